Background: an optimization exercise with open tools, aiming at small area. Do not read the settings as production practice.
At most, simulation tests tie the RTL to the original design; equivalence was not proved.
Runs are listed by start time; runs that overlapped did not see each other's results, and the first one shown may already differ from the original design.
Not every run is shown, and edits may drop behaviour that the tests do not exercise.
Function not checked in runs 17, 18, 21 and 22: the RTL went through the layout flow alone.
No driver is modelled on the clock port, so clocking that relies on it looks cheaper here than on a real chip.

==> design.v <==
module uart (
  input wire clk,
  input wire rst,
  input wire en,
  input wire [7:0] tx_byte,
  input wire tx_rdy,
  output reg tx,
  output reg [7:0] rx_byte,
  output reg rx_rdy,
  input wire rx
);
  reg [3:0] tx_state;
  always @ (posedge clk)
  begin
    if (rst) begin
      tx_state <= 0;
      tx <= 1;
    end
    else if (en) begin
    if (tx_state == 0) begin
      if (tx_rdy) begin
        tx_state <= 1;
        tx <= 0;
      end
      else
        tx <= 1;
    end
    else if (tx_state == 9) begin
      tx <= 1;
      tx_state <= 0;
    end
    else begin
      tx <= tx_byte[tx_state - 1];
      tx_state <= tx_state + 1;
    end
    end
  end
  reg [3:0] rx_state;
  always @ (posedge clk)
  begin
    if (rst) begin
      rx_state <= 0;
      rx_rdy <= 0;
    end
    else if (en) begin
    if (rx_state == 0) begin
      rx_rdy <= 0;
      if (~rx)
        rx_state <= 1;
    end
    else if (rx_state == 9) begin
      rx_state <= 0;
      rx_rdy <= 1;  
    end
    else begin
      rx_byte[rx_state - 1] <= rx;
      rx_state <= rx_state + 1;
    end
    end
  end
endmodule
module top (
  input wire clk,
  input wire rst,
  input wire rx,
  output wire tx
);
  reg tx_rdy;
  reg [7:0] tx_byte;
  wire rx_rdy;
  wire [7:0] rx_byte;
  reg [31:0] clk_counter;
  reg clk_uart;
  wire uart_tick = (clk_counter == 542);
  wire uart_rise = uart_tick & ~clk_uart;
  wire uart_fall = uart_tick & clk_uart;
  always @ (posedge clk)
  begin
    if (rst)
    begin
      clk_counter <= 0;
      clk_uart <= 0;
    end
    else if (clk_counter == 542)
    begin
      clk_counter <= 0;
      clk_uart <= ~clk_uart;
    end
    else
      clk_counter <= clk_counter + 1;
  end
  uart u (
    .clk(clk),
    .rst(rst),
    .en(uart_rise),
    .tx_byte(tx_byte),
    .tx_rdy(tx_rdy),
    .tx(tx),
    .rx_byte(rx_byte),
    .rx_rdy(rx_rdy),
    .rx(rx)
  );
  always @ (posedge clk)
  begin
    if (rst)
      tx_rdy <= 0;
    else if (uart_fall)
    begin
      tx_rdy <= rx_rdy;
      if (rx_rdy)
      begin
        if (rx_byte >= 65 && rx_byte <= 90)
          tx_byte <= rx_byte + 32;
        else if (rx_byte >= 97 && rx_byte <= 122)
          tx_byte <= rx_byte - 32;
        else
          tx_byte <= rx_byte;
      end
    end
  end
endmodule
==> run.sh <==
#!/bin/bash
# synth_recipe.tcl (not shown) runs the flow's synth.tcl, then flattens the netlist and writes it again
# the make line also repeats each setting of config.mk as NAME=value (left out here)
make -C /OpenROAD-flow-scripts/flow DESIGN_CONFIG=/design/flow/config.mk WORK_HOME=/design/flow/orfs CLKGATE_MAP_FILE= SYNTH_SCRIPT=/design/flow/synth_recipe.tcl finish
==> config.mk <==
export PLATFORM = sky130hd
export DESIGN_NAME = top
export DESIGN_NICKNAME = top
export VERILOG_FILES = /design/flow/design.v
export SDC_FILE = /design/flow/constraint.sdc
export NUM_CORES = 4
export LEC_CHECK = 0
export CAP_MARGIN = 20
export CORE_MARGIN = 2
export CORE_UTILIZATION = 40
export SLEW_MARGIN = 20
==> constraint.sdc <==
create_clock -name core_clock -period 8.0 [get_ports {clk}]
set_input_delay 1.6000 -clock core_clock [delete_from_list [all_inputs] [get_ports {clk}]]
set_output_delay 1.6000 -clock core_clock [all_outputs]
set_load 0.01 [all_outputs]
==> impl_metrics.ini, run 1 <==
[synth]
yosys_warnings = 2
ys.flop_type = dfxtp_1
synth.area.top_cells = dfxtp_1 (26%), edfxtp_1 (14%), xor2_1 (8.0%)
synth_area_um2 = 3390
yosys.area.top_type = dfxtp_1
synth_cell_types = 60
async_flop_share_pct = 0
yosysSeqAreaShare_pct = 40.1
synth_edf_count = 16
ys_ff_latch = 60
syn_nets = 374
synthCells = 353
avgSynthCellArea_um2 = 9.61
yosysTopAreaCellShare_pct = 26.0

[clock_network]
cts_tree = yes
cts_made_buffers = 9
clk_latency_ps = 330
hold_buffers = 0
cts_buffer_depth = 2
h-tree-depth = 3
path_clk_slew_ps = 70
post_cts_buffers = 0
cts.sinks = 60
clockRootBuffer = clkbuf_8
cts-resized-gates = 0

[grt]
grt_overflow = 0
antenna_found_initial = 0
grt_start_max_net_pins = 33
grt_usage_pct = 15.6
grt_pass1_wl_um = 11500
grt_pass1_vias = 2457

[floorplan]
start_util_pct = 41.3
core_area_um2 = 8220
die-area_um2 = 9230
io_pins = 4
die_x_um = 96.1
die_y_um = 96.1
num_rows = 33

[placed_design]
place_area_um2 = 3470
io_buffers = 3
gp_congestion = 0.801
hpwlAfterDp_um = 4540
placedCellCount = 446

[worst_setup_path]
rrSetupSlack_ps = 4040
crit_fanout = 19
worstPathCellList = inv_1, ha_1, or3_1, o21ai_0, nand2_1, ha_1, or4b_4, nor4_4, nor3b_2, nand3_1, mux2_1
worstReg2RegStart = u.rx_state[0]$_SDFFE_PP0P_
cp-end-kind = flip-flop
max_stage_delay_ps = 740
timing.rr.end = u.rx_byte[3]$_DFFE_PP_
start_kind = flip-flop
critPathLaunch = u.rx_state[0]$_SDFFE_PP0P_
path_class = flip-flop to flip-flop
arrival_ps = 4030
crit_slowest_cell = dfxtp_1
cp_data_required_time_ps = 8070
crit_top_cell = ha_1
worstRegToRegCells = 11
timing.critical_path.to = u.rx_byte[3]$_DFFE_PP_

[routing]
via_per_inst = 5.56
ant_nets = 0
vias = 2567
wirelength_um = 6480
detail_route.wl_per_cell_um = 14.0
drt-pass1-iter-count = 4
drt_iter0_drc = 104
drc = 0

[timing]
fin_crit_ps = 3960
skew_ps = 8.18
tightest_slew_ps = 721
rsz0062_at_grt = false
finalCritPeriodShare_pct = 49.5
max_freq_mhz = 253
drv_slew = 0
hold_violations = 0
setup_viol = 0
slew_headroom_pct = 51.5
setup_tns_ps = 0

[cells_and_area]
layout_common_cells = nor2_1 (45), dfxtp_1 (44), xor2_1 (31)
final_area_um2 = 3690
regArea_um2 = 1360
nNetsFinal = 373
nFillCells = 795
antenna_cells = 0
final_util_pct = 44.9
area_growth_pct = 8.82
final_common_cell = nor2_1
stdcell_count = 462
multiInputGateArea_um2 = 1920
layout-drive-gt1-share_pct = 10.1

[status]
outcome = no timing/DRC/antenna violations

[job]
cap_viol_max_count = 0

[worst_hold_path]
hold_class = flip-flop to flip-flop
worst max-delay path, delay by kind of cell, from the launching register on:
family / cells / cell delay [ps]
compound gates: 1 / 130
fa+ha+maj: 2 / 600
buf+inv: 1 / 160
flops: 1 / 740
mux: 1 / 360
simple gates: 6 / 1700
cell usage after synthesis, types with 9 or more instances:
master,count
nor2_1,45
dfxtp_1,44
xor2_1,31
nand2_1,20
nand4_1,19
ha_1,18
nand3_1,18
edfxtp_1,16
nor3_1,10
inv_1,9
cells by family (layout without fill, tap and decap cells):
group / count (synthesis) / in the layout / share of synthesized area (%)
adder cells (fa/ha/maj): 18 / 18 / 6.64
flip-flops: 60 / 60 / 40.1
AO/OA/AOI/OAI: 37 / 37 / 8.45
multiplexers: 8 / 8 / 3.25
buffers and inverters: 25 / 29 / 3.76
AND/OR/NAND/NOR: 167 / 167 / 27.5
XOR/XNOR: 38 / 38 / 10.3
state kept, by name, summed over array words and instances, names as in the netlist:
register and count:
tx_byte 8, u.tx_state 4, clk_counter 32, u.rx_state 4
tx_rdy 1, u.tx 1, u.rx_byte 8, clk_uart 1
u.rx_rdy 1
per-layer routing:
metal,up-vias,track usage [%],wire length [um]
li1,1295,-,-
met1,1237,21.8,3300
met2,29,24.3,2960
met3,6,2.82,144
met4,0,5.36,74
met5,-,0,0
metrics by stage:
stage / hold slack, ps / setup WS, ps
3_3_place_gp: 471 / 4200
5_1_grt: 519 / 3740
4_1_cts: 496 / 4030
3_5_place_dp: 480 / 4040
2_1_floorplan: 452 / 4360
6_report: 495 / 4040
final cells by class:
| cell class | count | share of cell area, % |
|---|---|---|
| clock buffer | 12 | 4.78 |
| clock inverter | 4 | 0.780 |
| inverter | 9 | 0.916 |
| multi-input combinational | 268 | 52.1 |
| sequential | 60 | 36.9 |
| tap | 105 | 3.56 |
| timing repair buffer | 4 | 1.02 |
worst min-delay path by stage:
| stage | from | to | slack, ps | depth (start not counted) |
|---|---|---|---|---|
| global placement | clk_counter[0]$_SDFF_PP0_ | clk_counter[0]$_SDFF_PP0_ | 470 | 1 |
| global route | clk_counter[0]$_SDFF_PP0_ | clk_counter[0]$_SDFF_PP0_ | 520 | 1 |
| floorplan | u.rx_byte[0]$_DFFE_PP_ | tx_byte[0]$_DFFE_PP_ | 450 | 0 |
| detailed placement | clk_counter[0]$_SDFF_PP0_ | clk_counter[0]$_SDFF_PP0_ | 480 | 1 |
| CTS | clk_counter[0]$_SDFF_PP0_ | clk_counter[0]$_SDFF_PP0_ | 500 | 1 |
| finish | clk_counter[0]$_SDFF_PP0_ | clk_counter[0]$_SDFF_PP0_ | 490 | 1 |
Power of run 1 is not shown: the default activity estimate is doubtful for this run.
==> inputs of run 2 (changes only) <==
==> design.v (replaced) <==
module top (
  input wire clk,
  input wire rst,
  input wire rx,
  output wire tx
);
  localparam [10:0] LFSR_END  = 11'd144;
  localparam [10:0] LFSR_MASK = 11'b11101101011;
  reg [10:0] lfsr;
  wire tick = (lfsr & LFSR_MASK) == (LFSR_END & LFSR_MASK);
  always @(posedge clk)
    lfsr <= {lfsr[9:0], lfsr[10] ^ lfsr[1] ^ tick};
  reg [3:0] fc;
  wire idle    = ~fc[3] & ~fc[2] & ~fc[0];
  wire at_stop =  fc[3] & ~fc[1] & ~fc[0];
  wire fc_in   = ~(fc[3] ^ (fc[2] & ~fc[0]));
  always @(posedge clk)
    if (rst)
      fc <= 4'd0;
    else if (tick & ~(idle & rx))
      fc <= {fc[2:0], fc_in};
  reg [9:0] line;
  wire [7:0] byte_in = {line[0], line[1], line[2], line[3],
                        line[4], line[5], line[6], line[7]};
  wire letter = (byte_in[7:6] == 2'b01) &&
                (byte_in[4:0] != 5'd0) && (byte_in[4:0] <= 5'd26);
  wire flip = at_stop & letter;
  always @(posedge clk)
    if (rst)
      line <= 10'h3ff;
    else if (tick)
      line <= {line[8:3], line[2] ^ flip, line[1:0], rx};
  assign tx = line[9];
endmodule
--- a/config.mk
+++ b/config.mk
@@ -8,4 +8,6 @@
 export CAP_MARGIN = 20
-export CORE_MARGIN = 2
-export CORE_UTILIZATION = 40
+export CORE_AREA = 2 2 60 60
+export CTS_BUF_LIST = sky130_fd_sc_hd__clkbuf_8
+export DIE_AREA = 0 0 62 62
+export PLACE_DENSITY = 0.95
 export SLEW_MARGIN = 20
==> run 2 against run 1 <==
Sequential share of layout area increased by 14 points. Synthesized cell count decreased by 74%. Clock-buffer cell count decreased by 9. Register-to-register slack improved by 2300 ps. Setup slack improved by 1200 ps. Via count decreased by 77%. Design area decreased by 74%. Final cell count decreased by 69%. Global-route usage decreased by 7.1 points. Sequential cell count decreased by 35.
==> impl_metrics.ini, run 2 <==
[status]
outcome = no timing/DRC/antenna violations

[synth]
synthAdderAreaFrac_pct = 0
ys_ff_latch = 25
async_flop_share_pct = 0
yosys.area.top_type = dfxtp_1
synth_edf_count = 0
syn_nets = 96
synth_commonest_cells = dfxtp_1 (25), nand2_1 (25), nand3b_1 (9)
synth_top_family_by_area = simple AND/OR/NAND/NOR gates
yosysTopAreaCellShare_pct = 58.1
synth_area_um2 = 862
synth-compound-area-share_pct = 6.53
muxShareOfSynthArea_pct = 0
yosys_warnings = 1
avgSynthCellArea_um2 = 9.27
yosysSeqAreaShare_pct = 58.1
synth.area.top_cells = dfxtp_1 (58%), nand2_1 (11%), nand3b_1 (7.8%)
synthCells = 93
synth_xor_area_share_pct = 1.02
synth_cell_types = 22
yosys.area_share.simple_pct = 31.9
ys.flop_type = dfxtp_1

[routing]
ant_nets = 0
drc = 0
vias = 603
drt_iter0_drc = 56
via_per_inst = 4.25
detail_route.wl_per_cell_um = 9.46
wirelength_um = 1340
drt-pass1-iter-count = 4

[placed_design]
post-place-ws_ps = 5080
io_buffers = 3
hpwlAfterDp_um = 918
gp_congestion = 0.751
place_area_um2 = 932

[clock_network]
cts_buffer_depth = 2
cts.sinks = 25
path_clk_slew_ps = 80
cts_tree = yes
post_cts_buffers = 0
cts_made_buffers = 3
clk_latency_ps = 260
h-tree-depth = 1
cts-resized-gates = 0
hold_buffers = 0
clockRootBuffer = clkbuf_8

[timing]
skew_ps = 7.58
rsz0062_at_grt = false
hold_violations = 0
drv_slew = 0
tightest_slew_ps = 481
slew_headroom_pct = 67.8
max_freq_mhz = 360
setup_viol = 0
fin_crit_ps = 2780
setup_tns_ps = 0
finalCritPeriodShare_pct = 34.7
setup_slack_ps = 5220

[worst_setup_path]
rrSetupSlack_ps = 6360
critPathLaunch = line[9]$_SDFFE_PP1N_
crit_slowest_cell = clkdlybuf4s50_1
path_class = flip-flop to primary output
start_kind = flip-flop
arrival_ps = 1180
timing.rr.end = line[3]$_SDFFE_PP1N_
crit_buf_inv = 1
worstRegToRegCells = 4
cp.depth = 1
crit_fanout = 2
max_stage_delay_ps = 550
worstPathCellList = clkdlybuf4s50_1
worstReg2RegStart = lfsr[1]$_DFF_P_
cp_data_required_time_ps = 6400
cp-end-kind = primary output
crit_family = buffers and inverters
timing.critical_path.to = tx

[grt]
grt_start_max_net_pins = 17
grt_pass1_vias = 506
antenna_found_initial = 0
grtUsageMet2_pct = 11.3
grt_overflow = 0
met3_usage_pct = 4.35
grt_pass1_wl_um = 2250
grt_usage_pct = 8.55
grt_use_met1_pct = 10.4
top_usage_layer = met2

[cells_and_area]
layout_common_cells = nand2_1 (25), dfxtp_1 (25), nand3b_1 (9)
area_growth_pct = 13.4
largest_reg_flops = 11
antenna_cells = 0
reg.largest.list = lfsr x11, line x10, fc x4
final_area_um2 = 977
regMostFlops = lfsr
nNetsFinal = 100
layout-drive-gt1-share_pct = 5.21
final_util_pct = 29.8

[floorplan]
die_y_um = 62
die_x_um = 62
num_rows = 21
io_pins = 4
core_area_um2 = 3280
start_util_pct = 26.2
die-area_um2 = 3840

[worst_hold_path]
holdPathStages = 0
hold_class = flip-flop to flip-flop

[job]
cap_viol_max_count = 0
## run 2: kinds of logic after synthesis
family	Yosys count
buffers and inverters	5
AND/OR/NAND/NOR	53
XOR/XNOR	1
AO/OA/AOI/OAI	9
flip-flops	25
## run 2: cell type report
| type | instances | area, um2 |
|---|---|---|
| Multi-Input combinational cell | 63 | 340 |
| Timing Repair Buffer | 3 | 30.0 |
| Sequential cell | 25 | 500 |
| Tap cell | 46 | 57.6 |
| Inverter | 1 | 3.75 |
| Clock buffer | 3 | 41.3 |
| Fill cell | 343 | 2310 |
| Clock inverter | 1 | 3.75 |
## run 2: per-stage QoR
step,instances,hold WS (ps)
final,142,330
after global routing,142,342
after CTS,142,330
after detailed placement,138,312
after global placement,138,311
after floorplan,93,310
## run 2: worst min-delay path by stage
stage                               start              end  slack [ps]
after global routing      lfsr[4]$_DFF_P_  lfsr[5]$_DFF_P_         340
final                     lfsr[4]$_DFF_P_  lfsr[5]$_DFF_P_         330
after detailed placement  lfsr[7]$_DFF_P_  lfsr[8]$_DFF_P_         310
after floorplan           lfsr[2]$_DFF_P_  lfsr[3]$_DFF_P_         310
after global placement    lfsr[4]$_DFF_P_  lfsr[5]$_DFF_P_         310
after CTS                 lfsr[7]$_DFF_P_  lfsr[8]$_DFF_P_         330
## run 2: per-layer routing
layer | part of all wire [%] | vias up
met5 | 0 | -
met4 | 2.5 | 0
met3 | 4.7 | 4
met2 | 41 | 10
met1 | 52 | 271
li1 | - | 318
Power of run 2 is not shown: the default activity estimate is doubtful for this run.
==> inputs of run 3 (changes only) <==
--- a/config.mk
+++ b/config.mk
@@ -9,3 +9,5 @@
 export CORE_AREA = 2 2 60 60
-export CTS_BUF_LIST = sky130_fd_sc_hd__clkbuf_8
+export CTS_BUF_LIST = sky130_fd_sc_hd__clkbuf_16
+export CTS_CLUSTER_DIAMETER = 100
+export CTS_CLUSTER_SIZE = 30
 export DIE_AREA = 0 0 62 62
==> run 3 against run 2 <==
Via count stayed put. Register-to-register slack about the same. Setup slack better by 17 ps. Hold slack worse by 4.2 ps. Critical path depth unchanged. Sequential share of layout area fell by 1.7 points. Sequential cell count did not move. Utilization grew 1.0 points. Global-route usage down 0.086 points. Routed wire length rose by 1.3%. Clock-buffer cell count did not move. Largest cell class unchanged.
==> impl_metrics.ini, run 3 <==
[status]
outcome = no timing/DRC/antenna violations

[worst_setup_path]
crit_slowest_cell = clkdlybuf4s50_1
timing.rr.end = line[3]$_SDFFE_PP1N_
crit_buf_inv = 1
cp_data_required_time_ps = 6400
crit_fanout = 2
worstReg2RegStart = lfsr[1]$_DFF_P_
path_class = flip-flop to primary output
critPathLaunch = line[9]$_SDFFE_PP1N_
timing.critical_path.to = tx
worstPathCellList = clkdlybuf4s50_1
crit_family = buffers and inverters
arrival_ps = 1160
max_stage_delay_ps = 550
rrSetupSlack_ps = 6370
start_kind = flip-flop
cp-end-kind = primary output
worstRegToRegCells = 4
cp.depth = 1

[grt]
grt_overflow = 0
grt_pass1_vias = 502
grt_pass1_wl_um = 2240
antenna_found_initial = 0
grt_start_max_net_pins = 17
grt_usage_pct = 8.47

[synth]
synthCells = 93
synth.area.top_cells = dfxtp_1 (58%), nand2_1 (11%), nand3b_1 (7.8%)
avgSynthCellArea_um2 = 9.27
ys_ff_latch = 25
ys.flop_type = dfxtp_1
synth_edf_count = 0
yosysSeqAreaShare_pct = 58.1
syn_nets = 96
async_flop_share_pct = 0
yosysTopAreaCellShare_pct = 58.1
yosys_warnings = 1
yosys.area.top_type = dfxtp_1
synth_cell_types = 22
synth_commonest_cells = dfxtp_1 (25), nand2_1 (25), nand3b_1 (9)
synth_area_um2 = 862

[placed_design]
hpwlAfterDp_um = 918
gp_congestion = 0.751
io_buffers = 3

[cells_and_area]
area_growth_pct = 17.3
regMostFlops = lfsr
layout_common_cells = nand2_1 (25), dfxtp_1 (25), nand3b_1 (9)
antenna_cells = 0
reg.largest.list = lfsr x11, line x10, fc x4
nFillCells = 337
largest_reg_flops = 11
nNetsFinal = 100
layout-drive-gt1-share_pct = 5.21

[floorplan]
core_area_um2 = 3280
num_rows = 21
die_x_um = 62
die-area_um2 = 3840
die_y_um = 62
io_pins = 4
start_util_pct = 26.2

[routing]
via_per_inst = 4.25
detail_route.wl_per_cell_um = 9.59
drt-pass1-iter-count = 4
drt_iter0_drc = 31
vias = 603
wirelength_um = 1360
ant_nets = 0
drc = 0

[worst_hold_path]
hold_class = flip-flop to flip-flop
min-delay-start = lfsr[4]$_DFF_P_

[timing]
setup_viol = 0
setup_tns_ps = 0
hold_violations = 0
drv_slew = 0
rsz0062_at_grt = false
finalCritPeriodShare_pct = 34.5
tightest_slew_ps = 484
slew_headroom_pct = 67.6
skew_ps = 5.17
max_freq_mhz = 362
fin_crit_ps = 2760

[clock_network]
cts_buffer_depth = 2
cts-resized-gates = 0
clk_latency_ps = 250
h-tree-depth = 1
cts_tree = yes
cts_made_buffers = 3
cts.sinks = 25
hold_buffers = 0
post_cts_buffers = 0
path_clk_slew_ps = 60
clockRootBuffer = clkbuf_16

[job]
cap_viol_max_count = 0
-- run 3: cell counts after synthesis --
Identical to the previous run, type by type.
-- run 3: metrics by stage --
step	util (%)	std cells	hold slack, ps	worst slack (ps)	instance area, um2
CTS	30.8	142	325	5220	1010
global route	30.8	142	336	5200	1010
floorplan	-	93	310	5670	862
detailed placement	28.4	138	312	5080	932
global placement	28.4	138	311	5100	932
finish	30.8	142	325	5240	1010
-- run 3: per-layer routing --
layer / share of wire, % / vias up / GRT usage [%]
li1: - / 319 / -
met1: 49 / 262 / 10.6
met2: 43 / 17 / 11.3
met3: 5.5 / 5 / 4.35
met4: 2.1 / 0 / 5.47
met5: 0 / - / 0
-- run 3: cell families (layout without fill, tap and decap cells) --
kind of cell	count (synthesis)	count (layout)	share of synthesized area (%)
AND/OR/NAND/NOR	53	53	31.9
flip-flops	25	25	58.1
AO/OA/AOI/OAI	9	9	6.53
buffers and inverters	5	8	2.47
XOR/XNOR	1	1	1.02
-- run 3: worst min-delay path by stage --
| stage | endpoint | cells after the start |
|---|---|---|
| final | lfsr[5]$_DFF_P_ | 0 |
| after global routing | lfsr[5]$_DFF_P_ | 0 |
| after CTS | lfsr[8]$_DFF_P_ | 0 |
| after detailed placement | lfsr[8]$_DFF_P_ | 0 |
| after global placement | lfsr[5]$_DFF_P_ | 0 |
| after floorplan | lfsr[3]$_DFF_P_ | 0 |
-- run 3: area by class of cell --
cell class	instances	area [um2]	share of cell area [%]
flip-flops and latches	25	500	49.5
repair buffers	3	30.0	2.97
multi-input cells	63	340	33.7
well taps	46	57.6	5.69
clock inverters	1	3.75	0.371
inverters	1	3.75	0.371
clock buffers	3	75.1	7.43
Power of run 3 is not shown: the default activity estimate is doubtful for this run.
==> inputs of run 4 (changes only) <==
--- a/config.mk
+++ b/config.mk
@@ -9,3 +9,3 @@
 export CORE_AREA = 2 2 60 60
-export CTS_BUF_LIST = sky130_fd_sc_hd__clkbuf_16
+export CTS_BUF_LIST = sky130_fd_sc_hd__clkbuf_8
 export CTS_CLUSTER_DIAMETER = 100
==> run 4 against run 3 <==
Register-to-register slack about the same. Global-route usage rose by 0.086 points. Non-clock buffer count unchanged.
==> impl_metrics.ini, run 4 <==
[status]
outcome = no timing/DRC/antenna violations

[routing]
wirelength_um = 1340
vias = 603
drt_iter0_drc = 56
drc = 0
via_per_inst = 4.25
ant_nets = 0
drt-pass1-iter-count = 4
detail_route.wl_per_cell_um = 9.46

[synth]
ys_ff_latch = 25
yosysTopAreaCellShare_pct = 58.1
synth_edf_count = 0
synth_commonest_cells = dfxtp_1 (25), nand2_1 (25), nand3b_1 (9)
yosysSeqAreaShare_pct = 58.1
yosys_warnings = 1
synthCells = 93
yosys.area.top_type = dfxtp_1
synth.area.top_cells = dfxtp_1 (58%), nand2_1 (11%), nand3b_1 (7.8%)
avgSynthCellArea_um2 = 9.27
async_flop_share_pct = 0
syn_nets = 96
synth_cell_types = 22
ys.flop_type = dfxtp_1
synth_area_um2 = 862

[timing]
max_freq_mhz = 360
skew_ps = 7.58
rsz0062_at_grt = false
setup_slack_ps = 5220
whs_ps = 330
fin_crit_ps = 2780
finalCritPeriodShare_pct = 34.7
slew_headroom_pct = 67.8
setup_tns_ps = 0
setup_viol = 0
tightest_slew_ps = 481
drv_slew = 0
hold_violations = 0

[clock_network]
hold_buffers = 0
h-tree-depth = 1
cts-resized-gates = 0
cts_made_buffers = 3
post_cts_buffers = 0
path_clk_slew_ps = 80
cts_buffer_depth = 2
clk_latency_ps = 260
clockRootBuffer = clkbuf_8
cts.sinks = 25
cts_tree = yes

[cells_and_area]
regMostFlops = lfsr
nFillCells = 343
reg.largest.list = lfsr x11, line x10, fc x4
antenna_cells = 0
final_area_um2 = 977
largest_reg_flops = 11
layout_common_cells = nand2_1 (25), dfxtp_1 (25), nand3b_1 (9)
layout-drive-gt1-share_pct = 5.21
area_growth_pct = 13.4
nNetsFinal = 100

[grt]
grt_pass1_wl_um = 2250
grt_start_max_net_pins = 17
grt_usage_pct = 8.55
grt_pass1_vias = 506
grt_overflow = 0
antenna_found_initial = 0

[worst_setup_path]
max_stage_delay_ps = 550
cp_data_required_time_ps = 6400
crit_family = buffers and inverters
start_kind = flip-flop
worstPathCellList = clkdlybuf4s50_1
arrival_ps = 1180
crit_fanout = 2
crit_slowest_cell = clkdlybuf4s50_1
rrSetupSlack_ps = 6360
crit_buf_inv = 1
cp-end-kind = primary output
path_class = flip-flop to primary output

[placed_design]
io_buffers = 3
gp_congestion = 0.751
place_area_um2 = 932
hpwlAfterDp_um = 918
post-place-ws_ps = 5080

[floorplan]
die_x_um = 62
die_y_um = 62
core_area_um2 = 3280
num_rows = 21
io_pins = 4
die-area_um2 = 3840
start_util_pct = 26.2

[job]
cap_viol_max_count = 0

[worst_hold_path]
hold_class = flip-flop to flip-flop
run 4: cell counts after synthesis:
No cell type changed its count.
run 4: through the flow:
| stage | utilization (%) | cells |
|---|---|---|
| finish | 29.8 | 142 |
| global route | 29.8 | 142 |
| CTS | 29.8 | 142 |
| detailed placement | 28.4 | 138 |
| global placement | 28.4 | 138 |
| floorplan | - | 93 |
run 4: worst paths after layout:
kind                   startpoint                    to  cells past startpoint
max          line[9]$_SDFFE_PP1N_                    tx                      1
min               lfsr[4]$_DFF_P_       lfsr[5]$_DFF_P_                      0
max reg2reg       lfsr[1]$_DFF_P_  line[3]$_SDFFE_PP1N_                      4
min reg2reg       lfsr[4]$_DFF_P_       lfsr[5]$_DFF_P_                      0
run 4: metal layers:
| layer | global-route usage (%) | vias up | routed length, um | share of wire (%) |
|---|---|---|---|---|
| met2 | 11.3 | 10 | 551 | 41 |
| li1 | - | 318 | - | - |
| met3 | 4.35 | 4 | 63 | 4.7 |
| met4 | 6.38 | 0 | 34 | 2.5 |
| met1 | 10.4 | 271 | 695 | 52 |
| met5 | 0 | - | 0 | 0 |
run 4: cell type report:
| type | count | area, um2 | area share (%) |
|---|---|---|---|
| flip-flops and latches | 25 | 500 | 51.2 |
| repair buffers | 3 | 30.0 | 3.07 |
| well taps | 46 | 57.6 | 5.89 |
| clock buffers | 3 | 41.3 | 4.23 |
| clock inverters | 1 | 3.75 | 0.384 |
| inverters | 1 | 3.75 | 0.384 |
| multi-input cells | 63 | 340 | 34.8 |
run 4: cell families (layout without fill, tap and decap cells):
kind of cell / Yosys count / count (layout) / share of synthesized area (%)
compound gates: 9 / 9 / 6.53
xor+xnor: 1 / 1 / 1.02
simple gates: 53 / 53 / 31.9
flops: 25 / 25 / 58.1
buf+inv: 5 / 8 / 2.47
Power of run 4 is not shown: the default activity estimate is doubtful for this run.
==> inputs of run 5 (changes only) <==
--- a/config.mk
+++ b/config.mk
@@ -10,6 +10,3 @@
 export CTS_BUF_LIST = sky130_fd_sc_hd__clkbuf_8
-export CTS_CLUSTER_DIAMETER = 100
-export CTS_CLUSTER_SIZE = 30
 export DIE_AREA = 0 0 62 62
-export PLACE_DENSITY = 0.95
 export SLEW_MARGIN = 20
==> run 5 against run 4 <==
Still clean on timing, DRC and antenna. Sequential cell count unchanged. Non-clock buffer count unchanged. Register-to-register slack worse by 40 ps. Die area unchanged. Clock skew shrank 1.6 ps. Clock-buffer cell count unchanged. Hold slack improved by 2.3 ps. Sequential share of layout area is the same. Highest routed layer unchanged.
==> impl_metrics.ini, run 5 <==
[grt]
grt_pass1_wl_um = 2370
grt_pass1_vias = 552
grt_start_max_net_pins = 17
grt_usage_pct = 8.49
antenna_found_initial = 0
grt_overflow = 0

[synth]
ys.flop_type = dfxtp_1
synthCells = 93
syn_nets = 96
yosys.area.top_type = dfxtp_1
async_flop_share_pct = 0
yosys_warnings = 1
yosysSeqAreaShare_pct = 58.1
synth_commonest_cells = dfxtp_1 (25), nand2_1 (25), nand3b_1 (9)
avgSynthCellArea_um2 = 9.27
synth_area_um2 = 862
ys_ff_latch = 25
yosysTopAreaCellShare_pct = 58.1
synth_edf_count = 0
synth_cell_types = 22
synth.area.top_cells = dfxtp_1 (58%), nand2_1 (11%), nand3b_1 (7.8%)

[cells_and_area]
layout-drive-gt1-share_pct = 5.21
regMostFlops = lfsr
nFillCells = 352
area_growth_pct = 13.4
nNetsFinal = 100
layout_common_cells = nand2_1 (25), dfxtp_1 (25), nand3b_1 (9)
reg.largest.list = lfsr x11, line x10, fc x4
antenna_cells = 0
final_area_um2 = 977
largest_reg_flops = 11
stdcell_count = 142

[worst_setup_path]
max_stage_delay_ps = 530
crit_fanout = 2
start_kind = flip-flop
crit_family = buffers and inverters
rrSetupSlack_ps = 6320
crit_slowest_cell = clkdlybuf4s50_1
path_class = flip-flop to primary output
cp_data_required_time_ps = 6400
arrival_ps = 1110
crit_buf_inv = 1
cp-end-kind = primary output
worstPathCellList = clkdlybuf4s50_1

[placed_design]
post-place-ws_ps = 5070
hpwlAfterDp_um = 874
gp_congestion = 0.715
placedCellCount = 138
io_buffers = 3
place_area_um2 = 932

[timing]
setup_viol = 0
fin_crit_ps = 2710
setup_slack_ps = 5290
slew_headroom_pct = 66.1
tightest_slew_ps = 508
setup_tns_ps = 0
rsz0062_at_grt = false
skew_ps = 6.02
max_freq_mhz = 369
drv_slew = 0
finalCritPeriodShare_pct = 33.9
hold_violations = 0

[routing]
drt_iter0_drc = 46
drt-pass1-iter-count = 4
drc = 0
via_per_inst = 4.30
wirelength_um = 1350
vias = 610
ant_nets = 0
detail_route.wl_per_cell_um = 9.49

[floorplan]
die-area_um2 = 3840
start_util_pct = 26.2
io_pins = 4
die_y_um = 62
core_area_um2 = 3280
num_rows = 21
die_x_um = 62

[clock_network]
cts_made_buffers = 3
cts_tree = yes
cts-resized-gates = 0
post_cts_buffers = 0
cts.sinks = 25
clk_latency_ps = 260
path_clk_slew_ps = 70
cts_buffer_depth = 2
h-tree-depth = 1
hold_buffers = 0
clockRootBuffer = clkbuf_8

[status]
outcome = no timing/DRC/antenna violations

[job]
cap_viol_max_count = 0

[worst_hold_path]
hold_class = flip-flop to flip-flop
run 5: worst paths after layout:
kind / start / end / cells after the start
max: line[9]$_SDFFE_PP1N_ / tx / 1
max reg2reg: lfsr[1]$_DFF_P_ / line[3]$_SDFFE_PP1N_ / 4
min reg2reg: lfsr[2]$_DFF_P_ / lfsr[3]$_DFF_P_ / 0
min: lfsr[2]$_DFF_P_ / lfsr[3]$_DFF_P_ / 0
run 5: area by class of cell:
type / count / area [um2] / area share (%)
clock buffer: 3 / 41.3 / 4.23
clock inverter: 1 / 3.75 / 0.384
inverter: 1 / 3.75 / 0.384
multi-input combinational: 63 / 340 / 34.8
sequential: 25 / 500 / 51.2
tap: 46 / 57.6 / 5.89
timing repair buffer: 3 / 30.0 / 3.07
run 5: stage by stage:
stage	hold slack, ps	util (%)
2_1_floorplan	310	-
3_3_place_gp	313	28.4
3_5_place_dp	317	28.4
4_1_cts	336	29.8
5_1_grt	342	29.8
6_report	332	29.8
run 5: metal layers:
| metal | track usage (%) | part of all wire, % | vias to the layer above |
|---|---|---|---|
| met1 | 10.9 | 54 | 284 |
| li1 | - | - | 318 |
| met4 | 2.74 | 0.67 | 0 |
| met2 | 12.4 | 42 | 6 |
| met5 | 0 | 0 | - |
| met3 | 4.35 | 3.9 | 2 |
run 5: logic make-up (layout without fill, tap and decap cells):
kind of cell / Yosys count / in the layout / synth area share (%)
flip-flops: 25 / 25 / 58.1
buffers and inverters: 5 / 8 / 2.47
AND/OR/NAND/NOR: 53 / 53 / 31.9
AO/OA/AOI/OAI: 9 / 9 / 6.53
XOR/XNOR: 1 / 1 / 1.02
Power of run 5 is not shown: the default activity estimate is doubtful for this run.
==> inputs of run 6 (changes only) <==
--- a/design.v
+++ b/design.v
@@ -15,3 +15,3 @@
   wire at_stop =  fc[3] & ~fc[1] & ~fc[0];
-  wire fc_in   = ~(fc[3] ^ (fc[2] & ~fc[0]));
+  wire fc_in   = idle ? ~rx : ~(fc[3] ^ (fc[2] & ~fc[0]));
   always @(posedge clk)
@@ -19,3 +19,3 @@
       fc <= 4'd0;
-    else if (tick & ~(idle & rx))
+    else if (tick)
       fc <= {fc[2:0], fc_in};
==> run 6 against run 5 <==
Still clean. Maximum frequency decreased by 0.62%. Setup slack got worse by 17 ps. Routed wire length is 0.30% higher. Final cell count decreased by 2.1%. Hold slack better by 1.6 ps. Die area unchanged. Utilization increased by 0.72 points. Synthesized cell count is 4.3% lower. Sequential share of layout area fell by 1.2 points. Critical path type unchanged. Critical endpoint unchanged. Largest cell class unchanged.
==> impl_metrics.ini, run 6 <==
[clock_network]
post_cts_buffers = 0
path_clk_slew_ps = 90
cts.sinks = 25
cts_made_buffers = 3
hold_buffers = 0
h-tree-depth = 1
clk_latency_ps = 270
cts_tree = yes
cts_buffer_depth = 2
cts-resized-gates = 0
clockRootBuffer = clkbuf_8

[worst_setup_path]
crit_family = buffers and inverters
crit_buf_inv = 1
arrival_ps = 1130
worstReg2RegStart = lfsr[1]$_DFF_P_
path_class = flip-flop to primary output
timing.rr.end = line[3]$_SDFFE_PP1N_
start_kind = flip-flop
max_stage_delay_ps = 530
cp-end-kind = primary output
cp_data_required_time_ps = 6400
worstPathCellList = clkdlybuf4s50_1
rrSetupSlack_ps = 6440
worstRegToRegCells = 4
crit_fanout = 2
crit_slowest_cell = clkdlybuf4s50_1

[synth]
yosysTopAreaCellShare_pct = 56.3
synthCells = 89
yosys.area_share.simple_pct = 32.9
synth_cell_types = 22
syn_nets = 92
synthAdderAreaFrac_pct = 0
synth_commonest_cells = nand2_1 (27), dfxtp_1 (25), nand3b_1 (9)
synth_area_um2 = 890
muxShareOfSynthArea_pct = 0
yosys_warnings = 1
synth.area.top_cells = dfxtp_1 (56%), nand2_1 (11%), nand3b_1 (7.6%)
synth_edf_count = 0
avgSynthCellArea_um2 = 10.0
synth_most_common_cell = nand2_1
synth_xor_area_share_pct = 0.985
yosysSeqAreaShare_pct = 56.3
synth_top_family_by_area = simple AND/OR/NAND/NOR gates
async_flop_share_pct = 0
ys_ff_latch = 25
ys.flop_type = dfxtp_1
synth-compound-area-share_pct = 6.89
yosys.area.top_type = dfxtp_1

[routing]
wirelength_um = 1350
via_per_inst = 4.22
vias = 587
drt-pass1-iter-count = 4
ant_nets = 0
detail_route.wl_per_cell_um = 9.73
drt_iter0_drc = 45
drc = 0

[cells_and_area]
largest_reg_flops = 11
layout_common_cells = nand2_1 (27), dfxtp_1 (25), nand3b_1 (9)
final_util_pct = 30.5
area_growth_pct = 12.5
stdcell_count = 139
layout-drive-gt1-share_pct = 16.1
antenna_cells = 0
regMostFlops = lfsr
final_common_cell = nand2_1
nNetsFinal = 97
nFillCells = 334
reg.largest.list = lfsr x11, line x10, fc x4

[worst_hold_path]
min-delay-start = lfsr[7]$_DFF_P_
hold_class = flip-flop to flip-flop
min_to = lfsr[8]$_DFF_P_
holdPathStages = 0

[timing]
finalCritPeriodShare_pct = 34.1
max_freq_mhz = 366
fin_crit_ps = 2730
drv_slew = 0
setup_tns_ps = 0
rsz0062_at_grt = false
skew_ps = 3.56
whs_ps = 333
slew_headroom_pct = 64.3
tightest_slew_ps = 534
hold_violations = 0
setup_viol = 0

[placed_design]
hpwlAfterDp_um = 921
gp_congestion = 0.712
placedCellCount = 135
io_buffers = 3

[floorplan]
die-area_um2 = 3840
core_area_um2 = 3280
die_y_um = 62
num_rows = 21
die_x_um = 62
io_pins = 4
start_util_pct = 27.1

[grt]
grt_usage_pct = 8.49
grt_start_max_net_pins = 17
grt_pass1_vias = 541
grt_overflow = 0
antenna_found_initial = 0
grt_pass1_wl_um = 2320

[job]
cap_viol_max_count = 0

[status]
outcome = no timing/DRC/antenna violations
[run 6: cell type report]
class	count	area [um2]	share of cell area, %
timing repair buffer	3	30.0	3.00
multi-input combinational	61	363	36.3
tap	46	57.6	5.75
clock buffer	3	41.3	4.13
sequential	25	500	50.0
clock inverter	1	8.76	0.875
[run 6: worst max-delay path by stage]
stage | from | endpoint | slack (ps) | cells after the start
6_report | line[9]$_SDFFE_PP1N_ | tx | 5270 | 1
5_1_grt | line[9]$_SDFFE_PP1N_ | tx | 5200 | 1
3_5_place_dp | rst | line[3]$_SDFFE_PP1N_ | 5150 | 4
4_1_cts | line[9]$_SDFFE_PP1N_ | tx | 5240 | 1
3_3_place_gp | rst | line[3]$_SDFFE_PP1N_ | 5190 | 4
2_1_floorplan | rx | fc[0]$_SDFFE_PP0N_ | 5950 | 4
[run 6: per-layer routing]
layer | global-route usage (%) | up-vias | wire (um)
met4 | 2.74 | 0 | 10
li1 | - | 305 | -
met2 | 12.8 | 4 | 590
met3 | 4.97 | 2 | 49
met5 | 0 | - | 0
met1 | 10.1 | 276 | 701
[run 6: logic make-up (layout without fill, tap and decap cells)]
kind of cell / Yosys count / in the layout
xor+xnor: 1 / 1
buf+inv: 3 / 7
flops: 25 / 25
compound gates: 8 / 8
simple gates: 52 / 52
[run 6: worst reg2reg max path, delay by kind of cell, from the launching register on]
family | cells | cell delay [ps]
AND/OR/NAND/NOR | 3 | 1020
flip-flops | 1 | 350
AO/OA/AOI/OAI | 1 | 90
[run 6: stage by stage]
| step | area, um2 | setup slack (ps) |
|---|---|---|
| 3_5_place_dp | 951 | 5150 |
| 2_1_floorplan | 890 | 5950 |
| 5_1_grt | 1000 | 5200 |
| 3_3_place_gp | 951 | 5190 |
| 4_1_cts | 1000 | 5240 |
| 6_report | 1000 | 5270 |
Power of run 6 is not shown: the default activity estimate is doubtful for this run.
==> inputs of run 7 (changes only) <==
--- a/design.v
+++ b/design.v
@@ -15,3 +15,3 @@
   wire at_stop =  fc[3] & ~fc[1] & ~fc[0];
-  wire fc_in   = idle ? ~rx : ~(fc[3] ^ (fc[2] & ~fc[0]));
+  wire fc_in   = ~(fc[3] ^ (fc[2] & ~fc[0]));
   always @(posedge clk)
@@ -19,3 +19,3 @@
       fc <= 4'd0;
-    else if (tick)
+    else if (tick & ~(idle & rx))
       fc <= {fc[2:0], fc_in};
--- a/config.mk
+++ b/config.mk
@@ -7,2 +7,3 @@
 export LEC_CHECK = 0
+export ABC_AREA = 1
 export CAP_MARGIN = 20
==> run 7 against run 6 <==
Synthesized cell count is 12% higher. Sequential cell count unchanged. Final cell count rose by 8.6%. Register-to-register slack better by 330 ps. Via count grew 3.4%. First-iteration DRC count shrank 13%. Clock-buffer cell count unchanged. Non-clock buffer count unchanged. Clock skew decreased by 1.1 ps. Setup slack worse by 28 ps. Hold slack got worse by 1.1 ps. Routed wire length is 3.8% lower. Critical endpoint unchanged.
==> impl_metrics.ini, run 7 <==
[clock_network]
cts_tree = yes
h-tree-depth = 1
cts_made_buffers = 3
cts-resized-gates = 0
cts_buffer_depth = 2
post_cts_buffers = 0
path_clk_slew_ps = 80
clk_latency_ps = 260
hold_buffers = 0
clockRootBuffer = clkbuf_8
cts.sinks = 25

[synth]
synth-compound-area-share_pct = 11.9
synthAdderAreaFrac_pct = 0
ys.flop_type = dfxtp_1
async_flop_share_pct = 0
synth_xor_area_share_pct = 1.00
synth.area.top_cells = dfxtp_1 (57%), nand2_1 (9.0%), a21oi_1 (8.0%)
synth_edf_count = 0
yosysSeqAreaShare_pct = 57.1
yosysTopAreaCellShare_pct = 57.1
synth_area_um2 = 876
synthCells = 100
muxShareOfSynthArea_pct = 0
synth_commonest_cells = dfxtp_1 (25), nand2_1 (21), a21oi_1 (14)
yosys.area.top_type = dfxtp_1
syn_nets = 103
yosys_warnings = 1
ys_ff_latch = 25
synth_cell_types = 18
yosys.area_share.simple_pct = 24.0
synth_top_family_by_area = simple AND/OR/NAND/NOR gates
synth_most_common_cell = dfxtp_1
avgSynthCellArea_um2 = 8.76

[worst_setup_path]
worstPathCellList = clkdlybuf4s50_1
path_class = flip-flop to primary output
crit_fanout = 2
start_kind = flip-flop
max_stage_delay_ps = 540
crit_family = buffers and inverters
arrival_ps = 1160
cp_data_required_time_ps = 6400
crit_buf_inv = 1
crit_slowest_cell = clkdlybuf4s50_1
cp-end-kind = primary output

[cells_and_area]
area_growth_pct = 13.0
antenna_cells = 0
nFillCells = 364
regMostFlops = lfsr
reg.largest.list = lfsr x11, line x10, fc x4
layout_common_cells = dfxtp_1 (25), nand2_1 (21), a21oi_1 (14)
final_common_cell = dfxtp_1
layout-drive-gt1-share_pct = 12.4
largest_reg_flops = 11
nNetsFinal = 109

[grt]
grt_usage_pct = 7.51
antenna_found_initial = 0
grt_pass1_wl_um = 2050
grt_overflow = 0
grt_pass1_vias = 505
grt_start_max_net_pins = 20

[timing]
fin_crit_ps = 2760
setup_slack_ps = 5240
setup_viol = 0
hold_violations = 0
tightest_slew_ps = 478
finalCritPeriodShare_pct = 34.5
setup_tns_ps = 0
max_freq_mhz = 363
drv_slew = 0
skew_ps = 2.42
slew_headroom_pct = 68.0
rsz0062_at_grt = false

[placed_design]
io_buffers = 3
post-place-ws_ps = 5290
hpwlAfterDp_um = 940
gp_congestion = 0.666

[routing]
wirelength_um = 1300
detail_route.wl_per_cell_um = 8.62
via_per_inst = 4.02
drt-pass1-iter-count = 4
vias = 607
drc = 0
ant_nets = 0
drt_iter0_drc = 39

[job]
cap_viol_max_count = 0

[floorplan]
io_pins = 4
die_y_um = 62
core_area_um2 = 3280
num_rows = 21
die_x_um = 62
die-area_um2 = 3840
start_util_pct = 26.7

[worst_hold_path]
hold_class = flip-flop to flip-flop

[status]
outcome = no timing/DRC/antenna violations
==> run 7: cell types whose count changed in the layout (fill, tap and decap cells not counted), sizes merged, moves of 2 or more <==
cell	previous run	this run
a21oi	5	14
inv	1	8
nand2	27	24
nand3	2	9
nand3b	9	0
nor2	5	10
nor3	3	0
nor4	2	0
o21ai	0	6
==> run 7: cell type report <==
class | instances | area (um2) | share of cell area [%]
tap | 46 | 57.6 | 5.82
multi-input combinational | 65 | 323 | 32.6
inverter | 8 | 32.5 | 3.29
sequential | 25 | 500 | 50.6
timing repair buffer | 3 | 30.0 | 3.03
clock inverter | 1 | 5.00 | 0.506
clock buffer | 3 | 41.3 | 4.17
==> run 7: stage by stage <==
step | cell area [um2] | hold WS (ps) | utilization (%) | cells
5_1_grt | 990 | 350 | 30.1 | 151
4_1_cts | 990 | 337 | 30.1 | 151
6_report | 990 | 332 | 30.1 | 151
3_3_place_gp | 943 | 315 | 28.7 | 147
2_1_floorplan | 876 | 310 | - | 100
3_5_place_dp | 943 | 319 | 28.7 | 147
==> run 7: path summary, 6_finish.rpt <==
kind,start,end,slack [ps],depth (start not counted)
min,lfsr[7]$_DFF_P_,lfsr[8]$_DFF_P_,330,0
min reg2reg,lfsr[7]$_DFF_P_,lfsr[8]$_DFF_P_,330,0
max reg2reg,lfsr[6]$_DFF_P_,line[8]$_SDFFE_PP1N_,6770,6
max,line[9]$_SDFFE_PP1N_,tx,5240,1
==> run 7: cells by family after synthesis <==
logic type             after synthesis
AO/OA/AOI/OAI                       20
XOR/XNOR                             1
buffers and inverters               10
flip-flops                          25
AND/OR/NAND/NOR                     44
==> run 7: routing by layer <==
metal / share of wire, % / wire length (um) / global-route usage (%) / up-vias
met5: 0 / 0 / 0 / -
met4: 1.4 / 18 / 1.82 / 0
met3: 4.0 / 52 / 4.35 / 2
met2: 46 / 600 / 12.4 / 7
met1: 48 / 630 / 8.38 / 265
li1: - / - / - / 333
Power of run 7 is not shown: the default activity estimate is doubtful for this run.
==> inputs of run 8 (changes only) <==
--- a/design.v
+++ b/design.v
@@ -15,3 +15,3 @@
   wire at_stop =  fc[3] & ~fc[1] & ~fc[0];
-  wire fc_in   = ~(fc[3] ^ (fc[2] & ~fc[0]));
+  wire fc_in   = idle ? ~rx : ~(fc[3] ^ (fc[2] & ~fc[0]));
   always @(posedge clk)
@@ -19,3 +19,3 @@
       fc <= 4'd0;
-    else if (tick & ~(idle & rx))
+    else if (tick)
       fc <= {fc[2:0], fc_in};
==> run 8 against run 7 <==
Synthesized cell count down 2.0%. Hold slack better by 1.6 ps. Global-route usage up 0.95 points. Sequential share of layout area up 1.4 points. First-iteration DRC count down 15%. Via count unchanged. Routed wire length up 6.6%. Sequential cell count unchanged. Die area unchanged. Utilization down 0.84 points. Maximum frequency up 0.88%. Design area down 2.8%.
==> impl_metrics.ini, run 8 <==
[cells_and_area]
area_growth_pct = 12.9
regMostFlops = lfsr
reg.largest.list = lfsr x11, line x10, fc x4
nFillCells = 354
layout-drive-gt1-share_pct = 10.8
antenna_cells = 0
final_common_cell = dfxtp_1
nNetsFinal = 106
largest_reg_flops = 11
layout_common_cells = dfxtp_1 (25), nand2_1 (18), inv_1 (10), nor2_1 (10)

[clock_network]
cts-resized-gates = 0
hold_buffers = 0
post_cts_buffers = 0
cts_made_buffers = 3
h-tree-depth = 1
clockRootBuffer = clkbuf_8
cts.sinks = 25
clk_latency_ps = 260
cts_tree = yes
path_clk_slew_ps = 80
cts_buffer_depth = 2

[floorplan]
die-area_um2 = 3840
die_x_um = 62
start_util_pct = 25.9
num_rows = 21
io_pins = 4
die_y_um = 62
core_area_um2 = 3280

[routing]
ant_nets = 0
drc = 0
via_per_inst = 4.10
drt_iter0_drc = 33
drt-pass1-iter-count = 4
vias = 607
detail_route.wl_per_cell_um = 9.37
wirelength_um = 1390

[synth]
avgSynthCellArea_um2 = 8.69
synth.area.top_cells = dfxtp_1 (59%), nand2_1 (7.9%), inv_1 (4.4%)
yosys_warnings = 1
synthCells = 98
syn_nets = 101
synth_edf_count = 0
synth_area_um2 = 852
yosysTopAreaCellShare_pct = 58.7
synth_cell_types = 18
ys.flop_type = dfxtp_1
synth_most_common_cell = dfxtp_1
ys_ff_latch = 25
yosysSeqAreaShare_pct = 58.7
yosys.area.top_type = dfxtp_1
synth_commonest_cells = dfxtp_1 (25), nand2_1 (18), inv_1 (10), nor2_1 (10)
async_flop_share_pct = 0

[timing]
drv_slew = 0
tightest_slew_ps = 374
rsz0062_at_grt = false
finalCritPeriodShare_pct = 34.2
hold_violations = 0
setup_viol = 0
max_freq_mhz = 366
skew_ps = 1.14
setup_tns_ps = 0
slew_headroom_pct = 75.0
fin_crit_ps = 2730

[job]
cap_viol_max_count = 0

[worst_setup_path]
worstPathCellList = clkdlybuf4s50_1
cp-end-kind = primary output
worstReg2RegStart = lfsr[1]$_DFF_P_
timing.rr.end = line[6]$_SDFFE_PP1N_
crit_slowest_cell = clkdlybuf4s50_1
arrival_ps = 1130
crit_family = buffers and inverters
crit_fanout = 2
start_kind = flip-flop
worstRegToRegCells = 6
max_stage_delay_ps = 530
rrSetupSlack_ps = 6600
path_class = flip-flop to primary output
cp_data_required_time_ps = 6400
crit_buf_inv = 1

[placed_design]
io_buffers = 3
gp_congestion = 0.718
hpwlAfterDp_um = 989

[grt]
grt_pass1_vias = 572
antenna_found_initial = 0
grt_start_max_net_pins = 19
grt_usage_pct = 8.46
grt_pass1_wl_um = 2370
grt_overflow = 0

[worst_hold_path]
min_to = lfsr[8]$_DFF_P_
holdPathStages = 0
min-delay-start = lfsr[7]$_DFF_P_
hold_class = flip-flop to flip-flop

[status]
outcome = no timing/DRC/antenna violations
==> run 8: changes by cell type in the layout (fill, tap and decap cells not counted), moves of 2 or more <==
cell / before / now
a21oi_2: 0 / 3
inv_1: 6 / 10
o21ai_1: 5 / 3
nor2_1: 8 / 10
nand2_1: 21 / 18
a21oi_1: 14 / 6
nand2_2: 3 / 1
o21ai_0: 0 / 7
==> run 8: final cells by class <==
| cell class | count | area [um2] | area share, % |
|---|---|---|---|
| repair buffers | 3 | 30.0 | 3.12 |
| clock buffers | 3 | 41.3 | 4.29 |
| well taps | 46 | 57.6 | 5.98 |
| multi-input cells | 59 | 287 | 29.8 |
| inverters | 11 | 41.3 | 4.29 |
| clock inverters | 1 | 5.00 | 0.520 |
| flip-flops and latches | 25 | 500 | 52.0 |
==> run 8: worst max path at each step <==
stage / startpoint / endpoint / slack, ps / cells past startpoint
floorplan: rst / fc[1]$_SDFFE_PP0N_ / 5870 / 4
global placement: rst / fc[1]$_SDFFE_PP0N_ / 5270 / 4
detailed placement: rst / fc[1]$_SDFFE_PP0N_ / 5220 / 4
CTS: line[9]$_SDFFE_PP1N_ / tx / 5240 / 1
global route: line[9]$_SDFFE_PP1N_ / tx / 5210 / 1
finish: line[9]$_SDFFE_PP1N_ / tx / 5270 / 1
==> run 8: metrics by stage <==
step / utilization [%] / setup slack [ps] / hold slack (ps) / cells / area [um2]
after floorplan: - / 5870 / 310 / 98 / 852
after global placement: 27.9 / 5270 / 315 / 144 / 916
final: 29.3 / 5270 / 334 / 148 / 962
after global routing: 29.3 / 5210 / 338 / 148 / 962
after detailed placement: 27.9 / 5220 / 315 / 144 / 916
after CTS: 29.3 / 5240 / 335 / 148 / 962
==> run 8: metal layers <==
metal | track usage (%) | wire (um) | part of all wire, % | up-vias
li1 | - | - | - | 317
met2 | 14.4 | 692 | 50 | 9
met1 | 9.80 | 623 | 45 | 279
met5 | 0 | 0 | 0 | -
met3 | 3.73 | 61 | 4.4 | 2
met4 | 1.82 | 9 | 0.65 | 0
==> run 8: cells by family after synthesis <==
| kind of cell | share of synthesized area [%] |
|---|---|
| simple gates | 20.0 |
| flops | 58.7 |
| compound gates | 13.7 |
| buf+inv | 7.64 |
Power of run 8 is not shown: the default activity estimate is doubtful for this run.
==> inputs of run 9 (changes only) <==
==> flow/run.sh (new file) <==
#!/bin/bash
# Standard ORFS layout, with plain buf_1 cells as port buffers and a
# clock tree built from clkbuf_8 without dummy loads.
set -euo pipefail
bash standard.sh finish \
  'BUFFER_PORTS_ARGS=-buffer_cell sky130_fd_sc_hd__buf_1' \
  'CTS_ARGS=-sink_clustering_enable -repair_clock_nets -dont_use_dummy_load -buf_list sky130_fd_sc_hd__clkbuf_8 -root_buf sky130_fd_sc_hd__clkbuf_8 -sink_clustering_size 30 -sink_clustering_max_diameter 200' \
  > standard.log 2>&1
==> standard.sh (new file) <==
#!/bin/bash
# synth_recipe.tcl (not shown) runs the flow's synth.tcl, then flattens the netlist and writes it again
# the make line also repeats each setting of config.mk as NAME=value (left out here)
make -C /OpenROAD-flow-scripts/flow DESIGN_CONFIG=/design/flow/config.mk WORK_HOME=/design/flow/orfs CLKGATE_MAP_FILE= SYNTH_SCRIPT=/design/flow/synth_recipe.tcl "${@:-finish}"
removed: run.sh
==> run 9 against run 8 <==
Area after synthesis unchanged. Sequential share of layout area grew 1.3 points. First-iteration DRC count is 9.1% lower. Maximum frequency increased by 16%. Register-to-register slack lost 20 ps. Critical endpoint unchanged. Sequential cell count unchanged. Setup slack better by 370 ps. Highest routed layer unchanged.
==> impl_metrics.ini, run 9 <==
[routing]
detail_route.wl_per_cell_um = 9.52
drc = 0
vias = 620
dr_wl_met2_um = 654
wl_met1_um = 638
via_per_inst = 4.22
wirelength_um = 1400
drt-pass1-iter-count = 4
drt_iter0_drc = 30
dr_wl_met3_um = 67
ant_nets = 0
routed.top_layer = met4

[synth]
synthAdderAreaFrac_pct = 0
synth_top_family_by_area = simple AND/OR/NAND/NOR gates
synth.area.top_cells = dfxtp_1 (59%), nand2_1 (7.9%), inv_1 (4.4%)
synth_edf_count = 0
yosysTopAreaCellShare_pct = 58.7
synth_xor_area_share_pct = 0
async_flop_share_pct = 0
muxShareOfSynthArea_pct = 0
synth-compound-area-share_pct = 13.7
synth_commonest_cells = dfxtp_1 (25), nand2_1 (18), inv_1 (10), nor2_1 (10)
ys_ff_latch = 25
synth_area_um2 = 852
yosys_warnings = 1
synth_most_common_cell = dfxtp_1
synth_cell_types = 18
yosysSeqAreaShare_pct = 58.7
yosys.area.top_type = dfxtp_1
syn_nets = 101
ys.flop_type = dfxtp_1
synthCells = 98
avgSynthCellArea_um2 = 8.69
yosys.area_share.simple_pct = 20.0

[cells_and_area]
layout-drive-gt1-share_pct = 9.90
nNetsFinal = 106
regMostFlops = lfsr
layout_common_cells = dfxtp_1 (25), nand2_1 (18), inv_1 (10), nor2_1 (10)
antenna_cells = 0
area_growth_pct = 10.1
final_common_cell = dfxtp_1
largest_reg_flops = 11
reg.largest.list = lfsr x11, line x10, fc x4

[placed_design]
hpwlAfterDp_um = 1010
io_buffers = 3
gp_congestion = 0.726
post-place-ws_ps = 5540

[worst_setup_path]
crit_buf_inv = 1
crit_slowest_cell = dfxtp_1
cp_data_required_time_ps = 6400
cp-end-kind = primary output
start_kind = flip-flop
arrival_ps = 760
crit_family = flip-flops
crit_fanout = 2
max_stage_delay_ps = 340
worstPathCellList = buf_1
path_class = flip-flop to primary output

[clock_network]
cts.sinks = 25
post_cts_buffers = 0
hold_buffers = 0
clockRootBuffer = clkbuf_8
cts_made_buffers = 3
cts_tree = yes
clk_latency_ps = 270
cts-resized-gates = 0
path_clk_slew_ps = 80
cts_buffer_depth = 2
h-tree-depth = 1

[grt]
grt_start_max_net_pins = 19
grt_pass1_wl_um = 2300
grt_usage_pct = 8.74
antenna_found_initial = 0
grt_overflow = 0
grt_pass1_vias = 563

[timing]
tightest_slew_ps = 443
setup_viol = 0
drv_slew = 0
rsz0062_at_grt = false
setup_tns_ps = 0
skew_ps = 14.9
max_freq_mhz = 424
setup_slack_ps = 5640
slew_headroom_pct = 70.4
fin_crit_ps = 2360
hold_violations = 0
finalCritPeriodShare_pct = 29.5

[floorplan]
core_area_um2 = 3280
num_rows = 21
die_x_um = 62
die_y_um = 62
start_util_pct = 25.9
io_pins = 4
die-area_um2 = 3840

[job]
cap_viol_max_count = 0

[worst_hold_path]
hold_class = flip-flop to flip-flop

[status]
outcome = no timing/DRC/antenna violations
-- run 9: logic make-up (layout without fill, tap and decap cells) --
family                 count (synthesis)  count (layout)
AO/OA/AOI/OAI                         20              20
buffers and inverters                 14              17
flip-flops                            25              25
AND/OR/NAND/NOR                       39              39
-- run 9: routing by layer --
| layer | track usage, % | up-vias |
|---|---|---|
| met5 | 0 | - |
| li1 | - | 318 |
| met1 | 8.72 | 287 |
| met4 | 6.38 | 0 |
| met3 | 3.73 | 4 |
| met2 | 14.4 | 11 |
-- run 9: final cells by class --
class,instances,area [um2]
Fill cell,358,2350
Sequential cell,25,500
Multi-Input combinational cell,59,287
Tap cell,46,57.6
Clock buffer,3,41.3
Inverter,11,41.3
Timing Repair Buffer,3,11.3
-- run 9: path summary, 6_finish.rpt --
check | startpoint | endpoint | slack [ps] | cells past startpoint
hold / removal | lfsr[7]$_DFF_P_ | lfsr[8]$_DFF_P_ | 330 | 0
setup reg to reg | lfsr[1]$_DFF_P_ | line[6]$_SDFFE_PP1N_ | 6580 | 6
hold reg to reg | lfsr[7]$_DFF_P_ | lfsr[8]$_DFF_P_ | 330 | 0
setup / recovery | line[9]$_SDFFE_PP1N_ | tx | 5640 | 1
-- run 9: stage by stage --
stage                     utilization, %  hold slack (ps)  cell area [um2]  instances
after floorplan                        -              310              852         98
after global placement              27.3              316              897        144
after detailed placement            27.3              312              897        144
after CTS                           28.6              336              938        147
after global routing                28.6              339              938        147
final                               28.6              332              938        147
Power of run 9 is not shown: the default activity estimate is doubtful for this run.
==> inputs of run 10 (changes only) <==
==> flow/run.sh (replaced) <==
#!/bin/bash
set -euo pipefail
export ONE_CLKBUF=sky130_fd_sc_hd__clkbuf_16
bash standard.sh finish \
  'BUFFER_PORTS_ARGS=-buffer_cell sky130_fd_sc_hd__buf_1' \
  "PRE_CTS_TCL=$PWD/flow/clkbuf.tcl" \
  'CTS_ARGS=-clk_nets clk -dont_use_dummy_load' \
  > standard.log 2>&1
==> flow/clkbuf.tcl (new file) <==
# Drive every clock sink from one clock buffer placed at the sinks' centroid;
# the clock port then feeds only that buffer.
set block [ord::get_db_block]
set db [ord::get_db]
set clk [$block findNet clk]
set master [$db findMaster $::env(ONE_CLKBUF)]
set inst [odb::dbInst_create $block $master clkbuf_root]
set net [odb::dbNet_create $block clknet_root]
$net setSigType CLOCK
set sx 0; set sy 0; set n 0
foreach it [$clk getITerms] {
  set i [$it getInst]
  set bb [$i getBBox]
  set sx [expr {$sx + ([$bb xMin] + [$bb xMax]) / 2}]
  set sy [expr {$sy + ([$bb yMin] + [$bb yMax]) / 2}]
  incr n
  $it disconnect
  $it connect $net
}
[$inst findITerm A] connect $clk
[$inst findITerm X] connect $net
$inst setLocation [expr {$sx / $n}] [expr {$sy / $n}]
$inst setPlacementStatus PLACED
puts "clkbuf.tcl: $::env(ONE_CLKBUF) drives $n clock sinks"
--- a/config.mk
+++ b/config.mk
@@ -10,3 +10,2 @@
 export CORE_AREA = 2 2 60 60
-export CTS_BUF_LIST = sky130_fd_sc_hd__clkbuf_8
 export DIE_AREA = 0 0 62 62
==> run 10 against run 9 <==
Die area stayed put. Critical path depth is 3 higher. Highest routed layer unchanged. Critical endpoint is now fc[1]$_SDFFE_PP0N_. Global-route usage is 0.90 points lower. Design area is 1.7% lower. Setup slack better by 73 ps. Sequential cell count stayed put. Via count is 1.3% higher. Utilization is 0.50 points lower. Area after synthesis stayed put. Maximum frequency is 3.2% higher. Register-to-register slack better by 20 ps.
==> impl_metrics.ini, run 10 <==
[status]
outcome = no timing/DRC/antenna violations

[worst_setup_path]
arrival_ps = 2320
cp-end-kind = flip-flop
start_kind = primary input
rrSetupSlack_ps = 6600
crit_fanout = 8
cp_data_required_time_ps = 8040
path_class = primary input to flip-flop

[grt]
grt_pass1_wl_um = 2370
grt_usage_pct = 7.85
grt_overflow = 0
antenna_found_initial = 0
grt_start_max_net_pins = 26
grt_pass1_vias = 559

[timing]
drv_slew = 0
rsz0062_at_grt = false
hold_violations = 0
setup_viol = 0
tightest_slew_ps = 415
slew_headroom_pct = 72.3
setup_tns_ps = 0
fin_crit_ps = 2290
max_freq_mhz = 437
skew_ps = 3.91
finalCritPeriodShare_pct = 28.6

[synth]
synth_commonest_cells = dfxtp_1 (25), nand2_1 (18), inv_1 (10), nor2_1 (10)
async_flop_share_pct = 0
yosysSeqAreaShare_pct = 58.7
ys.flop_type = dfxtp_1
synth.area.top_cells = dfxtp_1 (59%), nand2_1 (7.9%), inv_1 (4.4%)
avgSynthCellArea_um2 = 8.69
yosys.area.top_type = dfxtp_1
synthCells = 98
yosys_warnings = 1
syn_nets = 101
ys_ff_latch = 25
synth_area_um2 = 852
yosysTopAreaCellShare_pct = 58.7
synth_edf_count = 0
synth_cell_types = 18
synth_most_common_cell = dfxtp_1

[floorplan]
die_y_um = 62
io_pins = 4
start_util_pct = 25.9
die-area_um2 = 3840
die_x_um = 62
core_area_um2 = 3280
num_rows = 21

[clock_network]
hold_buffers = 0
post_cts_buffers = 0
clk_latency_ps = 150
path_clk_slew_ps = 90
cts-resized-gates = 0

[routing]
via_per_inst = 4.33
detail_route.wl_per_cell_um = 9.80
ant_nets = 0
wirelength_um = 1420
drt-pass1-iter-count = 4
drt_iter0_drc = 26
vias = 628
drc = 0

[cells_and_area]
stdcell_count = 145
final_area_um2 = 922
multiInputGateArea_um2 = 287
nFillCells = 355
layout_common_cells = dfxtp_1 (25), nand2_1 (18), inv_1 (10), nor2_1 (10)
regMostFlops = lfsr
antenna_cells = 0
largest_reg_flops = 11
final_common_cell = dfxtp_1
regArea_um2 = 500
area_growth_pct = 8.22
reg.largest.list = lfsr x11, line x10, fc x4
layout-drive-gt1-share_pct = 8.08
nNetsFinal = 104

[placed_design]
gp_congestion = 0.726
hpwlAfterDp_um = 1010
placedCellCount = 144
place_area_um2 = 897
io_buffers = 3

[job]
cap_viol_max_count = 0

[worst_hold_path]
hold_class = flip-flop to flip-flop
-- run 10: cell counts after synthesis --
Identical to the previous run, type by type.
-- run 10: kinds of logic (layout without fill, tap and decap cells) --
kind of cell / after synthesis / count (layout) / share of synthesized area (%)
compound gates: 20 / 20 / 13.7
simple gates: 39 / 39 / 20.0
buf+inv: 14 / 15 / 7.64
flops: 25 / 25 / 58.7
-- run 10: worst paths after layout --
| path | to | cells past startpoint | start |
|---|---|---|---|
| min reg2reg | lfsr[8]$_DFF_P_ | 0 | lfsr[7]$_DFF_P_ |
| max reg2reg | line[6]$_SDFFE_PP1N_ | 6 | lfsr[1]$_DFF_P_ |
| max | fc[1]$_SDFFE_PP0N_ | 4 | rst |
| min | lfsr[8]$_DFF_P_ | 0 | lfsr[7]$_DFF_P_ |
-- run 10: cell type report --
| cell class | instances | share of cell area (%) |
|---|---|---|
| Buffer | 1 | 2.71 |
| Inverter | 11 | 4.48 |
| Multi-Input combinational cell | 59 | 31.1 |
| Sequential cell | 25 | 54.3 |
| Tap cell | 46 | 6.24 |
| Timing Repair Buffer | 3 | 1.22 |
-- run 10: per-stage QoR --
stage | util (%) | hold WS [ps] | setup slack, ps
6_report | 28.1 | 334 | 5710
5_1_grt | 28.1 | 342 | 5640
4_1_cts | 28.1 | 315 | 5530
3_5_place_dp | 27.3 | 312 | 5540
3_3_place_gp | 27.3 | 316 | 5610
2_1_floorplan | - | 310 | 5870
-- run 10: per-layer routing --
layer  share of wire (%)  global-route usage (%)  vias to the layer above
met5                   0                       0                        -
met4                0.63                   0.608                        0
met3                 4.6                   0.621                        2
met2                  49                    15.0                       12
met1                  46                    9.86                      299
li1                    -                       -                      315
-- run 10: critical path, stage by stage --
cell	delay (ps)
buf_1	320
inv_1	210
o21ai_0	120
a21oi_1	60
Power of run 10 is not shown: the default activity estimate is doubtful for this run.
==> inputs of run 11 (changes only) <==
--- a/flow/run.sh
+++ b/flow/run.sh
@@ -2,3 +2,3 @@
 set -euo pipefail
-export ONE_CLKBUF=sky130_fd_sc_hd__clkbuf_16
+export ONE_CLKBUF=sky130_fd_sc_hd__buf_8
 bash standard.sh finish \
==> run 11 against run 10 <==
Register-to-register slack barely moved. Final cell count is the same. Hold slack better by 8.0 ps. Routed wire length down 4.3%. First-iteration DRC count is 38% lower. Utilization shrank 0.30 points. Global-route usage down 0.38 points. Setup slack worse by 18 ps. Largest cell class unchanged. Critical endpoint unchanged. Critical path type unchanged. Sequential cell count unchanged. Critical path depth is the same. Sequential share of layout area grew 0.60 points.
==> impl_metrics.ini, run 11 <==
[clock_network]
cts-resized-gates = 0
path_clk_slew_ps = 120
post_cts_buffers = 0
hold_buffers = 0
clk_latency_ps = 150

[cells_and_area]
final_area_um2 = 912
nFillCells = 363
final_common_cell = dfxtp_1
reg.largest.list = lfsr x11, line x10, fc x4
layout_common_cells = dfxtp_1 (25), nand2_1 (18), inv_1 (10), nor2_1 (10)
nNetsFinal = 104
layout-drive-gt1-share_pct = 8.08
area_growth_pct = 7.05
regMostFlops = lfsr
largest_reg_flops = 11
antenna_cells = 0

[placed_design]
gp_congestion = 0.726
io_buffers = 3
place_area_um2 = 897
hpwlAfterDp_um = 1010
post-place-ws_ps = 5540

[timing]
setup_tns_ps = 0
max_freq_mhz = 434
fin_crit_ps = 2310
drv_slew = 0
setup_viol = 0
slew_headroom_pct = 70.5
skew_ps = 4.06
tightest_slew_ps = 443
setup_slack_ps = 5690
rsz0062_at_grt = false
finalCritPeriodShare_pct = 28.8
hold_violations = 0

[synth]
syn_nets = 101
synth_area_um2 = 852
synth_cell_types = 18
synth.area.top_cells = dfxtp_1 (59%), nand2_1 (7.9%), inv_1 (4.4%)
yosys.area.top_type = dfxtp_1
ys_ff_latch = 25
async_flop_share_pct = 0
synthCells = 98
yosysTopAreaCellShare_pct = 58.7
avgSynthCellArea_um2 = 8.69
synth_commonest_cells = dfxtp_1 (25), nand2_1 (18), inv_1 (10), nor2_1 (10)
synth_edf_count = 0
synth_most_common_cell = dfxtp_1
yosys_warnings = 1
ys.flop_type = dfxtp_1
yosysSeqAreaShare_pct = 58.7

[floorplan]
die_y_um = 62
num_rows = 21
die-area_um2 = 3840
die_x_um = 62
core_area_um2 = 3280
io_pins = 4
start_util_pct = 25.9

[worst_setup_path]
cp-end-kind = flip-flop
crit_buf_inv = 2
cp_data_required_time_ps = 8040
max_stage_delay_ps = 340
crit_slowest_cell = buf_1
arrival_ps = 2340
crit_fanout = 8
start_kind = primary input
path_class = primary input to flip-flop
crit_family = buffers and inverters
worstPathCellList = buf_1, inv_1, o21ai_0, a21oi_1

[routing]
detail_route.wl_per_cell_um = 9.38
wirelength_um = 1360
drt_iter0_drc = 16
vias = 601
via_per_inst = 4.14
drc = 0
drt-pass1-iter-count = 4
ant_nets = 0

[grt]
grt_pass1_vias = 539
grt_usage_pct = 7.46
grt_start_max_net_pins = 26
antenna_found_initial = 0
grt_pass1_wl_um = 2240
grt_overflow = 0

[job]
cap_viol_max_count = 0

[status]
outcome = no timing/DRC/antenna violations

[worst_hold_path]
hold_class = flip-flop to flip-flop
[run 11: path summary, 6_finish.rpt]
kind	cells after the start	to	startpoint	slack, ps
hold / removal	0	lfsr[8]$_DFF_P_	lfsr[7]$_DFF_P_	340
hold reg to reg	0	lfsr[8]$_DFF_P_	lfsr[7]$_DFF_P_	340
setup / recovery	4	fc[1]$_SDFFE_PP0N_	rst	5690
setup reg to reg	6	line[6]$_SDFFE_PP1N_	lfsr[1]$_DFF_P_	6600
[run 11: kinds of logic after synthesis]
family	count (synthesis)	synth area share [%]
simple gates	39	20.0
flops	25	58.7
compound gates	20	13.7
buf+inv	14	7.64
[run 11: stage by stage]
stage / hold WS, ps / util (%) / instances
global placement: 316 / 27.3 / 144
CTS: 315 / 27.8 / 145
global route: 347 / 27.8 / 145
floorplan: 310 / - / 98
detailed placement: 312 / 27.3 / 144
finish: 342 / 27.8 / 145
[run 11: final cells by class]
class	count	area [um2]	area share, %
Buffer	1	15.0	1.65
Inverter	11	41.3	4.53
Multi-Input combinational cell	59	287	31.4
Sequential cell	25	500	54.9
Tap cell	46	57.6	6.31
Timing Repair Buffer	3	11.3	1.23
[run 11: routing by layer]
layer / track usage (%) / up-vias / share of wire, %
met1: 9.10 / 281 / 48
met2: 14.3 / 4 / 48
met5: 0 / - / 0
met4: 1.22 / 0 / 1.7
met3: 0.621 / 2 / 2.3
li1: - / 314 / -
[run 11: worst reg2reg max path: cells and delay by family (launching register included)]
| kind | cells | cell delay [ps] |
|---|---|---|
| AO/OA/AOI/OAI | 2 | 240 |
| buffers and inverters | 1 | 190 |
| flip-flops | 1 | 360 |
| AND/OR/NAND/NOR | 3 | 520 |
Power of run 11 is not shown: the default activity estimate is doubtful for this run.
==> inputs of run 12 (changes only) <==
--- a/flow/run.sh
+++ b/flow/run.sh
@@ -2,3 +2,3 @@
 set -euo pipefail
-export ONE_CLKBUF=sky130_fd_sc_hd__buf_8
+export ONE_CLKBUF=sky130_fd_sc_hd__buf_12
 bash standard.sh finish \
==> run 12 against run 11 <==
Sequential cell count unchanged. Via count stayed put. Setup slack got worse by 25 ps. Synthesized cell count unchanged.
==> impl_metrics.ini, run 12 <==
[synth]
yosysSeqAreaShare_pct = 58.7
synth.area.top_cells = dfxtp_1 (59%), nand2_1 (7.9%), inv_1 (4.4%)
async_flop_share_pct = 0
synth_edf_count = 0
ys.flop_type = dfxtp_1
synth_commonest_cells = dfxtp_1 (25), nand2_1 (18), inv_1 (10), nor2_1 (10)
avgSynthCellArea_um2 = 8.69
synth_cell_types = 18
yosys.area.top_type = dfxtp_1
synth_most_common_cell = dfxtp_1
yosysTopAreaCellShare_pct = 58.7
synthCells = 98
synth_area_um2 = 852
ys_ff_latch = 25
syn_nets = 101
yosys_warnings = 1

[worst_setup_path]
start_kind = primary input
rrSetupSlack_ps = 6600
arrival_ps = 2340
worstRegToRegCells = 6
worstReg2RegStart = lfsr[1]$_DFF_P_
timing.rr.end = line[6]$_SDFFE_PP1N_
path_class = primary input to flip-flop
cp-end-kind = flip-flop
crit_fanout = 8
cp_data_required_time_ps = 8010

[timing]
max_freq_mhz = 429
skew_ps = 4.06
setup_tns_ps = 0
tightest_slew_ps = 443
hold_violations = 0
finalCritPeriodShare_pct = 29.1
setup_viol = 0
fin_crit_ps = 2330
rsz0062_at_grt = false
whs_ps = 335
drv_slew = 0
slew_headroom_pct = 70.5

[grt]
grt_overflow = 0
antenna_found_initial = 0
grt_start_max_net_pins = 26
grt_usage_pct = 7.46
grt_pass1_wl_um = 2240
grt_pass1_vias = 539

[cells_and_area]
layout_common_cells = dfxtp_1 (25), nand2_1 (18), inv_1 (10), nor2_1 (10)
reg.largest.list = lfsr x11, line x10, fc x4
area_growth_pct = 7.64
layout-drive-gt1-share_pct = 8.08
final_common_cell = dfxtp_1
regMostFlops = lfsr
nNetsFinal = 104
stdcell_count = 145
antenna_cells = 0
largest_reg_flops = 11

[placed_design]
placedCellCount = 144
io_buffers = 3
hpwlAfterDp_um = 1010
gp_congestion = 0.726

[clock_network]
post_cts_buffers = 0
hold_buffers = 0
cts-resized-gates = 0
clk_latency_ps = 130
path_clk_slew_ps = 90

[worst_hold_path]
min-delay-start = lfsr[7]$_DFF_P_
min_to = lfsr[8]$_DFF_P_
holdPathStages = 0
hold_class = flip-flop to flip-flop

[floorplan]
die-area_um2 = 3840
start_util_pct = 25.9
die_x_um = 62
die_y_um = 62
num_rows = 21
core_area_um2 = 3280
io_pins = 4

[routing]
wirelength_um = 1360
detail_route.wl_per_cell_um = 9.37
ant_nets = 0
drc = 0
vias = 601
drt-pass1-iter-count = 4
drt_iter0_drc = 16
via_per_inst = 4.14

[status]
outcome = no timing/DRC/antenna violations

[job]
cap_viol_max_count = 0
-- run 12: cells by family (layout without fill, tap and decap cells) --
group | after synthesis | in the layout | synth area share, %
and+or+nand+nor | 39 | 39 | 20.0
AOI/OAI and AO/OA | 20 | 20 | 13.7
DFF | 25 | 25 | 58.7
buffers and inverters | 14 | 15 | 7.64
-- run 12: layout make-up --
| cell class | instances | area (um2) |
|---|---|---|
| Multi-Input combinational cell | 59 | 287 |
| Fill cell | 360 | 2370 |
| Sequential cell | 25 | 500 |
| Timing Repair Buffer | 3 | 11.3 |
| Tap cell | 46 | 57.6 |
| Buffer | 1 | 20.0 |
| Inverter | 11 | 41.3 |
-- run 12: stage by stage --
step                area (um2)  setup slack (ps)  util (%)
floorplan                  852              5870         -
global placement           897              5610      27.3
detailed placement         897              5540      27.3
CTS                        917              5530      27.9
global route               917              5610      27.9
finish                     917              5670      27.9
-- run 12: metal layers --
metal | vias to the layer above | GRT usage (%) | part of all wire (%)
li1 | 314 | - | -
met1 | 281 | 9.10 | 48
met2 | 4 | 14.3 | 48
met3 | 2 | 0.621 | 2.3
met4 | 0 | 1.22 | 1.7
met5 | - | 0 | 0
-- run 12: worst max path at each step --
stage | startpoint | endpoint | slack (ps) | cells past startpoint
floorplan | rst | fc[1]$_SDFFE_PP0N_ | 5870 | 4
finish | rst | fc[1]$_SDFFE_PP0N_ | 5670 | 4
global route | rst | fc[1]$_SDFFE_PP0N_ | 5610 | 4
detailed placement | rst | fc[1]$_SDFFE_PP0N_ | 5540 | 4
global placement | rst | fc[1]$_SDFFE_PP0N_ | 5610 | 4
CTS | rst | fc[1]$_SDFFE_PP0N_ | 5530 | 4
-- run 12: critical path, stage by stage --
cell     delay [ps]
buf_1           340
inv_1           220
o21ai_0         120
a21oi_1          60
Power of run 12 is not shown: the default activity estimate is doubtful for this run.
==> inputs of run 13 (changes only) <==
--- a/flow/run.sh
+++ b/flow/run.sh
@@ -1,2 +1,10 @@
 #!/bin/bash
+# The standard ORFS layout with two changes:
+#  - port buffers are plain sky130_fd_sc_hd__buf_1 cells;
+#  - the clock tree is a single buffer (inserted by clkbuf.tcl just before
+#    CTS) that drives every flip-flop, so TritonCTS, pointed at the clock
+#    port net that now has one sink, adds nothing. The hold repair of the
+#    CTS step still runs.
+# ORFS writes each step's full log under orfs/logs/; make's own output goes
+# to standard.log.
 set -euo pipefail
==> run 13 against run 12 <==
Largest cell class unchanged. Register-to-register slack is essentially flat. Final cell count unchanged. Utilization stayed put. Still clean. Synthesized cell count stayed put. Hold slack is the same.
==> impl_metrics.ini, run 13 <==
[status]
outcome = no timing/DRC/antenna violations

[clock_network]
hold_buffers = 0
clk_latency_ps = 130
cts-resized-gates = 0
post_cts_buffers = 0
path_clk_slew_ps = 90

[worst_setup_path]
arrival_ps = 2340
crit_fanout = 8
rrSetupSlack_ps = 6600
worstReg2RegStart = lfsr[1]$_DFF_P_
timing.rr.end = line[6]$_SDFFE_PP1N_
start_kind = primary input
cp_data_required_time_ps = 8010
path_class = primary input to flip-flop
worstRegToRegCells = 6
cp-end-kind = flip-flop

[grt]
grt_pass1_vias = 539
grt_overflow = 0
antenna_found_initial = 0
grt_usage_pct = 7.46
grt_pass1_wl_um = 2240
grt_start_max_net_pins = 26

[synth]
ys.flop_type = dfxtp_1
synth_commonest_cells = dfxtp_1 (25), nand2_1 (18), inv_1 (10), nor2_1 (10)
avgSynthCellArea_um2 = 8.69
synth_edf_count = 0
synth_area_um2 = 852
syn_nets = 101
yosysTopAreaCellShare_pct = 58.7
synth_cell_types = 18
yosysSeqAreaShare_pct = 58.7
yosys.area.top_type = dfxtp_1
async_flop_share_pct = 0
synth_most_common_cell = dfxtp_1
ys_ff_latch = 25
yosys_warnings = 1
synthCells = 98
synth.area.top_cells = dfxtp_1 (59%), nand2_1 (7.9%), inv_1 (4.4%)

[timing]
max_freq_mhz = 429
finalCritPeriodShare_pct = 29.1
fin_crit_ps = 2330
setup_slack_ps = 5670
hold_violations = 0
slew_headroom_pct = 70.5
setup_tns_ps = 0
tightest_slew_ps = 443
whs_ps = 335
skew_ps = 4.06
setup_viol = 0
drv_slew = 0
rsz0062_at_grt = false

[routing]
drc = 0
wirelength_um = 1360
detail_route.wl_per_cell_um = 9.37
drt-pass1-iter-count = 4
drt_iter0_drc = 16
ant_nets = 0
via_per_inst = 4.14
vias = 601

[cells_and_area]
final_util_pct = 27.9
nFillCells = 360
layout-drive-gt1-share_pct = 8.08
largest_reg_flops = 11
area_growth_pct = 7.64
nNetsFinal = 104
regMostFlops = lfsr
final_common_cell = dfxtp_1
reg.largest.list = lfsr x11, line x10, fc x4
antenna_cells = 0
layout_common_cells = dfxtp_1 (25), nand2_1 (18), inv_1 (10), nor2_1 (10)

[floorplan]
die_x_um = 62
io_pins = 4
core_area_um2 = 3280
num_rows = 21
die-area_um2 = 3840
die_y_um = 62
start_util_pct = 25.9

[worst_hold_path]
min_to = lfsr[8]$_DFF_P_
holdPathStages = 0
min-delay-start = lfsr[7]$_DFF_P_
hold_class = flip-flop to flip-flop

[placed_design]
gp_congestion = 0.726
io_buffers = 3
hpwlAfterDp_um = 1010
post-place-ws_ps = 5540

[job]
cap_viol_max_count = 0
run 13: per-layer routing:
layer / global-route usage, % / vias up / routed length, um
li1: - / 314 / -
met1: 9.10 / 281 / 654
met2: 14.3 / 4 / 649
met3: 0.621 / 2 / 31
met4: 1.22 / 0 / 23
met5: 0 / - / 0
run 13: final cells by class:
type	count	area (um2)	share of cell area, %
tap	46	57.6	6.28
inverter	11	41.3	4.50
sequential	25	500	54.6
multi-input combinational	59	287	31.2
timing repair buffer	3	11.3	1.23
buffer	1	20.0	2.18
run 13: worst max-delay path by stage:
stage,start,endpoint,slack [ps],cells after the start
CTS,rst,fc[1]$_SDFFE_PP0N_,5530,4
floorplan,rst,fc[1]$_SDFFE_PP0N_,5870,4
detailed placement,rst,fc[1]$_SDFFE_PP0N_,5540,4
finish,rst,fc[1]$_SDFFE_PP0N_,5670,4
global route,rst,fc[1]$_SDFFE_PP0N_,5610,4
global placement,rst,fc[1]$_SDFFE_PP0N_,5610,4
run 13: worst max-delay path, cell delays in order:
cell     delay (ps)
buf_1           340
inv_1           220
o21ai_0         120
a21oi_1          60
run 13: metrics by stage:
step | std cells | cell area (um2)
after floorplan | 98 | 852
after global placement | 144 | 897
after detailed placement | 144 | 897
after CTS | 145 | 917
after global routing | 145 | 917
final | 145 | 917
run 13: cell families (layout without fill, tap and decap cells):
logic type / after synthesis / after routing / share of synthesized area, %
buffers and inverters: 14 / 15 / 7.64
AND/OR/NAND/NOR: 39 / 39 / 20.0
flip-flops: 25 / 25 / 58.7
AO/OA/AOI/OAI: 20 / 20 / 13.7
Power of run 13 is not shown: the default activity estimate is doubtful for this run.
==> inputs of run 14 (changes only) <==
==> flow/run.sh (replaced) <==
#!/bin/bash
set -euo pipefail
export ONE_CLKBUF=sky130_fd_sc_hd__buf_12
export MY_ABC_SCRIPT=$PWD/flow/area.abc
bash standard.sh finish \
  "SYNTH_SCRIPT=$PWD/flow/my_synth.tcl" \
  'BUFFER_PORTS_ARGS=-buffer_cell sky130_fd_sc_hd__buf_1' \
  "PRE_CTS_TCL=$PWD/flow/clkbuf.tcl" \
  'CTS_ARGS=-clk_nets clk -dont_use_dummy_load' \
  > standard.log 2>&1
==> flow/area.abc (new file) <==
strash
&get -n
&deepsyn -T 60
&put
&get -n
&dch -f
&nf -R 1000
&put
topo
dnsize -c
==> flow/my_synth.tcl (new file) <==
# synth_recipe.tcl with ABC's mapping script replaced by $::env(MY_ABC_SCRIPT)
proc synth {args} { yosys synth -nofsm -noshare {*}$args }
proc abc {args} {
  set i [lsearch -exact $args -script]
  if { $i >= 0 } { lset args [expr {$i + 1}] $::env(MY_ABC_SCRIPT) }
  yosys abc {*}$args
}
source $::env(SCRIPTS_DIR)/synth.tcl
# left out here: clear keep_hierarchy, flatten, clean up, hide names made inside functions, write 1_2_yosys.v
==> run 14 against run 13 <==
Register-to-register slack got worse by 510 ps. Sequential cell count did not move. Sequential share of layout area rose by 5.1 points. Hold slack got worse by 1.2 ps. First-iteration DRC count fell by 13%. Highest routed layer unchanged.
==> impl_metrics.ini, run 14 <==
[worst_setup_path]
cp-end-kind = flip-flop
crit_slowest_cell = or3_1
cp_data_required_time_ps = 8030
path_class = primary input to flip-flop
start_kind = primary input
timing.rr.end = line[3]$_SDFFE_PP1N_
crit_fanout = 11
worstPathCellList = buf_1, or3_1, a21oi_1, o21ai_0, o21a_1
worstRegToRegCells = 5
worstReg2RegStart = lfsr[6]$_DFF_P_
arrival_ps = 2650
max_stage_delay_ps = 560
rrSetupSlack_ps = 6090

[cells_and_area]
regMostFlops = lfsr
layout-drive-gt1-share_pct = 1.52
final_common_cell = dfxtp_1
layout_common_cells = dfxtp_1 (25), o22a_1 (9), a21oi_1 (4), nor2_1 (4)
nNetsFinal = 71
reg.largest.list = lfsr x11, line x10, fc x4
antenna_cells = 0
area_growth_pct = 11.9
largest_reg_flops = 11

[timing]
hold_violations = 0
tightest_slew_ps = 387
setup_tns_ps = 0
rsz0062_at_grt = false
setup_viol = 0
fin_crit_ps = 2620
max_freq_mhz = 382
finalCritPeriodShare_pct = 32.8
slew_headroom_pct = 74.2
drv_slew = 0
skew_ps = 1.69

[routing]
detail_route.wl_per_cell_um = 9.95
dr_wl_met2_um = 495
vias = 472
wl_met1_um = 586
drt_iter0_drc = 14
via_per_inst = 4.21
drc = 0
dr_wl_met3_um = 22
routed.top_layer = met4
ant_nets = 0
drt-pass1-iter-count = 4
wirelength_um = 1110

[placed_design]
hpwlAfterDp_um = 787
io_buffers = 3
gp_congestion = 0.726

[grt]
grt_overflow = 0
grt_start_max_net_pins = 26
grt_pass1_wl_um = 1930
antenna_found_initial = 0
grt_usage_pct = 6.24
grt_pass1_vias = 461

[status]
outcome = no timing/DRC/antenna violations

[clock_network]
cts-resized-gates = 0
clk_latency_ps = 120
post_cts_buffers = 0
path_clk_slew_ps = 90
hold_buffers = 0

[floorplan]
io_pins = 4
core_area_um2 = 3280
die-area_um2 = 3840
die_x_um = 62
start_util_pct = 22.8
die_y_um = 62
num_rows = 21

[synth]
ys_ff_latch = 25
async_flop_share_pct = 0
avgSynthCellArea_um2 = 12.1
yosys_warnings = 1
yosysTopAreaCellShare_pct = 66.8
syn_nets = 65
synthCells = 62
yosys.area.top_type = dfxtp_1
ys.flop_type = dfxtp_1
synth_cell_types = 16
synth.area.top_cells = dfxtp_1 (67%), o22a_1 (11%), a22o_1 (3.5%)
yosysSeqAreaShare_pct = 66.8
synth_most_common_cell = dfxtp_1
synth_commonest_cells = dfxtp_1 (25), o22a_1 (9), a21oi_1 (4), nor2_1 (4)
synth_edf_count = 0
synth_area_um2 = 749

[worst_hold_path]
hold_class = flip-flop to flip-flop
min_to = lfsr[5]$_DFF_P_
min-delay-start = lfsr[4]$_DFF_P_
holdPathStages = 0

[job]
cap_viol_max_count = 0
==> run 14: cell types whose count changed after synthesis, moves of 2 or more <==
cell,change
a21oi_1,-2
a21oi_2,-3
a22o_1,+3
inv_1,-10
nand2_1,-15
nand2b_1,+2
nand3_1,-7
nor2_1,-6
o21ai_0,-5
o21ai_1,-3
o22a_1,+9
or4_1,+3
==> run 14: layout make-up <==
| class | instances | area [um2] |
|---|---|---|
| Fill cell | 348 | 2450 |
| Sequential cell | 25 | 500 |
| Multi-Input combinational cell | 37 | 249 |
| Tap cell | 46 | 57.6 |
| Buffer | 1 | 20.0 |
| Timing Repair Buffer | 3 | 11.3 |
==> run 14: cells by family after synthesis <==
logic type	after synthesis	share of synthesized area, %
flip-flops	25	66.8
AND/OR/NAND/NOR	15	10.5
XOR/XNOR	1	1.17
AO/OA/AOI/OAI	21	21.5
==> run 14: worst max-delay path by stage <==
stage	startpoint	cells past startpoint	endpoint
after floorplan	rst	4	line[3]$_SDFFE_PP1N_
after global placement	rst	5	line[3]$_SDFFE_PP1N_
after detailed placement	rst	5	line[3]$_SDFFE_PP1N_
after CTS	rst	5	line[3]$_SDFFE_PP1N_
after global routing	rst	5	line[3]$_SDFFE_PP1N_
final	rst	5	line[3]$_SDFFE_PP1N_
==> run 14: worst max-delay path: cells and delay by family <==
kind	cells	cell delay, ps
compound gates	3	380
buf+inv	1	110
simple gates	1	560
==> run 14: metal layers <==
layer  GRT usage [%]  vias up
met4           0.608        0
met1            9.28      226
met3           0.414        2
li1                -      242
met5               0        -
met2            10.3        2
==> run 14: through the flow <==
stage               utilization, %  hold WS (ps)  instances  area, um2  worst slack (ps)
finish                        25.5           333        112        838              5380
global route                  25.5           342        112        838              5280
floorplan                        -           310         62        749              5480
detailed placement            24.9           318        111        818              5240
CTS                           25.5           315        112        838              5240
global placement              24.9           311        111        818              5290
Power of run 14 is not shown: the default activity estimate is doubtful for this run.
==> inputs of run 15 (changes only) <==
==> flow/area.abc (replaced) <==
strash
balance; rewrite; refactor; balance; rewrite; rewrite -z; balance; refactor -z; rewrite -z; balance
dch -f
amap
topo
dnsize -c
==> run 15 against run 14 <==
Still clean. Final cell count up 1.8%. Register-to-register slack worse by 310 ps. Setup slack better by 290 ps. Sequential cell count unchanged. Utilization up 0.69 points. Sequential share of layout area down 1.6 points. Global-route usage up 0.12 points. Critical endpoint is now fc[2]$_SDFFE_PP0N_. Largest cell class unchanged.
==> impl_metrics.ini, run 15 <==
[timing]
setup_slack_ps = 5670
max_freq_mhz = 429
drv_slew = 0
setup_tns_ps = 0
skew_ps = 2.19
tightest_slew_ps = 399
hold_violations = 0
setup_viol = 0
rsz0062_at_grt = false
slew_headroom_pct = 73.4
fin_crit_ps = 2330
finalCritPeriodShare_pct = 29.1

[placed_design]
io_buffers = 3
hpwlAfterDp_um = 828
post-place-ws_ps = 5540
gp_congestion = 0.752

[synth]
yosys_warnings = 1
avgSynthCellArea_um2 = 12.0
synth_cell_types = 18
synth_edf_count = 0
synth_area_um2 = 758
ys.flop_type = dfxtp_1
synth_most_common_cell = dfxtp_1
synth.area.top_cells = dfxtp_1 (66%), a221o_1 (7.9%), o221a_1 (4.5%)
async_flop_share_pct = 0
ys_ff_latch = 25
yosys.area.top_type = dfxtp_1
yosysSeqAreaShare_pct = 66.0
syn_nets = 66
synthCells = 63
synth_commonest_cells = dfxtp_1 (25), a221o_1 (6), clkinv_1 (6)
yosysTopAreaCellShare_pct = 66.0

[cells_and_area]
reg.largest.list = lfsr x11, line x10, fc x4
layout-drive-gt1-share_pct = 4.41
regMostFlops = lfsr
area_growth_pct = 13.5
antenna_cells = 0
largest_reg_flops = 11
final_common_cell = dfxtp_1
nNetsFinal = 73
layout_common_cells = dfxtp_1 (25), clkinv_1 (6), a221o_1 (6)

[routing]
drt_iter0_drc = 77
detail_route.wl_per_cell_um = 10.1
drc = 0
wirelength_um = 1160
drt-pass1-iter-count = 4
via_per_inst = 4.54
ant_nets = 0
vias = 517

[worst_hold_path]
hold_class = flip-flop to flip-flop

[clock_network]
clk_latency_ps = 120
hold_buffers = 0
path_clk_slew_ps = 90
cts-resized-gates = 0
post_cts_buffers = 0

[floorplan]
core_area_um2 = 3280
io_pins = 4
die_x_um = 62
die-area_um2 = 3840
num_rows = 21
start_util_pct = 23.1
die_y_um = 62

[worst_setup_path]
path_class = primary input to flip-flop
start_kind = primary input
arrival_ps = 2350
cp_data_required_time_ps = 8020
cp-end-kind = flip-flop
crit_fanout = 9

[grt]
grt_start_max_net_pins = 26
grt_pass1_wl_um = 1950
grt_usage_pct = 6.35
antenna_found_initial = 0
grt_overflow = 0
grt_pass1_vias = 451

[job]
cap_viol_max_count = 0

[status]
outcome = no timing/DRC/antenna violations
[run 15: cell types whose count changed after synthesis, sizes merged, moves of 3 or more]
cell    change
clkinv      +6
o22a        -9
o221ai      +3
o221a       +3
a22o        -3
a221o       +6
[run 15: routing by layer]
layer  vias to the layer above  share of wire [%]  wire length, um  GRT usage [%]
li1                        256                  -                -              -
met3                         0                3.1               36          0.828
met1                       258                 51              595           9.36
met4                         0                  0                0              0
met2                         3                 45              525           10.6
met5                         -                  0                0              0
[run 15: layout make-up]
cell class,count,area (um2)
fillers,354,2420
flip-flops and latches,25,500
multi-input cells,32,241
well taps,46,57.6
inverters,6,22.5
plain buffers,1,20.0
repair buffers,4,18.8
[run 15: cell families after synthesis]
family / after synthesis / synth area share, %
simple gates: 10 / 7.26
buf+inv: 6 / 2.97
flops: 25 / 66.0
compound gates: 22 / 23.8
[run 15: worst paths after layout]
check / from / to / slack (ps) / cells after the start
min: lfsr[4]$_DFF_P_ / lfsr[5]$_DFF_P_ / 330 / 0
min reg2reg: lfsr[4]$_DFF_P_ / lfsr[5]$_DFF_P_ / 330 / 0
max reg2reg: lfsr[9]$_DFF_P_ / line[9]$_SDFFE_PP1N_ / 5780 / 5
max: rst / fc[2]$_SDFFE_PP0N_ / 5670 / 3
[run 15: critical path, stage by stage]
cell and delay, ps:
buf_1 310, clkinv_1 260, o221a_1 170
[run 15: per-stage QoR]
stage               hold slack [ps]  area, um2  util, %  cells
floorplan                       310        758        -     63
global placement                313        841     25.6    113
detailed placement              315        841     25.6    113
CTS                             316        861     26.2    114
global route                    341        861     26.2    114
finish                          334        861     26.2    114
Power of run 15 is not shown: the default activity estimate is doubtful for this run.
==> inputs of run 16 (changes only) <==
--- a/flow/run.sh
+++ b/flow/run.sh
@@ -1,2 +1,12 @@
 #!/bin/bash
+# The standard ORFS layout (standard.sh) with these changes:
+#  - synthesis runs my_synth.tcl: the standard synthesis, but ABC maps the
+#    logic with area.abc (deeper AIG optimisation, area-oriented mapping);
+#  - port buffers are plain sky130_fd_sc_hd__buf_1 cells;
+#  - the clock tree is a single buffer (inserted by clkbuf.tcl just before
+#    CTS) that drives every flip-flop, so TritonCTS, pointed at the clock
+#    port net that now has one sink, adds nothing. The CTS step's hold
+#    repair still runs.
+# ORFS writes each step's full log under orfs/logs/; make's own output goes
+# to standard.log.
 set -euo pipefail
==> flow/area.abc (replaced) <==
strash
&get -n
&deepsyn -J 20 -T 100
&put
&get -n
&dch -f
&nf -R 1000
&put
topo
dnsize -c
--- a/flow/my_synth.tcl
+++ b/flow/my_synth.tcl
@@ -1,2 +1,6 @@
-# synth_recipe.tcl with ABC's mapping script replaced by $::env(MY_ABC_SCRIPT)
+# synth_recipe.tcl (the standard synthesis) with one change: ABC maps the
+# combinational logic with the area-oriented script in $::env(MY_ABC_SCRIPT)
+# instead of ORFS's abc_area.script. Flip-flops are mapped before ABC runs,
+# so the registers, their names and cell types are those of the standard
+# synthesis.
 proc synth {args} { yosys synth -nofsm -noshare {*}$args }
==> run 16 against run 15 <==
Still clean on timing, DRC and antenna. Maximum frequency decreased by 11%. Global-route usage decreased by 0.12 points. Register-to-register slack improved by 310 ps. First-iteration DRC count decreased by 82%. Critical path depth increased by 2. Design area decreased by 2.6%. Routed wire length decreased by 3.7%. Utilization decreased by 0.69 points. Largest cell class unchanged.
==> impl_metrics.ini, run 16 <==
[status]
outcome = no timing/DRC/antenna violations

[grt]
grt_pass1_vias = 461
grt_overflow = 0
antenna_found_initial = 0
grt_usage_pct = 6.24
grt_start_max_net_pins = 26
grt_pass1_wl_um = 1930

[floorplan]
die-area_um2 = 3840
core_area_um2 = 3280
die_y_um = 62
io_pins = 4
num_rows = 21
die_x_um = 62
start_util_pct = 22.8

[clock_network]
cts-resized-gates = 0
path_clk_slew_ps = 90
post_cts_buffers = 0
hold_buffers = 0
clk_latency_ps = 120

[timing]
skew_ps = 1.69
max_freq_mhz = 382
finalCritPeriodShare_pct = 32.8
setup_viol = 0
hold_violations = 0
rsz0062_at_grt = false
tightest_slew_ps = 387
slew_headroom_pct = 74.2
setup_tns_ps = 0
drv_slew = 0
fin_crit_ps = 2620

[routing]
wirelength_um = 1110
drt-pass1-iter-count = 4
drc = 0
drt_iter0_drc = 14
vias = 472
ant_nets = 0
via_per_inst = 4.21
detail_route.wl_per_cell_um = 9.95

[synth]
yosys.area.top_type = dfxtp_1
yosysTopAreaCellShare_pct = 66.8
synth_area_um2 = 749
syn_nets = 65
synth_cell_types = 16
synth_commonest_cells = dfxtp_1 (25), o22a_1 (9), a21oi_1 (4), nor2_1 (4)
async_flop_share_pct = 0
synth.area.top_cells = dfxtp_1 (67%), o22a_1 (11%), a22o_1 (3.5%)
synthCells = 62
yosys_warnings = 1
yosysSeqAreaShare_pct = 66.8
synth_edf_count = 0
avgSynthCellArea_um2 = 12.1
synth_most_common_cell = dfxtp_1
ys.flop_type = dfxtp_1
ys_ff_latch = 25

[cells_and_area]
antenna_cells = 0
nFillCells = 348
final_util_pct = 25.5
final_area_um2 = 838
area_growth_pct = 11.9
regArea_um2 = 500
stdcell_count = 112
final_common_cell = dfxtp_1
layout_common_cells = dfxtp_1 (25), o22a_1 (9), a21oi_1 (4), nor2_1 (4)
layout-drive-gt1-share_pct = 1.52
regMostFlops = lfsr
reg.largest.list = lfsr x11, line x10, fc x4
multiInputGateArea_um2 = 249
nNetsFinal = 71
largest_reg_flops = 11

[worst_hold_path]
holdPathStages = 0
hold_class = flip-flop to flip-flop

[worst_setup_path]
arrival_ps = 2650
cp_data_required_time_ps = 8030
start_kind = primary input
cp-end-kind = flip-flop
path_class = primary input to flip-flop
crit_fanout = 11
worstRegToRegCells = 5

[placed_design]
place_area_um2 = 818
gp_congestion = 0.726
io_buffers = 3
placedCellCount = 111
hpwlAfterDp_um = 787

[job]
cap_viol_max_count = 0
## run 16: cell types whose count changed in the layout (fill, tap and decap cells not counted), moves of 2 or more
cell / previous run / this run
o22a_1: 0 / 9
a221o_1: 6 / 0
clkinv_1: 6 / 0
a22o_1: 0 / 3
o221a_1: 3 / 0
o221ai_1: 3 / 0
nand2_1: 1 / 3
nand2b_1: 0 / 2
nor2_1: 2 / 4
nor3_1: 3 / 1
or4_1: 1 / 3
## run 16: kinds of logic after synthesis
kind of cell / share of synthesized area [%]
AO/OA/AOI/OAI: 21.5
XOR/XNOR: 1.17
flip-flops: 66.8
AND/OR/NAND/NOR: 10.5
## run 16: path summary, 6_finish.rpt
| check | from | end | slack [ps] |
|---|---|---|---|
| setup / recovery | rst | line[3]$_SDFFE_PP1N_ | 5380 |
| hold / removal | lfsr[4]$_DFF_P_ | lfsr[5]$_DFF_P_ | 330 |
| setup reg to reg | lfsr[6]$_DFF_P_ | line[3]$_SDFFE_PP1N_ | 6090 |
| hold reg to reg | lfsr[4]$_DFF_P_ | lfsr[5]$_DFF_P_ | 330 |
## run 16: critical path, stage by stage
cell     delay, ps
buf_1          110
or3_1          560
a21oi_1        170
o21ai_0        100
o21a_1         110
## run 16: metal layers
metal,track usage (%),wire length (um),up-vias
met5,0,0,-
met4,0.608,10,0
met3,0.414,22,2
met2,10.3,495,2
met1,9.28,586,226
li1,-,-,242
## run 16: area by class of cell
cell class,instances,share of cell area [%]
sequential,25,59.7
multi-input combinational,37,29.7
tap,46,6.87
buffer,1,2.39
timing repair buffer,3,1.34
## run 16: metrics by stage
step                      worst slack (ps)  hold slack (ps)
after floorplan                       5480              310
after global placement                5290              311
after detailed placement              5240              318
after CTS                             5240              315
after global routing                  5280              342
final                                 5380              333
Power of run 16 is not shown: the default activity estimate is doubtful for this run.
==> inputs of run 17 (changes only) <==
--- a/design.v
+++ b/design.v
@@ -14,3 +14,3 @@
   wire idle    = ~fc[3] & ~fc[2] & ~fc[0];
-  wire at_stop =  fc[3] & ~fc[1] & ~fc[0];
+  wire at_d7   = ~fc[3] & fc[2] & ~fc[0];
   wire fc_in   = idle ? ~rx : ~(fc[3] ^ (fc[2] & ~fc[0]));
@@ -22,7 +22,7 @@
   reg [9:0] line;
-  wire [7:0] byte_in = {line[0], line[1], line[2], line[3],
-                        line[4], line[5], line[6], line[7]};
+  wire [7:0] byte_in = {rx, line[0], line[1], line[2],
+                        line[3], line[4], line[5], line[6]};
   wire letter = (byte_in[7:6] == 2'b01) &&
                 (byte_in[4:0] != 5'd0) && (byte_in[4:0] <= 5'd26);
-  wire flip = at_stop & letter;
+  wire flip = at_d7 & letter;
   always @(posedge clk)
@@ -31,3 +31,3 @@
     else if (tick)
-      line <= {line[8:3], line[2] ^ flip, line[1:0], rx};
+      line <= {line[8:2], line[1] ^ flip, line[0], rx};
   assign tx = line[9];
==> flow/run.sh (replaced) <==
#!/bin/bash
set -euo pipefail
export ONE_CLKBUF='sky130_fd_sc_hd__buf_8'
export MY_ABC_SCRIPT=$PWD/flow/area.abc
bash standard.sh finish \
  "SYNTH_SCRIPT=$PWD/flow/my_synth.tcl" \
  'BUFFER_PORTS_ARGS=-buffer_cell sky130_fd_sc_hd__buf_1' \
  "PRE_CTS_TCL=$PWD/flow/clkbuf.tcl" \
  'CTS_ARGS=-clk_nets clk -dont_use_dummy_load' \
  > standard.log 2>&1
==> flow/my_synth.tcl (replaced) <==
# synth_recipe.tcl with ABC's mapping script replaced by $::env(MY_ABC_SCRIPT)
proc synth {args} { yosys synth -nofsm -noshare {*}$args }
proc abc {args} {
  set i [lsearch -exact $args -script]
  if { $i >= 0 } { lset args [expr {$i + 1}] $::env(MY_ABC_SCRIPT) }
  yosys abc {*}$args
}
source $::env(SCRIPTS_DIR)/synth.tcl
# left out here: clear keep_hierarchy, flatten, clean up, hide names made inside functions, write 1_2_yosys.v
--- a/config.mk
+++ b/config.mk
@@ -11,2 +11,3 @@
 export DIE_AREA = 0 0 62 62
+export PLACE_DENSITY = 0.95
 export SLEW_MARGIN = 20
==> run 17 against run 16 <==
Still clean on timing, DRC and antenna. Area after synthesis fell by 1.2%. Utilization decreased by 0.42 points. Routed wire length rose by 9.8%. Setup slack improved by 130 ps. Sequential share of layout area is 1.0 points higher. Sequential cell count did not move. Global-route usage increased by 0.30 points. Die area stayed put. Register-to-register slack better by 80 ps. Final cell count unchanged. Synthesized cell count unchanged. Maximum frequency grew 5.3%. Largest cell class unchanged.
==> impl_metrics.ini, run 17 <==
[synth]
synth-compound-area-share_pct = 19.8
yosysTopAreaCellShare_pct = 67.6
synth_edf_count = 0
avgSynthCellArea_um2 = 11.9
ys.flop_type = dfxtp_1
ys_ff_latch = 25
yosysSeqAreaShare_pct = 67.6
syn_nets = 65
synth_most_common_cell = dfxtp_1
muxShareOfSynthArea_pct = 0
synth.area.top_cells = dfxtp_1 (68%), o22a_1 (11%), o21ai_0 (2.7%)
async_flop_share_pct = 0
yosys.area_share.simple_pct = 11.0
synth_area_um2 = 741
synthCells = 62
synth_cell_types = 17
synthAdderAreaFrac_pct = 0
synth_commonest_cells = dfxtp_1 (25), o22a_1 (9), nand2_1 (5)
yosys_warnings = 1
synth_xor_area_share_pct = 1.18
yosys.area.top_type = dfxtp_1
synth_top_family_by_area = compound AO/OA/AOI/OAI gates

[worst_setup_path]
cp-end-kind = flip-flop
arrival_ps = 2530
crit_fanout = 11
worstRegToRegCells = 4
start_kind = primary input
path_class = primary input to flip-flop
cp_data_required_time_ps = 8040

[timing]
finalCritPeriodShare_pct = 31.1
rsz0062_at_grt = false
skew_ps = 1.59
drv_slew = 0
max_freq_mhz = 402
tightest_slew_ps = 566
fin_crit_ps = 2490
hold_violations = 0
setup_viol = 0
slew_headroom_pct = 62.3
setup_tns_ps = 0

[placed_design]
hpwlAfterDp_um = 934
io_buffers = 3
gp_congestion = 0.717

[routing]
drt_iter0_drc = 10
via_per_inst = 4.44
detail_route.wl_per_cell_um = 10.9
drt-pass1-iter-count = 4
ant_nets = 0
wirelength_um = 1220
vias = 497
drc = 0

[grt]
grt_start_max_net_pins = 26
antenna_found_initial = 0
top_usage_layer = met2
grt_use_met1_pct = 7.38
grt_overflow = 0
grt_pass1_wl_um = 1990
met3_usage_pct = 0.828
grt_pass1_vias = 460
grt_usage_pct = 6.54
grtUsageMet2_pct = 13.1

[cells_and_area]
largest_reg_flops = 11
nNetsFinal = 71
antenna_cells = 0
layout-drive-gt1-share_pct = 1.52
regMostFlops = lfsr
area_growth_pct = 11.3
reg.largest.list = lfsr x11, line x10, fc x4
nFillCells = 340
final_common_cell = dfxtp_1
layout_common_cells = dfxtp_1 (25), o22a_1 (9), nand2_1 (5)

[floorplan]
io_pins = 4
num_rows = 21
start_util_pct = 22.6
die_x_um = 62
core_area_um2 = 3280
die-area_um2 = 3840
die_y_um = 62

[clock_network]
post_cts_buffers = 0
hold_buffers = 0
cts-resized-gates = 0
path_clk_slew_ps = 120
clk_latency_ps = 140

[worst_hold_path]
hold_class = flip-flop to flip-flop
holdPathStages = 0

[status]
outcome = no timing/DRC/antenna violations

[job]
cap_viol_max_count = 0
run 17: cell count changes after synthesis, sizes merged, moves of 2 or more:
cell	change
or4	-2
a22o	-2
o21ai	+2
nor4	+3
nand2	+2
a21oi	-2
run 17: per-layer routing:
layer	share of wire, %	vias to the layer above
met4	1.6	0
li1	-	244
met2	53	6
met3	4.2	2
met5	0	-
met1	41	245
run 17: kinds of logic after synthesis:
kind of cell,Yosys count
AO/OA/AOI/OAI,19
XOR/XNOR,1
buffers and inverters,1
flip-flops,25
AND/OR/NAND/NOR,16
run 17: cell type report:
cell class | instances | area, um2 | share of cell area, %
multi-input cells | 36 | 236 | 28.7
well taps | 46 | 57.6 | 6.98
repair buffers | 3 | 11.3 | 1.37
flip-flops and latches | 25 | 500 | 60.7
plain buffers | 1 | 15.0 | 1.82
inverters | 1 | 3.75 | 0.455
run 17: path summary, 6_finish.rpt:
check | startpoint | end | slack, ps
worst max-delay path | rst | line[2]$_SDFFE_PP1N_ | 5510
worst min-delay path | lfsr[4]$_DFF_P_ | lfsr[5]$_DFF_P_ | 340
worst max register to register | lfsr[6]$_DFF_P_ | line[2]$_SDFFE_PP1N_ | 6170
worst min register to register | lfsr[4]$_DFF_P_ | lfsr[5]$_DFF_P_ | 340
run 17: per-stage QoR:
step                util, %  hold slack [ps]  setup WS [ps]  cells  cell area (um2)
floorplan                 -              310           5560     62              741
global placement       24.6              313           5390    111              810
detailed placement     24.6              315           5360    111              810
CTS                    25.1              316           5350    112              825
global route           25.1              350           5450    112              825
finish                 25.1              342           5510    112              825
run 17: critical path, stage by stage:
cell and delay [ps]:
buf_1 100, or2_0 410, o32a_1 420
Power of run 17 is not shown: the default activity estimate is doubtful for this run.
==> inputs of run 18 (changes only) <==
--- a/design.v
+++ b/design.v
@@ -13,5 +13,5 @@
   reg [3:0] fc;
-  wire idle    = ~fc[3] & ~fc[2] & ~fc[0];
-  wire at_d7   = ~fc[3] & fc[2] & ~fc[0];
-  wire fc_in   = idle ? ~rx : ~(fc[3] ^ (fc[2] & ~fc[0]));
+  wire idle    = (~fc[3] & ~fc[1] & ~fc[0]);
+  wire at_d7   = (fc[3] & fc[2] & ~fc[1]);
+  wire fc_in   = idle ? ~rx : ((~fc[3] & fc[2]) | (~fc[2] & fc[1]));
   always @(posedge clk)
==> run 18 against run 17 <==
Setup slack worse by 160 ps. First-iteration DRC count down 40%. Die area unchanged. Highest routed layer unchanged.
==> impl_metrics.ini, run 18 <==
[grt]
grt_start_max_net_pins = 26
top_usage_layer = met2
met3_usage_pct = 0.828
grt_usage_pct = 5.99
grt_overflow = 0
grt_use_met1_pct = 7.77
grt_pass1_vias = 463
grtUsageMet2_pct = 10.4
grt_pass1_wl_um = 1870
antenna_found_initial = 0

[routing]
wirelength_um = 1070
via_per_inst = 4.26
drt-pass1-iter-count = 3
drc = 0
vias = 490
detail_route.wl_per_cell_um = 9.29
ant_nets = 0
drt_iter0_drc = 6

[worst_setup_path]
path_class = primary input to flip-flop
cp_data_required_time_ps = 8090
timing.critical_path.to = line[2]$_SDFFE_PP1N_
cp-end-kind = flip-flop
timing.rr.end = fc[0]$_SDFFE_PP0N_
critPathLaunch = rx
rrSetupSlack_ps = 6280
worstRegToRegCells = 6
start_kind = primary input
crit_fanout = 3
worstReg2RegStart = lfsr[1]$_DFF_P_
arrival_ps = 2740

[synth]
syn_nets = 68
async_flop_share_pct = 0
synth_cell_types = 14
ys_ff_latch = 25
synth_commonest_cells = dfxtp_1 (25), nand2_1 (9), o22a_1 (9)
synthCells = 65
synth.area.top_cells = dfxtp_1 (67%), o22a_1 (11%), nand2_1 (4.6%)
yosysSeqAreaShare_pct = 67.5
ys.flop_type = dfxtp_1
yosysTopAreaCellShare_pct = 67.5
yosys_warnings = 1
synth_area_um2 = 742
yosys.area.top_type = dfxtp_1
synth_most_common_cell = dfxtp_1
synth_edf_count = 0
avgSynthCellArea_um2 = 11.4

[clock_network]
path_clk_slew_ps = 120
cts-resized-gates = 0
post_cts_buffers = 0
clk_latency_ps = 140
hold_buffers = 0

[timing]
drv_slew = 0
slew_headroom_pct = 62.8
rsz0062_at_grt = false
tightest_slew_ps = 558
max_freq_mhz = 378
fin_crit_ps = 2650
setup_tns_ps = 0
setup_viol = 0
skew_ps = 1.54
hold_violations = 0
finalCritPeriodShare_pct = 33.1

[cells_and_area]
antenna_cells = 0
largest_reg_flops = 11
nNetsFinal = 74
reg.largest.list = lfsr x11, line x10, fc x4
final_common_cell = dfxtp_1
layout_common_cells = dfxtp_1 (25), nand2_1 (9), o22a_1 (9)
area_growth_pct = 11.3
layout-drive-gt1-share_pct = 1.45
regMostFlops = lfsr

[floorplan]
die_x_um = 62
die_y_um = 62
core_area_um2 = 3280
die-area_um2 = 3840
start_util_pct = 22.6
num_rows = 21
io_pins = 4

[job]
cap_viol_max_count = 0

[placed_design]
hpwlAfterDp_um = 787
gp_congestion = 0.732
io_buffers = 3

[worst_hold_path]
hold_class = flip-flop to flip-flop

[status]
outcome = no timing/DRC/antenna violations
[run 18: worst min-delay path by stage]
stage | cells past startpoint | startpoint | to | slack [ps]
final | 0 | lfsr[7]$_DFF_P_ | lfsr[8]$_DFF_P_ | 340
after global routing | 0 | lfsr[7]$_DFF_P_ | lfsr[8]$_DFF_P_ | 360
after global placement | 0 | lfsr[7]$_DFF_P_ | lfsr[8]$_DFF_P_ | 310
after floorplan | 0 | lfsr[2]$_DFF_P_ | lfsr[3]$_DFF_P_ | 310
after detailed placement | 0 | lfsr[7]$_DFF_P_ | lfsr[8]$_DFF_P_ | 320
after CTS | 0 | lfsr[7]$_DFF_P_ | lfsr[8]$_DFF_P_ | 320
[run 18: critical path, cell delays in order]
cell and delay [ps]:
buf_1 100, or4b_1 500, a21oi_1 130, o21ai_0 110, o21ai_0 160, a21oi_1 60
nor2_1 80
[run 18: metal layers]
metal	part of all wire, %	vias up	routed length (um)
li1	-	248	-
met1	49	233	526
met2	46	7	488
met3	3.2	2	34
met4	1.7	0	18
met5	0	-	0
[run 18: kinds of logic after synthesis]
logic type	after synthesis	synth area share, %
AO/OA/AOI/OAI	19	18.6
flip-flops	25	67.5
AND/OR/NAND/NOR	20	12.8
XOR/XNOR	1	1.18
[run 18: cell type report]
type | count | area, um2
Tap cell | 46 | 57.6
Multi-Input combinational cell | 40 | 241
Buffer | 1 | 15.0
Sequential cell | 25 | 500
Fill cell | 358 | 2460
Timing Repair Buffer | 3 | 11.3
[run 18: per-stage QoR]
| step | utilization, % | std cells | cell area (um2) | setup slack, ps | hold WS [ps] |
|---|---|---|---|---|---|
| after detailed placement | 24.7 | 114 | 811 | 5210 | 315 |
| after CTS | 25.1 | 115 | 826 | 5170 | 316 |
| final | 25.1 | 115 | 826 | 5350 | 341 |
| after floorplan | - | 65 | 742 | 5420 | 310 |
| after global routing | 25.1 | 115 | 826 | 5300 | 357 |
| after global placement | 24.7 | 114 | 811 | 5260 | 313 |
Power of run 18 is not shown: the default activity estimate is doubtful for this run.
==> inputs of run 19 (changes only) <==
--- a/design.v
+++ b/design.v
@@ -13,5 +13,5 @@
   reg [3:0] fc;
-  wire idle    = (~fc[3] & ~fc[1] & ~fc[0]);
-  wire at_d7   = (fc[3] & fc[2] & ~fc[1]);
-  wire fc_in   = idle ? ~rx : ((~fc[3] & fc[2]) | (~fc[2] & fc[1]));
+  wire idle    = (~fc[3] & ~fc[2] & ~fc[0]);
+  wire at_d7   = (fc[2] & ~fc[1] & ~fc[0]);
+  wire fc_in   = idle ? ~rx : ((~fc[3] & ~fc[1]) | (~fc[3] & ~fc[0]) | (fc[3] & fc[0]));
   always @(posedge clk)
==> run 19 against run 18 <==
Utilization down 0.15 points. Register-to-register slack gained 80 ps. Sequential share of layout area rose by 0.37 points. Hold slack got worse by 1.6 ps. Largest cell class unchanged. Die area unchanged. Still clean on timing, DRC and antenna. First-iteration DRC count down 67%. Design area is 0.61% lower. Critical endpoint unchanged. Synthesized cell count shrank 4.6%. Maximum frequency is 12% higher.
==> impl_metrics.ini, run 19 <==
[status]
outcome = no timing/DRC/antenna violations

[clock_network]
cts-resized-gates = 0
clk_latency_ps = 140
path_clk_slew_ps = 120
hold_buffers = 0
post_cts_buffers = 0

[timing]
hold_violations = 0
max_freq_mhz = 423
skew_ps = 3.76
tightest_slew_ps = 490
finalCritPeriodShare_pct = 29.5
rsz0062_at_grt = false
slew_headroom_pct = 67.3
fin_crit_ps = 2360
drv_slew = 0
setup_tns_ps = 0
setup_viol = 0

[routing]
wirelength_um = 1160
ant_nets = 0
drc = 0
detail_route.wl_per_cell_um = 10.3
via_per_inst = 4.13
vias = 463
drt-pass1-iter-count = 4
drt_iter0_drc = 2

[synth]
synth_area_um2 = 737
synth_commonest_cells = dfxtp_1 (25), o22a_1 (9), nor2_1 (6)
synth.area.top_cells = dfxtp_1 (68%), o22a_1 (11%), a22o_1 (3.6%)
avgSynthCellArea_um2 = 11.9
async_flop_share_pct = 0
ys_ff_latch = 25
syn_nets = 65
yosys_warnings = 1
synth_edf_count = 0
yosysTopAreaCellShare_pct = 67.9
synth_most_common_cell = dfxtp_1
ys.flop_type = dfxtp_1
synth_cell_types = 14
synthCells = 62
yosysSeqAreaShare_pct = 67.9
yosys.area.top_type = dfxtp_1

[worst_setup_path]
start_kind = primary input
worstRegToRegCells = 4
path_class = primary input to flip-flop
timing.rr.end = line[0]$_SDFFE_PP1N_
cp_data_required_time_ps = 8090
worstReg2RegStart = lfsr[1]$_DFF_P_
cp-end-kind = flip-flop
rrSetupSlack_ps = 6360
arrival_ps = 2450
crit_fanout = 3

[floorplan]
start_util_pct = 22.4
io_pins = 4
num_rows = 21
core_area_um2 = 3280
die_y_um = 62
die-area_um2 = 3840
die_x_um = 62

[cells_and_area]
antenna_cells = 0
regArea_um2 = 500
area_growth_pct = 11.4
nFillCells = 341
layout-drive-gt1-share_pct = 1.52
reg.largest.list = lfsr x11, line x10, fc x4
final_common_cell = dfxtp_1
layout_common_cells = dfxtp_1 (25), o22a_1 (9), nor2_1 (6)
regMostFlops = lfsr
multiInputGateArea_um2 = 236
largest_reg_flops = 11
nNetsFinal = 71

[worst_hold_path]
hold_class = flip-flop to flip-flop
holdPathStages = 0
min_to = lfsr[8]$_DFF_P_
min-delay-start = lfsr[7]$_DFF_P_

[grt]
grt_start_max_net_pins = 26
antenna_found_initial = 0
grt_overflow = 0
grt_pass1_wl_um = 2010
grt_pass1_vias = 458
grt_usage_pct = 6.74

[placed_design]
io_buffers = 3
gp_congestion = 0.807
hpwlAfterDp_um = 897

[job]
cap_viol_max_count = 0
## run 19: cells by family (layout without fill, tap and decap cells)
family	Yosys count	in the layout	share of synthesized area, %
compound gates	20	20	20.2
flops	25	25	67.9
xor+xnor	1	1	1.19
buf+inv	0	4	0
simple gates	16	16	10.7
## run 19: cell type report
type,instances,area share (%)
buffer,1,1.83
multi-input combinational,37,28.8
timing repair buffer,3,1.37
sequential,25,61.0
tap,46,7.01
## run 19: routing by layer
metal,track usage [%],up-vias,routed length (um),share of wire [%]
met1,7.72,213,510,44
met4,1.82,0,36,3.1
met2,12.8,7,558,48
met5,0,-,0,0
li1,-,239,-,-
met3,1.04,4,53,4.6
## run 19: how the worst max path moves through the flow
stage          start                    to  slack (ps)  cells past startpoint
5_1_grt          rst  line[1]$_SDFFE_PP1N_        5570                      3
4_1_cts           rx  line[2]$_SDFFE_PP1N_        5470                      8
6_report          rx  line[2]$_SDFFE_PP1N_        5640                      8
2_1_floorplan     rx  line[2]$_SDFFE_PP1N_        5720                      7
3_5_place_dp      rx  line[2]$_SDFFE_PP1N_        5480                      8
3_3_place_gp     rst  line[0]$_SDFFE_PP1N_        5530                      3
## run 19: metrics by stage
step	instances	hold WS [ps]	cell area (um2)	util, %	setup slack (ps)
3_5_place_dp	111	315	806	24.5	5480
6_report	112	340	821	25.0	5640
3_3_place_gp	111	314	806	24.5	5530
5_1_grt	112	346	821	25.0	5570
2_1_floorplan	62	310	737	-	5720
4_1_cts	112	312	821	25.0	5470
## run 19: critical path, cell delays in order
cell	delay, ps
buf_1	100
nor2_1	100
nand4b_1	120
a21oi_1	120
o21ai_0	120
o21ai_0	150
a21oi_1	50
nor2_1	80
Power of run 19 is not shown: the default activity estimate is doubtful for this run.
==> inputs of run 20 (changes only) <==
--- a/flow/run.sh
+++ b/flow/run.sh
@@ -1,4 +1,14 @@
 #!/bin/bash
+# The standard ORFS layout (standard.sh) with these changes:
+#  - synthesis runs my_synth.tcl: the standard synthesis, but ABC maps the
+#    logic with area.abc (deeper AIG optimisation, area-oriented mapping);
+#  - port buffers are plain sky130_fd_sc_hd__buf_1 cells;
+#  - the clock tree is a single buffer (inserted by clkbuf.tcl just before
+#    CTS) that drives every flip-flop, so TritonCTS, pointed at the clock
+#    port net that now has one sink, adds nothing. The CTS step's hold
+#    repair still runs.
+# ORFS writes each step's full log under orfs/logs/; make's own output goes
+# to standard.log.
 set -euo pipefail
-export ONE_CLKBUF='sky130_fd_sc_hd__buf_8'
+export ONE_CLKBUF=sky130_fd_sc_hd__buf_8
 export MY_ABC_SCRIPT=$PWD/flow/area.abc
--- a/flow/my_synth.tcl
+++ b/flow/my_synth.tcl
@@ -1,2 +1,6 @@
-# synth_recipe.tcl with ABC's mapping script replaced by $::env(MY_ABC_SCRIPT)
+# synth_recipe.tcl (the standard synthesis) with one change: ABC maps the
+# combinational logic with the area-oriented script in $::env(MY_ABC_SCRIPT)
+# instead of ORFS's abc_area.script. Flip-flops are mapped before ABC runs,
+# so the registers, their names and cell types are those of the standard
+# synthesis.
 proc synth {args} { yosys synth -nofsm -noshare {*}$args }
==> run 20 against run 19 <==
Still clean on timing, DRC and antenna. Utilization unchanged. Global-route usage unchanged. Die area did not move. Setup slack did not move. Area after synthesis unchanged. Largest cell class unchanged. Clock skew unchanged. Routed wire length stayed put. Synthesized cell count unchanged. Sequential share of layout area unchanged. Final cell count unchanged.
==> impl_metrics.ini, run 20 <==
[status]
outcome = no timing/DRC/antenna violations

[placed_design]
io_buffers = 3
hpwlAfterDp_um = 897
gp_congestion = 0.807

[grt]
antenna_found_initial = 0
grt_overflow = 0
grt_pass1_vias = 458
grt_start_max_net_pins = 26
grt_usage_pct = 6.74
grt_pass1_wl_um = 2010

[routing]
wirelength_um = 1160
vias = 463
drt-pass1-iter-count = 4
ant_nets = 0
drc = 0
detail_route.wl_per_cell_um = 10.3
via_per_inst = 4.13
drt_iter0_drc = 2

[timing]
fin_crit_ps = 2360
setup_viol = 0
rsz0062_at_grt = false
drv_slew = 0
tightest_slew_ps = 490
setup_tns_ps = 0
skew_ps = 3.76
finalCritPeriodShare_pct = 29.5
slew_headroom_pct = 67.3
max_freq_mhz = 423
hold_violations = 0

[worst_setup_path]
arrival_ps = 2450
path_class = primary input to flip-flop
timing.rr.end = line[0]$_SDFFE_PP1N_
worstReg2RegStart = lfsr[1]$_DFF_P_
crit_slowest_cell = o21ai_0
start_kind = primary input
worstPathCellList = buf_1, nor2_1, nand4b_1, a21oi_1, o21ai_0, o21ai_0, a21oi_1, nor2_1
cp-end-kind = flip-flop
worstRegToRegCells = 4
cp_data_required_time_ps = 8090
rrSetupSlack_ps = 6360
crit_fanout = 3
max_stage_delay_ps = 150

[clock_network]
path_clk_slew_ps = 120
cts-resized-gates = 0
hold_buffers = 0
clk_latency_ps = 140
post_cts_buffers = 0

[floorplan]
core_area_um2 = 3280
die_y_um = 62
start_util_pct = 22.4
die-area_um2 = 3840
io_pins = 4
die_x_um = 62
num_rows = 21

[worst_hold_path]
holdPathStages = 0
min_to = lfsr[8]$_DFF_P_
hold_class = flip-flop to flip-flop
min-delay-start = lfsr[7]$_DFF_P_

[synth]
synth_most_common_cell = dfxtp_1
yosysTopAreaCellShare_pct = 67.9
yosysSeqAreaShare_pct = 67.9
yosys.area.top_type = dfxtp_1
synth_edf_count = 0
syn_nets = 65
yosys_warnings = 1
avgSynthCellArea_um2 = 11.9
synth_area_um2 = 737
ys_ff_latch = 25
async_flop_share_pct = 0
ys.flop_type = dfxtp_1
synth_cell_types = 14
synth.area.top_cells = dfxtp_1 (68%), o22a_1 (11%), a22o_1 (3.6%)
synthCells = 62
synth_commonest_cells = dfxtp_1 (25), o22a_1 (9), nor2_1 (6)

[job]
cap_viol_max_count = 0

[cells_and_area]
nFillCells = 341
area_growth_pct = 11.4
layout_common_cells = dfxtp_1 (25), o22a_1 (9), nor2_1 (6)
regMostFlops = lfsr
antenna_cells = 0
reg.largest.list = lfsr x11, line x10, fc x4
largest_reg_flops = 11
layout-drive-gt1-share_pct = 1.52
final_common_cell = dfxtp_1
nNetsFinal = 71
==> run 20: cells by family (layout without fill, tap and decap cells) <==
| kind of cell | Yosys count | in the layout | synth area share [%] |
|---|---|---|---|
| xor gates and xnor gates | 1 | 1 | 1.19 |
| AOI/OAI and AO/OA | 20 | 20 | 20.2 |
| and+or+nand+nor | 16 | 16 | 10.7 |
| buffers and inverters | 0 | 4 | 0 |
| DFF | 25 | 25 | 67.9 |
==> run 20: through the flow <==
stage / util [%] / area [um2] / setup slack [ps] / hold WS (ps) / cells
after floorplan: - / 737 / 5720 / 310 / 62
after global placement: 24.5 / 806 / 5530 / 314 / 111
after detailed placement: 24.5 / 806 / 5480 / 315 / 111
after CTS: 25.0 / 821 / 5470 / 312 / 112
after global routing: 25.0 / 821 / 5570 / 346 / 112
final: 25.0 / 821 / 5640 / 340 / 112
==> run 20: cell type report <==
class / instances / area [um2] / share of cell area [%]
Timing Repair Buffer: 3 / 11.3 / 1.37
Buffer: 1 / 15.0 / 1.83
Multi-Input combinational cell: 37 / 236 / 28.8
Tap cell: 46 / 57.6 / 7.01
Sequential cell: 25 / 500 / 61.0
==> run 20: worst max path at each step <==
stage / from / endpoint / slack (ps) / cells past startpoint
detailed placement: rx / line[2]$_SDFFE_PP1N_ / 5480 / 8
global placement: rst / line[0]$_SDFFE_PP1N_ / 5530 / 3
finish: rx / line[2]$_SDFFE_PP1N_ / 5640 / 8
global route: rst / line[1]$_SDFFE_PP1N_ / 5570 / 3
floorplan: rx / line[2]$_SDFFE_PP1N_ / 5720 / 7
CTS: rx / line[2]$_SDFFE_PP1N_ / 5470 / 8
==> run 20: metal layers <==
layer	wire, um	up-vias	track usage, %
met5	0	-	0
met4	36	0	1.82
met3	53	4	1.04
met2	558	7	12.8
met1	510	213	7.72
li1	-	239	-
==> run 20: critical path: cells and delay by family <==
family	cells	cell delay, ps
AOI/OAI and AO/OA	4	440
and+or+nand+nor	3	300
buffers and inverters	1	100
Power of run 20 is not shown: the default activity estimate is doubtful for this run.
==> inputs of run 21 (changes only) <==
--- a/design.v
+++ b/design.v
@@ -13,8 +13,8 @@
   reg [3:0] fc;
-  wire idle    = (~fc[3] & ~fc[2] & ~fc[0]);
-  wire at_d7   = (fc[2] & ~fc[1] & ~fc[0]);
-  wire fc_in   = idle ? ~rx : ((~fc[3] & ~fc[1]) | (~fc[3] & ~fc[0]) | (fc[3] & fc[0]));
+  wire idle    = (fc[3] & fc[1] & fc[0]);
+  wire at_d7   = (~fc[3] & ~fc[2] & fc[1]);
+  wire fc_in   = idle ? rx : ~((fc[3] & ~fc[2]) | (fc[2] & ~fc[1]));
   always @(posedge clk)
     if (rst)
-      fc <= 4'd0;
+      fc <= 4'hf;
     else if (tick)
==> flow/run.sh (replaced) <==
#!/bin/bash
set -euo pipefail
export ONE_CLKBUF='sky130_fd_sc_hd__buf_8'
export MY_ABC_SCRIPT=$PWD/flow/area.abc
bash standard.sh finish \
  "SYNTH_SCRIPT=$PWD/flow/my_synth.tcl" \
  'BUFFER_PORTS_ARGS=-buffer_cell sky130_fd_sc_hd__buf_1' \
  "PRE_CTS_TCL=$PWD/flow/clkbuf.tcl" \
  'CTS_ARGS=-clk_nets clk -dont_use_dummy_load' \
  > standard.log 2>&1
==> flow/my_synth.tcl (replaced) <==
# synth_recipe.tcl with ABC's mapping script replaced by $::env(MY_ABC_SCRIPT)
proc synth {args} { yosys synth -nofsm -noshare {*}$args }
proc abc {args} {
  set i [lsearch -exact $args -script]
  if { $i >= 0 } { lset args [expr {$i + 1}] $::env(MY_ABC_SCRIPT) }
  yosys abc {*}$args
}
source $::env(SCRIPTS_DIR)/synth.tcl
# left out here: clear keep_hierarchy, flatten, clean up, hide names made inside functions, write 1_2_yosys.v
==> run 21 against run 20 <==
Still clean. Clock skew is 1.4 ps lower. Register-to-register slack lost 180 ps. Routed wire length shrank 16%. Hold slack is essentially flat. Die area unchanged.
==> impl_metrics.ini, run 21 <==
[status]
outcome = no timing/DRC/antenna violations

[synth]
yosysSeqAreaShare_pct = 68.4
muxShareOfSynthArea_pct = 0
synth_most_common_cell = dfxtp_1
syn_nets = 66
synth_commonest_cells = dfxtp_1 (25), o22a_1 (10), nor2_1 (8)
ys.flop_type = dfxtp_1
yosys_warnings = 1
synth_top_family_by_area = compound AO/OA/AOI/OAI gates
synthAdderAreaFrac_pct = 0
ys_ff_latch = 25
synth_cell_types = 14
synth_area_um2 = 732
synth.area.top_cells = dfxtp_1 (68%), o22a_1 (12%), nor2_1 (4.1%)
async_flop_share_pct = 0
yosysTopAreaCellShare_pct = 68.4
yosys.area_share.simple_pct = 12.1
synthCells = 63
avgSynthCellArea_um2 = 11.6
synth_xor_area_share_pct = 1.20
yosys.area.top_type = dfxtp_1
synth-compound-area-share_pct = 18.3
synth_edf_count = 0

[job]
cap_viol_max_count = 0

[routing]
via_per_inst = 3.94
drc = 0
detail_route.wl_per_cell_um = 8.56
wirelength_um = 967
drt_iter0_drc = 10
vias = 445
drt-pass1-iter-count = 3
ant_nets = 0

[worst_setup_path]
arrival_ps = 2760
crit_fanout = 14
cp-end-kind = flip-flop
start_kind = primary input
worstReg2RegStart = lfsr[1]$_DFF_P_
cp_data_required_time_ps = 8060
critPathLaunch = rst
path_class = primary input to flip-flop

[clock_network]
path_clk_slew_ps = 110
cts-resized-gates = 0
hold_buffers = 0
post_cts_buffers = 0
clk_latency_ps = 140

[grt]
grt_usage_pct = 5.13
grt_pass1_wl_um = 1590
grt_start_max_net_pins = 26
grt_pass1_vias = 373
grt_overflow = 0
antenna_found_initial = 0

[timing]
max_freq_mhz = 370
drv_slew = 0
finalCritPeriodShare_pct = 33.8
fin_crit_ps = 2700
slew_headroom_pct = 52.6
setup_viol = 0
hold_violations = 0
setup_tns_ps = 0
rsz0062_at_grt = false
setup_slack_ps = 5300
tightest_slew_ps = 711
skew_ps = 2.34

[floorplan]
die_y_um = 62
die-area_um2 = 3840
start_util_pct = 22.3
die_x_um = 62
core_area_um2 = 3280
num_rows = 21
io_pins = 4

[cells_and_area]
layout-drive-gt1-share_pct = 1.49
antenna_cells = 0
area_growth_pct = 11.5
largest_reg_flops = 11
layout_common_cells = dfxtp_1 (25), o22a_1 (10), nor2_1 (8)
reg.largest.list = lfsr x11, line x10, fc x4
final_common_cell = dfxtp_1
stdcell_count = 113
final_area_um2 = 816
regMostFlops = lfsr
nNetsFinal = 72

[worst_hold_path]
hold_class = flip-flop to flip-flop
min-delay-start = lfsr[4]$_DFF_P_

[placed_design]
placedCellCount = 112
io_buffers = 3
place_area_um2 = 801
gp_congestion = 0.698
post-place-ws_ps = 5130
hpwlAfterDp_um = 745
[run 21: cell count changes after synthesis]
cell / previous run / this run
a22o_1: 3 / 0
nor2_1: 6 / 8
a21oi_1: 5 / 4
nand2_1: 3 / 4
nand2b_1: 2 / 1
nor3_1: 1 / 2
o21a_1: 0 / 1
o22a_1: 9 / 10
[run 21: final timing paths]
kind                                           end  slack, ps  cells past startpoint
worst min-delay path               lfsr[5]$_DFF_P_        340                      0
worst min register to register     lfsr[5]$_DFF_P_        340                      0
worst max-delay path            fc[0]$_SDFFE_PP1N_       5300                      6
worst max register to register  fc[0]$_SDFFE_PP1N_       6180                      7
[run 21: critical path, cell delays in order]
cell      delay (ps)
buf_1             80
or2_0            560
nor2_1           120
nand2_1          100
a21oi_1           60
a311oi_1         240
[run 21: through the flow]
| stage | hold WS [ps] | utilization [%] |
|---|---|---|
| after floorplan | 310 | - |
| after global placement | 312 | 24.4 |
| after detailed placement | 314 | 24.4 |
| after CTS | 315 | 24.8 |
| after global routing | 350 | 24.8 |
| final | 340 | 24.8 |
[run 21: final cells by class]
type / instances / area [um2]
Timing Repair Buffer: 3 / 11.3
Sequential cell: 25 / 500
Tap cell: 46 / 57.6
Buffer: 1 / 15.0
Multi-Input combinational cell: 38 / 231
Fill cell: 356 / 2470
[run 21: logic make-up (layout without fill, tap and decap cells)]
family                 after synthesis  after routing
flip-flops                          25             25
buffers and inverters                0              4
XOR/XNOR                             1              1
AO/OA/AOI/OAI                       18             18
AND/OR/NAND/NOR                     19             19
[run 21: metal layers]
layer / GRT usage, % / share of wire [%] / vias up
li1: - / - / 239
met1: 7.12 / 53 / 204
met2: 8.93 / 44 / 2
met3: 0.621 / 3.8 / 0
met4: 0.304 / 0 / 0
met5: 0 / 0 / -
Power of run 21 is not shown: the default activity estimate is doubtful for this run.
==> inputs of run 22 (changes only) <==
--- a/design.v
+++ b/design.v
@@ -13,5 +13,5 @@
   reg [3:0] fc;
-  wire idle    = (fc[3] & fc[1] & fc[0]);
-  wire at_d7   = (~fc[3] & ~fc[2] & fc[1]);
-  wire fc_in   = idle ? rx : ~((fc[3] & ~fc[2]) | (fc[2] & ~fc[1]));
+  wire idle    = (fc[3] & fc[2] & fc[0]);
+  wire at_d7   = (~fc[2] & fc[1] & fc[0]);
+  wire fc_in   = idle ? rx : ~((fc[3] & fc[1]) | (fc[3] & fc[0]) | (~fc[3] & ~fc[0]));
   always @(posedge clk)
==> run 22 against run 21 <==
Still clean. Clock skew is 1.4 ps lower. Hold slack got worse by 1.0 ps. Routed wire length up 21%. Sequential cell count unchanged. Design area is 0.15% lower. Critical path type unchanged.
==> impl_metrics.ini, run 22 <==
[routing]
vias = 450
wirelength_um = 1170
via_per_inst = 4.13
drc = 0
detail_route.wl_per_cell_um = 10.8
drt_iter0_drc = 3
drt-pass1-iter-count = 3
ant_nets = 0

[worst_setup_path]
worstReg2RegStart = lfsr[1]$_DFF_P_
max_stage_delay_ps = 520
path_class = primary input to flip-flop
crit_slowest_cell = or4b_1
crit_fanout = 3
crit_family = compound AO/OA/AOI/OAI gates
rrSetupSlack_ps = 6160
worstRegToRegCells = 6
start_kind = primary input
cp.depth = 7
worstPathCellList = buf_1, or4b_1, a21oi_1, o21ai_0, a21oi_1, o21ai_0, o21a_1
timing.rr.end = line[2]$_SDFFE_PP1N_
cp-end-kind = flip-flop
arrival_ps = 2830
cp_data_required_time_ps = 8050
crit_buf_inv = 1

[synth]
synth_edf_count = 0
ys_ff_latch = 25
synthCells = 59
async_flop_share_pct = 0
yosys_warnings = 1
synth_area_um2 = 731
yosys.area.top_type = dfxtp_1
synth_commonest_cells = dfxtp_1 (25), o22a_1 (12), a21oi_1 (4), nand2_1 (4)
synth_cell_types = 16
avgSynthCellArea_um2 = 12.4
yosysSeqAreaShare_pct = 68.5
ys.flop_type = dfxtp_1
synth_most_common_cell = dfxtp_1
synth.area.top_cells = dfxtp_1 (68%), o22a_1 (14%), a21oi_1 (2.7%)
syn_nets = 62
yosysTopAreaCellShare_pct = 68.5

[status]
outcome = no timing/DRC/antenna violations

[floorplan]
die_x_um = 62
die_y_um = 62
die-area_um2 = 3840
start_util_pct = 22.2
core_area_um2 = 3280
num_rows = 21
io_pins = 4

[timing]
hold_violations = 0
slew_headroom_pct = 54.0
fin_crit_ps = 2780
setup_tns_ps = 0
rsz0062_at_grt = false
drv_slew = 0
setup_viol = 0
skew_ps = 0.898
finalCritPeriodShare_pct = 34.7
max_freq_mhz = 360
tightest_slew_ps = 690

[clock_network]
cts-resized-gates = 0
hold_buffers = 0
path_clk_slew_ps = 120
post_cts_buffers = 0
clk_latency_ps = 140

[worst_hold_path]
hold_class = flip-flop to flip-flop
min-delay-start = lfsr[4]$_DFF_P_
min_to = lfsr[5]$_DFF_P_
holdPathStages = 0

[placed_design]
gp_congestion = 0.704
hpwlAfterDp_um = 889
io_buffers = 3

[cells_and_area]
reg.largest.list = lfsr x11, line x10, fc x4
layout_common_cells = dfxtp_1 (25), o22a_1 (12), nand2_1 (4), a21oi_1 (4), buf_1 (3)
nFillCells = 350
largest_reg_flops = 11
nNetsFinal = 68
area_growth_pct = 11.5
regMostFlops = lfsr
regArea_um2 = 500
multiInputGateArea_um2 = 230
layout-drive-gt1-share_pct = 1.59
final_common_cell = dfxtp_1
antenna_cells = 0

[grt]
antenna_found_initial = 0
grt_overflow = 0
grt_start_max_net_pins = 26
grt_usage_pct = 6.80
grt_pass1_wl_um = 2040
grt_pass1_vias = 436

[job]
cap_viol_max_count = 0
-- run 22: cell families (layout without fill, tap and decap cells) --
logic type / Yosys count / after routing / share of synthesized area, %
simple gates: 12 / 12 / 8.73
xor+xnor: 1 / 1 / 1.20
buf+inv: 0 / 4 / 0
compound gates: 21 / 21 / 21.6
flops: 25 / 25 / 68.5
-- run 22: final cells by class --
| type | instances | area share [%] |
|---|---|---|
| Tap cell | 46 | 7.07 |
| Multi-Input combinational cell | 34 | 28.3 |
| Buffer | 1 | 1.84 |
| Sequential cell | 25 | 61.4 |
| Timing Repair Buffer | 3 | 1.38 |
-- run 22: routing by layer --
| metal | GRT usage, % | up-vias | share of wire [%] |
|---|---|---|---|
| li1 | - | 233 | - |
| met1 | 8.41 | 215 | 45 |
| met2 | 13.1 | 2 | 51 |
| met3 | 0.828 | 0 | 3.8 |
| met4 | 0.304 | 0 | 0 |
| met5 | 0 | - | 0 |
-- run 22: worst max path at each step --
| stage | from | to | slack, ps |
|---|---|---|---|
| after floorplan | rx | line[2]$_SDFFE_PP1N_ | 5290 |
| after global placement | rx | line[2]$_SDFFE_PP1N_ | 5130 |
| after detailed placement | rx | line[2]$_SDFFE_PP1N_ | 5050 |
| after CTS | rx | line[2]$_SDFFE_PP1N_ | 5050 |
| after global routing | rx | line[2]$_SDFFE_PP1N_ | 5090 |
| final | rx | line[2]$_SDFFE_PP1N_ | 5220 |
-- run 22: stage by stage --
step / cells / util [%] / cell area [um2] / hold slack, ps / worst slack [ps]
2_1_floorplan: 59 / - / 731 / 310 / 5290
3_3_place_gp: 108 / 24.3 / 800 / 313 / 5130
3_5_place_dp: 108 / 24.3 / 800 / 313 / 5050
4_1_cts: 109 / 24.8 / 815 / 313 / 5050
5_1_grt: 109 / 24.8 / 815 / 345 / 5090
6_report: 109 / 24.8 / 815 / 339 / 5220
Power of run 22 is not shown: the default activity estimate is doubtful for this run.
==> inputs of run 23 (changes only) <==
--- a/design.v
+++ b/design.v
@@ -6,3 +6,3 @@
 );
-  localparam [10:0] LFSR_END  = 11'd144;
+  localparam [10:0] LFSR_END  = 11'd1903;
   localparam [10:0] LFSR_MASK = 11'b11101101011;
@@ -11,3 +11,3 @@
   always @(posedge clk)
-    lfsr <= {lfsr[9:0], lfsr[10] ^ lfsr[1] ^ tick};
+    lfsr <= {lfsr[9:0], ~(lfsr[10] ^ lfsr[1] ^ tick)};
   reg [3:0] fc;
==> run 23 against run 22 <==
Utilization is 0.11 points lower. Sequential share of layout area is 0.28 points higher. Sequential cell count stayed put. Register-to-register slack better by 180 ps. Clock skew is 1.1 ps higher. Hold slack better by 2.7 ps. Die area stayed put. Global-route usage is 0.60 points lower. Critical path depth stayed put. Routed wire length is 6.1% lower. Highest routed layer unchanged.
==> impl_metrics.ini, run 23 <==
[status]
outcome = no timing/DRC/antenna violations

[timing]
drv_slew = 0
max_freq_mhz = 365
setup_tns_ps = 0
slew_headroom_pct = 51.6
rsz0062_at_grt = false
fin_crit_ps = 2740
setup_viol = 0
tightest_slew_ps = 726
finalCritPeriodShare_pct = 34.3
skew_ps = 2.02
hold_violations = 0

[floorplan]
core_area_um2 = 3280
die-area_um2 = 3840
die_x_um = 62
start_util_pct = 22.1
io_pins = 4
die_y_um = 62
num_rows = 21

[synth]
yosys.area.top_type = dfxtp_1
syn_nets = 63
synth_most_common_cell = dfxtp_1
synth_edf_count = 0
async_flop_share_pct = 0
synth.area.top_cells = dfxtp_1 (69%), o22a_1 (13%), nor2_1 (3.1%)
avgSynthCellArea_um2 = 12.1
synth_cell_types = 15
synthCells = 60
synth_area_um2 = 727
ys.flop_type = dfxtp_1
yosysTopAreaCellShare_pct = 68.8
yosys_warnings = 1
ys_ff_latch = 25
synth_commonest_cells = dfxtp_1 (25), o22a_1 (11), nor2_1 (6)
yosysSeqAreaShare_pct = 68.8

[routing]
drc = 0
ant_nets = 0
vias = 458
detail_route.wl_per_cell_um = 10.0
via_per_inst = 4.16
dr_wl_met3_um = 38
routed.top_layer = met3
dr_wl_met2_um = 556
drt-pass1-iter-count = 2
drt_iter0_drc = 3
wl_met1_um = 507
wirelength_um = 1100

[worst_setup_path]
worstReg2RegStart = lfsr[3]$_DFF_P_
max_stage_delay_ps = 500
crit_family = compound AO/OA/AOI/OAI gates
path_class = primary input to flip-flop
rrSetupSlack_ps = 6340
cp-end-kind = flip-flop
arrival_ps = 2790
crit_slowest_cell = or4b_1
crit_fanout = 3
timing.rr.end = fc[0]$_SDFFE_PP1N_
worstPathCellList = buf_1, or4b_1, a21oi_1, o21ai_0, a21oi_1, o21ai_0, o21a_1
start_kind = primary input
cp_data_required_time_ps = 8050
worstRegToRegCells = 5
crit_buf_inv = 1

[grt]
grt_pass1_wl_um = 1900
grt_overflow = 0
antenna_found_initial = 0
grt_usage_pct = 6.20
grt_start_max_net_pins = 26
grt_pass1_vias = 447

[cells_and_area]
final_util_pct = 24.7
reg.largest.list = lfsr x11, line x10, fc x4
final_common_cell = dfxtp_1
antenna_cells = 0
nFillCells = 345
regArea_um2 = 500
nNetsFinal = 69
stdcell_count = 110
largest_reg_flops = 11
multiInputGateArea_um2 = 226
layout_common_cells = dfxtp_1 (25), o22a_1 (11), nor2_1 (6)
regMostFlops = lfsr
layout-drive-gt1-share_pct = 1.56
area_growth_pct = 11.5

[clock_network]
clk_latency_ps = 140
path_clk_slew_ps = 120
cts-resized-gates = 0
post_cts_buffers = 0
hold_buffers = 0

[worst_hold_path]
min_to = lfsr[3]$_DFF_P_
holdPathStages = 0
hold_class = flip-flop to flip-flop
min-delay-start = lfsr[2]$_DFF_P_

[placed_design]
placedCellCount = 109
io_buffers = 3
gp_congestion = 0.716

[job]
cap_viol_max_count = 0
==> run 23: changes by cell type in the layout (fill, tap and decap cells not counted), moves of 2 or more <==
cell / delta
nor4_1: -2
nand2_1: -2
nor2_1: +5
nand4_1: +2
==> run 23: how the worst max path moves through the flow <==
stage          from                    to  slack [ps]  depth (start not counted)
5_1_grt          rx  line[2]$_SDFFE_PP1N_        5190                          7
3_3_place_gp     rx  line[2]$_SDFFE_PP1N_        5140                          7
6_report         rx  line[2]$_SDFFE_PP1N_        5260                          7
2_1_floorplan    rx  line[2]$_SDFFE_PP1N_        5290                          6
3_5_place_dp     rx  line[2]$_SDFFE_PP1N_        5110                          7
4_1_cts          rx  line[2]$_SDFFE_PP1N_        5100                          7
==> run 23: cell type report <==
type,instances,area share (%)
plain buffers,1,1.85
multi-input cells,35,27.9
flip-flops and latches,25,61.7
well taps,46,7.10
repair buffers,3,1.39
==> run 23: cells by family after synthesis <==
logic type | share of synthesized area (%)
flops | 68.8
compound gates | 20.3
simple gates | 9.64
xor+xnor | 1.21
==> run 23: stage by stage <==
step	cell area (um2)	setup WS, ps	hold slack (ps)
3_3_place_gp	796	5140	313
5_1_grt	811	5190	347
4_1_cts	811	5100	315
6_report	811	5260	342
2_1_floorplan	727	5290	310
3_5_place_dp	796	5110	315
==> run 23: metal layers <==
metal	vias up	global-route usage [%]
li1	234	-
met1	221	7.77
met2	3	11.9
met3	0	0.828
met4	0	0
met5	-	0
Power of run 23 is not shown: the default activity estimate is doubtful for this run.
==> inputs of run 24 (changes only) <==
--- a/flow/run.sh
+++ b/flow/run.sh
@@ -1,4 +1,14 @@
 #!/bin/bash
+# The standard ORFS layout (standard.sh) with these changes:
+#  - synthesis runs my_synth.tcl: the standard synthesis, but ABC maps the
+#    logic with area.abc (deeper AIG optimisation, area-oriented mapping);
+#  - port buffers are plain sky130_fd_sc_hd__buf_1 cells;
+#  - the clock tree is a single buffer (inserted by clkbuf.tcl just before
+#    CTS) that drives every flip-flop, so TritonCTS, pointed at the clock
+#    port net that now has one sink, adds nothing. The CTS step's hold
+#    repair still runs.
+# ORFS writes each step's full log under orfs/logs/; make's own output goes
+# to standard.log.
 set -euo pipefail
-export ONE_CLKBUF='sky130_fd_sc_hd__buf_8'
+export ONE_CLKBUF=sky130_fd_sc_hd__buf_8
 export MY_ABC_SCRIPT=$PWD/flow/area.abc
--- a/flow/my_synth.tcl
+++ b/flow/my_synth.tcl
@@ -1,2 +1,6 @@
-# synth_recipe.tcl with ABC's mapping script replaced by $::env(MY_ABC_SCRIPT)
+# synth_recipe.tcl (the standard synthesis) with one change: ABC maps the
+# combinational logic with the area-oriented script in $::env(MY_ABC_SCRIPT)
+# instead of ORFS's abc_area.script. Flip-flops are mapped before ABC runs,
+# so the registers, their names and cell types are those of the standard
+# synthesis.
 proc synth {args} { yosys synth -nofsm -noshare {*}$args }
==> run 24 against run 23 <==
Critical path depth unchanged. Global-route usage unchanged. Final cell count unchanged. Sequential cell count unchanged. Design area unchanged. Area after synthesis unchanged. Synthesized cell count unchanged.
==> impl_metrics.ini, run 24 <==
[status]
outcome = no timing/DRC/antenna violations

[timing]
tightest_slew_ps = 726
finalCritPeriodShare_pct = 34.3
rsz0062_at_grt = false
skew_ps = 2.02
setup_viol = 0
drv_slew = 0
max_freq_mhz = 365
fin_crit_ps = 2740
hold_violations = 0
slew_headroom_pct = 51.6
setup_tns_ps = 0

[worst_setup_path]
start_kind = primary input
crit_fanout = 3
crit_slowest_cell = or4b_1
cp-end-kind = flip-flop
cp_data_required_time_ps = 8050
arrival_ps = 2790
worstPathCellList = buf_1, or4b_1, a21oi_1, o21ai_0, a21oi_1, o21ai_0, o21a_1
crit_family = compound AO/OA/AOI/OAI gates
max_stage_delay_ps = 500
path_class = primary input to flip-flop
crit_buf_inv = 1

[clock_network]
clk_latency_ps = 140
path_clk_slew_ps = 120
hold_buffers = 0
post_cts_buffers = 0
cts-resized-gates = 0

[cells_and_area]
regMostFlops = lfsr
final_common_cell = dfxtp_1
layout-drive-gt1-share_pct = 1.56
final_area_um2 = 811
largest_reg_flops = 11
area_growth_pct = 11.5
reg.largest.list = lfsr x11, line x10, fc x4
antenna_cells = 0
nNetsFinal = 69
layout_common_cells = dfxtp_1 (25), o22a_1 (11), nor2_1 (6)

[grt]
grt_overflow = 0
grt_start_max_net_pins = 26
grt_pass1_vias = 447
grt_usage_pct = 6.20
antenna_found_initial = 0
grt_pass1_wl_um = 1900

[routing]
ant_nets = 0
drt_iter0_drc = 3
drt-pass1-iter-count = 2
detail_route.wl_per_cell_um = 10.0
drc = 0
vias = 458
via_per_inst = 4.16
wirelength_um = 1100

[synth]
yosys_warnings = 1
yosysTopAreaCellShare_pct = 68.8
synth.area.top_cells = dfxtp_1 (69%), o22a_1 (13%), nor2_1 (3.1%)
yosysSeqAreaShare_pct = 68.8
synth_edf_count = 0
async_flop_share_pct = 0
yosys.area.top_type = dfxtp_1
ys.flop_type = dfxtp_1
syn_nets = 63
ys_ff_latch = 25
synth_most_common_cell = dfxtp_1
synth_cell_types = 15
synthCells = 60
synth_commonest_cells = dfxtp_1 (25), o22a_1 (11), nor2_1 (6)
synth_area_um2 = 727
avgSynthCellArea_um2 = 12.1

[floorplan]
die-area_um2 = 3840
core_area_um2 = 3280
die_x_um = 62
start_util_pct = 22.1
io_pins = 4
die_y_um = 62
num_rows = 21

[placed_design]
io_buffers = 3
place_area_um2 = 796
gp_congestion = 0.716

[job]
cap_viol_max_count = 0

[worst_hold_path]
hold_class = flip-flop to flip-flop
## run 24: cell families after synthesis
kind of cell              count (synthesis)  synth area share (%)
DFF                                      25                  68.8
AOI/OAI and AO/OA                        20                  20.3
xor gates and xnor gates                  1                  1.21
and+or+nand+nor                          14                  9.64
## run 24: layer usage
| layer | vias up | track usage, % | wire length, um |
|---|---|---|---|
| met2 | 3 | 11.9 | 556 |
| met4 | 0 | 0 | 0 |
| met1 | 221 | 7.77 | 507 |
| met5 | - | 0 | 0 |
| met3 | 0 | 0.828 | 38 |
| li1 | 234 | - | - |
## run 24: worst register-to-register path, cell delays in order (launching register included)
cell and delay (ps):
dfxtp_1 370, nand4_1 130, or3_1 570, nor2_1 230, a211oi_1 120, a31oi_1 170
## run 24: cell type report
type	instances	area, um2
sequential	25	500
tap	46	57.6
timing repair buffer	3	11.3
multi-input combinational	35	226
buffer	1	15.0
fill	345	2470
## run 24: path summary, 6_finish.rpt
| path | startpoint | to | slack (ps) | cells past startpoint |
|---|---|---|---|---|
| max | rx | line[2]$_SDFFE_PP1N_ | 5260 | 7 |
| max reg2reg | lfsr[3]$_DFF_P_ | fc[0]$_SDFFE_PP1N_ | 6340 | 5 |
| min reg2reg | lfsr[2]$_DFF_P_ | lfsr[3]$_DFF_P_ | 340 | 0 |
| min | lfsr[2]$_DFF_P_ | lfsr[3]$_DFF_P_ | 340 | 0 |
## run 24: through the flow
| step | hold WS (ps) | utilization [%] | worst slack [ps] | instances |
|---|---|---|---|---|
| after floorplan | 310 | - | 5290 | 60 |
| after detailed placement | 315 | 24.2 | 5110 | 109 |
| after global routing | 347 | 24.7 | 5190 | 110 |
| after CTS | 315 | 24.7 | 5100 | 110 |
| final | 342 | 24.7 | 5260 | 110 |
| after global placement | 313 | 24.2 | 5140 | 109 |
Power of run 24 is not shown: the default activity estimate is doubtful for this run.

separate check: timing with driven ports:
The results above use ideal ports. As a check the final layouts listed here were re-extracted and re-timed, cells and wires unchanged. Step 1, drivers: a clkbuf_16 drives clk and a buf_2 each remaining input, both assumed. Step 2 moves the port delays by t, midway between the first and last clock arrival at a register: inputs arrive t later, outputs are due t later. That takes back most of the time a late clock gives input paths. Slacks: ideal ports / drivers / drivers and shift; pairs: ideal ports / drivers.
run | t (ns) | setup slack, ns | hold slack, ns | worst register clock-pin slew, ns | pins driven straight from the clock port
run 1 | 0.354 | 4.042 / 4.042 / 4.042 | 0.495 / 0.495 / 0.495 | 0.08 / 0.08 | 1
run 2 | 0.283 | 5.223 / 5.200 / 5.081 | 0.330 / 0.330 / 0.330 | 0.08 / 0.08 | 1
run 3 | 0.279 | 5.240 / 5.214 / 5.070 | 0.325 / 0.325 / 0.325 | 0.06 / 0.06 | 1
run 4 | 0.283 | 5.223 / 5.200 / 5.081 | 0.330 / 0.330 / 0.330 | 0.08 / 0.08 | 1
run 5 | 0.279 | 5.287 / 5.265 / 5.063 | 0.332 / 0.332 / 0.332 | 0.08 / 0.08 | 1
run 6 | 0.286 | 5.271 / 5.248 / 5.126 | 0.333 / 0.333 / 0.333 | 0.09 / 0.09 | 1
run 7 | 0.282 | 5.243 / 5.219 / 5.280 | 0.332 / 0.332 / 0.332 | 0.08 / 0.08 | 1
run 8 | 0.280 | 5.267 / 5.245 / 5.220 | 0.334 / 0.334 / 0.334 | 0.08 / 0.08 | 1
run 9 | 0.286 | 5.640 / 5.616 / 5.515 | 0.332 / 0.332 / 0.332 | 0.08 / 0.08 | 1
run 10 | 0.179 | 5.713 / 5.718 / 5.539 | 0.334 / 0.334 / 0.334 | 0.09 / 0.09 | 1
run 11 | 0.173 | 5.695 / 5.701 / 5.528 | 0.342 / 0.342 / 0.342 | 0.12 / 0.12 | 1
run 12 | 0.158 | 5.670 / 5.679 / 5.521 | 0.335 / 0.335 / 0.335 | 0.09 / 0.09 | 1
run 13 | 0.158 | 5.670 / 5.679 / 5.521 | 0.335 / 0.335 / 0.335 | 0.09 / 0.09 | 1
run 14 | 0.152 | 5.379 / 5.388 / 5.236 | 0.333 / 0.333 / 0.333 | 0.09 / 0.09 | 1
run 15 | 0.151 | 5.671 / 5.671 / 5.520 | 0.334 / 0.334 / 0.334 | 0.09 / 0.09 | 1
run 16 | 0.152 | 5.379 / 5.388 / 5.236 | 0.333 / 0.333 / 0.333 | 0.09 / 0.09 | 1
run 17 | 0.167 | 5.510 / 5.518 / 5.351 | 0.342 / 0.342 / 0.342 | 0.12 / 0.12 | 1
run 18 | 0.166 | 5.352 / 5.351 / 5.185 | 0.341 / 0.341 / 0.341 | 0.12 / 0.12 | 1
run 19 | 0.167 | 5.636 / 5.644 / 5.477 | 0.340 / 0.340 / 0.340 | 0.12 / 0.12 | 1
run 20 | 0.167 | 5.636 / 5.644 / 5.477 | 0.340 / 0.340 / 0.340 | 0.12 / 0.12 | 1
run 21 | 0.162 | 5.300 / 5.303 / 5.141 | 0.340 / 0.340 / 0.340 | 0.11 / 0.11 | 1
run 22 | 0.165 | 5.220 / 5.219 / 5.054 | 0.339 / 0.339 / 0.339 | 0.12 / 0.12 | 1
run 23 | 0.165 | 5.259 / 5.255 / 5.090 | 0.342 / 0.342 / 0.342 | 0.12 / 0.12 | 1
run 24 | 0.165 | 5.259 / 5.255 / 5.090 | 0.342 / 0.342 / 0.342 | 0.12 / 0.12 | 1
After both steps setup and hold are still met in every run listed. For run 5, which loses most, drivers alone change the setup slack by -0.022 ns; drivers and shift together by -0.224 ns.
